Background: an optimization exercise with open tools, aiming at a short achievable clock period and few clock cycles per item. Do not read the settings as production practice. RTL that was checked went through simulation tests only; none was proved equivalent to the original. Runs are listed by start time; runs that overlapped did not see each other's results, and the first one shown may already differ from the original design. Not every run is shown, and edits may drop behaviour that the tests do not exercise. No functional check of the RTL was part of runs 1 to 4. The clock port is modelled as an ideal driver; clocking choices that lean on that would not hold on a real chip. Power figures rest on the tool's default switching activity, not on a simulated workload.

$ cat flow/config.mk
export PLATFORM = sky130hd
export DESIGN_NAME = processor
export DESIGN_NICKNAME = processor
export VERILOG_FILES = /design/flow/design.v
export SDC_FILE = /design/flow/constraint.sdc
export NUM_CORES = 8
export LEC_CHECK = 0
export CAP_MARGIN = 20
export CORE_MARGIN = 2
export CORE_UTILIZATION = 40
export SETUP_SLACK_MARGIN = 2.0
export SLEW_MARGIN = 20
$ cat flow/constraint.sdc
create_clock -name core_clock -period 10.0 [get_ports {clk}]
set_input_delay 2.0000 -clock core_clock [delete_from_list [all_inputs] [get_ports {clk}]]
set_output_delay 2.0000 -clock core_clock [all_outputs]
set_load 0.01 [all_outputs]
$ cat flow/design.v
`timescale 1ns / 1ps
module processor (
    input clk, reset,
    output [7:0] pc,
    input [31:0] instruction,
    output [31:0] Result,
    output result_valid
    );
    wire [6:0] opcode, funct7;
    wire [2:0] funct3;
    wire [1:0] alu_op;
    wire [3:0] alu_cc;
    wire reg_write, mem2reg, alu_src, mem_write, mem_read;
    Controller ctrl (
        .Opcode (opcode),
        .ALUSrc (alu_src),
        .MemtoReg (mem2reg),
        .RegWrite (reg_write),
        .MemRead (mem_read),
        .MemWrite (mem_write),
        .ALUOp (alu_op));
    ALUController aluctrl (
        .ALUOp (alu_op),
        .Funct7 (funct7),
        .Funct3 (funct3),
        .Operation (alu_cc));
    data_path dp (
        .clk (clk),
        .reset (reset),
        .reg_write (reg_write),
        .mem2reg (mem2reg),
        .alu_src (alu_src),
        .mem_write (mem_write),
        .mem_read (mem_read),
        .alu_cc (alu_cc),
        .instr_in (instruction),
        .pc_out (pc),
        .opcode (opcode),
        .funct7 (funct7),
        .funct3 (funct3),
        .alu_result (Result));
    assign result_valid = ~reset;
endmodule
`timescale 1ns / 1ps
module Controller (
    Opcode,
    ALUSrc, MemtoReg, RegWrite, MemRead, MemWrite,
    ALUOp
    );
    input [6:0] Opcode;
    output reg ALUSrc, MemtoReg, RegWrite, MemRead, MemWrite;
    output reg [1:0] ALUOp;
    always @(*)
    begin
        case(Opcode)
        7'b0000011:
            begin
                MemtoReg = 1;
                MemWrite = 0;
                MemRead = 1;
                ALUSrc = 1;
                RegWrite = 1;
                ALUOp = 2'b01;
            end
        7'b0100011:
            begin
                MemtoReg = 0;
                MemWrite = 1;
                MemRead = 0;
                ALUSrc = 1;
                RegWrite = 0;
                ALUOp = 2'b01;
            end
        7'b0110011:
            begin
                MemtoReg = 0;
                MemWrite = 0;
                MemRead = 0;
                ALUSrc = 0;
                RegWrite = 1;
                ALUOp = 2'b10;
            end
        7'b0010011:
            begin
                MemtoReg = 0;
                MemWrite = 0;
                MemRead = 0;
                ALUSrc = 1;
                RegWrite = 1;
                ALUOp = 2'b00;
            end
        default:
            begin
                MemtoReg = 0;
                MemWrite = 0;
                MemRead = 0;
                ALUSrc = 0;
                RegWrite = 0;
                ALUOp = 2'b00;
            end
        endcase
    end
endmodule
`timescale 1ns / 1ps
module ALUController (
    ALUOp, Funct7, Funct3, Operation
    );
    input [1:0] ALUOp;
    input [6:0] Funct7;
    input [2:0] Funct3;
    output reg [3:0] Operation;
    wire [9:0] ALUControlIn;
    assign ALUControlIn = {Funct7, Funct3, ALUOp};
    always @(*)
    begin
        if (ALUOp == 2'b01)
            Operation = 4'b0010;
        else
            case (Funct3)
            3'b111: Operation = 4'b0000;                   
            3'b110: Operation = 4'b0001;                   
            3'b010: Operation = 4'b0111;                   
            3'b100: Operation = 4'b1100;                   
            3'b000: Operation = (ALUOp == 2'b10 && Funct7 == 7'b0100000) ?
                                4'b0110 : 4'b0010;         
            default: Operation = 4'b0010;
            endcase
    end
endmodule
`timescale 1ns / 1ps
module data_path #(
    parameter PC_W = 8,        
    parameter INS_W = 32,      
    parameter RF_ADDRESS = 5,  
    parameter DATA_W = 32,     
    parameter DM_ADDRESS = 9,  
    parameter ALU_CC_W = 4     
 )(
    input                  clk ,     
    input                  reset,    
    input                  reg_write,    
    input                  mem2reg,      
    input                  alu_src,      
    input                  mem_write,    
    input                  mem_read,     
    input  [ALU_CC_W-1:0]  alu_cc,       
    input     [INS_W-1:0]  instr_in,     
    output     [PC_W-1:0]  pc_out,       
    output          [6:0]  opcode,       
    output          [6:0]  funct7,       
    output          [2:0]  funct3,       
    output   [DATA_W-1:0]  alu_result    
 );
    wire [PC_W -1:0] pc , pc_next;
    wire [INS_W -1:0] instruction;
    wire [DATA_W -1:0] l_alu_result;
    wire [DATA_W -1:0] reg1 , reg2;
    wire [DATA_W -1:0] l_read_data;
    wire [DATA_W -1:0] l_reg_wr_data;
    wire [DATA_W -1:0] srcb;
    wire [DATA_W -1:0] extimm;
    assign pc_next = pc + 4;
    FlipFlop pcreg(clk, reset, pc_next, pc);
    assign pc_out = pc;
    assign instruction = instr_in;
    assign opcode = instruction[6:0];
    assign funct3 = instruction[14:12];
    assign funct7 = instruction[31:25];
    RegFile rf (
        .clk (clk),
        .reset (reset),
        .rg_wrt_en (reg_write),
        .rg_wrt_addr (instruction[11:7]),
        .rg_rd_addr1 (instruction[19:15]) ,
        .rg_rd_addr2 (instruction[24:20]) ,
        .rg_wrt_data (l_reg_wr_data),
        .rg_rd_data1 (reg1),
        .rg_rd_data2 (reg2));
    assign l_reg_wr_data = mem2reg ? l_read_data : l_alu_result;
    ImmGen ext_imm(instruction, extimm);
    assign srcb = alu_src ? extimm : reg2;
    alu_32 alu_module(.A_in(reg1), .B_in(srcb), .ALU_Sel(alu_cc), .ALU_Out(l_alu_result), .Carry_Out(), .Zero(), .Overflow());
    assign alu_result = l_alu_result;
    DataMem data_mem(.clk(clk), .reset(reset), .addr(l_alu_result[DM_ADDRESS-1:0]), .read_data(l_read_data), .write_data(reg2), .MemWrite(mem_write), .MemRead(mem_read));
endmodule
`timescale 1ns / 1ps
module RegFile(
    input clk, reset, rg_wrt_en,
    input [4:0] rg_wrt_addr, 
    input [4:0] rg_rd_addr1,
    input [4:0] rg_rd_addr2, 
    input [31:0] rg_wrt_data,
    output wire [31:0] rg_rd_data1,
    output wire [31:0] rg_rd_data2
    );
    reg [31:0] rg_file [0:31];
    assign rg_rd_data1 = rg_file[rg_rd_addr1];
    assign rg_rd_data2 = rg_file[rg_rd_addr2];
    integer i;
    always @(posedge clk) begin
        if (reset) begin
            for (i = 0; i < 32; i = i + 1) begin
                rg_file[i[4:0]] <= 0;
            end
        end else begin
            if (rg_wrt_en) rg_file[rg_wrt_addr] <= rg_wrt_data;
        end
    end
endmodule
`timescale 1ns / 1ps
module DataMem(clk, reset, MemRead, MemWrite, addr, write_data, read_data);
input wire clk, reset;
input wire [8:0] addr;
input wire [31:0] write_data;
input wire MemWrite, MemRead;
output wire [31:0] read_data;
reg [31:0] mem [0:127];
integer i;
always @(posedge clk) begin
    if (reset) begin
        for (i = 0; i < 128; i = i + 1) begin
            mem[i[6:0]] <= i;
        end
    end else if (MemWrite == 1'b1) begin
        mem[addr[8:2]] <= write_data;
    end
end
assign read_data = mem[addr[8:2]];
endmodule
`timescale 1ns / 1ps
module alu_32(
    input [31:0] A_in, B_in,
    input [3:0] ALU_Sel,
    output [31:0] ALU_Out,
    output reg Carry_Out,
    output Zero,
    output reg Overflow
    );
    reg [31:0] ALU_Result;
    reg [32:0] temp;
    reg [32:0] twos_com;
    assign ALU_Out = ALU_Result;
    assign Zero = (ALU_Result == 0);
    always @(*)
        begin
        Overflow = 1'b0;
        Carry_Out = 1'b0;
        temp = 33'b0;
        twos_com = 33'b0;
        case(ALU_Sel)
            4'b0000:
                ALU_Result = A_in & B_in;
            4'b0001:
                ALU_Result = A_in | B_in;
            4'b0010:
                begin
                    ALU_Result = $signed(A_in) + $signed(B_in);
                    temp = {1'b0, A_in} + {1'b0, B_in};
                    Carry_Out = temp[32];
                    if ((A_in[31] & B_in[31] & ~ALU_Out[31]) | (~A_in[31] & ~B_in[31] & ALU_Out[31]))
                        Overflow = 1'b1;
                    else
                        Overflow =1'b0;
                end
            4'b0110:
                begin
                    ALU_Result = $signed(A_in) - $signed(B_in);
                    twos_com = ~(B_in) + 1'b1;
                    if ((A_in[31] & twos_com[31] & ~ALU_Out[31]) | (~A_in[31] & ~twos_com[31] & ALU_Out[31]))
                        Overflow = 1'b1;
                    else
                        Overflow = 1'b0;
                end
            4'b0111:
                ALU_Result = ($signed(A_in) < $signed(B_in))?32'd1:32'd0;
            4'b1100:
                ALU_Result = ~(A_in | B_in);
            4'b1111:
                ALU_Result = (A_in == B_in)?32'd1:32'd0;
            default: ALU_Result = A_in + B_in;
        endcase
    end
endmodule
`timescale 1ns / 1ps
module ImmGen(
    InstCode,
    ImmOut
    );
    input [31:0] InstCode;
    output reg [31:0] ImmOut;
    always @(InstCode)
    begin
        case (InstCode[6:0])
            7'b0000011:
                ImmOut = {InstCode[31]? {20{1'b1}}:20'b0, InstCode[31:20]};
            7'b0010011:
                ImmOut = {InstCode[31]? {20{1'b1}}:20'b0, InstCode[31:20]};
            7'b0100011:
                ImmOut = {InstCode[31]? {20{1'b1}}:20'b0, InstCode[31:25], InstCode[11:7]};
            7'b0010111:
                ImmOut = {InstCode[31:12], 12'b0};
            default
                ImmOut = {32'b0};
        endcase
    end
endmodule
`timescale 1ns / 1ps
module FlipFlop(clk, reset, d, q);
    input [7:0] d;
    input clk, reset;
    output reg [7:0] q;
    always @(posedge clk)
    begin
        if(reset)
            q <= 0;
        else
            q <= d;
    end
endmodule
$ cat flow/run.sh
#!/bin/bash
# synth_recipe.tcl (not shown) runs the flow's synth.tcl, then flattens the netlist and writes it again
# the make line also repeats each setting of config.mk as NAME=value (left out here)
make -C /OpenROAD-flow-scripts/flow DESIGN_CONFIG=/design/flow/config.mk WORK_HOME=/design/flow/orfs CLKGATE_MAP_FILE= SYNTH_SCRIPT=/design/flow/synth_recipe.tcl finish
==> metrics.md, run 1 <==
| Metric | Value |
|---|---|
| Status | `complete, no violations` |
| Worst vdd ir | `0.218 mV` |
| Yosys cell types | `100` |
| Met3 Use GR | `10.7%` |
| Vias in the first global route | `167659` |
| Max cap viols | `0` |
| Worst R2R Path Depth | `41` |
| H-tree levels | `6` |
| DRC viols | `0` |
| Layout cells sized above 1 | `24.2%` |
| DIE HEIGHT | `772 µm` |
| Number of CTS-inserted buffers | `554` |
| Sequential fraction of the synthesis area | `65.2%` |
| Most Crowded Layer GR | `met2` |
| CTS clk-pin slew, worst paths | `0.06 ns` |
| CP bufs+invs | `8` |
| Worst path depth | `26` |
| Final Max Slew Viols | `0` |
| Slew of the pin with the lowest slew margin | `1.46 ns` |
| Initial antenna violation count | `64` |
| Final Skew | `0.128 ns` |
| Relative slew margins | `2.66%` |
| Crit Path Max Fanout | `6` |
| CTS tree | `done` |
| FF+latch count, synth | `5126` |
| Crit path largest cell delay | `0.57 ns` |
| Largest family of logic cells by synthesized area | `simple AND/OR/NAND/NOR gates` |
| Min Tclk post-route | `9.11 ns` |
| Simple-gate share of the synthesized area | `14.7%` |
| Initial Utilization | `40.1%` |
| RePlAce Congestion | `0.968` |
| Leak | `102 nW` |
| Post-Syn Area | `0.236 mm²` |
| Most frequent cells in the layout | `edfxtp_1, nor2_1, nand2_1, buf_4, clkbuf_16` |
| Fmax | `110 MHz` |
| Worst EP required | `8.00 ns` |
| Internal power | `43.8 mW` |
| Area grow syn2layout | `23.5%` |
| Rows | `282` |
| Part of the cycle the worst path needs | `91.1%` |
| CP Launch Type | `input port` |
| Total grt overflow | `0` |
| Total power | `70.2 mW` |
| Syn Area/Cell | `11.9 µm²` |
| Mapped Cells | `19794` |
| Clock network fraction of total power | `29.0%` |
| Worst Hold Depth | `1` |
| Drt total wl | `1020 mm` |
| Drt first pass iters | `9` |
| Xor-xnor portion of the synthesized cell area | `0.282%` |
| Die area | `0.596 mm²` |
| Top FF cell, synth | `edfxtp_1` |
| Placed inst area | `0.253 mm²` |
| Compound-Gate Fraction of Synth Area | `8.13%` |
| Met2 usage | `44.7%` |
| DP Wirelength | `575 mm` |
| Final Worst Setup Slack | `0.892 ns` |
| Clock Sinks | `5126` |
| WL/cell | `35.5 µm` |
| Pre-CTS worst setup slack | `-0.309 ns` |
| Commonest non-fill, non-tap cell in the layout | `edfxtp_1` |
| IO Port Bufs | `72` |
| Synth warn | `7` |
| Clk buf depth | `4` |
| Final Setup Violations | `0` |
| Critical path type | `in -> out` |
| Adder-cell area share of the yosys netlist | `0.637%` |
| Placed Instances | `26962` |
| Delay-heaviest family, CP | `compound AO/OA/AOI/OAI gates` |
| CTS Root Cell | `clkbuf_16` |
| Nets | `20682` |
| CP Capture Type | `primary output` |
| Hold crit path type | `reg -> reg` |
| Hold Buf Count CTS | `0` |
| Pin count of the biggest net entering global routing | `129` |
| Critical path data arrival time | `7.11 ns` |
| M1 GR Usage | `42.0%` |
| DIE WIDTH | `772 µm` |
| Antenna viol nets, final | `0` |
| I/O Pins | `75` |
| Via density | `6.44` |
| Post-synthesis mux area share | `7.47%` |
| Vias | `185897` |
| Reg power frac | `34.8%` |
| Clk Latency, worst-skew pair | `1.16 ns` |
| Fin Setup TNS | `0 ns` |
| GRT Util Overall | `31.1%` |
| Non-filler cells, final | `28844` |
| Net switching power | `26.4 mW` |
| EDFF count, synth | `5120` |
| Final hold viol count | `0` |
| Fill count | `50584` |
| First-pass GRT wire length | `1320 mm` |
| Asr flop ratio synth | `0%` |
| Final Cell Area | `0.291 mm²` |
| Core Area | `0.589 mm²` |
| Iter 0 DRT Violations | `34732` |
| Pwr/cell area | `241 mW/mm²` |
| Net Sw Frac | `37.7%` |
| Logic pwr share | `36.2%` |
| Slowest cell on crit path | `mux4_2` |
| RSZ-0062 raised after global routing | `yes` |
flip-flops by register name, indices dropped and copies added, names as in the netlist:
register	cells
dp.data_mem.mem	4096
dp.rf.rg_file	1024
dp.pcreg.q	6
power by group through the flow:
stage / Combinational, mW / Sequential, mW / Clock, mW
finish: 25.4 / 24.4 / 20.3
global route: 25.3 / 24.5 / 21.0
detailed placement: 18.2 / 24.9 / 0
floorplan: 8.74 / 24.8 / 0
CTS: 19.1 / 24.4 / 20.2
global placement: 18.2 / 24.9 / 0
Yosys cell counts, types with 16 or more instances:
master	n	area, µm²
buf_2	473	2370
o2bb2ai_1	56	490
edfxtp_1	5120	154000
o21ai_0	236	1180
mux4_2	644	14500
a22oi_1	392	2940
a221o_1	34	340
a222oi_1	38	380
a31oi_1	160	1000
nand2b_1	19	119
a32oi_1	22	193
o22ai_1	212	1330
clkbuf_1	1242	4660
buf_1	248	931
o221ai_1	48	420
nand2_1	2857	10700
o31ai_1	16	120
xnor2_1	37	324
a22o_1	86	753
o211ai_1	17	128
xor2_1	39	342
mux2i_1	173	1730
a211oi_1	199	1490
nor3_1	205	1030
a21o_1	45	338
a21oi_1	748	3740
a311oi_1	55	482
ha_1	117	1460
and3_1	229	1430
mux2_1	27	304
nand4_1	29	181
nand3_1	537	2690
inv_1	99	372
mux2_2	97	1090
a221oi_1	239	2090
and2_1	39	244
nor2_1	4646	17400
per-stage QoR:
| stage | hold WS [ns] | utilization [%] |
|---|---|---|
| global route | 0.480 | 49.5 |
| global placement | 0.442 | 43.0 |
| detailed placement | 0.455 | 43.0 |
| floorplan | 0.469 | - |
| CTS | 0.469 | 46.5 |
| finish | 0.462 | 49.5 |
metal layers:
| layer | up-vias | wire [µm] |
|---|---|---|
| li1 | 73536 | - |
| met1 | 93146 | 350000 |
| met2 | 16306 | 427000 |
| met3 | 2860 | 176000 |
| met4 | 49 | 69900 |
| met5 | - | 771 |
cell type report:
type	count	area (µm²)	area share, %
Clock inverter	299	2740	0.941
Timing Repair inverter	2	17.5	0.00601
Sequential cell	5126	154000	52.8
Multi-Input combinational cell	12604	84300	29.0
Inverter	104	472	0.162
Clock buffer	699	14600	5.02
Antenna cell	63	158	0.0541
Tap cell	7810	9770	3.35
Timing Repair Buffer	2137	25300	8.68
timing repair:
action / in CTS / in global routing
resized for setup: 395 / 2002
endpoints found under the setup margin: 1788 / 1579
buffers inserted: 175 / 444
cloned: 27 / 174
pin swaps: 115 / 362
path summary, 6_finish.rpt:
check / startpoint / end / slack, ns
hold reg to reg: dp.pcreg.q[2] / dp.pcreg.q[2] / 0.46
setup reg to reg: dp.rf.rg_file[31][0] / dp.rf.rg_file[14][17] / 1.72
hold / removal: dp.pcreg.q[2] / dp.pcreg.q[2] / 0.46
setup / recovery: instruction[20] / Result[31] / 0.89
logic make-up after synthesis:
| family | Yosys count |
|---|---|
| simple gates | 8656 |
| flops | 5126 |
| compound gates | 2793 |
| buf+inv | 2082 |
| mux | 941 |
| fa+ha+maj | 119 |
| xor+xnor | 76 |
| other cells | 1 |
==> run 2, diff against run 1 <==
==> flow/design.v (replaced) <==
`timescale 1ns / 1ps
module processor (
    input clk, reset,
    output [7:0] pc,
    input [31:0] instruction,
    output [31:0] Result,
    output result_valid
    );
    reg [7:0] pc_q;
    always @(posedge clk) begin
        if (reset) pc_q <= 8'd0;
        else       pc_q <= pc_q + 8'd4;
    end
    assign pc = pc_q;
    reg [31:0] ir;
    reg        v_d;
    always @(posedge clk) begin
        ir  <= instruction;
        v_d <= ~reset;
    end
    wire [6:0] opc = ir[6:0];
    wire [4:0] rd  = ir[11:7];
    wire [2:0] f3  = ir[14:12];
    wire [4:0] rs1 = ir[19:15];
    wire [4:0] rs2 = ir[24:20];
    wire is_r  = (opc == 7'b0110011);
    wire is_i  = (opc == 7'b0010011);
    wire is_ld = (opc == 7'b0000011);
    wire is_st = (opc == 7'b0100011);
    wire wr_rd = is_r | is_i | is_ld;
    wire is_alu = is_r | is_i;
    wire [31:0] imm = is_st ? {{20{ir[31]}}, ir[31:25], ir[11:7]}
                            : {{20{ir[31]}}, ir[31:20]};
    wire d_sub = is_r & (f3 == 3'b000) & ir[30];
    wire d_slt = is_alu & (f3 == 3'b010);
    wire d_and = is_alu & (f3 == 3'b111);
    wire d_or  = is_alu & (f3 == 3'b110);
    wire d_nor = is_alu & (f3 == 3'b100);
    wire d_sum = ~(d_slt | d_and | d_or | d_nor);
    wire d_inv = d_sub | d_slt;           
    reg  [31:0] w_val;
    reg  [31:0] w_valn;
    reg  [4:0]  w_rd;
    reg         w_we;
    reg  [4:0]  e_rd;
    reg         e_we;
    wire [31:0] rf_a, rf_b;
    RegFile rf (
        .clk (clk),
        .reset (reset),
        .rg_wrt_en (w_we),
        .rg_wrt_addr (w_rd),
        .rg_rd_addr1 (rs1),
        .rg_rd_addr2 (rs2),
        .rg_wrt_data (w_val),
        .rg_rd_data1 (rf_a),
        .rg_rd_data2 (rf_b));
    wire [31:0] d_a = (w_we && w_rd == rs1) ? w_val : rf_a;
    wire [31:0] d_b = (w_we && w_rd == rs2) ? w_val : rf_b;
    wire fwd1 = e_we && (e_rd == rs1);
    wire fwd2 = e_we && (e_rd == rs2);
    reg  [31:0] e_a;         
    reg  [31:0] e_b;         
    reg  [31:0] e_s;         
    reg         e_fa;        
    reg         e_fbw;       
    reg         e_fbn;       
    reg         e_fbq;       
    reg         e_fs;        
    reg         e_cin;
    reg         e_sum, e_slt, e_and, e_or, e_nor;
    reg         e_ld, e_st, e_v;
    always @(posedge clk) begin
        e_a   <= d_a;
        e_b   <= is_r ? (d_inv ? ~d_b : d_b) : (d_inv ? ~imm : imm);
        e_s   <= d_b;
        e_fa  <= fwd1;
        e_fbw <= is_r & fwd2 & ~d_inv;
        e_fbn <= is_r & fwd2 & d_inv;
        e_fbq <= ~(is_r & fwd2);
        e_fs  <= fwd2;
        e_cin <= d_inv;
        e_sum <= d_sum;
        e_slt <= d_slt;
        e_and <= d_and;
        e_or  <= d_or;
        e_nor <= d_nor;
        e_ld  <= is_ld;
        e_rd  <= rd;
        if (reset) begin
            e_v  <= 1'b0;
            e_we <= 1'b0;
            e_st <= 1'b0;
        end else begin
            e_v  <= v_d;
            e_we <= v_d & wr_rd;
            e_st <= v_d & is_st;
        end
    end
    wire [31:0] a = e_fa ? w_val : e_a;
    wire [31:0] b = ({32{e_fbw}} & w_val) | ({32{e_fbn}} & w_valn) | ({32{e_fbq}} & e_b);
    wire [31:0] s = e_fs ? w_val : e_s;
    wire [31:0] sum = a + b + {31'd0, e_cin};
    wire lt = (a[31] == b[31]) ? a[31] : sum[31];
    wire [31:0] alu = ({32{e_sum}} & sum)
                    | ({32{e_and}} & (a & b))
                    | ({32{e_or}}  & (a | b))
                    | ({32{e_nor}} & ~(a | b))
                    | {31'd0, e_slt & lt};
    wire [8:0] maddr = a[8:0] + e_b[8:0];
    wire [31:0] mdata;
    DataMem dm (
        .clk (clk),
        .reset (reset),
        .MemWrite (e_st),
        .MemRead (e_ld),
        .addr (maddr),
        .write_data (s),
        .read_data (mdata));
    wire [31:0] w_next = e_ld ? mdata : alu;
    reg [31:0] res_q;
    reg        res_v;
    always @(posedge clk) begin
        w_val  <= w_next;
        w_valn <= ~w_next;
        w_rd   <= e_rd;
        res_q  <= alu;
        if (reset) begin
            w_we  <= 1'b0;
            res_v <= 1'b0;
        end else begin
            w_we  <= e_we;
            res_v <= e_v;
        end
    end
    assign Result = res_q;
    assign result_valid = res_v;
endmodule
`timescale 1ns / 1ps
`timescale 1ns / 1ps
`timescale 1ns / 1ps
`timescale 1ns / 1ps
module RegFile(
    input clk, reset, rg_wrt_en,
    input [4:0] rg_wrt_addr, 
    input [4:0] rg_rd_addr1,
    input [4:0] rg_rd_addr2, 
    input [31:0] rg_wrt_data,
    output wire [31:0] rg_rd_data1,
    output wire [31:0] rg_rd_data2
    );
    reg [31:0] rg_file [0:31];
    assign rg_rd_data1 = rg_file[rg_rd_addr1];
    assign rg_rd_data2 = rg_file[rg_rd_addr2];
    integer i;
    always @(posedge clk) begin
        if (reset) begin
            for (i = 0; i < 32; i = i + 1) begin
                rg_file[i[4:0]] <= 0;
            end
        end else begin
            if (rg_wrt_en) rg_file[rg_wrt_addr] <= rg_wrt_data;
        end
    end
endmodule
`timescale 1ns / 1ps
module DataMem(clk, reset, MemRead, MemWrite, addr, write_data, read_data);
input wire clk, reset;
input wire [8:0] addr;
input wire [31:0] write_data;
input wire MemWrite, MemRead;
output wire [31:0] read_data;
reg [31:0] mem [0:127];
integer i;
always @(posedge clk) begin
    if (reset) begin
        for (i = 0; i < 128; i = i + 1) begin
            mem[i[6:0]] <= i;
        end
    end else if (MemWrite == 1'b1) begin
        mem[addr[8:2]] <= write_data;
    end
end
assign read_data = mem[addr[8:2]];
endmodule
`timescale 1ns / 1ps
`timescale 1ns / 1ps
`timescale 1ns / 1ps
==> metrics.md, run 2 <==
| Metric | Value |
|---|---|
| Mapped Cells | `18328 (-7.4%)` |
| WL/cell | `33.2 µm (-6.6%)` |
| Critical path type | `reg -> reg` |
| Initial antenna violation count | `60 (-6.3%)` |
| Area grow syn2layout | `11.7%` |
| Worst EP required | `10.93 ns (+2.93 ns)` |
| Synth cell count leaders | `edfxtp_1, nor2_1, nand2_1` |
| IO Port Bufs | `72 (unchanged)` |
| I/O Pins | `75 (unchanged)` |
| FF+latch count, synth | `5378 (+4.9%)` |
| Pin count of the biggest net entering global routing | `131 (+1.6%)` |
| Iter 0 DRT Violations | `26096 (-25%)` |
| H-tree levels | `6 (unchanged)` |
| Drt total wl | `864 mm (-16%)` |
| Syn Area/Cell | `13.0 µm² (+9.4%)` |
| Max cap viols | `0 (unchanged)` |
| Rows | `283 (+0.35%)` |
| EDFF count, synth | `5120 (unchanged)` |
| CTS clk-pin slew, worst paths | `0.06 ns (about the same)` |
| FF+latch area | `0.159 mm² (+3.3%)` |
| Antenna viol nets, final | `0 (unchanged)` |
| Placed inst area | `0.249 mm² (-1.5%)` |
| Nets | `17826 (-14%)` |
| CTS Root Cell | `clkbuf_16` |
| Total power | `59.4 mW (-15%)` |
| Critical path data arrival time | `8.59 ns (+1.48 ns)` |
| DP Wirelength | `515 mm (-10%)` |
| Commonest non-fill, non-tap cell in the layout | `edfxtp_1` |
| Final Max Slew Viols | `0 (unchanged)` |
| Adder-cell area share of the yosys netlist | `0.398% (-0.24 points)` |
| Pwr/cell area | `222 mW/mm² (-7.7%)` |
| Asr flop ratio synth | `0% (unchanged)` |
| Post-CTS Setup Inserts | `0 (-100%)` |
| Flop2flop setup slack | `2.34 ns (+0.62 ns)` |
| DRC viols | `0 (unchanged)` |
| Relative slew margins | `13.4% (+11 points)` |
| Vias | `161715 (-13%)` |
| Final Cell Area | `0.267 mm² (-8.3%)` |
| Vias in the first global route | `152541 (-9.0%)` |
| Status | `complete, no violations` |
| Initial Utilization | `40.2% (+0.11 points)` |
| Area contributors post-synth | `edfxtp_1, nor2_1, mux4_2` |
| RePlAce Congestion | `0.940 (-2.8%)` |
| Post-cts resize count | `0 (-100%)` |
| Final Setup Violations | `0 (unchanged)` |
| Final hold viol count | `0 (unchanged)` |
| Simple-gate share of the synthesized area | `11.8% (-2.9 points)` |
| Footprint of the multi-input gates | `0.0740 mm² (-12%)` |
| Layout cells sized above 1 | `13.7% (-10 points)` |
| Most frequent cells in the layout | `edfxtp_1, nor2_1, nand2_1, and2_1, mux2i_1` |
| Via density | `6.20 (-3.7%)` |
| Final Skew | `0.0941 ns (-0.0335 ns)` |
| Top cell type's share of synthesized area | `64.3% (-0.83 points)` |
| Clk Latency, worst-skew pair | `1.12 ns (-0.04 ns)` |
| Part of the cycle the worst path needs | `76.6% (-14 points)` |
| CP Capture Type | `register` |
| Max reg flops | `4096 (unchanged)` |
| Util after Layout | `44.9% (-4.6 points)` |
| Fmax | `131 MHz (+19%)` |
| Post-synthesis mux area share | `10.3% (+2.8 points)` |
| Hold crit path type | `reg -> reg` |
| Fill count | `52602 (+4.0%)` |
| Clock Sinks | `5378 (+4.9%)` |
| GRT Util Overall | `27.7% (-3.4 points)` |
| Die area | `0.604 mm² (+1.3%)` |
| RSZ-0062 raised after global routing | `no` |
| Sequential fraction of the synthesis area | `66.5% (+1.3 points)` |
| Post-Syn Area | `0.239 mm² (+1.3%)` |
| Xor-xnor portion of the synthesized cell area | `0.312% (+0.029 points)` |
| Yosys cell types | `94 (-6.0%)` |
| Clk buf depth | `4 (unchanged)` |
| Leak | `90.0 nW (-12%)` |
| Top FF cell, synth | `edfxtp_1` |
| DIE WIDTH | `777 µm (+0.64%)` |
| Drt first pass iters | `8 (-1)` |
| DIE HEIGHT | `777 µm (+0.64%)` |
| First-pass GRT wire length | `1200 mm (-8.9%)` |
| Cell taking the most area after synthesis | `edfxtp_1` |
| CP Launch Type | `register` |
| Total grt overflow | `0 (unchanged)` |
| Synth warn | `3 (-4)` |
| Fin Setup TNS | `0 ns (unchanged)` |
| Worst vdd ir | `0.197 mV (-9.7%)` |
| CTS tree | `done` |
| Compound-Gate Fraction of Synth Area | `7.48% (-0.65 points)` |
| Cell with the most instances after synthesis | `edfxtp_1` |
| Crit Path Max Fanout | `107 (+101)` |
| Slew of the pin with the lowest slew margin | `1.28 ns (-0.176 ns)` |
| Number of CTS-inserted buffers | `566 (+2.2%)` |
| Hold Buf Count CTS | `0 (unchanged)` |
| Core Area | `0.595 mm² (+1.0%)` |
| Largest family of logic cells by synthesized area | `simple AND/OR/NAND/NOR gates` |
| Min Tclk post-route | `7.66 ns (-1.45 ns)` |
## run 2: cell types whose count changed after synthesis, sizes merged, moves of 89 or more
cell	before	now
mux2i	173	780
a222oi	38	321
nand2	2858	1466
a211oi	201	17
a221oi	240	112
buf	736	535
dfxtp	6	258
a21oi	748	614
nor2	4647	3891
nand3	537	94
clkbuf	1242	1331
and2	40	1040
nor3	211	9
and3	229	14
## run 2: final timing paths
path | startpoint | to | depth (start not counted)
min reg2reg | e_rd[1] | w_rd[1] | 0
max reg2reg | e_fa | w_val[31] | 15
max | e_fa | w_val[31] | 15
min | e_rd[1] | w_rd[1] | 0
## run 2: power breakdown
| group | internal [mW] | switching, mW | leakage, nW | total, mW |
|---|---|---|---|---|
| logic | 3.15 | 9.64 | 27.8 | 12.8 |
| clock network | 11.5 | 9.14 | 8.57 | 20.6 |
| registers | 25.5 | 0.510 | 53.6 | 26.0 |
| total | 40.1 | 19.3 | 90.0 | 59.4 |
## run 2: stage by stage
step	instances	hold WS (ns)	setup WS [ns]
after detailed placement	24981	0.394	2.84
after global placement	24973	0.393	2.49
after floorplan	18329	0.331	4.42
final	26066	0.408	2.34
after global routing	26033	0.406	2.23
after CTS	26000	0.406	2.80
## run 2: kinds of logic after synthesis
logic type               Yosys count
AND/OR/NAND/NOR                 6637
flip-flops                      5378
AO/OA/AOI/OAI                   2566
buffers and inverters           1963
multiplexers                    1623
XOR/XNOR                          85
adder cells (fa/ha/maj)           75
other                              1
## run 2: layer usage
layer | share of wire (%) | GRT usage, %
met1 | 37 | 36.9
met2 | 45 | 42.3
met3 | 13 | 7.01
met4 | 5.9 | 13.9
met5 | 0.035 | 0.174
## run 2: worst max-delay path: stages, from the launching register on
cell       delay [ns]
dfxtp_2          0.34
buf_4            0.47
mux2i_1          0.40
inv_1            0.22
ha_1             0.38
and3_1           0.28
a21boi_4         0.75
nand2_8          0.53
buf_12           0.49
mux2i_1          0.30
o22ai_1          0.11
o21ai_0          0.65
nand4_1          0.93
a2111oi_1        1.11
buf_4            0.25
a22oi_1          0.08
## run 2: area by class of cell
| class | count | share of cell area, % |
|---|---|---|
| inverters | 97 | 0.139 |
| clock buffers | 758 | 5.72 |
| multi-input cells | 10988 | 27.7 |
| well taps | 7837 | 3.67 |
| flip-flops and latches | 5378 | 59.5 |
| diodes | 60 | 0.0562 |
| clock inverters | 261 | 0.887 |
| repair buffers | 687 | 2.27 |
==> run 3, diff against run 2 <==
==> flow/design.v (replaced) <==
`timescale 1ns / 1ps
module processor (
    input clk, reset,
    output [7:0] pc,
    input [31:0] instruction,
    output [31:0] Result,
    output result_valid
    );
    reg         d_v;
    reg  [4:0]  d_rd;
    reg  [31:0] d_rd_oh;
    reg  [31:0] d_rs1_oh, d_rs2_oh;
    reg  [31:0] d_imm;         
    reg         d_isr;         
    reg         d_we;          
    reg         d_ld, d_st;    
    reg         d_sum, d_slt, d_and, d_or, d_nor, d_inv;
    reg         d_m1a, d_m1b;  
    reg         d_m2a, d_m2b;  
    reg         e_v;
    reg  [4:0]  e_rd;
    reg  [31:0] e_rd_oh;
    reg         e_we, e_ld, e_st;
    reg  [31:0] e_a, e_b, e_s;
    reg  [127:0] e_sel;        
    reg  [8:0]  e_off;         
    reg         e_cin;
    reg         e_sum, e_slt, e_and, e_or, e_nor;
    reg  [31:0] w_val;         
    reg  [31:0] w_valn;        
    reg  [31:0] w_wen;         
    reg  [31:0] res_q;
    wire [127:0] n_sel;
    wire [31:0] w_next;
    reg         res_v;
    reg  [7:0]  pc_q;
    reg         rst_q;         
    wire stall;
    always @(posedge clk) begin
        if (reset) pc_q <= 8'd0;
        else       pc_q <= pc_q + {5'd0, ~stall, 2'd0};
        rst_q <= reset;
    end
    assign pc = pc_q;
    wire [31:0] ins = instruction;
    wire [6:0] f_opc = ins[6:0];
    wire [4:0] f_rd  = ins[11:7];
    wire [2:0] f_f3  = ins[14:12];
    wire [4:0] f_rs1 = ins[19:15];
    wire [4:0] f_rs2 = ins[24:20];
    wire f_isr = (f_opc == 7'b0110011);
    wire f_isi = (f_opc == 7'b0010011);
    wire f_isl = (f_opc == 7'b0000011);
    wire f_iss = (f_opc == 7'b0100011);
    wire f_alu = f_isr | f_isi;
    wire f_wr  = f_isr | f_isi | f_isl;
    wire f_sub = f_isr & (f_f3 == 3'b000) & ins[30];
    wire f_slt = f_alu & (f_f3 == 3'b010);
    wire f_and = f_alu & (f_f3 == 3'b111);
    wire f_or  = f_alu & (f_f3 == 3'b110);
    wire f_nor = f_alu & (f_f3 == 3'b100);
    wire f_inv = f_sub | f_slt;
    wire f_sum = ~(f_slt | f_and | f_or | f_nor);
    wire [31:0] f_immv = f_iss ? {{20{ins[31]}}, ins[31:25], ins[11:7]}
                               : {{20{ins[31]}}, ins[31:20]};
    wire f_m1a = d_we & (d_rd == f_rs1);
    wire f_m1b = d_we & (d_rd == f_rs2);
    wire f_m2a = e_we & (e_rd == f_rs1);
    wire f_m2b = e_we & (e_rd == f_rs2);
    assign stall = f_isl & (d_ld | d_slt) & f_m1a;
    integer k;
    reg [31:0] f_rd_oh, f_rs1_oh, f_rs2_oh;
    always @(*) begin
        for (k = 0; k < 32; k = k + 1) begin
            f_rd_oh[k]  = (f_rd  == k[4:0]);
            f_rs1_oh[k] = (f_rs1 == k[4:0]);
            f_rs2_oh[k] = (f_rs2 == k[4:0]);
        end
    end
    always @(posedge clk) begin
        if (reset || stall) begin
            d_v  <= 1'b0;
            d_we <= 1'b0;
            d_ld <= 1'b0;
            d_st <= 1'b0;
        end else begin
            d_v  <= 1'b1;
            d_we <= f_wr;
            d_ld <= f_isl;
            d_st <= f_iss;
        end
        d_rd     <= f_rd;
        d_rd_oh  <= f_rd_oh;
        d_rs1_oh <= f_rs1_oh;
        d_rs2_oh <= f_rs2_oh;
        d_imm    <= f_inv ? ~f_immv : f_immv;
        d_isr    <= f_isr;
        d_sum    <= f_sum;
        d_slt    <= f_slt;
        d_and    <= f_and;
        d_or     <= f_or;
        d_nor    <= f_nor;
        d_inv    <= f_inv;
        d_m1a    <= f_m1a;
        d_m1b    <= f_m1b;
        d_m2a    <= f_m2a;
        d_m2b    <= f_m2b;
    end
    wire [31:0] rf_a, rf_b;
    RegFile rf (
        .clk (clk),
        .reset (rst_q),
        .wen (w_wen),
        .wdata_n (w_valn),
        .sel1 (d_rs1_oh),
        .sel2 (d_rs2_oh),
        .rd1 (rf_a),
        .rd2 (rf_b));
    wire [31:0] d_a = d_m2a ? w_val : rf_a;
    wire [31:0] d_b = d_m2b ? w_val : rf_b;
    wire [127:0] d_sel;
    WordSel dsel (.a (d_a[8:0]), .b (d_imm[8:0]), .sel (d_sel));
    always @(posedge clk) begin
        if (reset) begin
            e_v  <= 1'b0;
            e_we <= 1'b0;
            e_ld <= 1'b0;
            e_st <= 1'b0;
        end else begin
            e_v  <= d_v;
            e_we <= d_we;
            e_ld <= d_ld;
            e_st <= d_st;
        end
        e_rd    <= d_rd;
        e_rd_oh <= d_rd_oh;
        e_a     <= d_m1a ? w_next : d_a;
        e_b     <= ~d_isr ? d_imm
                 : d_m1b  ? (d_inv ? ~w_next : w_next)
                 :          (d_inv ? ~d_b : d_b);
        e_s     <= d_m1b ? w_next : d_b;
        e_sel   <= d_m1a ? n_sel : d_sel;
        e_off   <= d_imm[8:0];
        e_cin   <= d_inv;
        e_sum   <= d_sum;
        e_slt   <= d_slt;
        e_and   <= d_and;
        e_or    <= d_or;
        e_nor   <= d_nor;
    end
    wire [31:0] a = e_a;
    wire [31:0] b = e_b;
    wire [31:0] s = e_s;
    wire [32:0] sum_c = {a, 1'b1} + {b, e_cin};
    wire [31:0] sum = sum_c[32:1];
    wire lt = (a[31] == b[31]) ? a[31] : sum[31];
    wire [31:0] alu = ({32{e_sum}} & sum)
                    | ({32{e_and}} & (a & b))
                    | ({32{e_or}}  & (a | b))
                    | ({32{e_nor}} & ~(a | b))
                    | {31'd0, e_slt & lt};
    wire [8:0] ni = d_imm[8:0];
    wire [8:0] cs_s = a[8:0] ^ b[8:0] ^ ni;
    wire [8:0] cs_c = (a[8:0] & b[8:0]) | (a[8:0] & ni) | (b[8:0] & ni);
    wire [127:0] sel_sum;
    WordSel nsum (.a (cs_s), .b ({cs_c[7:0], e_cin}), .sel (sel_sum));
    wire [8:0] lg = ({9{e_and}} & (a[8:0] & b[8:0]))
                  | ({9{e_or}}  & (a[8:0] | b[8:0]))
                  | ({9{e_nor}} & ~(a[8:0] | b[8:0]));
    wire [127:0] sel_lg;
    WordSel nlg (.a (lg), .b (ni), .sel (sel_lg));
    assign n_sel = e_sum ? sel_sum : sel_lg;
    wire [127:0] ssel;
    WordSel nst (.a (a[8:0]), .b (e_off), .sel (ssel));
    wire [127:0] wsel = {128{e_st}} & ssel;
    wire [31:0] mdata;
    DataMem dm (
        .clk (clk),
        .reset (rst_q),
        .wsel (wsel),
        .wdata (s),
        .rsel (e_sel),
        .rdata (mdata));
    assign w_next = e_ld ? mdata : alu;
    always @(posedge clk) begin
        w_val  <= w_next;
        w_valn <= ~w_next;
        w_wen  <= e_rd_oh & {32{e_we}};
        res_q  <= alu;
        if (reset) res_v <= 1'b0;
        else       res_v <= e_v;
    end
    assign Result = res_q;
    assign result_valid = res_v;
endmodule
`timescale 1ns / 1ps
`timescale 1ns / 1ps
`timescale 1ns / 1ps
module WordSel(
    input  [8:0] a,
    input  [8:0] b,
    output [127:0] sel
    );
    wire [8:0] p = a ^ b;
    wire [8:0] g = a & b;
    wire [8:0] o = a | b;
    wire c2 = g[1] | (p[1] & g[0]);      
    wire [35:0] hit;
    genvar j, k;
    generate
        for (j = 2; j <= 8; j = j + 1) begin : bits
            if (j == 2) begin : first
                assign hit[4*j+0] = ~(p[j] ^ c2);
                assign hit[4*j+1] = ~(p[j] ^ c2);
                assign hit[4*j+2] =  (p[j] ^ c2);
                assign hit[4*j+3] =  (p[j] ^ c2);
            end else begin : rest
                assign hit[4*j+0] = ~(p[j] ^ o[j-1]);
                assign hit[4*j+1] = ~(p[j] ^ g[j-1]);
                assign hit[4*j+2] =  (p[j] ^ o[j-1]);
                assign hit[4*j+3] =  (p[j] ^ g[j-1]);
            end
        end
        for (k = 0; k < 128; k = k + 1) begin : words
            localparam [7:0] K = {k[6:0], 1'b0};    
            assign sel[k] = hit[4*2 + 2*K[1] + K[0]] & hit[4*3 + 2*K[2] + K[1]]
                          & hit[4*4 + 2*K[3] + K[2]] & hit[4*5 + 2*K[4] + K[3]]
                          & hit[4*6 + 2*K[5] + K[4]] & hit[4*7 + 2*K[6] + K[5]]
                          & hit[4*8 + 2*K[7] + K[6]];
        end
    endgenerate
endmodule
`timescale 1ns / 1ps
module RegFile(
    input clk, reset,
    input  [31:0] wen,
    input  [31:0] wdata_n,
    input  [31:0] sel1,
    input  [31:0] sel2,
    output reg [31:0] rd1,
    output reg [31:0] rd2
    );
    reg [1023:0] rg_file;
    integer i;
    always @(*) begin
        rd1 = 32'd0;
        rd2 = 32'd0;
        for (i = 0; i < 32; i = i + 1) begin
            rd1 = rd1 | (rg_file[i*32 +: 32] & {32{sel1[i]}});
            rd2 = rd2 | (rg_file[i*32 +: 32] & {32{sel2[i]}});
        end
    end
    always @(posedge clk) begin
        for (i = 0; i < 32; i = i + 1) begin
            if (reset)       rg_file[i*32 +: 32] <= 32'd0;
            else if (wen[i]) rg_file[i*32 +: 32] <= ~wdata_n;
        end
    end
endmodule
`timescale 1ns / 1ps
module DataMem(
    input clk, reset,
    input  [127:0] wsel,
    input  [31:0]  wdata,
    input  [127:0] rsel,
    output reg [31:0] rdata
    );
    reg [4095:0] mem;
    integer i;
    always @(*) begin
        rdata = 32'd0;
        for (i = 0; i < 128; i = i + 1)
            rdata = rdata | (mem[i*32 +: 32] & {32{rsel[i]}});
    end
    always @(posedge clk) begin
        for (i = 0; i < 128; i = i + 1) begin
            if (reset)        mem[i*32 +: 32] <= i;
            else if (wsel[i]) mem[i*32 +: 32] <= wdata;
        end
    end
endmodule
`timescale 1ns / 1ps
`timescale 1ns / 1ps
`timescale 1ns / 1ps
==> flow/flow/run.sh (new file) <==
#!/bin/bash
# The standard layout, with timing repair aimed at a period well below the
# 10 ns clock: repair_timing treats paths with less than 6.6 ns of slack as
# violating. The SDC is the design's, unchanged.
set -euo pipefail
bash standard.sh SETUP_SLACK_MARGIN=6.6 finish > standard_make.log 2>&1
==> flow/standard.sh (new file) <==
#!/bin/bash
# synth_recipe.tcl (not shown) runs the flow's synth.tcl, then flattens the netlist and writes it again
# the make line also repeats each setting of config.mk as NAME=value (left out here)
make -C /OpenROAD-flow-scripts/flow DESIGN_CONFIG=/design/flow/config.mk WORK_HOME=/design/flow/orfs CLKGATE_MAP_FILE= SYNTH_SCRIPT=/design/flow/synth_recipe.tcl "${@:-finish}"
--- a/flow/config.mk
+++ b/flow/config.mk
@@ -7,6 +7,8 @@
 export LEC_CHECK = 0
 export CAP_MARGIN = 20
 export CORE_MARGIN = 2
-export CORE_UTILIZATION = 40
-export SETUP_SLACK_MARGIN = 2.0
+export CORE_UTILIZATION = 60
+export GPL_TIMING_DRIVEN = 1
+export SETUP_SLACK_MARGIN = 5
 export SLEW_MARGIN = 20
+export TNS_END_PERCENT = 100
removed: flow/run.sh
==> metrics.md, run 3 <==
| Metric | Value |
|---|---|
| Asr flop ratio synth | `0% (unchanged)` |
| FF+latch count, synth | `5664 (+5.3%)` |
| Cell taking the most area after synthesis | `dfxtp_1` |
| DIE WIDTH | `625 µm (-20%)` |
| Stopped at | `global routing` |
| RePlAce Congestion | `1.20 (+28%)` |
| I/O Pins | `75 (unchanged)` |
| Placed Instances | `32102 (+29%)` |
| IO Port Bufs | `72 (unchanged)` |
| Area contributors post-synth | `dfxtp_1, nand2_1, a21oi_1` |
| GRT Util Overall | `93.4%` |
| Total grt overflow | `3236` |
| Clk buf depth | `4 (unchanged)` |
| DIE HEIGHT | `625 µm (-20%)` |
| Yosys cell types | `104 (+11%)` |
| H-tree levels | `6 (unchanged)` |
| Status | `aborted with a tool error` |
| Number of CTS-inserted buffers | `579 (+2.3%)` |
| CTS Root Cell | `clkbuf_16` |
| Cell with the most instances after synthesis | `nand2_1` |
| Initial Utilization | `60.1% (+20 points)` |
| Pre-CTS worst setup slack | `4.72 ns (+1.88 ns)` |
| Rows | `228 (-19%)` |
| Syn Area/Cell | `8.03 µm² (-38%)` |
| Top cell type's share of synthesized area | `49.0% (-15 points)` |
| Synth cell count leaders | `nand2_1, dfxtp_1, a21oi_1` |
| EDFF count, synth | `0 (-100%)` |
| Sequential fraction of the synthesis area | `49.0% (-17 points)` |
| Synth warn | `3 (unchanged)` |
| Pin count of the biggest net entering global routing | `238` |
| First-pass GRT wire length | `2600 mm` |
| Placed inst area | `0.238 mm² (-4.4%)` |
| Top FF cell, synth | `dfxtp_1` |
| Post-Syn Area | `0.231 mm² (-3.2%)` |
| Error message | `[ERROR GRT-0116] Global routing finished with congestion. Check the congestion regions in the DRC Viewer.` |
| Clock Sinks | `5664 (+5.3%)` |
| Mapped Cells | `28806 (+57%)` |
| Vias in the first global route | `279528` |
| DP Wirelength | `1040 mm (+100%)` |
## run 3: changes by cell type after synthesis, moves of 1248 or more
cell      delta
edfxtp_1  -5120
a21oi_1   +3156
nor2_1    -2485
nand2_1   +7211
clkbuf_1  +1248
dfxtp_1   +5406
## run 3: how the worst min path moves through the flow
stage                start     endpoint  slack (ns)  cells past startpoint
3_5_place_dp          d_or         e_or        0.31                      0
4_1_cts               d_or         e_or        0.32                      0
2_1_floorplan        d_and        e_and        0.31                      0
3_3_place_gp   d_rd_oh[11]  e_rd_oh[11]        0.31                      0
## run 3: per-layer routing
layer | GRT usage [%] | overflow
met1 | 93.7 | 475
met2 | 99.0 | 1139
met3 | 88.1 | 539
met4 | 94.1 | 1012
met5 | 72.5 | 71
## run 3: kinds of logic after synthesis
logic type	count (synthesis)	synth area share, %
other cells	1	0.00162
flops	5664	49.0
compound gates	8311	24.1
mux	66	0.305
xor+xnor	155	0.587
simple gates	11519	20.4
fa+ha+maj	128	0.721
buf+inv	2962	4.86
## run 3: power by group through the flow
| stage | registers, mW | clock network, mW | logic, mW |
|---|---|---|---|
| after floorplan | 23.2 | 0 | 0.786 |
| after global placement | 23.3 | 0 | 1.37 |
| after detailed placement | 23.3 | 0 | 1.36 |
| after CTS | 22.8 | 22.0 | 1.54 |
## run 3: timing repair
| item | CTS |
|---|---|
| hold endpoints to repair | 0 |
| gates resized for setup | 1645 |
| hold buffers | 0 |
| setup endpoints to repair | 4394 |
| buffers inserted | 415 |
| pin swaps | 297 |
| gates cloned | 7 |
==> run 4, diff against run 3 <==
--- a/flow/design.v
+++ b/flow/design.v
@@ -26,6 +26,7 @@
     reg  [8:0]  e_off;         
     reg         e_cin;
     reg         e_sum, e_slt, e_and, e_or, e_nor;
+    reg         e_sumw;        
     reg  [31:0] w_val;         
     reg  [31:0] w_valn;        
     reg  [31:0] w_wen;         
@@ -91,8 +92,8 @@
         end
         d_rd     <= f_rd;
         d_rd_oh  <= f_rd_oh;
-        d_rs1_oh <= f_rs1_oh;
-        d_rs2_oh <= f_rs2_oh;
+        d_rs1_oh <= f_rs1_oh & {32{~f_m2a}};    
+        d_rs2_oh <= f_rs2_oh & {32{~f_m2b}};
         d_imm    <= f_inv ? ~f_immv : f_immv;
         d_isr    <= f_isr;
         d_sum    <= f_sum;
@@ -116,8 +117,8 @@
         .sel2 (d_rs2_oh),
         .rd1 (rf_a),
         .rd2 (rf_b));
-    wire [31:0] d_a = d_m2a ? w_val : rf_a;
-    wire [31:0] d_b = d_m2b ? w_val : rf_b;
+    wire [31:0] d_a = ({32{d_m2a}} & w_val) | rf_a;
+    wire [31:0] d_b = ({32{d_m2b}} & w_val) | rf_b;
     wire [127:0] d_sel;
     WordSel dsel (.a (d_a[8:0]), .b (d_imm[8:0]), .sel (d_sel));
     always @(posedge clk) begin
@@ -139,10 +140,11 @@
                  : d_m1b  ? (d_inv ? ~w_next : w_next)
                  :          (d_inv ? ~d_b : d_b);
         e_s     <= d_m1b ? w_next : d_b;
-        e_sel   <= d_m1a ? n_sel : d_sel;
+        e_sel   <= {128{d_ld}} & (d_m1a ? n_sel : d_sel);
         e_off   <= d_imm[8:0];
         e_cin   <= d_inv;
         e_sum   <= d_sum;
+        e_sumw  <= d_sum & ~d_ld;
         e_slt   <= d_slt;
         e_and   <= d_and;
         e_or    <= d_or;
@@ -181,7 +183,12 @@
         .wdata (s),
         .rsel (e_sel),
         .rdata (mdata));
-    assign w_next = e_ld ? mdata : alu;
+    wire [31:0] alu_w = ({32{e_sumw}} & sum)
+                      | ({32{e_and}} & (a & b))
+                      | ({32{e_or}}  & (a | b))
+                      | ({32{e_nor}} & ~(a | b))
+                      | {31'd0, e_slt & lt};
+    assign w_next = alu_w | mdata;
     always @(posedge clk) begin
         w_val  <= w_next;
         w_valn <= ~w_next;
==> flow/flow/run.sh (replaced) <==
#!/bin/bash
# Layout: the standard flow (standard.sh), with timing repair aimed
# well below the 10 ns clock (repair_timing's setup margin), and one more
# round of design and timing repair after clock tree synthesis
# (flow/repair.tcl). The SDC is the design's, unchanged.
set -euo pipefail
M=6.7
R=orfs/results/sky130hd/processor/base
bash standard.sh SETUP_SLACK_MARGIN=$M cts > make_cts.log 2>&1
RESULTS=$R SETUP_MARGIN=$M SLEW_M=80 CAP_M=50 openroad -exit flow/repair.tcl > repair.log 2>&1
bash standard.sh SETUP_SLACK_MARGIN=$M finish > make_finish.log 2>&1
==> flow/flow/repair.tcl (new file) <==
# One more round of design and timing repair on the clock-tree stage's
# layout (orfs/results/.../4_cts.odb), written back in place before
# global routing. Timing uses the design's SDC; repair aims for
# SETUP_MARGIN ns of setup slack at the 10 ns clock.
set plat $::env(FLOW_HOME)/platforms/sky130hd
set res $::env(RESULTS)
read_lef $plat/lef/sky130_fd_sc_hd.tlef
read_lef $plat/lef/sky130_fd_sc_hd_merged.lef
read_liberty $plat/lib/sky130_fd_sc_hd__tt_025C_1v80.lib
read_db $res/4_cts.odb
read_sdc $res/4_cts.sdc
source $plat/setRC.tcl
set_propagated_clock [all_clocks]
set_dont_use [get_lib_cells {sky130_fd_sc_hd__probe_p_8 sky130_fd_sc_hd__probec_p_8 sky130_fd_sc_hd__lpflow_*}]
estimate_parasitics -placement
puts "start: setup ws [sta::worst_slack_cmd max], hold ws [sta::worst_slack_cmd min]"
repair_design -slew_margin $::env(SLEW_M) -cap_margin $::env(CAP_M) -match_cell_footprint -verbose
estimate_parasitics -placement
puts "after repair_design: setup ws [sta::worst_slack_cmd max]"
for {set i 0} {$i < 2} {incr i} {
  repair_timing -setup -setup_margin $::env(SETUP_MARGIN) -repair_tns 100 -match_cell_footprint -verbose
  estimate_parasitics -placement
  puts "after repair_timing $i: setup ws [sta::worst_slack_cmd max]"
}
detailed_placement
estimate_parasitics -placement
repair_timing -hold -hold_margin 0.05 -match_cell_footprint -verbose
detailed_placement
check_placement -verbose
estimate_parasitics -placement
puts "end: setup ws [sta::worst_slack_cmd max], hold ws [sta::worst_slack_cmd min]"
write_db $res/4_cts.odb
==> flow/config.mk (replaced) <==
export PLATFORM = sky130hd
export DESIGN_NAME = processor
export DESIGN_NICKNAME = processor
export VERILOG_FILES = /design/flow/design.v
export SDC_FILE = /design/flow/constraint.sdc
export NUM_CORES = 8
export LEC_CHECK = 0
export CAP_MARGIN = 50
export CORE_MARGIN = 2
export CORE_UTILIZATION = 45
export GPL_ROUTABILITY_DRIVEN = 1
export GPL_TIMING_DRIVEN = 1
export SETUP_SLACK_MARGIN = 5
export SLEW_MARGIN = 80
export TNS_END_PERCENT = 100
==> metrics.md, run 4 <==
| Metric | Value |
|---|---|
| RePlAce Congestion | `1.14 (-5.2%)` |
| Area contributors post-synth | `dfxtp_1, nand2_1, a21oi_1` |
| Xor-xnor portion of the synthesized cell area | `0.654% (+0.067 points)` |
| I/O Pins | `75 (unchanged)` |
| Post-Syn Area | `0.232 mm² (+0.35%)` |
| Initial Utilization | `45.2% (-15 points)` |
| Hold Buf Count CTS | `0 (unchanged)` |
| Sequential fraction of the synthesis area | `48.8% (-0.17 points)` |
| Total grt overflow | `97` |
| Post-synthesis mux area share | `0.0771% (-0.23 points)` |
| Top cell type's share of synthesized area | `48.8% (-0.17 points)` |
| Top FF cell, synth | `dfxtp_1` |
| Compound-Gate Fraction of Synth Area | `24.2% (+0.047 points)` |
| Syn Area/Cell | `7.98 µm² (-0.62%)` |
| Synth warn | `3 (unchanged)` |
| Pin count of the biggest net entering global routing | `50` |
| Clk buf depth | `4 (unchanged)` |
| DP Wirelength | `1530 mm (+47%)` |
| DIE HEIGHT | `722 µm (+16%)` |
| Simple-gate share of the synthesized area | `20.7% (+0.31 points)` |
| Mapped Cells | `29088 (+0.98%)` |
| Clock Sinks | `5664 (unchanged)` |
| DIE WIDTH | `722 µm (+16%)` |
| IO Port Bufs | `72 (unchanged)` |
| Yosys cell types | `88 (-15%)` |
| GRT Util Overall | `79.9%` |
| Asr flop ratio synth | `0% (unchanged)` |
| Cell with the most instances after synthesis | `nand2_1` |
| Rows | `263 (+15%)` |
| Number of CTS-inserted buffers | `620 (+7.1%)` |
| Pre-CTS worst setup slack | `4.90 ns (+0.188 ns)` |
| Status | `aborted with a tool error` |
| EDFF count, synth | `0 (unchanged)` |
| Largest family of logic cells by synthesized area | `compound AO/OA/AOI/OAI gates` |
| CTS Root Cell | `clkbuf_16` |
| Error message | `[ERROR GRT-0116] Global routing finished with congestion. Check the congestion regions in the DRC Viewer.` |
| First-pass GRT wire length | `2830 mm` |
| H-tree levels | `6 (unchanged)` |
| Vias in the first global route | `281910` |
| Synth cell count leaders | `nand2_1, dfxtp_1, a21oi_1` |
| Cell taking the most area after synthesis | `dfxtp_1` |
| Adder-cell area share of the yosys netlist | `0.718% (-0.0025 points)` |
| FF+latch count, synth | `5664 (unchanged)` |
| Stopped at | `global routing` |
-- run 4: cell types whose count changed after synthesis, moves of 34 or more --
cell,previous run,this run
o31ai_1,51,2
buf_1,191,231
a22o_1,1041,970
a21boi_0,3,37
a22oi_1,844,1125
a21oi_1,3770,3862
nor2_1,1401,1489
nand4_1,377,414
o22ai_1,132,1
a222oi_1,96,10
a221oi_1,1057,974
o221ai_1,8,64
nor2b_1,43,80
-- run 4: cells by family after synthesis --
| logic type | Yosys count |
|---|---|
| simple gates | 11689 |
| compound gates | 8431 |
| flops | 5664 |
| buf+inv | 2988 |
| xor+xnor | 170 |
| fa+ha+maj | 128 |
| mux | 17 |
| other cells | 1 |
-- run 4: how the worst max path moves through the flow --
stage	start	to	slack (ns)
CTS	e_sel[50]	e_b[21]	5.81
detailed placement	e_sel[43]	e_b[2]	4.90
global placement	d_rs1_oh[10]	e_sel[70]	3.95
floorplan	instruction[18]	pc_q[6]	6.51
-- run 4: stage by stage --
stage,total power [mW],cell area [µm²],utilization [%],std cells
4_1_cts,48.7,337000,65.6,38974
3_5_place_dp,24.9,306000,59.6,37354
3_3_place_gp,24.5,242000,47.2,34158
2_1_floorplan,23.9,232000,-,29089
-- run 4: power groups by stage --
stage	logic [mW]	clock network, mW	registers [mW]
4_1_cts	1.98	24.1	22.6
3_5_place_dp	1.80	0	23.1
3_3_place_gp	1.26	0	23.2
2_1_floorplan	0.717	0	23.2
-- run 4: per-layer routing --
layer	global-route usage, %	GRT overflow
met1	82.0	0
met2	91.2	54
met3	68.6	2
met4	76.1	41
met5	46.1	0
-- run 4: repair_timing --
| item | 4_1_cts |
|---|---|
| pin swaps | 436 |
| setup endpoints to repair | 1317 |
| hold endpoints to repair | 0 |
| buffers inserted | 483 |
| cloned | 0 |
| resized for setup | 1754 |
==> run 5, diff against run 4 <==
--- a/flow/design.v
+++ b/flow/design.v
@@ -10,6 +10,7 @@
     reg  [4:0]  d_rd;
     reg  [31:0] d_rd_oh;
     reg  [31:0] d_rs1_oh, d_rs2_oh;
+    reg  [31:0] d_rs1_ohn;     
     reg  [31:0] d_imm;         
     reg         d_isr;         
     reg         d_we;          
@@ -22,7 +23,8 @@
     reg  [31:0] e_rd_oh;
     reg         e_we, e_ld, e_st;
     reg  [31:0] e_a, e_b, e_s;
-    reg  [127:0] e_sel;        
+    reg  [7:0]  e_sello;       
+    reg  [31:0] e_selhi;       
     reg  [8:0]  e_off;         
     reg         e_cin;
     reg         e_sum, e_slt, e_and, e_or, e_nor;
@@ -31,7 +33,8 @@
     reg  [31:0] w_valn;        
     reg  [31:0] w_wen;         
     reg  [31:0] res_q;
-    wire [127:0] n_sel;
+    wire [7:0]  n_sello;
+    wire [31:0] n_selhi;
     wire [31:0] w_next;
     reg         res_v;
     reg  [7:0]  pc_q;
@@ -68,7 +71,7 @@
     wire f_m1b = d_we & (d_rd == f_rs2);
     wire f_m2a = e_we & (e_rd == f_rs1);
     wire f_m2b = e_we & (e_rd == f_rs2);
-    assign stall = f_isl & (d_ld | d_slt) & f_m1a;
+    assign stall = f_isl & d_ld & f_m1a;
     integer k;
     reg [31:0] f_rd_oh, f_rs1_oh, f_rs2_oh;
     always @(*) begin
@@ -93,8 +96,9 @@
         d_rd     <= f_rd;
         d_rd_oh  <= f_rd_oh;
         d_rs1_oh <= f_rs1_oh & {32{~f_m2a}};    
+        d_rs1_ohn <= ~(f_rs1_oh & {32{~f_m2a}});
         d_rs2_oh <= f_rs2_oh & {32{~f_m2b}};
-        d_imm    <= f_inv ? ~f_immv : f_immv;
+        d_imm    <= f_immv;
         d_isr    <= f_isr;
         d_sum    <= f_sum;
         d_slt    <= f_slt;
@@ -119,8 +123,18 @@
         .rd2 (rf_b));
     wire [31:0] d_a = ({32{d_m2a}} & w_val) | rf_a;
     wire [31:0] d_b = ({32{d_m2b}} & w_val) | rf_b;
-    wire [127:0] d_sel;
-    WordSel dsel (.a (d_a[8:0]), .b (d_imm[8:0]), .sel (d_sel));
+    wire [7:0]  d_sello;
+    wire [31:0] d_selhi;
+    wire [8:0] rfl_an;
+    RegFileLow rfl (
+        .clk (clk),
+        .reset (rst_q),
+        .wen (w_wen),
+        .wdata_n (w_valn[8:0]),
+        .sel_n (d_rs1_ohn),
+        .rd_n (rfl_an));
+    wire [8:0] d_a_low = ~(({9{d_m2a}} & w_valn[8:0]) | rfl_an);
+    WordSelPart dsel (.a (d_a_low), .b (d_imm[8:0]), .lo (d_sello), .hi (d_selhi));
     always @(posedge clk) begin
         if (reset) begin
             e_v  <= 1'b0;
@@ -137,10 +151,11 @@
         e_rd_oh <= d_rd_oh;
         e_a     <= d_m1a ? w_next : d_a;
         e_b     <= ~d_isr ? d_imm
-                 : d_m1b  ? (d_inv ? ~w_next : w_next)
-                 :          (d_inv ? ~d_b : d_b);
+                 : d_m1b  ? w_next
+                 :          d_b;
         e_s     <= d_m1b ? w_next : d_b;
-        e_sel   <= {128{d_ld}} & (d_m1a ? n_sel : d_sel);
+        e_sello <= {8{d_ld}} & (d_m1a ? n_sello : d_sello);
+        e_selhi <= d_m1a ? n_selhi : d_selhi;
         e_off   <= d_imm[8:0];
         e_cin   <= d_inv;
         e_sum   <= d_sum;
@@ -151,7 +166,7 @@
         e_nor   <= d_nor;
     end
     wire [31:0] a = e_a;
-    wire [31:0] b = e_b;
+    wire [31:0] b = e_b ^ {32{e_cin}};    
     wire [31:0] s = e_s;
     wire [32:0] sum_c = {a, 1'b1} + {b, e_cin};
     wire [31:0] sum = sum_c[32:1];
@@ -164,17 +179,28 @@
     wire [8:0] ni = d_imm[8:0];
     wire [8:0] cs_s = a[8:0] ^ b[8:0] ^ ni;
     wire [8:0] cs_c = (a[8:0] & b[8:0]) | (a[8:0] & ni) | (b[8:0] & ni);
-    wire [127:0] sel_sum;
-    WordSel nsum (.a (cs_s), .b ({cs_c[7:0], e_cin}), .sel (sel_sum));
+    wire [7:0]  sum_lo;
+    wire [31:0] sum_hi;
+    WordSelPart nsum (.a (cs_s), .b ({cs_c[7:0], e_cin}), .lo (sum_lo), .hi (sum_hi));
     wire [8:0] lg = ({9{e_and}} & (a[8:0] & b[8:0]))
                   | ({9{e_or}}  & (a[8:0] | b[8:0]))
                   | ({9{e_nor}} & ~(a[8:0] | b[8:0]));
-    wire [127:0] sel_lg;
-    WordSel nlg (.a (lg), .b (ni), .sel (sel_lg));
-    assign n_sel = e_sum ? sel_sum : sel_lg;
+    wire [7:0]  lg_lo;
+    wire [31:0] lg_hi;
+    WordSelPart nlg (.a (lg), .b (ni), .lo (lg_lo), .hi (lg_hi));
+    wire [7:0]  s0_lo, s1_lo;
+    wire [31:0] s0_hi, s1_hi;
+    WordSelPart ns0 (.a (9'd0), .b (ni), .lo (s0_lo), .hi (s0_hi));
+    WordSelPart ns1 (.a (9'd1), .b (ni), .lo (s1_lo), .hi (s1_hi));
+    wire [7:0]  slt_lo = lt ? s1_lo : s0_lo;
+    wire [31:0] slt_hi = lt ? s1_hi : s0_hi;
+    assign n_sello = e_sum ? sum_lo : e_slt ? slt_lo : lg_lo;
+    assign n_selhi = e_sum ? sum_hi : e_slt ? slt_hi : lg_hi;
     wire [127:0] ssel;
     WordSel nst (.a (a[8:0]), .b (e_off), .sel (ssel));
     wire [127:0] wsel = {128{e_st}} & ssel;
+    wire [127:0] e_sel;
+    WordSelJoin ejoin (.lo (e_sello), .hi (e_selhi), .sel (e_sel));
     wire [31:0] mdata;
     DataMem dm (
         .clk (clk),
@@ -208,6 +234,17 @@
     input  [8:0] b,
     output [127:0] sel
     );
+    wire [7:0]  lo;
+    wire [31:0] hi;
+    WordSelPart part (.a (a), .b (b), .lo (lo), .hi (hi));
+    WordSelJoin join_ (.lo (lo), .hi (hi), .sel (sel));
+endmodule
+module WordSelPart(
+    input  [8:0] a,
+    input  [8:0] b,
+    output [7:0]  lo,
+    output [31:0] hi
+    );
     wire [8:0] p = a ^ b;
     wire [8:0] g = a & b;
     wire [8:0] o = a | b;
@@ -228,12 +265,27 @@
                 assign hit[4*j+3] =  (p[j] ^ g[j-1]);
             end
         end
+        for (k = 0; k < 8; k = k + 1) begin : los
+            localparam [3:0] K = {k[2:0], 1'b0};    
+            assign lo[k] = hit[4*2 + 2*K[1] + K[0]] & hit[4*3 + 2*K[2] + K[1]]
+                         & hit[4*4 + 2*K[3] + K[2]];
+        end
+        for (k = 0; k < 32; k = k + 1) begin : his
+            localparam [4:0] K = k[4:0];              
+            assign hi[k] = hit[4*5 + 2*K[1] + K[0]] & hit[4*6 + 2*K[2] + K[1]]
+                         & hit[4*7 + 2*K[3] + K[2]] & hit[4*8 + 2*K[4] + K[3]];
+        end
+    endgenerate
+endmodule
+module WordSelJoin(
+    input  [7:0]  lo,
+    input  [31:0] hi,
+    output [127:0] sel
+    );
+    genvar k;
+    generate
         for (k = 0; k < 128; k = k + 1) begin : words
-            localparam [7:0] K = {k[6:0], 1'b0};    
-            assign sel[k] = hit[4*2 + 2*K[1] + K[0]] & hit[4*3 + 2*K[2] + K[1]]
-                          & hit[4*4 + 2*K[3] + K[2]] & hit[4*5 + 2*K[4] + K[3]]
-                          & hit[4*6 + 2*K[5] + K[4]] & hit[4*7 + 2*K[6] + K[5]]
-                          & hit[4*8 + 2*K[7] + K[6]];
+            assign sel[k] = lo[k % 8] & hi[k / 4];
         end
     endgenerate
 endmodule
@@ -257,10 +309,31 @@
             rd2 = rd2 | (rg_file[i*32 +: 32] & {32{sel2[i]}});
         end
     end
+    wire [31:0] wd = ~wdata_n & {32{~reset}};
+    always @(posedge clk) begin
+        for (i = 0; i < 32; i = i + 1) begin
+            if (reset || wen[i]) rg_file[i*32 +: 32] <= wd;
+        end
+    end
+endmodule
+module RegFileLow(
+    input clk, reset,
+    input  [31:0] wen,
+    input  [8:0]  wdata_n,
+    input  [31:0] sel_n,
+    output reg [8:0] rd_n
+    );
+    reg [287:0] rg_low_n;
+    integer i;
+    always @(*) begin
+        rd_n = 9'd0;
+        for (i = 0; i < 32; i = i + 1)
+            rd_n = rd_n | (rg_low_n[i*9 +: 9] & {9{~sel_n[i]}});
+    end
+    wire [8:0] wd = wdata_n | {9{reset}};
     always @(posedge clk) begin
         for (i = 0; i < 32; i = i + 1) begin
-            if (reset)       rg_file[i*32 +: 32] <= 32'd0;
-            else if (wen[i]) rg_file[i*32 +: 32] <= ~wdata_n;
+            if (reset || wen[i]) rg_low_n[i*9 +: 9] <= wd;
         end
     end
 endmodule
@@ -279,10 +352,12 @@
         for (i = 0; i < 128; i = i + 1)
             rdata = rdata | (mem[i*32 +: 32] & {32{rsel[i]}});
     end
+    wire [31:0] wd1 = wdata | {32{reset}};    
+    wire [31:0] wd0 = wdata & {32{~reset}};   
     always @(posedge clk) begin
         for (i = 0; i < 128; i = i + 1) begin
-            if (reset)        mem[i*32 +: 32] <= i;
-            else if (wsel[i]) mem[i*32 +: 32] <= wdata;
+            if (reset || wsel[i])
+                mem[i*32 +: 32] <= (wd1 & i) | (wd0 & ~i);
         end
     end
 endmodule
==> flow/flow/run.sh (replaced) <==
#!/bin/bash
# Layout: the standard flow (standard.sh) run in steps, with
#  - timing repair aimed well below the 10 ns clock (repair_timing's setup
#    margin on make's command line),
#  - one more round of timing repair after clock tree synthesis
#    (flow/repair.tcl),
#  - antenna diodes with a ratio margin after global routing
#    (flow/antenna.tcl), so detailed routing normally runs once.
# The SDC is the design's, unchanged. Each step logs to its own file here.
set -euo pipefail
M=6.7
R=orfs/results/sky130hd/processor/base
bash standard.sh SETUP_SLACK_MARGIN=$M cts > make_cts.log 2>&1
RESULTS=$R SETUP_MARGIN=$M SLEW_M=0 CAP_M=0 openroad -exit flow/repair.tcl > repair.log 2>&1
bash standard.sh SETUP_SLACK_MARGIN=$M grt > make_grt.log 2>&1
RESULTS=$R openroad -exit flow/antenna.tcl > antenna.log 2>&1
bash standard.sh SETUP_SLACK_MARGIN=$M finish > make_finish.log 2>&1
==> flow/flow/antenna.tcl (new file) <==
# Diodes for antenna rules on the global routes, with a 40% ratio margin, so
# that the detailed routes rarely break the rules and no second detailed
# routing pass is needed. Written back to orfs/results/.../5_1_grt.odb.
set plat $::env(FLOW_HOME)/platforms/sky130hd
set res $::env(RESULTS)
read_lef $plat/lef/sky130_fd_sc_hd.tlef
read_lef $plat/lef/sky130_fd_sc_hd_merged.lef
read_liberty $plat/lib/sky130_fd_sc_hd__tt_025C_1v80.lib
read_db $res/5_1_grt.odb
read_sdc $res/5_1_grt.sdc
source $plat/setRC.tcl
set_global_routing_layer_adjustment met1-met5 0.2
set_routing_layers -clock met3-met5
set_routing_layers -signal met1-met5
puts "global routes: [grt::have_routes]"
repair_antennas -ratio_margin 40 -iterations 5 -allow_congestion
check_antennas
check_placement -verbose
write_db $res/5_1_grt.odb
--- a/flow/flow/repair.tcl
+++ b/flow/flow/repair.tcl
@@ -14,9 +14,11 @@
 set_dont_use [get_lib_cells {sky130_fd_sc_hd__probe_p_8 sky130_fd_sc_hd__probec_p_8 sky130_fd_sc_hd__lpflow_*}]
 estimate_parasitics -placement
 puts "start: setup ws [sta::worst_slack_cmd max], hold ws [sta::worst_slack_cmd min]"
-repair_design -slew_margin $::env(SLEW_M) -cap_margin $::env(CAP_M) -match_cell_footprint -verbose
-estimate_parasitics -placement
-puts "after repair_design: setup ws [sta::worst_slack_cmd max]"
+if {$::env(SLEW_M) > 0} {
+  repair_design -slew_margin $::env(SLEW_M) -cap_margin $::env(CAP_M) -match_cell_footprint -verbose
+  estimate_parasitics -placement
+  puts "after repair_design: setup ws [sta::worst_slack_cmd max]"
+}
 for {set i 0} {$i < 2} {incr i} {
   repair_timing -setup -setup_margin $::env(SETUP_MARGIN) -repair_tns 100 -match_cell_footprint -verbose
   estimate_parasitics -placement
--- a/flow/config.mk
+++ b/flow/config.mk
@@ -5,11 +5,12 @@
 export SDC_FILE = /design/flow/constraint.sdc
 export NUM_CORES = 8
 export LEC_CHECK = 0
-export CAP_MARGIN = 50
+export CAP_MARGIN = 40
 export CORE_MARGIN = 2
 export CORE_UTILIZATION = 45
 export GPL_ROUTABILITY_DRIVEN = 1
 export GPL_TIMING_DRIVEN = 1
 export SETUP_SLACK_MARGIN = 5
-export SLEW_MARGIN = 80
+export SLEW_MARGIN = 60
+export SYNTH_HIERARCHICAL = 1
 export TNS_END_PERCENT = 100
==> metrics.md, run 5 <==
| Metric | Value |
|---|---|
| Status | `complete, no violations` |
| Final hold viol count | `0` |
| Rows | `259 (-1.5%)` |
| Hold crit path type | `reg -> reg` |
| Fin Setup TNS | `0 ns` |
| Relative slew margins | `51.0%` |
| Die area | `0.506 mm²` |
| Met3 Use GR | `5.17%` |
| Flop2flop setup slack | `6.15 ns` |
| M1 GR Usage | `38.5%` |
| Placed Instances | `20223 (-46%)` |
| Drt total wl | `721 mm` |
| Non-filler cells, final | `21768` |
| Clk Latency, worst-skew pair | `1.12 ns` |
| Worst EP required | `10.98 ns` |
| EDFF count, synth | `5408 (+5408)` |
| Initial antenna violation count | `46` |
| Cell Chain, Critical Path | `buf_8, and2_4, buf_12, buf_16, buf_6, a22o_1, a221oi_2, nand4_1, nor4_4, nand3_4, nor2_4, a21oi_2, a31o_2, a21o_1` |
| Worst vdd ir | `0.202 mV` |
| Synth cell count leaders | `edfxtp_1, a22oi_1, a221oi_1` |
| Part of the cycle the worst path needs | `38.5%` |
| CTS Root Cell | `clkbuf_16` |
| Synth warn | `10 (+7)` |
| Antenna viol nets, final | `0` |
| Area grow syn2layout | `20.0%` |
| Via density | `6.34` |
| RePlAce Congestion | `0.973 (-15%)` |
| H-tree levels | `6 (unchanged)` |
| Fmax | `260 MHz` |
| Top cell type's share of synthesized area | `72.1% (+23 points)` |
| Most frequent cells in the layout | `edfxtp_1, a22oi_1, a22o_1, clkbuf_16, nand4_1` |
| Compound-Gate Fraction of Synth Area | `13.2% (-11 points)` |
| Total grt overflow | `0` |
| Xor-xnor portion of the synthesized cell area | `1.11% (+0.45 points)` |
| Critical path type | `reg -> reg` |
| Most Crowded Layer GR | `met2` |
| Pin count of the biggest net entering global routing | `89` |
| Asr flop ratio synth | `0% (unchanged)` |
| Simple-gate share of the synthesized area | `5.62% (-15 points)` |
| Hold Path Sink | `e_rd_oh[27]` |
| Syn Area/Cell | `16.5 µm² (+110%)` |
| Post-synthesis mux area share | `0.222% (+0.15 points)` |
| Worst Hold Depth | `0` |
| Top FF cell, synth | `edfxtp_1` |
| Crit Path Max Fanout | `5` |
| DRC viols | `0` |
| Vias | `137901` |
| CP bufs+invs | `4` |
| Clk buf depth | `4 (unchanged)` |
| FF+latch count, synth | `5896 (+4.1%)` |
| Initial Utilization | `45.2% (about the same)` |
| Area contributors post-synth | `edfxtp_1, a22oi_1, dfxtp_1` |
| Worst R2R Path Depth | `14` |
| Final Max Slew Viols | `0` |
| Max reg flops | `4096` |
| GRT Util Overall | `27.4%` |
| Final Skew | `0.0664 ns` |
| CTS clk-pin slew, worst paths | `0.06 ns` |
| I/O Pins | `75 (unchanged)` |
| Pwr/cell area | `227 mW/mm²` |
| Clock Sinks | `5896 (+4.1%)` |
| Critical path data arrival time | `4.83 ns` |
| Largest family of logic cells by synthesized area | `compound AO/OA/AOI/OAI gates` |
| Number of CTS-inserted buffers | `603 (-2.7%)` |
| Leak | `95.8 nW` |
| Drt first pass iters | `6` |
| Reg-to-Reg Start | `e_sello[0]` |
| Iter 0 DRT Violations | `20716` |
| WL/cell | `33.1 µm` |
| Final Setup Violations | `0` |
| Slew of the pin with the lowest slew margin | `0.730 ns` |
| DIE HEIGHT | `711 µm (-1.5%)` |
| RR Endpoint | `e_b[31]` |
| Post-Syn Area | `0.225 mm² (-3.0%)` |
| Nets | `14722` |
| DIE WIDTH | `711 µm (-1.5%)` |
| Adder-cell area share of the yosys netlist | `0.872% (+0.15 points)` |
| Sequential fraction of the synthesis area | `76.5% (+28 points)` |
| IO Port Bufs | `72 (unchanged)` |
| RSZ-0062 raised after global routing | `yes` |
| Core Area | `0.498 mm²` |
| Cell with the most instances after synthesis | `edfxtp_1` |
| Mapped Cells | `13630 (-53%)` |
| CTS tree | `done` |
| Commonest non-fill, non-tap cell in the layout | `edfxtp_1` |
| First-pass GRT wire length | `998 mm` |
| Min Tclk post-route | `3.85 ns` |
| Vias in the first global route | `129655` |
| Delay-heaviest family, CP | `simple AND/OR/NAND/NOR gates` |
| Slowest cell on crit path | `nor4_4` |
| Crit path largest cell delay | `0.82 ns` |
| Layout cells sized above 1 | `21.3%` |
| Met2 usage | `42.8%` |
| Hold_sp | `d_rd_oh[27]` |
| DP Wirelength | `443 mm (-71%)` |
| Cell taking the most area after synthesis | `edfxtp_1` |
| CP Capture Type | `register` |
| CP Launch Type | `register` |
| Max cap viols | `0` |
| Yosys cell types | `82 (-6.8%)` |
run 5: changes by cell type after synthesis, sizes merged, moves of 265 or more:
cell and change:
a211oi -960, a21oi -3724, a22o -265, a22oi +572, and2 +367, clkbuf -2022
dfxtp -5176, edfxtp +5408, inv +359, nand2 -8488, nand3b -449, nor2 -1124
run 5: worst max path at each step:
stage / start / to / slack (ns) / cells past startpoint
after global routing: e_sello[1] / e_b[1] / 6.26 / 17
after global placement: e_sello[3] / e_b[18] / 4.92 / 9
after CTS: res_q[7] / Result[7] / 6.28 / 1
after detailed placement: instruction[18] / d_rs1_ohn[3] / 5.29 / 7
after floorplan: rst_q / dm.mem[1000] / 5.44 / 2
final: e_sello[0] / e_b[31] / 6.15 / 14
run 5: report_power, final:
group | internal [mW] | switching [mW]
logic | 2.27 | 4.90
clock network | 12.0 | 9.66
registers | 31.2 | 1.44
run 5: cell families after synthesis:
logic type	count (synthesis)
xor+xnor	243
compound gates	3740
simple gates	2251
other cells	2
mux	48
flops	5896
buf+inv	1298
fa+ha+maj	152
run 5: through the flow:
step | setup WS (ns) | total power [mW] | utilization (%) | hold slack (ns) | area (µm²)
after floorplan | 5.44 | 35.3 | - | 0.310 | 225000
after global placement | 4.92 | 38.3 | 47.0 | 0.310 | 234000
after detailed placement | 5.29 | 38.8 | 48.1 | 0.312 | 239000
after CTS | 6.28 | 60.9 | 53.5 | 0.326 | 266000
after global routing | 6.26 | 63.1 | 54.2 | 0.330 | 270000
final | 6.15 | 61.5 | 54.3 | 0.326 | 270000
run 5: final cells by class:
class / count / area, µm²
clock inverters: 286 / 2700
flip-flops and latches: 5896 / 172000
fillers: 39016 / 228000
repair buffers: 1038 / 13200
well taps: 6655 / 8330
multi-input cells: 6477 / 55200
diodes: 100 / 250
inverters: 520 / 1960
clock buffers: 796 / 16200
run 5: per-module statistics from Yosys, one instance, submodules excluded, a selection:
module       cells  flip-flops and latches  times used
DataMem       7193                    4096           1
RegFile       2631                    1024           1
WordSelJoin    136                       0           2
RegFileLow     842                     288           1
processor     2038                     488           1
WordSelPart    109                       0           6
run 5: what timing repair did:
item / 4_1_cts / 5_1_grt
hold buffers: 0 / 0
cloned: 45 / 10
pin swaps: 357 / 148
resized for setup: 1347 / 250
endpoints found under the setup margin: 2423 / 1378
setup buffers: 153 / 42
run 5: per-layer routing:
metal  vias to the layer above  part of all wire, %
met4                        22                  4.2
met3                      1201                   10
met1                     70990                   39
met2                      7975                   46
met5                         -                0.020
li1                      57713                    -
Testbench counts for the RTL of run 5, summed over its fixed seeds: cycles 130,094, instrs 128,000.
==> run 6, diff against run 5 <==
--- a/flow/design.v
+++ b/flow/design.v
@@ -29,6 +29,7 @@
     reg         e_cin;
     reg         e_sum, e_slt, e_and, e_or, e_nor;
     reg         e_sumw;        
+    reg         e_sadd, e_ssub, e_saddw, e_ssubw;    
     reg  [31:0] w_val;         
     reg  [31:0] w_valn;        
     reg  [31:0] w_wen;         
@@ -36,6 +37,8 @@
     wire [7:0]  n_sello;
     wire [31:0] n_selhi;
     wire [31:0] w_next;
+    wire [31:0] alu_w;         
+    wire [31:0] mdata;         
     reg         res_v;
     reg  [7:0]  pc_q;
     reg         rst_q;         
@@ -135,6 +138,13 @@
         .rd_n (rfl_an));
     wire [8:0] d_a_low = ~(({9{d_m2a}} & w_valn[8:0]) | rfl_an);
     WordSelPart dsel (.a (d_a_low), .b (d_imm[8:0]), .lo (d_sello), .hi (d_selhi));
+    wire [31:0] e_a_early = d_m1a ? alu_w : d_a;
+    wire [31:0] e_b_early = ~d_isr ? d_imm : d_m1b ? alu_w : d_b;
+    wire [31:0] e_s_early = d_m1b ? alu_w : d_b;
+    wire [31:0] e_a_next, e_b_next, e_s_next;
+    LateOr la (.en (d_m1a),         .late (mdata), .early (e_a_early), .nxt (e_a_next));
+    LateOr lb (.en (d_isr & d_m1b), .late (mdata), .early (e_b_early), .nxt (e_b_next));
+    LateOr ls (.en (d_m1b),         .late (mdata), .early (e_s_early), .nxt (e_s_next));
     always @(posedge clk) begin
         if (reset) begin
             e_v  <= 1'b0;
@@ -149,39 +159,48 @@
         end
         e_rd    <= d_rd;
         e_rd_oh <= d_rd_oh;
-        e_a     <= d_m1a ? w_next : d_a;
-        e_b     <= ~d_isr ? d_imm
-                 : d_m1b  ? w_next
-                 :          d_b;
-        e_s     <= d_m1b ? w_next : d_b;
+        e_a     <= e_a_next;
+        e_b     <= e_b_next;
+        e_s     <= e_s_next;
         e_sello <= {8{d_ld}} & (d_m1a ? n_sello : d_sello);
         e_selhi <= d_m1a ? n_selhi : d_selhi;
         e_off   <= d_imm[8:0];
         e_cin   <= d_inv;
         e_sum   <= d_sum;
         e_sumw  <= d_sum & ~d_ld;
+        e_sadd  <= d_sum & ~d_inv;
+        e_ssub  <= d_sum & d_inv;
+        e_saddw <= d_sum & ~d_ld & ~d_inv;
+        e_ssubw <= d_sum & ~d_ld & d_inv;
         e_slt   <= d_slt;
         e_and   <= d_and;
         e_or    <= d_or;
         e_nor   <= d_nor;
     end
     wire [31:0] a = e_a;
-    wire [31:0] b = e_b ^ {32{e_cin}};    
+    wire [31:0] b = e_b;
     wire [31:0] s = e_s;
-    wire [32:0] sum_c = {a, 1'b1} + {b, e_cin};
-    wire [31:0] sum = sum_c[32:1];
-    wire lt = (a[31] == b[31]) ? a[31] : sum[31];
-    wire [31:0] alu = ({32{e_sum}} & sum)
+    wire [31:0] sum_add = a + b;
+    wire [31:0] sum_sub = a - b;
+    wire lt = (a[31] != b[31]) ? a[31] : sum_sub[31];
+    wire [31:0] alu = ({32{e_sadd}} & sum_add)
+                    | ({32{e_ssub}} & sum_sub)
                     | ({32{e_and}} & (a & b))
                     | ({32{e_or}}  & (a | b))
                     | ({32{e_nor}} & ~(a | b))
                     | {31'd0, e_slt & lt};
     wire [8:0] ni = d_imm[8:0];
-    wire [8:0] cs_s = a[8:0] ^ b[8:0] ^ ni;
-    wire [8:0] cs_c = (a[8:0] & b[8:0]) | (a[8:0] & ni) | (b[8:0] & ni);
-    wire [7:0]  sum_lo;
-    wire [31:0] sum_hi;
-    WordSelPart nsum (.a (cs_s), .b ({cs_c[7:0], e_cin}), .lo (sum_lo), .hi (sum_hi));
+    wire [8:0] nb = ~b[8:0];
+    wire [8:0] ca_s = a[8:0] ^ b[8:0] ^ ni;
+    wire [8:0] ca_c = (a[8:0] & b[8:0]) | (a[8:0] & ni) | (b[8:0] & ni);
+    wire [8:0] cb_s = a[8:0] ^ nb ^ ni;
+    wire [8:0] cb_c = (a[8:0] & nb) | (a[8:0] & ni) | (nb & ni);
+    wire [7:0]  add_lo, sub_lo;
+    wire [31:0] add_hi, sub_hi;
+    WordSelPart nadd (.a (ca_s), .b ({ca_c[7:0], 1'b0}), .lo (add_lo), .hi (add_hi));
+    WordSelPart nsub (.a (cb_s), .b ({cb_c[7:0], 1'b1}), .lo (sub_lo), .hi (sub_hi));
+    wire [7:0]  sum_lo = e_cin ? sub_lo : add_lo;
+    wire [31:0] sum_hi = e_cin ? sub_hi : add_hi;
     wire [8:0] lg = ({9{e_and}} & (a[8:0] & b[8:0]))
                   | ({9{e_or}}  & (a[8:0] | b[8:0]))
                   | ({9{e_nor}} & ~(a[8:0] | b[8:0]));
@@ -201,7 +220,6 @@
     wire [127:0] wsel = {128{e_st}} & ssel;
     wire [127:0] e_sel;
     WordSelJoin ejoin (.lo (e_sello), .hi (e_selhi), .sel (e_sel));
-    wire [31:0] mdata;
     DataMem dm (
         .clk (clk),
         .reset (rst_q),
@@ -209,7 +227,8 @@
         .wdata (s),
         .rsel (e_sel),
         .rdata (mdata));
-    wire [31:0] alu_w = ({32{e_sumw}} & sum)
+    assign alu_w = ({32{e_saddw}} & sum_add)
+                 | ({32{e_ssubw}} & sum_sub)
                       | ({32{e_and}} & (a & b))
                       | ({32{e_or}}  & (a | b))
                       | ({32{e_nor}} & ~(a | b))
@@ -228,6 +247,13 @@
 endmodule
 `timescale 1ns / 1ps
 `timescale 1ns / 1ps
+module LateOr(
+    input         en,
+    input  [31:0] late, early,
+    output [31:0] nxt
+    );
+    assign nxt = ({32{en}} & late) | early;
+endmodule
 `timescale 1ns / 1ps
 module WordSel(
     input  [8:0] a,
==> metrics.md, run 6 <==
| Metric | Value |
|---|---|
| Crit path largest cell delay | `0.43 ns (-0.39 ns)` |
| Reg-to-Reg Start | `e_a[12]` |
| Drt total wl | `765 mm (+6.1%)` |
| Mapped Cells | `14361 (+5.4%)` |
| Fmax | `271 MHz (+4.3%)` |
| Pin count of the biggest net entering global routing | `83 (-6.7%)` |
| Iter 0 DRT Violations | `22502 (+8.6%)` |
| CP bufs+invs | `1 (-3)` |
| CTS Root Cell | `clkbuf_16` |
| Final hold viol count | `0 (unchanged)` |
| Synth warn | `10 (unchanged)` |
| Delay-heaviest family, CP | `flip-flops` |
| Nets | `15422 (+4.8%)` |
| RePlAce Congestion | `0.951 (-2.3%)` |
| Slowest cell on crit path | `dfxtp_4` |
| Post-Syn Area | `0.230 mm² (+2.2%)` |
| Number of CTS-inserted buffers | `605 (+0.33%)` |
| Final Setup Violations | `0 (unchanged)` |
| DRC viols | `0 (unchanged)` |
| Leak | `96.9 nW (+1.2%)` |
| Hold Buf Count CTS | `0 (unchanged)` |
| Fill count | `40467 (+3.7%)` |
| Core Area | `0.509 mm² (+2.3%)` |
| Cell Chain, Critical Path | `buf_6` |
| Clock Sinks | `5899 (+0.051%)` |
| IO Port Bufs | `72 (unchanged)` |
| Pwr/cell area | `231 mW/mm² (+1.4%)` |
| Most frequent cells in the layout | `edfxtp_1, a22oi_1, a22o_1, clkbuf_16, a221oi_1` |
| Cell with the most instances after synthesis | `edfxtp_1` |
| Hold_sp | `d_rd_oh[3]` |
| FF+latch count, synth | `5899 (+0.051%)` |
| Synth cell count leaders | `edfxtp_1, a22oi_1, a22o_1` |
| Yosys cell types | `98 (+20%)` |
| CTS tree | `done` |
| Worst EP required | `8.00 ns (-2.98 ns)` |
| Syn Area/Cell | `16.0 µm² (-3.0%)` |
| Max reg flops | `4096 (unchanged)` |
| H-tree levels | `6 (unchanged)` |
| Util after Layout | `53.3% (-0.95 points)` |
| Cell taking the most area after synthesis | `edfxtp_1` |
| Rows | `262 (+1.2%)` |
| Die area | `0.517 mm² (+2.2%)` |
| Vias | `145258 (+5.3%)` |
| Antenna viol nets, final | `0 (unchanged)` |
| Asr flop ratio synth | `0% (unchanged)` |
| Placed inst area | `0.245 mm² (+2.5%)` |
| Initial antenna violation count | `67 (+46%)` |
| I/O Pins | `75 (unchanged)` |
| Fin Setup TNS | `0 ns (unchanged)` |
| Drt first pass iters | `8 (+2)` |
| Hold crit path type | `reg -> reg` |
| Critical path data arrival time | `1.69 ns (-3.14 ns)` |
| Relative slew margins | `52.2% (+1.2 points)` |
| Top FF cell, synth | `edfxtp_1` |
| CP Capture Type | `primary output` |
| DP Wirelength | `466 mm (+5.3%)` |
| WL/cell | `34.0 µm (+2.7%)` |
| Status | `complete, no violations` |
| GRT Util Overall | `28.4% (+0.95 points)` |
| Total grt overflow | `0 (unchanged)` |
| Sequential fraction of the synthesis area | `74.9% (-1.6 points)` |
| Critical Path Source | `pc_q[6]` |
| Crit Path Max Fanout | `2 (-3)` |
| Area contributors post-synth | `edfxtp_1, a22oi_1, dfxtp_1` |
| Initial Utilization | `45.2% (-0.049 points)` |
| Via density | `6.46 (+2.0%)` |
| Clk buf depth | `4 (unchanged)` |
| Min Tclk post-route | `3.69 ns (-0.158 ns)` |
| Critical path type | `reg -> out` |
| RSZ-0062 raised after global routing | `yes` |
| Part of the cycle the worst path needs | `36.9% (-1.6 points)` |
| CTS clk-pin slew, worst paths | `0.06 ns (about the same)` |
| DIE WIDTH | `719 µm (+1.1%)` |
| Area grow syn2layout | `18.1%` |
| Top cell type's share of synthesized area | `70.6% (-1.5 points)` |
| EDFF count, synth | `5408 (unchanged)` |
| First-pass GRT wire length | `1050 mm (+5.3%)` |
| CP Launch Type | `register` |
| Clk Latency, worst-skew pair | `1.15 ns (+0.03 ns)` |
| Flop2flop setup slack | `6.35 ns (+0.20 ns)` |
| Final Skew | `0.0970 ns (+0.0306 ns)` |
| Final Max Slew Viols | `0 (unchanged)` |
| Commonest non-fill, non-tap cell in the layout | `edfxtp_1` |
| Worst vdd ir | `0.215 mV (+6.4%)` |
| Final Cell Area | `0.272 mm² (+0.49%)` |
| Vias in the first global route | `136548 (+5.3%)` |
| Layout cells sized above 1 | `18.8% (-2.6 points)` |
| Slew of the pin with the lowest slew margin | `0.717 ns (-0.0127 ns)` |
| Max cap viols | `0 (unchanged)` |
| DIE HEIGHT | `719 µm (+1.1%)` |
## run 6: cell types whose count changed in the layout (fill, tap and decap cells not counted), sizes merged, moves of 37 or more
cell / previous run / this run
a21o: 59 / 139
a21oi: 139 / 185
buf: 986 / 933
ha: 144 / 188
inv: 548 / 592
mux2i: 38 / 98
nand2: 169 / 269
nor2: 365 / 456
o211ai: 4 / 41
## run 6: stage by stage
stage,cells,power [mW],hold WS (ns),setup slack [ns]
6_report,22483,62.6,0.321,6.31
5_1_grt,22403,64.3,0.328,6.20
4_1_cts,22231,62.1,0.322,6.21
3_5_place_dp,21037,39.8,0.312,5.53
3_3_place_gp,20780,39.2,0.311,5.33
2_1_floorplan,14393,36.1,0.310,5.44
## run 6: path summary, 6_finish.rpt
path / end / cells after the start
setup reg to reg: e_sello[0] / 22
setup / recovery: pc[6] / 1
hold reg to reg: e_rd_oh[3] / 0
hold / removal: e_rd_oh[3] / 0
## run 6: power by group
| group | switching, mW | internal, mW |
|---|---|---|
| Clock | 9.71 | 12.3 |
| Sequential | 1.32 | 31.1 |
| Combinational | 5.56 | 2.55 |
## run 6: logic make-up (layout without fill, tap and decap cells)
kind of cell | count (synthesis) | count (layout) | synth area share [%]
flops | 5899 | 5899 | 74.9
compound gates | 3947 | 3947 | 13.5
simple gates | 2552 | 2556 | 6.11
buf+inv | 1399 | 2670 | 2.69
xor+xnor | 237 | 237 | 1.09
fa+ha+maj | 207 | 207 | 1.19
mux | 118 | 118 | 0.524
other cells | 2 | 117 | 0.00327
## run 6: cell type report
cell class                 count  area (µm²)  area share (%)
sequential                  5899      172000            63.5
multi-input combinational   7099       56900            20.9
clock inverter               311        3030            1.12
antenna                       83         208          0.0765
timing repair buffer        1004       12100            4.45
clock buffer                 783       16200            5.98
tap                         6732        8420            3.10
inverter                     572        2180           0.803
## run 6: repair_timing
item | CTS | global route
setup buffers | 93 | 82
cloned | 7 | 13
gates resized for setup | 685 | 271
pin swaps | 162 | 150
setup endpoints to repair | 494 | 1525
## run 6: Yosys stat by module, one instance, submodules excluded, excerpt
| module | flops+latches | area (µm²) | times used | cells inside |
|---|---|---|---|---|
| LateOr | 0 | 277 | 3 | 35 |
| WordSelPart | 0 | 746 | 7 | 109 |
| RegFileLow | 288 | 11400 | 1 | 842 |
| DataMem | 4096 | 146000 | 1 | 7193 |
| WordSelJoin | 0 | 891 | 2 | 136 |
| RegFile | 1024 | 41800 | 1 | 2631 |
| processor | 491 | 22900 | 1 | 2555 |
## run 6: layer usage
| layer | up-vias | GRT usage (%) | part of all wire (%) |
|---|---|---|---|
| li1 | 60024 | - | - |
| met1 | 73892 | 38.8 | 38 |
| met2 | 9566 | 43.3 | 45 |
| met3 | 1740 | 7.13 | 12 |
| met4 | 36 | 12.0 | 4.9 |
| met5 | - | 0 | 0.033 |
Testbench counts for the RTL of run 6, summed over its fixed seeds: cycles 130,094, instrs 128,000.
==> run 7, diff against run 6 <==
--- a/flow/design.v
+++ b/flow/design.v
@@ -74,7 +74,7 @@
     wire f_m1b = d_we & (d_rd == f_rs2);
     wire f_m2a = e_we & (e_rd == f_rs1);
     wire f_m2b = e_we & (e_rd == f_rs2);
-    assign stall = f_isl & d_ld & f_m1a;
+    assign stall = f_isl & (d_ld | d_slt) & f_m1a;
     integer k;
     reg [31:0] f_rd_oh, f_rs1_oh, f_rs2_oh;
     always @(*) begin
@@ -207,14 +207,8 @@
     wire [7:0]  lg_lo;
     wire [31:0] lg_hi;
     WordSelPart nlg (.a (lg), .b (ni), .lo (lg_lo), .hi (lg_hi));
-    wire [7:0]  s0_lo, s1_lo;
-    wire [31:0] s0_hi, s1_hi;
-    WordSelPart ns0 (.a (9'd0), .b (ni), .lo (s0_lo), .hi (s0_hi));
-    WordSelPart ns1 (.a (9'd1), .b (ni), .lo (s1_lo), .hi (s1_hi));
-    wire [7:0]  slt_lo = lt ? s1_lo : s0_lo;
-    wire [31:0] slt_hi = lt ? s1_hi : s0_hi;
-    assign n_sello = e_sum ? sum_lo : e_slt ? slt_lo : lg_lo;
-    assign n_selhi = e_sum ? sum_hi : e_slt ? slt_hi : lg_hi;
+    assign n_sello = e_sum ? sum_lo : lg_lo;
+    assign n_selhi = e_sum ? sum_hi : lg_hi;
     wire [127:0] ssel;
     WordSel nst (.a (a[8:0]), .b (e_off), .sel (ssel));
     wire [127:0] wsel = {128{e_st}} & ssel;
--- a/flow/flow/run.sh
+++ b/flow/flow/run.sh
@@ -5,11 +5,16 @@
 #  - one more round of timing repair after clock tree synthesis
 #    (flow/repair.tcl),
 #  - antenna diodes with a ratio margin after global routing
-#    (flow/antenna.tcl), so detailed routing normally runs once.
+#    (flow/antenna.tcl), so detailed routing normally runs once,
+#  - after placement, each flip-flop that drives an output port's buffer
+#    moved next to that buffer (flow/outflops.tcl). The clock tree is built
+#    afterwards as usual and reaches these flip-flops like all others.
 # The SDC is the design's, unchanged. Each step logs to its own file here.
 set -euo pipefail
 M=6.7
 R=orfs/results/sky130hd/processor/base
+bash standard.sh SETUP_SLACK_MARGIN=$M place > make_place.log 2>&1
+RESULTS=$R openroad -exit flow/outflops.tcl > outflops.log 2>&1
 bash standard.sh SETUP_SLACK_MARGIN=$M cts > make_cts.log 2>&1
 RESULTS=$R SETUP_MARGIN=$M SLEW_M=0 CAP_M=0 openroad -exit flow/repair.tcl > repair.log 2>&1
 bash standard.sh SETUP_SLACK_MARGIN=$M grt > make_grt.log 2>&1
==> flow/flow/outflops.tcl (new file) <==
# Move each flip-flop that drives an output port (through the port's buffer)
# next to that buffer, then legalize. Reads and writes RESULTS/3_place.odb.
set plat $::env(FLOW_HOME)/platforms/sky130hd
set res $::env(RESULTS)
read_lef $plat/lef/sky130_fd_sc_hd.tlef
read_lef $plat/lef/sky130_fd_sc_hd_merged.lef
read_liberty $plat/lib/sky130_fd_sc_hd__tt_025C_1v80.lib
read_db $res/3_place.odb
read_sdc $res/3_place.sdc
source $plat/setRC.tcl
set block [ord::get_db_block]
set moved 0
foreach bt [$block getBTerms] {
  if {[$bt getIoType] ne "OUTPUT"} { continue }
  set net [$bt getNet]
  set drv ""
  foreach it [$net getITerms] { if {[$it isOutputSignal]} { set drv [$it getInst] } }
  if {$drv eq ""} { continue }
  # the port buffer's input net and the cell driving it
  set inet ""
  foreach it [$drv getITerms] { if {[$it isInputSignal] && [$it getNet] ne "NULL"} { set inet [$it getNet] } }
  if {$inet eq ""} { continue }
  set src ""
  foreach it [$inet getITerms] { if {[$it isOutputSignal]} { set src [$it getInst] } }
  if {$src eq ""} { continue }
  if {![string match "*dfxtp*" [[$src getMaster] getName]]} { continue }
  # a flip-flop driving few other cells (the pc register also feeds its
  # incrementer)
  if {[llength [$inet getITerms]] > 6} { continue }
  set loc [$drv getLocation]
  $src setLocation [lindex $loc 0] [lindex $loc 1]
  $src setPlacementStatus PLACED
  incr moved
}
puts "moved $moved output flip-flops"
detailed_placement
check_placement -verbose
estimate_parasitics -placement
write_db $res/3_place.odb
==> metrics.md, run 7 <==
| Metric | Value |
|---|---|
| Cell with the most instances after synthesis | `edfxtp_1` |
| Synth cell count leaders | `edfxtp_1, a22oi_1, a22o_1` |
| Status | `complete, no violations` |
| Cell Chain, Critical Path | `buf_6` |
| Commonest non-fill, non-tap cell in the layout | `edfxtp_1` |
| Via density | `6.41 (-0.85%)` |
| Iter 0 DRT Violations | `22337 (-0.73%)` |
| Top FF cell, synth | `edfxtp_1` |
| Cell taking the most area after synthesis | `edfxtp_1` |
| Fin Setup TNS | `0 ns (unchanged)` |
| Final Worst Setup Slack | `6.47 ns (+0.158 ns)` |
| Final Cell Area | `0.269 mm² (-0.86%)` |
| Hold_ws | `0.299 ns (-0.0219 ns)` |
| Met2 usage | `43.0% (-0.29 points)` |
| FF+latch count, synth | `5899 (unchanged)` |
| Total power | `62.0 mW (-0.93%)` |
| Most Crowded Layer GR | `met2` |
| Part of the cycle the worst path needs | `35.3% (-1.6 points)` |
| IO Port Bufs | `72 (unchanged)` |
| Clock Sinks | `5899 (unchanged)` |
| RePlAce Congestion | `0.955 (+0.41%)` |
| CP Capture Type | `primary output` |
| Top cell type's share of synthesized area | `71.3% (+0.67 points)` |
| CP Launch Type | `register` |
| Relative slew margins | `53.2% (+1.0 points)` |
| Critical path data arrival time | `1.53 ns (-0.16 ns)` |
| Pwr/cell area | `230 mW/mm² (about the same)` |
| Layout cells sized above 1 | `19.2% (+0.47 points)` |
| Sequential fraction of the synthesis area | `75.6% (+0.71 points)` |
| Initial antenna violation count | `60 (-10%)` |
| Final Max Slew Viols | `0 (unchanged)` |
| Placed inst area | `0.243 mm² (-0.82%)` |
| Crit path largest cell delay | `0.34 ns (-0.09 ns)` |
| Drt total wl | `750 mm (-1.9%)` |
| Worst EP required | `8.00 ns (about the same)` |
| Final Skew | `0.0930 ns (-0.00403 ns)` |
| Mapped Cells | `13966 (-2.8%)` |
| Yosys cell types | `116 (+18%)` |
| CTS tree | `done` |
| Initial Utilization | `45.1% (-0.051 points)` |
| Number of CTS-inserted buffers | `608 (+0.50%)` |
| DP Wirelength | `467 mm (+0.12%)` |
| Asr flop ratio synth | `0% (unchanged)` |
| Worst vdd ir | `0.225 mV (+4.6%)` |
| Clk Latency, worst-skew pair | `1.11 ns (-0.04 ns)` |
| Area contributors post-synth | `edfxtp_1, a22oi_1, dfxtp_1` |
| CP bufs+invs | `1 (unchanged)` |
| Pre-CTS worst setup slack | `5.37 ns (-0.161 ns)` |
| RSZ-0062 raised after global routing | `yes` |
| Fmax | `283 MHz (+4.5%)` |
| Critical path type | `reg -> out` |
| H-tree levels | `6 (unchanged)` |
| Max reg flops | `4096 (unchanged)` |
| DRC viols | `0 (unchanged)` |
| Post-Syn Area | `0.228 mm² (-0.94%)` |
| Synth warn | `10 (unchanged)` |
| Max cap viols | `0 (unchanged)` |
| I/O Pins | `75 (unchanged)` |
| Final hold viol count | `0 (unchanged)` |
| Nets | `14974 (-2.9%)` |
| Min Tclk post-route | `3.53 ns (-0.158 ns)` |
| CTS clk-pin slew, worst paths | `0.06 ns (about the same)` |
| CTS Root Cell | `clkbuf_16` |
| Vias in the first global route | `132215 (-3.2%)` |
| Met3 Use GR | `6.42% (-0.71 points)` |
| Core Area | `0.505 mm² (-0.83%)` |
| DIE WIDTH | `716 µm (-0.47%)` |
| Delay-heaviest family, CP | `flip-flops` |
| Leak | `95.8 nW (-1.2%)` |
| GRT Util Overall | `28.3% (-0.036 points)` |
| Hold Buf Count CTS | `0 (unchanged)` |
| Rows | `261 (-0.38%)` |
| EDFF count, synth | `5408 (unchanged)` |
| Most frequent cells in the layout | `edfxtp_1, a22oi_1, a22o_1, clkbuf_16, a221oi_1` |
| M1 GR Usage | `39.3% (+0.55 points)` |
| Pin count of the biggest net entering global routing | `89 (+7.2%)` |
| Area grow syn2layout | `18.2% (about the same)` |
| WL/cell | `33.8 µm (-0.54%)` |
| Slowest cell on crit path | `dfxtp_2` |
| Final Setup Violations | `0 (unchanged)` |
| FF+latch area | `0.172 mm² (about the same)` |
| Syn Area/Cell | `16.3 µm² (+1.9%)` |
| Crit Path Max Fanout | `1 (-1)` |
| DIE HEIGHT | `716 µm (-0.47%)` |
| Total grt overflow | `0 (unchanged)` |
| Drt first pass iters | `6 (-2)` |
| Fill count | `40165 (-0.75%)` |
| First-pass GRT wire length | `1030 mm (-2.0%)` |
| Vias | `142082 (-2.2%)` |
| Die area | `0.512 mm² (-0.94%)` |
| Clk buf depth | `4 (unchanged)` |
| Hold crit path type | `reg -> reg` |
| Antenna viol nets, final | `0 (unchanged)` |
| Footprint of the multi-input gates | `0.0545 mm² (-4.2%)` |
| Slew of the pin with the lowest slew margin | `0.702 ns (-0.0150 ns)` |
## run 7: changes by cell type after synthesis, sizes merged, moves of 15 or more
cell / change
nand2: -71
o21ai: -28
ha: -26
inv: -52
xor2: -24
nor3: -15
clkbuf: -19
o211ai: -31
nor2: -71
mux2: +30
mux2i: -40
xnor2: -20
## run 7: per-layer routing
layer | up-vias | part of all wire (%)
met3 | 1363 | 11
li1 | 58906 | -
met1 | 72912 | 39
met2 | 8875 | 45
met5 | - | 0.024
met4 | 26 | 4.9
## run 7: report_power, final
| part | internal, mW | switching (mW) | total (mW) |
|---|---|---|---|
| clock | 12.2 | 9.65 | 21.8 |
| combinational | 2.37 | 5.43 | 7.80 |
| sequential | 31.1 | 1.26 | 32.4 |
| total | 45.7 | 16.3 | 62.0 |
## run 7: kinds of logic (layout without fill, tap and decap cells)
logic type                 count (synthesis)  in the layout  share of synthesized area (%)
buffers and inverters                   1329           2614                           2.61
muxes                                    108            108                          0.502
other                                      2            223                        0.00330
xor gates and xnor gates                 185            185                          0.843
DFF                                     5899           5899                           75.6
adders and majority gates                181            181                           1.06
and+or+nand+nor                         2380           2381                           5.87
AOI/OAI and AO/OA                       3882           3882                           13.5
## run 7: area by class of cell
type / count / area share, %
antenna: 219 / 0.204
clock inverter: 293 / 0.955
multi-input combinational: 6741 / 20.2
clock buffer: 812 / 6.15
sequential: 5899 / 64.1
timing repair buffer: 986 / 4.55
tap: 6706 / 3.12
inverter: 523 / 0.741
## run 7: timing repair
action | CTS | global route
setup buffers | 91 | 61
gates resized for setup | 617 | 282
pin swaps | 157 | 143
cloned | 4 | 5
endpoints found under the hold margin | 0 | 0
endpoints found under the setup margin | 491 | 993
## run 7: Yosys stat by module (local to each module, per instance), excerpt
module / cell area (µm²) / cells / copies in the design
DataMem: 146000 / 7193 / 1
LateOr: 277 / 35 / 3
RegFile: 41800 / 2631 / 1
RegFileLow: 11400 / 842 / 1
WordSelJoin: 891 / 136 / 2
WordSelPart: 746 / 109 / 5
processor: 22200 / 2378 / 1
## run 7: worst paths after layout
path         cells past startpoint     endpoint         from  slack (ns)
max                              1    Result[6]     res_q[6]        6.47
min                              0  e_rd_oh[14]  d_rd_oh[14]        0.30
max reg2reg                     16      e_b[31]       e_b[8]        6.50
min reg2reg                      0  e_rd_oh[14]  d_rd_oh[14]        0.30
## run 7: stage by stage
stage | instances | utilization, %
floorplan | 13968 | -
global placement | 20369 | 47.0
detailed placement | 20610 | 48.2
CTS | 21810 | 52.5
global route | 22003 | 53.2
finish | 22179 | 53.3
Testbench counts for the RTL of run 7, summed over its fixed seeds: cycles 130,468, instrs 128,000.
==> run 8, diff against run 7 <==
--- a/flow/flow/run.sh
+++ b/flow/flow/run.sh
@@ -9,10 +9,14 @@
 #  - after placement, each flip-flop that drives an output port's buffer
 #    moved next to that buffer (flow/outflops.tcl). The clock tree is built
 #    afterwards as usual and reaches these flip-flops like all others.
+#  - synthesis without the platform's adder mapping (ADDER_MAP_FILE empty:
+#    adders are left to abc as plain gates instead of full/half adder
+#    cells). Otherwise it is standard.sh's synthesis: the same registers.
 # The SDC is the design's, unchanged. Each step logs to its own file here.
 set -euo pipefail
 M=6.7
 R=orfs/results/sky130hd/processor/base
+bash standard.sh SETUP_SLACK_MARGIN=$M ADDER_MAP_FILE= synth > make_synth.log 2>&1
 bash standard.sh SETUP_SLACK_MARGIN=$M place > make_place.log 2>&1
 RESULTS=$R openroad -exit flow/outflops.tcl > outflops.log 2>&1
 bash standard.sh SETUP_SLACK_MARGIN=$M cts > make_cts.log 2>&1
==> metrics.md, run 8 <==
| Metric | Value |
|---|---|
| Initial antenna violation count | `79 (+32%)` |
| Cell taking the most area after synthesis | `edfxtp_1` |
| Part of the cycle the worst path needs | `36.2% (+0.92 points)` |
| RePlAce Congestion | `0.960 (+0.58%)` |
| Final hold viol count | `0 (unchanged)` |
| Initial Utilization | `45.3% (+0.13 points)` |
| CP bufs+invs | `1 (unchanged)` |
| Fill count | `39964 (-0.50%)` |
| Clk buf depth | `4 (unchanged)` |
| Pre-CTS worst setup slack | `5.63 ns (+0.257 ns)` |
| Non-filler cells, final | `22062 (-0.53%)` |
| Met2 usage | `44.4% (+1.3 points)` |
| Synth cell count leaders | `edfxtp_1, a22oi_1, a22o_1` |
| Worst path depth | `1 (unchanged)` |
| Cell with the most instances after synthesis | `edfxtp_1` |
| Synth warn | `10 (unchanged)` |
| Via density | `6.63 (+3.4%)` |
| IO Port Bufs | `72 (unchanged)` |
| Max reg flops | `4096 (unchanged)` |
| Yosys cell types | `108 (-6.9%)` |
| RSZ-0062 raised after global routing | `yes` |
| Slew of the pin with the lowest slew margin | `0.795 ns (+0.0930 ns)` |
| Pin count of the biggest net entering global routing | `82 (-7.9%)` |
| Critical path data arrival time | `1.62 ns (+0.09 ns)` |
| CP Launch Type | `register` |
| FF+latch count, synth | `5899 (unchanged)` |
| Vias | `146161 (+2.9%)` |
| Number of CTS-inserted buffers | `599 (-1.5%)` |
| Fin Setup TNS | `0 ns (unchanged)` |
| Vias in the first global route | `135874 (+2.8%)` |
| I/O Pins | `75 (unchanged)` |
| Worst R2R Path Depth | `9 (-7)` |
| CP Capture Type | `primary output` |
| Area grow syn2layout | `17.3%` |
| Footprint of the multi-input gates | `0.0539 mm² (-1.1%)` |
| H-tree levels | `6 (unchanged)` |
| Most frequent cells in the layout | `edfxtp_1, a22oi_1, a22o_1, a221oi_1, clkbuf_16` |
| FF+latch area | `0.173 mm² (+0.10%)` |
| Final Max Slew Viols | `0 (unchanged)` |
| Final Skew | `0.0957 ns (+0.00267 ns)` |
| Met3 Use GR | `8.76% (+2.3 points)` |
| Core Area | `0.502 mm² (-0.58%)` |
| Leak | `93.5 nW (-2.4%)` |
| Area contributors post-synth | `edfxtp_1, a22oi_1, dfxtp_1` |
| Sequential fraction of the synthesis area | `75.8% (+0.22 points)` |
| Top FF cell, synth | `edfxtp_1` |
| Slowest cell on crit path | `dfxtp_2` |
| Iter 0 DRT Violations | `24836 (+11%)` |
| Final Cell Area | `0.266 mm² (-1.0%)` |
| Relative slew margins | `47.0% (-6.2 points)` |
| CTS clk-pin slew, worst paths | `0.07 ns (about the same)` |
| Final Setup Violations | `0 (unchanged)` |
| Clk Latency, worst-skew pair | `1.13 ns (+0.02 ns)` |
| DP Wirelength | `488 mm (+4.6%)` |
| DIE HEIGHT | `714 µm (-0.15%)` |
| Crit path largest cell delay | `0.37 ns (+0.03 ns)` |
| Max cap viols | `0 (unchanged)` |
| Antenna viol nets, final | `0 (unchanged)` |
| M1 GR Usage | `41.2% (+1.9 points)` |
| Hold crit path type | `reg -> reg` |
| DRC viols | `0 (unchanged)` |
| Final Worst Setup Slack | `6.38 ns (-0.0919 ns)` |
| Total grt overflow | `0 (unchanged)` |
| Most Crowded Layer GR | `met2` |
| Total power | `61.7 mW (-0.50%)` |
| EDFF count, synth | `5408 (unchanged)` |
| Worst Hold Depth | `0 (unchanged)` |
| WL/cell | `36.0 µm (+6.4%)` |
| Post-Syn Area | `0.227 mm² (-0.30%)` |
| Drt first pass iters | `10 (+4)` |
| Layout cells sized above 1 | `18.3% (-0.93 points)` |
| Drt total wl | `794 mm (+5.9%)` |
| Nets | `14777 (-1.3%)` |
| Die area | `0.510 mm² (-0.29%)` |
| CTS tree | `done` |
| Placed Instances | `20675 (+0.32%)` |
| Delay-heaviest family, CP | `flip-flops` |
| First-pass GRT wire length | `1080 mm (+5.0%)` |
| Pwr/cell area | `232 mW/mm² (+0.52%)` |
| DIE WIDTH | `714 µm (-0.15%)` |
| Util after Layout | `53.1% (-0.23 points)` |
| Asr flop ratio synth | `0% (unchanged)` |
| Crit Path Max Fanout | `2 (+1)` |
| Worst EP required | `8.00 ns (about the same)` |
| Min Tclk post-route | `3.62 ns (+0.0919 ns)` |
| Placed inst area | `0.243 mm² (-0.23%)` |
| Hold Buf Count CTS | `0 (unchanged)` |
| Syn Area/Cell | `16.1 µm² (-1.0%)` |
| Top cell type's share of synthesized area | `71.5% (+0.21 points)` |
| Critical path type | `reg -> out` |
| Fmax | `276 MHz (-2.5%)` |
| Rows | `260 (-0.38%)` |
| Cell Chain, Critical Path | `buf_6` |
| Worst vdd ir | `0.235 mV (+4.6%)` |
| Status | `complete, no violations` |
| Hold_ws | `0.323 ns (+0.0234 ns)` |
| CTS Root Cell | `clkbuf_16` |
| Clock Sinks | `5899 (unchanged)` |
| Commonest non-fill, non-tap cell in the layout | `edfxtp_1` |
| Mapped Cells | `14066 (+0.72%)` |
| GRT Util Overall | `30.1% (+1.7 points)` |
[run 8: changes by cell type in the layout (fill, tap and decap cells not counted), sizes merged, moves of 40 or more]
cell	change
ha	-162
inv	-113
buf	-78
xnor2	+69
nor2	+68
maj3	+58
o21ai	+53
diode	-46
a31oi	+42
nor3	+40
[run 8: Yosys stat by module (local to each module, per instance), excerpt]
| module | cell area (µm²) | cells | times used |
|---|---|---|---|
| RegFile | 41800 | 2631 | 1 |
| WordSelJoin | 891 | 136 | 2 |
| DataMem | 146000 | 7193 | 1 |
| WordSelPart | 694 | 120 | 5 |
| processor | 21800 | 2423 | 1 |
| RegFileLow | 11400 | 842 | 1 |
[run 8: cell families (layout without fill, tap and decap cells)]
logic type               Yosys count  in the layout  synth area share, %
AND/OR/NAND/NOR                 2520           2520                 6.15
adder cells (fa/ha/maj)           58             58                0.258
AO/OA/AOI/OAI                   4010           4010                 13.9
other                              2            177              0.00331
multiplexers                      91             91                0.418
flip-flops                      5899           5899                 75.8
XOR/XNOR                         240            240                 1.01
buffers and inverters           1246           2386                 2.47
[run 8: final timing paths]
check        slack, ns        from         end
max reg2reg       6.63  e_sello[0]   w_val[10]
min               0.32  d_rd_oh[5]  e_rd_oh[5]
max               6.38     pc_q[3]       pc[3]
min reg2reg       0.32  d_rd_oh[5]  e_rd_oh[5]
[run 8: area by class of cell]
class | instances | area share (%)
Multi-Input combinational cell | 6923 | 20.2
Inverter | 413 | 0.584
Clock inverter | 263 | 0.989
Sequential cell | 5899 | 64.8
Clock buffer | 803 | 6.09
Antenna cell | 173 | 0.162
Tap cell | 6681 | 3.14
Timing Repair Buffer | 907 | 4.04
[run 8: routing by layer]
metal | up-vias | wire [µm]
met5 | - | 465
met4 | 38 | 41600
met3 | 1850 | 108000
met2 | 10395 | 346000
met1 | 74678 | 298000
li1 | 59200 | -
[run 8: repair_timing]
action / 4_1_cts / 5_1_grt
gates resized for setup: 611 / 215
setup endpoints to repair: 1007 / 808
gates cloned: 1 / 0
pin swaps: 125 / 122
setup buffers: 57 / 50
[run 8: report_power, final]
part	internal, mW	switching [mW]
Clock	12.1	9.65
Combinational	2.19	5.25
Sequential	31.1	1.38
==> run 9, diff against run 8 <==
--- a/flow/config.mk
+++ b/flow/config.mk
@@ -8,6 +8,8 @@
 export CAP_MARGIN = 40
 export CORE_MARGIN = 2
 export CORE_UTILIZATION = 45
+export CTS_CLUSTER_DIAMETER = 150
+export CTS_CLUSTER_SIZE = 20
 export GPL_ROUTABILITY_DRIVEN = 1
 export GPL_TIMING_DRIVEN = 1
 export SETUP_SLACK_MARGIN = 5
==> metrics.md, run 9 <==
| Metric | Value |
|---|---|
| Area contributors post-synth | `edfxtp_1, a22oi_1, dfxtp_1` |
| Nets | `14573 (-1.4%)` |
| RePlAce Congestion | `0.960 (unchanged)` |
| First-pass GRT wire length | `1070 mm (-0.88%)` |
| Drt first pass iters | `8 (-2)` |
| Cell Chain, Critical Path | `buf_6` |
| Max cap viols | `0 (unchanged)` |
| Final Cell Area | `0.258 mm² (-3.2%)` |
| Slew of the pin with the lowest slew margin | `0.941 ns (+0.145 ns)` |
| Logic pwr share | `13.8% (+1.8 points)` |
| Asr flop ratio synth | `0% (unchanged)` |
| WL/cell | `36.6 µm (+1.6%)` |
| RSZ-0062 raised after global routing | `yes` |
| Crit path largest cell delay | `0.36 ns (about the same)` |
| DP Wirelength | `488 mm (unchanged)` |
| Placed Instances | `20675 (unchanged)` |
| Part of the cycle the worst path needs | `35.3% (-0.97 points)` |
| Util after Layout | `51.4% (-1.7 points)` |
| DRC viols | `0 (unchanged)` |
| Top FF cell, synth | `edfxtp_1` |
| Post-Syn Area | `0.227 mm² (unchanged)` |
| Critical path data arrival time | `1.53 ns (-0.09 ns)` |
| Clk Latency, worst-skew pair | `1.05 ns (-0.08 ns)` |
| Vias in the first global route | `132782 (-2.3%)` |
| Die area | `0.510 mm² (unchanged)` |
| H-tree levels | `5 (-1)` |
| Synth cell count leaders | `edfxtp_1, a22oi_1, a22o_1` |
| EDFF count, synth | `5408 (unchanged)` |
| Pin count of the biggest net entering global routing | `82 (unchanged)` |
| Worst path depth | `1 (unchanged)` |
| I/O Pins | `75 (unchanged)` |
| Final Max Slew Viols | `0 (unchanged)` |
| Worst vdd ir | `0.199 mV (-15%)` |
| Core Area | `0.502 mm² (unchanged)` |
| Delay-heaviest family, CP | `flip-flops` |
| Crit Path Max Fanout | `2 (unchanged)` |
| Relative slew margins | `37.3% (-9.7 points)` |
| Yosys cell types | `108 (unchanged)` |
| Final Setup Violations | `0 (unchanged)` |
| CP endpoint | `pc[5]` |
| DIE WIDTH | `714 µm (unchanged)` |
| Initial Utilization | `45.3% (unchanged)` |
| Worst Hold Depth | `0 (unchanged)` |
| Worst R2R Path Depth | `13 (+4)` |
| Pre-CTS worst setup slack | `5.63 ns (unchanged)` |
| Sequential fraction of the synthesis area | `75.8% (unchanged)` |
| Min Tclk post-route | `3.53 ns (-0.0972 ns)` |
| Layout cells sized above 1 | `16.5% (-1.8 points)` |
| Critical Path Source | `pc_q[5]` |
| Iter 0 DRT Violations | `23578 (-5.1%)` |
| RR Endpoint | `e_b[28]` |
| Antenna viol nets, final | `0 (unchanged)` |
| Flop2flop setup slack | `6.62 ns (about the same)` |
| Cell taking the most area after synthesis | `edfxtp_1` |
| Synth warn | `10 (unchanged)` |
| Commonest non-fill, non-tap cell in the layout | `edfxtp_1` |
| Most frequent cells in the layout | `edfxtp_1, a22oi_1, a22o_1, a221oi_1, nand4_1` |
| CTS tree | `done` |
| Status | `complete, no violations` |
| Non-filler cells, final | `21593 (-2.1%)` |
| FF+latch count, synth | `5899 (unchanged)` |
| Net Sw Frac | `27.0% (+0.64 points)` |
| Final Worst Setup Slack | `6.47 ns (+0.0972 ns)` |
| Initial antenna violation count | `83 (+5.1%)` |
| Final hold viol count | `0 (unchanged)` |
| Syn Area/Cell | `16.1 µm² (unchanged)` |
| Internal power | `39.7 mW (-13%)` |
| Reg power frac | `59.6% (+6.9 points)` |
| Clock Sinks | `5899 (unchanged)` |
| CTS Root Cell | `clkbuf_16` |
| Slowest cell on crit path | `dfxtp_4` |
| Net switching power | `14.7 mW (-9.7%)` |
| Pwr/cell area | `211 mW/mm² (-9.0%)` |
| Total grt overflow | `0 (unchanged)` |
| CP bufs+invs | `1 (unchanged)` |
| Mapped Cells | `14066 (unchanged)` |
| Fmax | `284 MHz (+2.8%)` |
| Number of CTS-inserted buffers | `335 (-44%)` |
| Drt total wl | `790 mm (-0.54%)` |
| Rows | `260 (unchanged)` |
| CTS clk-pin slew, worst paths | `0.09 ns (+0.02 ns)` |
| Leak | `89.4 nW (-4.4%)` |
| Fill count | `40773 (+2.0%)` |
| IO Port Bufs | `72 (unchanged)` |
| Placed inst area | `0.243 mm² (unchanged)` |
| Reg-to-Reg Start | `e_b[4]` |
| Critical path type | `reg -> out` |
| DIE HEIGHT | `714 µm (unchanged)` |
| CP Launch Type | `register` |
| Clock network fraction of total power | `26.6% (-8.7 points)` |
| GRT Util Overall | `29.9% (-0.21 points)` |
| Via density | `6.66 (+0.46%)` |
| Max reg flops | `4096 (unchanged)` |
| Hold crit path type | `reg -> reg` |
| Worst EP required | `8.00 ns (about the same)` |
| Cell with the most instances after synthesis | `edfxtp_1` |
| Vias | `143713 (-1.7%)` |
| Hold_ws | `0.314 ns (-0.00919 ns)` |
| Total power | `54.4 mW (-12%)` |
| Fin Setup TNS | `0 ns (unchanged)` |
| CP Capture Type | `primary output` |
| Top cell type's share of synthesized area | `71.5% (unchanged)` |
| Final Skew | `0.0931 ns (-0.00256 ns)` |
| Area grow syn2layout | `13.6%` |
| Clk buf depth | `4 (unchanged)` |
-- run 9: cell counts after synthesis --
No cell type changed its count.
-- run 9: worst min-delay path by stage --
| stage | end | slack [ns] | start |
|---|---|---|---|
| after global routing | e_rd_oh[2] | 0.33 | d_rd_oh[2] |
| after global placement | e_rd_oh[24] | 0.31 | d_rd_oh[24] |
| after CTS | e_rd_oh[18] | 0.32 | d_rd_oh[18] |
| final | e_rd_oh[2] | 0.31 | d_rd_oh[2] |
| after detailed placement | e_rd_oh[1] | 0.31 | d_rd_oh[1] |
| after floorplan | e_and | 0.31 | d_and |
-- run 9: kinds of logic after synthesis --
logic type	Yosys count	share of synthesized area (%)
flops	5899	75.8
compound gates	4010	13.9
simple gates	2520	6.15
buf+inv	1246	2.47
xor+xnor	240	1.01
mux	91	0.418
fa+ha+maj	58	0.258
other cells	2	0.00331
-- run 9: power by group through the flow --
stage               Clock, mW  Combinational (mW)  Sequential [mW]
global route             15.4                7.73             32.7
finish                   14.5                7.49             32.4
CTS                      14.5                6.86             32.4
floorplan                   0                3.25             32.5
detailed placement          0                6.45             33.0
global placement            0                5.93             32.9
-- run 9: per-module statistics from Yosys (local to each module, per instance), a selection --
module       cell area, µm²  times used  cells inside  flops+latches
RegFile               41800           1          2631           1024
processor             21800           1          2423            491
LateOr                  277           3            35              0
WordSelPart             694           5           120              0
RegFileLow            11400           1           842            288
WordSelJoin             891           2           136              0
DataMem              146000           1          7193           4096
-- run 9: area by class of cell --
class / count / area, µm² / share of cell area [%]
Inverter: 413 / 1560 / 0.603
Tap cell: 6681 / 8360 / 3.24
Clock buffer: 514 / 9140 / 3.54
Sequential cell: 5899 / 173000 / 66.9
Multi-Input combinational cell: 6923 / 53900 / 20.9
Antenna cell: 167 / 418 / 0.162
Timing Repair Buffer: 967 / 11400 / 4.42
Clock inverter: 29 / 528 / 0.205
-- run 9: repair_timing --
action,CTS,global route
pin swaps,105,135
gates cloned,3,1
gates resized for setup,603,265
setup buffers,61,85
hold buffers,0,0
setup endpoints to repair,965,459
-- run 9: per-layer routing --
metal	track usage [%]	vias to the layer above	routed length, µm
met5	0.226	-	458
met4	12.8	46	40100
met3	8.61	1697	104000
met2	44.5	9697	346000
met1	41.0	73832	299000
li1	-	58441	-
==> run 10, diff against run 9 <==
--- a/flow/design.v
+++ b/flow/design.v
@@ -74,7 +74,7 @@
     wire f_m1b = d_we & (d_rd == f_rs2);
     wire f_m2a = e_we & (e_rd == f_rs1);
     wire f_m2b = e_we & (e_rd == f_rs2);
-    assign stall = f_isl & (d_ld | d_slt) & f_m1a;
+    assign stall = f_isl & d_ld & f_m1a;
     integer k;
     reg [31:0] f_rd_oh, f_rs1_oh, f_rs2_oh;
     always @(*) begin
@@ -207,8 +207,14 @@
     wire [7:0]  lg_lo;
     wire [31:0] lg_hi;
     WordSelPart nlg (.a (lg), .b (ni), .lo (lg_lo), .hi (lg_hi));
-    assign n_sello = e_sum ? sum_lo : lg_lo;
-    assign n_selhi = e_sum ? sum_hi : lg_hi;
+    wire [7:0]  s0_lo, s1_lo;
+    wire [31:0] s0_hi, s1_hi;
+    WordSelPart ns0 (.a (9'd0), .b (ni), .lo (s0_lo), .hi (s0_hi));
+    WordSelPart ns1 (.a (9'd1), .b (ni), .lo (s1_lo), .hi (s1_hi));
+    wire [7:0]  slt_lo = lt ? s1_lo : s0_lo;
+    wire [31:0] slt_hi = lt ? s1_hi : s0_hi;
+    assign n_sello = e_sum ? sum_lo : e_slt ? slt_lo : lg_lo;
+    assign n_selhi = e_sum ? sum_hi : e_slt ? slt_hi : lg_hi;
     wire [127:0] ssel;
     WordSel nst (.a (a[8:0]), .b (e_off), .sel (ssel));
     wire [127:0] wsel = {128{e_st}} & ssel;
--- a/flow/config.mk
+++ b/flow/config.mk
@@ -8,8 +8,6 @@
 export CAP_MARGIN = 40
 export CORE_MARGIN = 2
 export CORE_UTILIZATION = 45
-export CTS_CLUSTER_DIAMETER = 150
-export CTS_CLUSTER_SIZE = 20
 export GPL_ROUTABILITY_DRIVEN = 1
 export GPL_TIMING_DRIVEN = 1
 export SETUP_SLACK_MARGIN = 5
==> metrics.md, run 10 <==
| Metric | Value |
|---|---|
| Status | `complete, no violations` |
| Xor-xnor portion of the synthesized cell area | `1.15% (+0.15 points)` |
| Initial Utilization | `45.2% (-0.065 points)` |
| Max reg flops | `4096 (unchanged)` |
| Leak | `94.2 nW (+5.4%)` |
| Min Tclk post-route | `3.56 ns (+0.0324 ns)` |
| Via density | `6.38 (-4.2%)` |
| Final Max Slew Viols | `0 (unchanged)` |
| Area grow syn2layout | `17.7%` |
| CP Capture Type | `primary output` |
| H-tree levels | `6 (+1)` |
| Slowest cell on crit path | `dfxtp_2` |
| Hold_ws | `0.321 ns (+0.00758 ns)` |
| DRC viols | `0 (unchanged)` |
| Pin count of the biggest net entering global routing | `87 (+6.1%)` |
| Delay-heaviest family, CP | `flip-flops` |
| I/O Pins | `75 (unchanged)` |
| CTS clk-pin slew, worst paths | `0.06 ns (-0.03 ns)` |
| RSZ-0062 raised after global routing | `yes` |
| Simple-gate share of the synthesized area | `6.33% (+0.17 points)` |
| Crit Path Max Fanout | `1 (-1)` |
| Number of CTS-inserted buffers | `603 (+80%)` |
| Final Setup Violations | `0 (unchanged)` |
| Synth cell count leaders | `edfxtp_1, a22oi_1, a22o_1` |
| Crit path largest cell delay | `0.32 ns (-0.04 ns)` |
| CP bufs+invs | `1 (unchanged)` |
| Final Skew | `0.0784 ns (-0.0147 ns)` |
| Worst vdd ir | `0.186 mV (-6.3%)` |
| Yosys cell types | `80 (-26%)` |
| Drt total wl | `731 mm (-7.5%)` |
| Top FF cell, synth | `edfxtp_1` |
| CP Launch Type | `register` |
| IO Port Bufs | `72 (unchanged)` |
| Nets | `15121 (+3.8%)` |
| Final hold viol count | `0 (unchanged)` |
| Pre-CTS worst setup slack | `5.44 ns (-0.194 ns)` |
| DP Wirelength | `454 mm (-7.1%)` |
| Max cap viols | `0 (unchanged)` |
| Asr flop ratio synth | `0% (unchanged)` |
| EDFF count, synth | `5408 (unchanged)` |
| DIE WIDTH | `716 µm (+0.25%)` |
| Clock Sinks | `5899 (unchanged)` |
| Fmax | `281 MHz (-0.91%)` |
| Commonest non-fill, non-tap cell in the layout | `edfxtp_1` |
| Pwr/cell area | `230 mW/mm² (+9.0%)` |
| Cell Chain, Critical Path | `buf_6` |
| Critical path type | `reg -> out` |
| GRT Util Overall | `27.5% (-2.4 points)` |
| Layout cells sized above 1 | `18.1% (+1.7 points)` |
| Fin Setup TNS | `0 ns (unchanged)` |
| Synth warn | `10 (unchanged)` |
| CTS tree | `done` |
| Antenna viol nets, final | `0 (unchanged)` |
| Clk buf depth | `4 (unchanged)` |
| Compound-Gate Fraction of Synth Area | `13.7% (-0.12 points)` |
| Initial antenna violation count | `70 (-16%)` |
| Critical path data arrival time | `1.56 ns (+0.03 ns)` |
| Cell with the most instances after synthesis | `edfxtp_1` |
| CTS Root Cell | `clkbuf_16` |
| Most frequent cells in the layout | `edfxtp_1, a22oi_1, a22o_1, clkbuf_16, a221oi_1` |
| Footprint of the multi-input gates | `0.0558 mm² (+3.4%)` |
| Iter 0 DRT Violations | `21290 (-9.7%)` |
| Die area | `0.513 mm² (+0.50%)` |
| FF+latch area | `0.173 mm² (about the same)` |
| Syn Area/Cell | `15.9 µm² (-1.4%)` |
| Post-Syn Area | `0.228 mm² (+0.50%)` |
| Rows | `261 (+0.38%)` |
| Clk Latency, worst-skew pair | `1.11 ns (+0.06 ns)` |
| Final Worst Setup Slack | `6.44 ns (-0.0324 ns)` |
| Total grt overflow | `0 (unchanged)` |
| DIE HEIGHT | `716 µm (+0.25%)` |
| Hold Buf Count CTS | `0 (unchanged)` |
| Post-synthesis mux area share | `0.679% (+0.26 points)` |
| Vias | `142540 (-0.82%)` |
| Area contributors post-synth | `edfxtp_1, a22oi_1, dfxtp_1` |
| Adder-cell area share of the yosys netlist | `0.195% (-0.063 points)` |
| Sequential fraction of the synthesis area | `75.4% (-0.38 points)` |
| Cell taking the most area after synthesis | `edfxtp_1` |
| Mapped Cells | `14334 (+1.9%)` |
| RePlAce Congestion | `0.917 (-4.5%)` |
| Top cell type's share of synthesized area | `71.1% (-0.36 points)` |
| Vias in the first global route | `133922 (+0.86%)` |
| WL/cell | `32.7 µm (-11%)` |
| Part of the cycle the worst path needs | `35.6% (+0.32 points)` |
| First-pass GRT wire length | `1010 mm (-5.7%)` |
| Hold crit path type | `reg -> reg` |
| Fill count | `40069 (-1.7%)` |
| Drt first pass iters | `6 (-2)` |
| FF+latch count, synth | `5899 (unchanged)` |
| Relative slew margins | `51.2% (+14 points)` |
| Core Area | `0.505 mm² (+0.64%)` |
| Slew of the pin with the lowest slew margin | `0.729 ns (-0.211 ns)` |
| Worst EP required | `8.00 ns (about the same)` |
| Largest family of logic cells by synthesized area | `compound AO/OA/AOI/OAI gates` |
[run 10: changes by cell type after synthesis, moves of 17 or more]
cell	previous run	this run
o21ai_0	113	214
nand2_1	189	277
a211oi_1	82	24
a22oi_1	1688	1738
a21o_1	161	113
xnor2_1	147	190
mux2_2	15	57
nor2_1	452	494
nor3_1	140	174
clkbuf_1	545	571
buf_2	150	129
o21ai_1	6	23
[run 10: power by group]
group	total (mW)	internal (mW)	leakage (nW)	switching, mW
Sequential	32.5	31.1	58.6	1.33
Combinational	7.60	2.41	26.5	5.19
Clock	21.7	12.1	9.16	9.56
Total	61.8	45.7	94.2	16.1
[run 10: logic make-up (layout without fill, tap and decap cells)]
family	Yosys count	in the layout
AOI/OAI and AO/OA	4055	4055
xor gates and xnor gates	283	283
adders and majority gates	44	44
buffers and inverters	1249	2427
DFF	5899	5899
muxes	145	145
other	2	134
and+or+nand+nor	2657	2657
[run 10: Yosys stat by module, one instance, submodules excluded, excerpt]
module,copies in the design,cells,cell area (µm²)
DataMem,1,7193,146000
LateOr,3,35,277
RegFile,1,2631,41800
RegFileLow,1,842,11400
WordSelJoin,2,136,891
WordSelPart,7,120,694
processor,1,2451,21500
[run 10: stage by stage]
stage               total power [mW]  instance area, µm²  instances  utilization, %
finish                          61.8              269000      22350            53.2
detailed placement              39.5              243000      20974            48.2
global route                    63.6              268000      22284            53.1
CTS                             61.2              265000      22127            52.4
global placement                38.8              237000      20737            47.0
floorplan                       35.9              229000      14396               -
[run 10: routing by layer]
layer / GRT usage, % / vias to the layer above / share of wire, %
li1: - / 60020 / -
met5: 0 / - / 0.024
met4: 10.3 / 25 / 4.3
met3: 5.40 / 1246 / 10
met2: 43.5 / 8062 / 47
met1: 37.8 / 73187 / 39
[run 10: path summary, 6_finish.rpt]
kind               start  depth (start not counted)  slack (ns)     endpoint
min          d_rd_oh[14]                          0        0.32  e_rd_oh[14]
min reg2reg  d_rd_oh[14]                          0        0.32  e_rd_oh[14]
max             res_q[9]                          1        6.44    Result[9]
max reg2reg       e_b[9]                         13        6.49       e_b[0]
[run 10: timing repair]
item                                     CTS  global route
pin swaps                                122           124
gates resized for setup                  609           289
endpoints found under the setup margin  1818          1329
setup buffers                             59            68
gates cloned                               2             7
[run 10: layout make-up]
cell class | instances | area share, %
sequential | 5899 | 64.2
multi-input combinational | 7248 | 20.8
clock buffer | 829 | 6.11
timing repair buffer | 923 | 4.19
tap | 6706 | 3.12
clock inverter | 263 | 0.930
inverter | 412 | 0.578
antenna | 70 | 0.0652
Testbench counts for the RTL of run 10, summed over its fixed seeds: cycles 130,094, instrs 128,000.
==> run 11, diff against run 10 <==
--- a/flow/config.mk
+++ b/flow/config.mk
@@ -8,6 +8,8 @@
 export CAP_MARGIN = 40
 export CORE_MARGIN = 2
 export CORE_UTILIZATION = 45
+export CTS_CLUSTER_DIAMETER = 150
+export CTS_CLUSTER_SIZE = 20
 export GPL_ROUTABILITY_DRIVEN = 1
 export GPL_TIMING_DRIVEN = 1
 export SETUP_SLACK_MARGIN = 5
==> metrics.md, run 11 <==
| Metric | Value |
|---|---|
| Leak | `89.6 nW (-4.9%)` |
| Pin count of the biggest net entering global routing | `87 (unchanged)` |
| WL/cell | `33.2 µm (+1.7%)` |
| EDFF count, synth | `5408 (unchanged)` |
| Antenna viol nets, final | `0 (unchanged)` |
| H-tree levels | `5 (-1)` |
| Pwr/cell area | `210 mW/mm² (-8.8%)` |
| Hold Buf Count CTS | `0 (unchanged)` |
| Vias in the first global route | `130491 (-2.6%)` |
| Drt total wl | `723 mm (-1.0%)` |
| DRC viols | `0 (unchanged)` |
| FF+latch count, synth | `5899 (unchanged)` |
| RSZ-0062 raised after global routing | `yes` |
| Max cap viols | `0 (unchanged)` |
| Synth cell count leaders | `edfxtp_1, a22oi_1, a22o_1` |
| Hold Path Sink | `e_nor` |
| Crit path largest cell delay | `0.33 ns (about the same)` |
| Pre-CTS worst setup slack | `5.44 ns (unchanged)` |
| CP bufs+invs | `1 (unchanged)` |
| DIE HEIGHT | `716 µm (unchanged)` |
| Crit Path Max Fanout | `1 (unchanged)` |
| Hold_sp | `d_nor` |
| Hold_ws | `0.305 ns (-0.0158 ns)` |
| First-pass GRT wire length | `999 mm (-1.2%)` |
| Final Max Slew Viols | `0 (unchanged)` |
| Worst Hold Depth | `0 (unchanged)` |
| DIE WIDTH | `716 µm (unchanged)` |
| Part of the cycle the worst path needs | `35.2% (-0.44 points)` |
| Reg-to-Reg Start | `e_b[9]` |
| Delay-heaviest family, CP | `flip-flops` |
| Max reg flops | `4096 (unchanged)` |
| GRT Util Overall | `27.2% (-0.29 points)` |
| Final hold viol count | `0 (unchanged)` |
| Hold crit path type | `reg -> reg` |
| Status | `complete, no violations` |
| Final Worst Setup Slack | `6.48 ns (+0.0438 ns)` |
| Worst EP required | `8.00 ns (about the same)` |
| Cell with the most instances after synthesis | `edfxtp_1` |
| Initial Utilization | `45.2% (unchanged)` |
| Via density | `6.45 (+1.1%)` |
| Cell Chain, Critical Path | `buf_6` |
| Clk Latency, worst-skew pair | `1.08 ns (-0.03 ns)` |
| Core Area | `0.505 mm² (unchanged)` |
| Area contributors post-synth | `edfxtp_1, a22oi_1, dfxtp_1` |
| Layout cells sized above 1 | `16.1% (-2.0 points)` |
| Clk buf depth | `4 (unchanged)` |
| Vias | `140263 (-1.6%)` |
| Relative slew margins | `52.1% (+0.91 points)` |
| Cell taking the most area after synthesis | `edfxtp_1` |
| Min Tclk post-route | `3.52 ns (-0.0438 ns)` |
| Nets | `14859 (-1.7%)` |
| CP Launch Type | `register` |
| Total grt overflow | `0 (unchanged)` |
| Flop2flop setup slack | `6.57 ns (+0.08 ns)` |
| IO Port Bufs | `72 (unchanged)` |
| Iter 0 DRT Violations | `21246 (-0.21%)` |
| Commonest non-fill, non-tap cell in the layout | `edfxtp_1` |
| Critical path data arrival time | `1.52 ns (-0.04 ns)` |
| Top cell type's share of synthesized area | `71.1% (unchanged)` |
| DP Wirelength | `454 mm (unchanged)` |
| Fin Setup TNS | `0 ns (unchanged)` |
| Worst path depth | `1 (unchanged)` |
| Top FF cell, synth | `edfxtp_1` |
| Fill count | `41021 (+2.4%)` |
| Drt first pass iters | `9 (+3)` |
| Syn Area/Cell | `15.9 µm² (unchanged)` |
| Number of CTS-inserted buffers | `333 (-45%)` |
| Yosys cell types | `80 (unchanged)` |
| CP Capture Type | `primary output` |
| Slowest cell on crit path | `dfxtp_2` |
| Sequential fraction of the synthesis area | `75.4% (unchanged)` |
| Final Setup Violations | `0 (unchanged)` |
| RR Endpoint | `e_s[29]` |
| RePlAce Congestion | `0.917 (unchanged)` |
| Asr flop ratio synth | `0% (unchanged)` |
| Fmax | `284 MHz (+1.2%)` |
| Most frequent cells in the layout | `edfxtp_1, a22oi_1, a22o_1, a221oi_1, nand4_1` |
| Post-Syn Area | `0.228 mm² (unchanged)` |
| Total power | `54.3 mW (-12%)` |
| Clock Sinks | `5899 (unchanged)` |
| Worst R2R Path Depth | `14 (+1)` |
| Critical path type | `reg -> out` |
| CTS Root Cell | `clkbuf_16` |
| Die area | `0.513 mm² (unchanged)` |
| Final Skew | `0.111 ns (+0.0328 ns)` |
| Area grow syn2layout | `13.5%` |
| Synth warn | `10 (unchanged)` |
| CTS tree | `done` |
| CTS clk-pin slew, worst paths | `0.09 ns (+0.03 ns)` |
| Initial antenna violation count | `67 (-4.3%)` |
| Slew of the pin with the lowest slew margin | `0.716 ns (-0.0136 ns)` |
| Rows | `261 (unchanged)` |
| Mapped Cells | `14334 (unchanged)` |
| Worst vdd ir | `0.162 mV (-13%)` |
| I/O Pins | `75 (unchanged)` |
-- run 11: changes by cell type in the layout (fill, tap and decap cells not counted), moves of 17 or more --
cell | before | now
diode_2 | 70 | 53
clkbuf_16 | 622 | 340
bufinv_16 | 21 | 0
clkbuf_8 | 28 | 6
clkbuf_1 | 188 | 147
clkinv_2 | 67 | 1
buf_4 | 376 | 400
clkinv_1 | 109 | 0
-- run 11: how the worst max path moves through the flow --
stage	slack (ns)	end	startpoint
2_1_floorplan	5.44	dm.mem[1000]	rst_q
3_3_place_gp	5.12	pc_q[7]	instruction[18]
3_5_place_dp	5.44	pc_q[7]	instruction[18]
4_1_cts	6.44	Result[29]	res_q[29]
5_1_grt	6.45	Result[29]	res_q[29]
6_report	6.48	Result[29]	res_q[29]
-- run 11: layer usage --
metal / up-vias / routed length [µm] / track usage [%] / part of all wire, %
met5: - / 145 / 0 / 0.020
met4: 20 / 30900 / 9.86 / 4.3
met3: 1095 / 70900 / 4.77 / 9.8
met2: 7734 / 336000 / 43.1 / 46
met1: 72342 / 286000 / 37.8 / 39
li1: 59072 / - / - / -
-- run 11: Yosys stat by module (local to each module, per instance), a selection --
module | copies in the design | cells inside | area [µm²]
WordSelPart | 7 | 120 | 694
WordSelJoin | 2 | 136 | 891
LateOr | 3 | 35 | 277
processor | 1 | 2451 | 21500
RegFileLow | 1 | 842 | 11400
DataMem | 1 | 7193 | 146000
RegFile | 1 | 2631 | 41800
-- run 11: power by group --
part	total, mW	switching [mW]	internal, mW
clock	14.3	7.97	6.30
combinational	7.63	5.21	2.42
sequential	32.4	1.34	31.1
total	54.3	14.5	39.8
-- run 11: through the flow --
stage	cell area (µm²)	std cells	util, %
3_3_place_gp	237000	20737	47.0
3_5_place_dp	243000	20974	48.2
4_1_cts	256000	21556	50.6
2_1_floorplan	229000	14396	-
6_report	259000	21758	51.3
5_1_grt	259000	21709	51.3
-- run 11: what timing repair did --
action / 4_1_cts / 5_1_grt
pin swaps: 135 / 133
resized for setup: 663 / 309
endpoints found under the setup margin: 1886 / 1522
endpoints found under the hold margin: 0 / 0
gates cloned: 2 / 5
setup buffers: 71 / 71
-- run 11: final cells by class --
cell class | count | area, µm² | area share (%)
well taps | 6706 | 8390 | 3.24
diodes | 53 | 133 | 0.0512
repair buffers | 931 | 11100 | 4.27
clock buffers | 483 | 8960 | 3.46
multi-input cells | 7248 | 55900 | 21.6
inverters | 412 | 1550 | 0.599
clock inverters | 26 | 504 | 0.195
flip-flops and latches | 5899 | 173000 | 66.6
-- run 11: logic make-up after synthesis --
group                    Yosys count  share of synthesized area, %
other                              2                       0.00329
buffers and inverters           1249                          2.45
AO/OA/AOI/OAI                   4055                          13.7
XOR/XNOR                         283                          1.15
multiplexers                     145                         0.679
adder cells (fa/ha/maj)           44                         0.195
AND/OR/NAND/NOR                 2657                          6.33
flip-flops                      5899                          75.4
==> run 12, diff against run 11 <==
--- a/flow/config.mk
+++ b/flow/config.mk
@@ -7,7 +7,7 @@
 export LEC_CHECK = 0
 export CAP_MARGIN = 40
 export CORE_MARGIN = 2
-export CORE_UTILIZATION = 45
+export CORE_UTILIZATION = 50
 export CTS_CLUSTER_DIAMETER = 150
 export CTS_CLUSTER_SIZE = 20
 export GPL_ROUTABILITY_DRIVEN = 1
==> metrics.md, run 12 <==
| Metric | Value |
|---|---|
| Status | `complete, no violations` |
| DIE HEIGHT | `680 µm (-5.1%)` |
| Most frequent cells in the layout | `edfxtp_1, a22oi_1, a22o_1, a221oi_1, nand4_1` |
| CTS Root Cell | `clkbuf_16` |
| Flop2flop setup slack | `6.45 ns (-0.12 ns)` |
| EDFF count, synth | `5408 (unchanged)` |
| Commonest non-fill, non-tap cell in the layout | `edfxtp_1` |
| Total grt overflow | `0 (unchanged)` |
| Clk Latency, worst-skew pair | `1.05 ns (-0.03 ns)` |
| Number of CTS-inserted buffers | `334 (+0.30%)` |
| Mapped Cells | `14334 (unchanged)` |
| Drt total wl | `760 mm (+5.1%)` |
| Rows | `248 (-5.0%)` |
| Net Sw Frac | `26.8% (+0.077 points)` |
| Worst EP required | `10.92 ns (+2.92 ns)` |
| Crit Path Max Fanout | `3 (+2)` |
| Yosys cell types | `80 (unchanged)` |
| Clock network fraction of total power | `26.2% (about the same)` |
| Clk buf depth | `4 (unchanged)` |
| Layout cells sized above 1 | `17.0% (+0.88 points)` |
| Clock Sinks | `5899 (unchanged)` |
| Area contributors post-synth | `edfxtp_1, a22oi_1, dfxtp_1` |
| Fill count | `34480 (-16%)` |
| Synth warn | `10 (unchanged)` |
| Relative slew margins | `53.8% (+1.7 points)` |
| GRT Util Overall | `31.8% (+4.6 points)` |
| Slew of the pin with the lowest slew margin | `0.692 ns (-0.0233 ns)` |
| Cell with the most instances after synthesis | `edfxtp_1` |
| Worst vdd ir | `0.169 mV (+4.3%)` |
| Max cap viols | `0 (unchanged)` |
| I/O Pins | `75 (unchanged)` |
| Met3 Use GR | `5.68% (+0.91 points)` |
| Total power | `54.7 mW (+0.60%)` |
| FF+latch count, synth | `5899 (unchanged)` |
| Met2 usage | `49.9% (+6.8 points)` |
| Synth cell count leaders | `edfxtp_1, a22oi_1, a22o_1` |
| DIE WIDTH | `680 µm (-5.1%)` |
| Hold crit path type | `reg -> reg` |
| Critical path type | `reg -> reg` |
| Initial antenna violation count | `53 (-21%)` |
| Core Area | `0.456 mm² (-9.8%)` |
| Critical path data arrival time | `4.47 ns (+2.95 ns)` |
| Top FF cell, synth | `edfxtp_1` |
| DP Wirelength | `484 mm (+6.6%)` |
| Area grow syn2layout | `14.1%` |
| M1 GR Usage | `43.5% (+5.7 points)` |
| Part of the cycle the worst path needs | `35.5% (+0.39 points)` |
| CP Capture Type | `register` |
| First-pass GRT wire length | `1050 mm (+4.8%)` |
| Reg power frac | `59.4% (-0.3 points)` |
| Fin Setup TNS | `0 ns (unchanged)` |
| Min Tclk post-route | `3.55 ns (+0.0386 ns)` |
| Final Setup Violations | `0 (unchanged)` |
| IO Port Bufs | `72 (unchanged)` |
| Via density | `6.75 (+4.7%)` |
| Max reg flops | `4096 (unchanged)` |
| CTS clk-pin slew, worst paths | `0.10 ns (about the same)` |
| Final Cell Area | `0.260 mm² (+0.53%)` |
| Final Max Slew Viols | `0 (unchanged)` |
| Drt first pass iters | `9 (unchanged)` |
| Pin count of the biggest net entering global routing | `97 (+11%)` |
| Final Skew | `0.0853 ns (-0.0259 ns)` |
| Die area | `0.462 mm² (-9.9%)` |
| RSZ-0062 raised after global routing | `yes` |
| Vias in the first global route | `135689 (+4.0%)` |
| Logic pwr share | `14.4% (+0.4 points)` |
| Iter 0 DRT Violations | `21879 (+3.0%)` |
| Post-Syn Area | `0.228 mm² (unchanged)` |
| Nets | `14958 (+0.67%)` |
| Hold Buf Count CTS | `0 (unchanged)` |
| DRC viols | `0 (unchanged)` |
| Pwr/cell area | `210 mW/mm² (about the same)` |
| Top cell type's share of synthesized area | `71.1% (unchanged)` |
| CP Launch Type | `register` |
| Fmax | `281 MHz (-1.1%)` |
| Leak | `90.5 nW (+1.0%)` |
| Sequential fraction of the synthesis area | `75.4% (unchanged)` |
| WL/cell | `35.8 µm (+7.6%)` |
| H-tree levels | `5 (unchanged)` |
| Syn Area/Cell | `15.9 µm² (unchanged)` |
| Placed inst area | `0.243 mm² (-0.13%)` |
| Asr flop ratio synth | `0% (unchanged)` |
| Vias | `143441 (+2.3%)` |
| Internal power | `40.0 mW (+0.50%)` |
| Most Crowded Layer GR | `met2` |
| Antenna viol nets, final | `0 (unchanged)` |
| Initial Utilization | `50.1% (+4.9 points)` |
| CTS tree | `done` |
| Net switching power | `14.6 mW (+0.89%)` |
| Util after Layout | `57.2% (+5.9 points)` |
| Cell taking the most area after synthesis | `edfxtp_1` |
| RePlAce Congestion | `0.946 (+3.3%)` |
| Final hold viol count | `0 (unchanged)` |
==> run 12: area by class of cell <==
cell class	count	area, µm²	area share (%)
Inverter	412	1550	0.596
Clock buffer	494	9090	3.49
Clock inverter	26	504	0.194
Multi-Input combinational cell	7248	56300	21.6
Tap cell	6000	7510	2.88
Timing Repair Buffer	1029	12600	4.84
Sequential cell	5899	173000	66.2
Antenna cell	146	365	0.140
==> run 12: critical path, cell delays in order (launching register included) <==
cell      delay (ns)
dfxtp_4         0.36
nor2b_4         0.12
maj3_2          0.33
a21oi_4         0.20
o211ai_1        0.11
buf_4           0.18
a311oi_4        0.38
a211oi_4        0.13
buf_4           0.16
buf_6           0.10
buf_6           0.11
o211ai_1        0.18
o311ai_2        0.15
a221o_1         0.42
a21o_1          0.20
a21o_1          0.17
a21o_1          0.15
==> run 12: worst paths after layout <==
| kind | start | to | depth (start not counted) |
|---|---|---|---|
| worst max-delay path | e_b[0] | e_b[27] | 16 |
| worst min-delay path | d_or | e_or | 0 |
| worst max register to register | e_b[0] | e_b[27] | 16 |
| worst min register to register | d_or | e_or | 0 |
==> run 12: logic make-up after synthesis <==
kind of cell	synth area share (%)
flip-flops	75.4
AO/OA/AOI/OAI	13.7
AND/OR/NAND/NOR	6.33
buffers and inverters	2.45
XOR/XNOR	1.15
multiplexers	0.679
adder cells (fa/ha/maj)	0.195
other	0.00329
==> run 12: per-module statistics from Yosys, one instance, submodules excluded, a selection <==
module,copies in the design,flops+latches,area [µm²]
DataMem,1,4096,146000
RegFile,1,1024,41800
processor,1,491,21500
RegFileLow,1,288,11400
WordSelJoin,2,0,891
LateOr,3,0,277
==> run 12: timing repair <==
item                                    4_1_cts  5_1_grt
endpoints found under the setup margin     2002     1092
gates cloned                                  6        9
pin swaps                                   138      128
hold endpoints to repair                      0        0
buffers inserted                             74       82
resized for setup                           720      343
==> run 12: through the flow <==
stage / std cells / worst slack (ns) / hold slack [ns]
2_1_floorplan: 14396 / 5.44 / 0.310
3_3_place_gp: 20063 / 5.02 / 0.310
3_5_place_dp: 20323 / 5.49 / 0.312
4_1_cts: 20923 / 6.43 / 0.288
5_1_grt: 21135 / 6.36 / 0.321
6_report: 21254 / 6.45 / 0.307
==> run 12: power groups by stage <==
stage	clock (mW)	sequential [mW]	combinational [mW]
2_1_floorplan	0	32.5	3.36
3_3_place_gp	0	32.8	6.05
3_5_place_dp	0	33.0	6.63
4_1_cts	14.5	32.4	7.09
5_1_grt	15.3	32.7	8.13
6_report	14.3	32.5	7.85
==> run 12: metal layers <==
layer | up-vias | wire [µm] | part of all wire, %
li1 | 59399 | - | -
met5 | - | 92 | 0.012
met4 | 16 | 38500 | 5.1
met2 | 9031 | 353000 | 46
met1 | 73658 | 287000 | 38
met3 | 1337 | 81100 | 11

## separate check: timing with driven ports
The flow's constraints put no driver on any port. The routed layouts listed below were extracted and timed again, unchanged, in two steps.
Step 1: set_driving_cell puts a clkbuf_16 on clk and a buf_2 on each other input, an assumption about the parent block.
Step 2 moves the port delays by t, midway between the first and last clock arrival at a register: inputs arrive t later, outputs are due t later. That takes back most of the time a late clock gives input paths.
Slacks: no drivers / after step 1 / after step 2; pairs: no drivers / after step 1.
run | t (ns) | setup slack, ns | worst setup path at the end | worst register clock-pin slew, ns | worst data-port slew with drivers (ns)
run 1 | 1.228 | 0.892 / 0.516 / -0.564 | input to register | 0.07 / 0.07 | 0.43
run 2 | 1.204 | 2.339 / 2.339 / 2.339 | register to register | 0.07 / 0.07 | 0.09
run 5 | 1.214 | 6.153 / 6.153 / 5.673 | input to register | 0.08 / 0.08 | 0.10
run 6 | 1.223 | 6.310 / 6.189 / 5.715 | input to register | 0.07 / 0.07 | 0.20
run 7 | 1.187 | 6.468 / 6.344 / 5.728 | input to register | 0.07 / 0.07 | 0.09
run 8 | 1.233 | 6.376 / 6.242 / 5.560 | input to register | 0.07 / 0.07 | 0.31
run 9 | 1.152 | 6.473 / 6.337 / 5.577 | input to register | 0.09 / 0.09 | 0.31
run 10 | 1.205 | 6.441 / 6.313 / 5.555 | input to register | 0.07 / 0.07 | 0.21
run 11 | 1.141 | 6.485 / 6.365 / 5.604 | input to register | 0.10 / 0.10 | 0.21
run 12 | 1.102 | 6.446 / 6.365 / 5.706 | input to register | 0.10 / 0.10 | 0.18
With both steps, setup timing fails in run 1, where it was met with ideal ports. For run 1, which loses most, drivers alone change the setup slack by -0.376 ns; drivers and shift together by -1.456 ns.
